This is an optimization exercise on Yosys and OpenROAD, whose aim is small area and few clock cycles, not a production implementation. Function was checked by simulation only, so behaviour that the tests miss may differ from the original. Runs are listed by start time; runs that overlapped did not see each other's results, and the first one shown may already differ from the original design. Some runs may be left out. An edit can pass the tests and still lose a function that they never use. No activity file was given, so power comes from the tool's default toggle rates.

<file path="flow/run.sh">
#!/bin/bash
# synth_recipe.tcl (not shown) runs the flow's synth.tcl, then flattens the netlist and writes it again
# the make line also repeats each setting of config.mk as NAME=value (left out here)
make -C /OpenROAD-flow-scripts/flow DESIGN_CONFIG=/design/flow/config.mk WORK_HOME=/design/flow/orfs CLKGATE_MAP_FILE= SYNTH_SCRIPT=/design/flow/synth_recipe.tcl finish
</file>
<file path="flow/config.mk">
export PLATFORM = sky130hd
export DESIGN_NAME = rwt_sample_pack
export DESIGN_NICKNAME = rwt_sample_pack
export VERILOG_FILES = /design/flow/design.v
export SDC_FILE = /design/flow/constraint.sdc
export NUM_CORES = 4
export LEC_CHECK = 0
export CAP_MARGIN = 20
export CORE_MARGIN = 2
export CORE_UTILIZATION = 40
export PLACE_DENSITY = 0.6
export SLEW_MARGIN = 20
</file>
<file path="flow/constraint.sdc">
create_clock -name core_clock -period 4.0 [get_ports {clk}]
set_input_delay 0.8000 -clock core_clock [delete_from_list [all_inputs] [get_ports {clk}]]
set_output_delay 0.8000 -clock core_clock [all_outputs]
set_load 0.01 [all_outputs]
</file>
<file path="flow/design.v">
`timescale 1ns/100ps
module util_axis_fifo #(
  parameter DATA_WIDTH = 64,
  parameter ASYNC_CLK = 0,
  parameter ADDRESS_WIDTH = 4,
  parameter M_AXIS_REGISTERED = 1
)(
  input                       m_axis_aclk,
  input                       m_axis_aresetn,
  input                       m_axis_ready,
  output                      m_axis_valid,
  output [DATA_WIDTH-1:0]     m_axis_data,
  output                      m_axis_empty,
  output [ADDRESS_WIDTH:0]    m_axis_level,
  input                       s_axis_aclk,
  input                       s_axis_aresetn,
  output                      s_axis_ready,
  input                       s_axis_valid,
  input [DATA_WIDTH-1:0]      s_axis_data,
  output                      s_axis_full,
  output [ADDRESS_WIDTH:0]    s_axis_room);
  localparam DEPTH = 1 << ADDRESS_WIDTH;
  reg [DATA_WIDTH-1:0]  mem [0:DEPTH-1];
  reg [ADDRESS_WIDTH:0] waddr;
  reg [ADDRESS_WIDTH:0] raddr;
  wire [ADDRESS_WIDTH:0] count;
  wire                  mem_full;
  wire                  mem_empty;
  wire                  wr;
  wire                  rd;
  assign count = waddr - raddr;
  assign mem_full = (count == DEPTH);
  assign mem_empty = (count == 0);
  assign s_axis_ready = ~mem_full;
  assign s_axis_full = mem_full;
  assign s_axis_room = DEPTH - count;
  assign wr = s_axis_valid & ~mem_full;
  always @(posedge s_axis_aclk)
    if (wr)
      mem[waddr[ADDRESS_WIDTH-1:0]] <= s_axis_data;
  generate
    if (M_AXIS_REGISTERED == 1) begin : g_reg
      reg                  out_valid;
      reg [DATA_WIDTH-1:0] out_data;
      assign rd = ~mem_empty & (~out_valid | m_axis_ready);
      always @(posedge m_axis_aclk) begin
        if (m_axis_aresetn == 1'b0) begin
          out_valid <= 1'b0;
        end else if (~out_valid | m_axis_ready) begin
          out_valid <= ~mem_empty;
        end
      end
      always @(posedge m_axis_aclk)
        if (rd)
          out_data <= mem[raddr[ADDRESS_WIDTH-1:0]];
      assign m_axis_valid = out_valid;
      assign m_axis_data = out_data;
      assign m_axis_empty = ~out_valid;
      assign m_axis_level = count + out_valid;
    end else begin : g_noreg
      assign rd = ~mem_empty & m_axis_ready;
      assign m_axis_valid = ~mem_empty;
      assign m_axis_data = mem[raddr[ADDRESS_WIDTH-1:0]];
      assign m_axis_empty = mem_empty;
      assign m_axis_level = count;
    end
  endgenerate
  always @(posedge s_axis_aclk) begin
    if (s_axis_aresetn == 1'b0) begin
      waddr <= 'd0;
      raddr <= 'd0;
    end else begin
      if (wr)
        waddr <= waddr + 1'b1;
      if (rd)
        raddr <= raddr + 1'b1;
    end
  end
endmodule
module rwt_sample_pack #(
  parameter UWIDTH = 56
)(
  input               clk,
  input               aresetn,
  output              s_axi_ready,
  input               s_axi_valid,
  input [3:0]         s_axi_enables,
  input [63:0]        s_axi_data,
  input [UWIDTH-1:0]  s_axi_user,
  input               s_axi_last,
  input               m_axi_ready,
  output              m_axi_valid,
  output [63:0]       m_axi_data,
  output [UWIDTH-1:0] m_axi_user,
  output              m_axi_last
);
  wire        en_a = |s_axi_enables[1:0];
  wire        en_b = |s_axi_enables[3:2];
  wire        both = en_a & en_b;
  wire [31:0] half = en_a ? s_axi_data[31:0] : s_axi_data[63:32];
  reg         out_valid;
  reg         hold_valid;
  reg [31:0]  out_hi;       
  reg [31:0]  out_lo;
  reg [UWIDTH-1:0] out_user;
  reg         out_last;     
  wire        free = ~out_valid | m_axi_ready;
  assign s_axi_ready = free;
  assign m_axi_valid = out_valid;
  assign m_axi_data  = {out_hi, out_lo};
  assign m_axi_user  = out_user;
  assign m_axi_last  = out_last;
  always @(posedge clk)
  begin
    if (aresetn == 1'b0) begin
      out_valid <= 1'b0;
      hold_valid <= 1'b0;
    end else if (free) begin
      out_valid <= s_axi_valid & (hold_valid | both);
      if (s_axi_valid)
        hold_valid <= ~hold_valid & ~both;
    end
  end
  always @(posedge clk)
  begin
    if (free) begin
      out_lo <= half;
      out_user <= s_axi_user;
      out_last <= s_axi_last | (hold_valid & out_last);
      if (~hold_valid)
        out_hi <= (en_a & ~en_b) ? s_axi_data[31:0] : s_axi_data[63:32];
    end
  end
endmodule
</file>
==> results of run 1 <==
## critical path, delay by kind of cell
kind / cells / cell delay [ns]
buffers and inverters: 2 / 1.11
and+or+nand+nor: 1 / 0.13
## flip-flops by register name, indices dropped and copies added, names as in the netlist
name and flops:
hold_valid 1, out_valid 1, out_lo 32, out_hi 32, out_user 56, out_last 1
## power by group through the flow
stage	Clock (mW)	Sequential, mW	Combinational (mW)
final	1.40	1.58	0.546
after global routing	1.49	1.59	0.575
after CTS	1.42	1.59	0.553
after detailed placement	0	1.61	0.550
after global placement	0	1.61	0.546
after floorplan	0	1.67	0.108
## metrics by stage
| step | hold slack (ns) | std cells | util [%] |
|---|---|---|---|
| finish | 0.554 | 626 | 69.1 |
| global route | 0.572 | 626 | 69.1 |
| CTS | 0.554 | 626 | 69.1 |
| detailed placement | 0.541 | 596 | 64.4 |
| global placement | 0.549 | 596 | 64.4 |
| floorplan | 0.579 | 206 | - |
## cell usage in the layout, fill, tap and decap left out
master	Yosys	routed
clkdlybuf4s50_1	0	251
edfxtp_1	121	121
mux2_2	34	34
mux2_4	30	30
clkbuf_16	0	17
clkinv_1	0	4
clkinv_2	0	3
buf_4	0	3
bufinv_16	0	2
clkbuf_1	0	2
clkinvlp_4	0	2
dfxtp_1	2	2
nor2_4	0	1
or3_2	0	1
nand2b_4	0	1
nor2b_4	0	1
a21o_1	1	1
o22a_1	1	1
nor2_1	2	1
nand2_1	1	1
a21oi_1	1	1
a41o_1	1	1
o21ai_0	1	1
a21boi_0	1	1
## area by class of cell
cell class	count	area, sq um
well taps	143	179
multi-input cells	76	931
fillers	834	3510
flip-flops and latches	123	3670
clock buffers	19	433
repair buffers	254	2530
clock inverters	11	105
## cell families after synthesis
family | share of synthesized area (%)
multiplexers | 18.0
flip-flops | 79.3
buffers and inverters | 1.16
AND/OR/NAND/NOR | 0.648
AO/OA/AOI/OAI | 0.945
## metal layers
| metal | vias up | routed length (um) | track usage [%] |
|---|---|---|---|
| met5 | - | 0 | 0 |
| met1 | 1425 | 4990 | 25.0 |
| met2 | 171 | 6130 | 32.4 |
| met4 | 0 | 319 | 9.14 |
| met3 | 21 | 1150 | 8.17 |
| li1 | 1359 | - | - |
## final timing paths
check / end / cells after the start
max reg2reg: out_lo[17] / 3
max: s_axi_ready / 3
min reg2reg: out_last / 1
min: out_last / 1
==> reports/metrics.sh, run 1 <==
GRT_FIRST_PASS_WIRELENGTH_UM=18800
OUTCOME='complete, no violations'
POWER_SWITCHING_SHARE_PCT=20.7
HP-CLASS='register to register'
SYNTH_EDF_COUNT=121
YOSYS-TOP-CELLS-AREA='edfxtp_1 78%, mux2_4 9.7%, mux2_2 8.3%'
FF2FF_SETUP_SLACK_NS=2.05
WIRELENGTH_UM=12600
FINAL_ANTENNA_NET_COUNT=0
BIGGEST_FANOUT_ALONG_THE_WORST_TIMING_PATH=3
PEAK_CLOCK_FREQUENCY_SUPPORTED_BY_TIMING_MHz=353
CHIPHEIGHT_UM=112
TIMING.RR.START='out_valid'
SYNTHESIS.AREA_PER_INSTANCE_SQ_UM=22.5
TRITONCTS='done'
HOLDCRITSTARTPOINT='out_last'
SEQ_AREA_FRAC_SYNTH_PCT=79.3
VDD.IR_DROP.WORST_uV=294
CTS_NUM_SINKS=123
DPL_WORST_SLACK_NS=0.997
GRT_MAX_DEGREE=50
CTS_HOLD_BUF=0
ANTENNADIODECOUNT=0
CTS_INSERTED_BUFFERS=17
RSZ0062_AT_GRT='false'
GLOBAL_ROUTE.USAGE.TOTAL_PCT=20.5
CLK-INSERTION-DELAY-LATE_NS=0.40
SYNTHFLOPTYPE='edfxtp_1'
DRC=0
CAP_VIOL_MAX_COUNT=0
DETAIL_ROUTE.FIRST_PASS.ITERATIONS=5
VIASPERCELL=4.75
ANTENNA_FOUND_INITIAL=0
DRIVE_GT1_SHARE_PCT=19.7
IO-PIN-COUNT=252
FINAL-HOLD-VIOLATION-COUNT=0
GLOBALPLACE.CONGESTION=0.770
FIN_CRIT_NS=2.84
WIRELENGTH_PER_CELL_UM=20.1
INITIAL_UTILIZATION_PCT=40.8
YOSYSWARNINGS=1
SYNTH-SEQ-CELLS=123
CRIT_PATH_MAX_INCR_DELAY_NS=0.64
TIMING.CLOCK.SKEW_NS=0.00745
NUM_VIAS=2976
FINALSETUPTNS_NS=0
POWER.STATIC_LEAKAGE_nW=2.98
MAPPEDNETLISTNETS=335
VIA_COUNT_OF_THE_FIRST_GLOBAL_ROUTING_PASS=3010
REPORT.FINAL.SETUP_VIOL=0
CTS_HTREE_LEVELS=4
SYNTHARSTFLOPSHARE_PCT=0
FINAL_CELL_AREA_SQ_UM=7860
FLOORPLAN.ROWS=39
CELLINTERNALPOWER_mW=2.80
AREA_GROWTH_SYN_TO_LAYOUT_PCT=69.5
GLOBALROUTE.TOTALOVERFLOW=0
PORT_BUFFERS=251
SYNTH_MOST_COMMON_CELL='edfxtp_1'
CTSROOTBUFFERMASTER='clkbuf_16'
CRITPATHMOSTFREQUENTCELL='clkdlybuf4s50_1'
P_COMB_SHARE_PCT=15.5
P_SW_uW=731
SYNTHCELLS=206
CRITICAL-PATH-SLOWEST-CELL='clkdlybuf4s50_1'
SYNTH_TOP_CELLS_BY_COUNT='121 x edfxtp_1, 34 x mux2_2, 30 x mux2_4, 4 x buf_2, 3 x buf_6'
CRIT_PATH_START_KIND='input port'
POWER_PER_CELL_AREA_nW_PER_UM2=449
TIMING.CRITICAL_PATH.CELLS='clkdlybuf4s50_1 > nand2b_4 > clkdlybuf4s50_1'
POWER.CLOCK.FRACTION_PCT=39.6
PORTION_OF_THE_CLOCK_CYCLE_CONSUMED_BY_THE_WORST_PATH_IN_THE_FINAL_LAYOUT_PCT=70.9
DETAIL_ROUTE.ITER0.VIOLATIONS=152
LARGEST_BUFFER_COUNT_ON_ANY_CLOCK_PATH=2
SYNTH_LARGEST_AREA_CELL='edfxtp_1'
WORST_SETUP_PATH_STARTPOINT='m_axi_ready'
TOTAL_POWER_AFTER_LAYOUT_mW=3.53
TIMING.SETUP.CRITICAL_PATH_CLASS='input port to primary output'
WORSTMARGINPINSLEW_NS=1.06
SYN-CELL-AREA_SQ_UM=4630
REGISTER_SHARE_OF_TOTAL_POWER_PCT=44.9
TIMING.FINAL.MAX_SLEW_VIOLATIONS=0
REQUIRED_WORST_ENDPOINT_NS=3.20
PLACEABLECOREAREA_SQ_UM=11400
DIE_AREA_SQ_UM=12500
DPL_CELL_AREA_SQ_UM=7320
LAYOUT_SETUP_WS_NS=1.16
CP.ARRIVAL_NS=2.04
CTS.CLK_SLEW.WORST_PATHS_NS=0.05
SYNTH_TOP_AREA_SHARE_PCT=78.4
TIMING.CRITICAL_PATH.TO_TYPE='primary output'
CTS.REPAIR_TIMING.SETUP_BUFFER_COUNT=0
POST_CTS_RESIZED=0
DIE_WIDTH_UM=112
PLACE_HPWL_UM=9330
NUM-NETS-FINAL=601
SLEW_HEADROOM_PCT=29.5
YOSYS.CELL_TYPES.COUNT=17
Testbench counts, summed over its fixed seeds: cycles 26,703.
==> run 2: changes to the inputs <==
--- a/flow/design.v
+++ b/flow/design.v
@@ -100,14 +100,15 @@
   wire [31:0] half = en_a ? s_axi_data[31:0] : s_axi_data[63:32];
   reg         out_valid;
   reg         hold_valid;
-  reg [31:0]  out_hi;       
-  reg [31:0]  out_lo;
+  reg [31:0]  hold_data;
+  reg         hold_last;
+  reg [63:0]  out_data;
   reg [UWIDTH-1:0] out_user;
-  reg         out_last;     
+  reg         out_last;
   wire        free = ~out_valid | m_axi_ready;
-  assign s_axi_ready = free;
+  assign s_axi_ready = free | (~hold_valid & ~both);
   assign m_axi_valid = out_valid;
-  assign m_axi_data  = {out_hi, out_lo};
+  assign m_axi_data  = out_data;
   assign m_axi_user  = out_user;
   assign m_axi_last  = out_last;
   always @(posedge clk)
@@ -115,20 +116,23 @@
     if (aresetn == 1'b0) begin
       out_valid <= 1'b0;
       hold_valid <= 1'b0;
-    end else if (free) begin
-      out_valid <= s_axi_valid & (hold_valid | both);
-      if (s_axi_valid)
+    end else begin
+      if (free)
+        out_valid <= s_axi_valid & (hold_valid | both);
+      if (s_axi_valid & s_axi_ready)
         hold_valid <= ~hold_valid & ~both;
     end
   end
   always @(posedge clk)
   begin
     if (free) begin
-      out_lo <= half;
+      out_data <= {hold_valid ? hold_data : s_axi_data[63:32], half};
       out_user <= s_axi_user;
-      out_last <= s_axi_last | (hold_valid & out_last);
-      if (~hold_valid)
-        out_hi <= (en_a & ~en_b) ? s_axi_data[31:0] : s_axi_data[63:32];
+      out_last <= s_axi_last | (hold_valid & hold_last);
+    end
+    if (~hold_valid) begin
+      hold_data <= half;
+      hold_last <= s_axi_last;
     end
   end
 endmodule
==> run 2 against run 1 <==
Still clean on timing, DRC and antenna. Fmax decreased by 9.2%. Core utilization down 4.6 points. Combinational power is 1% lower. Synthesized cell count grew 17%. Die area rose by 19%. Clock power up 8%. Critical path depth is 2 higher. Area after synthesis grew 20%. Register-to-register slack improved by 0.47 ns. Clock skew down 0.0027 ns. Largest cell class unchanged. Highest routed layer unchanged.
==> reports/metrics.sh, run 2 <==
CTS_NUM_SINKS=156
WIRELENGTH_UM=14000
TRITONCTS='done'
IO-PIN-COUNT=252
POWER.STATIC_LEAKAGE_nW=3.23
FIN_CRIT_NS=3.12
REQUIRED_WORST_ENDPOINT_NS=3.20
ANTENNA_FOUND_INITIAL=0
CRIT_PATH_START_KIND='input port'
TIMING.SETUP.CRITICAL_PATH_CLASS='input port to primary output'
LARGEST-REGISTER='out_data'
SYNTHARSTFLOPSHARE_PCT=0
LARGEST_BUFFER_COUNT_ON_ANY_CLOCK_PATH=2
CTS.CLK_SLEW.WORST_PATHS_NS=0.06
YOSYS-TOP-CELLS-AREA='edfxtp_1 83%, mux2_2 11%, mux2_4 2.7%'
SYNTH_MOST_COMMON_CELL='edfxtp_1'
MULTI_INPUT_AREA_SQ_UM=827
SLEW_HEADROOM_PCT=63.2
SEQ_AREA_FRAC_SYNTH_PCT=83.7
VIASPERCELL=4.72
VDD.IR_DROP.WORST_uV=276
FINAL_ANTENNA_NET_COUNT=0
GRT_FIRST_PASS_WIRELENGTH_UM=20300
WORST_R2R_PATH_DEPTH=3
CAP_VIOL_MAX_COUNT=0
POWER.CLOCK.FRACTION_PCT=37.2
REPORT.FINAL.SETUP_VIOL=0
PORT_BUFFERS=251
DRC=0
PLACEABLECOREAREA_SQ_UM=13700
SYNTH_LARGEST_AREA_CELL='edfxtp_1'
NUM-FILL-CELLS=1045
GLOBALPLACE.CONGESTION=0.841
INITIAL_UTILIZATION_PCT=40.6
PLACE_HPWL_UM=10200
ANTENNADIODECOUNT=0
TIMING.HOLD.WORST_PATH_DEPTH=1
FOOTPRINT_OF_THE_FLIP_FLOPS_AND_LATCHES_SQ_UM=4670
CELLINTERNALPOWER_mW=3.21
SYNTHCELLS=240
SYN-CELL-AREA_SQ_UM=5570
POWER_SWITCHING_SHARE_PCT=20.8
CTS_HOLD_BUF=0
WORST_R2R_ENDPOINT='out_user[50]'
TIMING.CLOCK.SKEW_NS=0.00476
DETAIL_ROUTE.ITER0.VIOLATIONS=208
CTS_HTREE_LEVELS=4
HP-CLASS='register to register'
LAYOUT_TOP_REGISTERS='out_data (64), out_user (56), hold_data (32)'
SYNTHESIS.AREA_PER_INSTANCE_SQ_UM=23.2
CTSROOTBUFFERMASTER='clkbuf_16'
CTS.REPAIR_TIMING.SETUP_BUFFER_COUNT=0
PEAK_CLOCK_FREQUENCY_SUPPORTED_BY_TIMING_MHz=320
GRT_MAX_DEGREE=76
FF2FF_SETUP_SLACK_NS=2.52
DRIVE_GT1_SHARE_PCT=19.9
SYNTH_TOP_AREA_SHARE_PCT=83.0
CLK-INSERTION-DELAY-LATE_NS=0.41
WORSTMARGINPINSLEW_NS=0.552
DIE_AREA_SQ_UM=14900
DIE_WIDTH_UM=122
TIMING.CRITICAL_PATH.TO_TYPE='primary output'
SYNTH-SEQ-CELLS=156
DETAIL_ROUTE.FIRST_PASS.ITERATIONS=4
TIMING.FINAL.MAX_SLEW_VIOLATIONS=0
RSZ0062_AT_GRT='false'
TOTAL_POWER_AFTER_LAYOUT_mW=4.05
P_COMB_SHARE_PCT=13.3
TIMING.RR.START='out_valid'
CTS_INSERTED_BUFFERS=17
GLOBAL_ROUTE.USAGE.TOTAL_PCT=19.1
SYNTH_TOP_CELLS_BY_COUNT='154 x edfxtp_1, 54 x mux2_2, 10 x mux2_4, 6 x buf_6, 3 x nand2_1'
PORTION_OF_THE_CLOCK_CYCLE_CONSUMED_BY_THE_WORST_PATH_IN_THE_FINAL_LAYOUT_PCT=78.1
NUM_VIAS=3313
YOSYS.CELL_TYPES.COUNT=16
FINALSETUPTNS_NS=0
YOSYSWARNINGS=1
SYNTHFLOPTYPE='edfxtp_1'
WIRELENGTH_PER_CELL_UM=20.0
CP.ARRIVAL_NS=2.32
POST_CTS_RESIZED=0
FLOORPLAN.ROWS=43
ENDPOINT_WORST_HOLD='out_last'
FINAL_CELL_MIX='251 x clkdlybuf4s50_1, 154 x edfxtp_1, 54 x mux2_2, 17 x clkbuf_16, 10 x mux2_4'
MAPPEDNETLISTNETS=369
SYNTH_EDF_COUNT=154
HOLDCRITSTARTPOINT='hold_last'
BIGGEST_FANOUT_ALONG_THE_WORST_TIMING_PATH=3
CHIPHEIGHT_UM=122
NUM-NETS-FINAL=638
FINAL-HOLD-VIOLATION-COUNT=0
VIA_COUNT_OF_THE_FIRST_GLOBAL_ROUTING_PASS=3284
OUTCOME='complete, no violations'
MOSTFREQUENTLAYOUTCELL='clkdlybuf4s50_1'
P_SW_uW=843
AREA_GROWTH_SYN_TO_LAYOUT_PCT=58.9
LARGEST_REGISTER_FF_COUNT=64
POWER_PER_CELL_AREA_nW_PER_UM2=457
GLOBALROUTE.TOTALOVERFLOW=0
REGISTER_SHARE_OF_TOTAL_POWER_PCT=49.4
-- run 2: changes by cell type in the layout (fill, tap and decap cells not counted), sizes merged, moves of 2 or more --
cell	delta
edfxtp	+33
clkinv	+4
buf	+3
clkbuf	-2
inv	+2
nand2	+2
-- run 2: stage by stage --
stage / cells / hold WS [ns] / worst slack [ns] / instance area [sq um] / utilization, %
detailed placement: 670 / 0.531 / 0.848 / 8300 / 60.5
floorplan: 240 / 0.498 / 0.145 / 5570 / -
finish: 702 / 0.536 / 0.876 / 8850 / 64.5
CTS: 702 / 0.543 / 0.842 / 8850 / 64.5
global placement: 670 / 0.507 / 0.868 / 8300 / 60.5
global route: 702 / 0.555 / 0.790 / 8850 / 64.5
-- run 2: worst max path at each step --
| stage | to | cells after the start | from |
|---|---|---|---|
| 2_1_floorplan | hold_valid | 4 | m_axi_ready |
| 3_5_place_dp | s_axi_ready | 5 | s_axi_enables[1] |
| 6_report | s_axi_ready | 5 | s_axi_enables[1] |
| 4_1_cts | s_axi_ready | 5 | s_axi_enables[1] |
| 3_3_place_gp | s_axi_ready | 5 | s_axi_enables[1] |
| 5_1_grt | s_axi_ready | 5 | s_axi_enables[1] |
-- run 2: kinds of logic after synthesis --
kind of cell | count (synthesis) | synth area share [%]
flops | 156 | 83.7
simple gates | 5 | 0.517
mux | 64 | 13.6
compound gates | 6 | 0.719
buf+inv | 9 | 1.44
-- run 2: final cells by class --
type / count / share of cell area (%)
Clock buffer: 17 / 4.80
Clock inverter: 15 / 1.48
Inverter: 2 / 0.113
Multi-Input combinational cell: 75 / 9.34
Sequential cell: 156 / 52.7
Tap cell: 180 / 2.54
Timing Repair Buffer: 257 / 29.0
-- run 2: worst max-delay path: stages --
cell and delay (ns):
clkdlybuf4s50_1 0.46, o22ai_1 0.34, nand2_1 0.10, nand2_1 0.08, clkdlybuf4s50_1 0.54
-- run 2: per-layer routing --
metal	vias to the layer above	track usage (%)	share of wire [%]
met5	-	0	0
met4	0	6.54	1.2
met3	13	8.24	9.8
met2	167	29.0	47
met1	1634	24.7	42
li1	1499	-	-
-- run 2: power by group through the flow --
stage	Clock (mW)	Sequential, mW	Combinational [mW]
floorplan	0	2.10	0.110
global placement	0	2.03	0.542
detailed placement	0	2.04	0.544
CTS	1.54	2.00	0.547
global route	1.62	2.02	0.573
finish	1.51	2.00	0.540
Testbench counts for the RTL of run 2, summed over its fixed seeds: cycles 25,399.
==> run 3: changes to the inputs <==
--- a/flow/design.v
+++ b/flow/design.v
@@ -100,15 +100,14 @@
   wire [31:0] half = en_a ? s_axi_data[31:0] : s_axi_data[63:32];
   reg         out_valid;
   reg         hold_valid;
-  reg [31:0]  hold_data;
-  reg         hold_last;
-  reg [63:0]  out_data;
+  reg [31:0]  out_hi;       
+  reg [31:0]  out_lo;
   reg [UWIDTH-1:0] out_user;
-  reg         out_last;
+  reg         out_last;     
   wire        free = ~out_valid | m_axi_ready;
-  assign s_axi_ready = free | (~hold_valid & ~both);
+  assign s_axi_ready = free;
   assign m_axi_valid = out_valid;
-  assign m_axi_data  = out_data;
+  assign m_axi_data  = {out_hi, out_lo};
   assign m_axi_user  = out_user;
   assign m_axi_last  = out_last;
   always @(posedge clk)
@@ -116,23 +115,20 @@
     if (aresetn == 1'b0) begin
       out_valid <= 1'b0;
       hold_valid <= 1'b0;
-    end else begin
-      if (free)
-        out_valid <= s_axi_valid & (hold_valid | both);
-      if (s_axi_valid & s_axi_ready)
+    end else if (free) begin
+      out_valid <= s_axi_valid & (hold_valid | both);
+      if (s_axi_valid)
         hold_valid <= ~hold_valid & ~both;
     end
   end
   always @(posedge clk)
   begin
     if (free) begin
-      out_data <= {hold_valid ? hold_data : s_axi_data[63:32], half};
+      out_lo <= half;
       out_user <= s_axi_user;
-      out_last <= s_axi_last | (hold_valid & hold_last);
-    end
-    if (~hold_valid) begin
-      hold_data <= half;
-      hold_last <= s_axi_last;
+      out_last <= s_axi_last | (hold_valid & out_last);
+      if (~hold_valid)
+        out_hi <= (en_a & ~en_b) ? s_axi_data[31:0] : s_axi_data[63:32];
     end
   end
 endmodule
==> flow/flow/run.sh (new file) <==
#!/bin/bash
# The standard layout, with every port buffered by the smallest buffer
# (sky130_fd_sc_hd__buf_1) instead of the one buffer_ports picks by default.
set -euo pipefail
bash standard.sh "BUFFER_PORTS_ARGS=-buffer_cell sky130_fd_sc_hd__buf_1" finish > make_finish.log 2>&1
==> flow/standard.sh (new file) <==
#!/bin/bash
# synth_recipe.tcl (not shown) runs the flow's synth.tcl, then flattens the netlist and writes it again
# the make line also repeats each setting of config.mk as NAME=value (left out here)
make -C /OpenROAD-flow-scripts/flow DESIGN_CONFIG=/design/flow/config.mk WORK_HOME=/design/flow/orfs CLKGATE_MAP_FILE= SYNTH_SCRIPT=/design/flow/synth_recipe.tcl "${@:-finish}"
--- a/flow/config.mk
+++ b/flow/config.mk
@@ -5,8 +5,10 @@
 export SDC_FILE = /design/flow/constraint.sdc
 export NUM_CORES = 4
 export LEC_CHECK = 0
+export ABC_AREA = 1
 export CAP_MARGIN = 20
 export CORE_MARGIN = 2
-export CORE_UTILIZATION = 40
+export CORE_UTILIZATION = 35
+export CTS_BUF_LIST = sky130_fd_sc_hd__clkbuf_4
 export PLACE_DENSITY = 0.6
 export SLEW_MARGIN = 20
removed: flow/run.sh
==> run 3 against run 2 <==
Register-to-register slack lost 0.45 ns. Clock power shrank 39%. Global-route usage shrank 4.0 points. Non-clock buffer count shrank 4. First-iteration DRC count shrank 7.2%. Sequential power shrank 21%. Total power shrank 30%. Combinational power shrank 37%. Critical path type is now register to primary output. Critical endpoint unchanged.
==> reports/metrics.sh, run 3 <==
GLOBALROUTE.TOTALOVERFLOW=0
FINALSETUPTNS_NS=0
CHIPHEIGHT_UM=121
GLOBAL_ROUTE.USAGE.TOTAL_PCT=15.1
FINAL-HOLD-VIOLATION-COUNT=0
TIMING.CLOCK.SKEW_NS=0.0136
VIASPERCELL=4.32
FIN_CRIT_NS=2.66
SLEW_HEADROOM_PCT=31.7
SYNTH_TOP_AREA_SHARE_PCT=76.2
SEQ_AREA_FRAC_SYNTH_PCT=77.1
SYNTHFLOPTYPE='edfxtp_1'
TRITONCTS='done'
FINAL_ANTENNA_NET_COUNT=0
FINAL_CELL_MIX='251 x buf_1, 121 x edfxtp_1, 41 x nand2_1, 37 x inv_1'
MOSTFREQUENTLAYOUTCELL='buf_1'
SYNTH_TOP_CELLS_BY_COUNT='121 x edfxtp_1, 41 x nand2_1, 38 x inv_1, 32 x o21ai_1, 32 x o21ai_2'
LAYOUT_TOP_REGISTERS='out_user (56), out_hi (32), out_lo (32)'
CTS.CLK_SLEW.WORST_PATHS_NS=0.12
PLACE_HPWL_UM=8050
REPORT.FINAL.SETUP_VIOL=0
REQUIRED_WORST_ENDPOINT_NS=3.20
CTS_INSERTED_BUFFERS=17
MAPPEDNETLISTNETS=448
GRT_MAX_DEGREE=65
SYNTH-SEQ-CELLS=123
CTSROOTBUFFERMASTER='clkbuf_4'
CTS_NUM_SINKS=123
HOLDCRITSTARTPOINT='s_axi_user[23]'
CP_NUM_BUF_INV=3
OUTCOME='complete, no violations'
LARGEST_BUFFER_COUNT_ON_ANY_CLOCK_PATH=2
YOSYSWARNINGS=1
ANTENNA_FOUND_INITIAL=1
TIMING.FINAL.MAX_SLEW_VIOLATIONS=0
FLOORPLAN.ROWS=42
HP-CLASS='input port to register'
GLOBALPLACE.CONGESTION=0.781
WORST_SETUP_PATH_STARTPOINT='out_valid'
AREA_GROWTH_SYN_TO_LAYOUT_PCT=29.1
LARGEST-REGISTER='out_user'
SYNTHCELLS=319
TIMING.RR.START='out_valid'
WHS_NS=0.436
SYN-CELL-AREA_SQ_UM=4770
TIMING.CRITICAL_PATH.CELLS='inv_1 > nor2_1 > inv_4 > buf_1'
CTS.REPAIR_TIMING.SETUP_BUFFER_COUNT=0
DRC=0
GRT_FIRST_PASS_WIRELENGTH_UM=16200
NUM-NETS-FINAL=708
POWER.STATIC_LEAKAGE_nW=2.26
CRIT_PATH_MAX_INCR_DELAY_NS=0.36
SYNTH_EDF_COUNT=121
CAP_VIOL_MAX_COUNT=0
SYNTHARSTFLOPSHARE_PCT=0
TIMING.CRITICAL_PATH.MAX_DELAY_FAMILY='buffers and inverters'
CLK-INSERTION-DELAY-LATE_NS=0.52
FINAL_CELL_AREA_SQ_UM=6150
VDD.IR_DROP.WORST_uV=145
INITIAL_UTILIZATION_PCT=35.8
SYNTH_MOST_COMMON_CELL='edfxtp_1'
CTS_HTREE_LEVELS=4
DRIVE_GT1_SHARE_PCT=17.1
DETAIL_ROUTE.FIRST_PASS.ITERATIONS=4
LAYOUT_SETUP_WS_NS=1.34
NUM_VIAS=3324
DIE_AREA_SQ_UM=14600
PLACEABLECOREAREA_SQ_UM=13300
POWER_PER_CELL_AREA_nW_PER_UM2=462
IO-PIN-COUNT=252
TIMING.SETUP.CRITICAL_PATH_CLASS='register to primary output'
YOSYS-TOP-CELLS-AREA='edfxtp_1 76%, o21ai_2 5.9%, nand2_2 3.7%'
WIRELENGTH_PER_CELL_UM=14.4
DETAIL_ROUTE.ITER0.VIOLATIONS=193
BIGGEST_FANOUT_ALONG_THE_WORST_TIMING_PATH=47
POST_CTS_RESIZED=0
VIA_COUNT_OF_THE_FIRST_GLOBAL_ROUTING_PASS=3179
WIRELENGTH_UM=11100
PORTION_OF_THE_CLOCK_CYCLE_CONSUMED_BY_THE_WORST_PATH_IN_THE_FINAL_LAYOUT_PCT=66.6
LARGEST_REGISTER_FF_COUNT=56
SYNTH_LARGEST_AREA_CELL='edfxtp_1'
PEAK_CLOCK_FREQUENCY_SUPPORTED_BY_TIMING_MHz=375
CP.ARRIVAL_NS=1.86
CRIT_PATH_START_KIND='register'
CRITICAL-PATH-SLOWEST-CELL='dfxtp_1'
DPL_CELL_AREA_SQ_UM=5850
WORSTMARGINPINSLEW_NS=1.02
PORT_BUFFERS=251
DPL_WORST_SLACK_NS=1.36
DIE_WIDTH_UM=121
SYNTHESIS.AREA_PER_INSTANCE_SQ_UM=14.9
CTS_HOLD_BUF=0
RSZ0062_AT_GRT='false'
TIMING.CRITICAL_PATH.TO_TYPE='primary output'
YOSYS.CELL_TYPES.COUNT=16
==> run 3: cell types whose count changed after synthesis, moves of 2 or more <==
| cell | change |
|---|---|
| inv_1 | +36 |
| edfxtp_1 | -33 |
| mux2_2 | -54 |
| nor2_1 | +5 |
| buf_4 | +3 |
| nand2_2 | +28 |
| buf_2 | +2 |
| o21ai_1 | +32 |
| nand2_1 | +38 |
| o21ai_2 | +32 |
| mux2_4 | -10 |
| inv_2 | +4 |
==> run 3: layout make-up <==
cell class	instances	area (sq um)
fillers	1295	7140
flip-flops and latches	123	3670
repair buffers	253	957
multi-input cells	142	837
well taps	176	220
clock inverters	14	169
inverters	42	160
clock buffers	18	135
diodes	1	2.50
==> run 3: layer usage <==
metal / vias to the layer above / share of wire, % / global-route usage (%)
met1: 1510 / 39 / 16.5
met2: 156 / 51 / 25.8
met4: 0 / 1.8 / 6.76
met5: - / 0 / 0
met3: 15 / 8.7 / 5.75
li1: 1643 / - / -
==> run 3: power breakdown <==
group / switching (mW) / internal, mW / total, mW
logic: 0.227 / 0.111 / 0.338
registers: 0.0348 / 1.55 / 1.59
clock network: 0.480 / 0.439 / 0.919
total: 0.742 / 2.10 / 2.85
==> run 3: logic make-up (layout without fill, tap and decap cells) <==
family	Yosys count	after routing	synth area share, %
AOI/OAI and AO/OA	66	66	9.50
buffers and inverters	54	327	5.51
DFF	123	123	77.1
other	0	1	0
and+or+nand+nor	76	76	7.90
==> run 3: per-stage QoR <==
stage	utilization, %	power [mW]	instances
4_1_cts	46.3	2.89	768
3_5_place_dp	44.0	1.97	736
5_1_grt	46.3	2.98	769
6_report	46.3	2.85	769
2_1_floorplan	-	1.80	319
3_3_place_gp	44.0	1.96	736
==> run 3: worst paths after layout <==
check / to / slack (ns) / cells past startpoint
setup / recovery: s_axi_ready / 1.34 / 4
hold / removal: out_user[23] / 0.44 / 1
setup reg to reg: out_user[4] / 2.07 / 4
hold reg to reg: hold_valid / 0.59 / 2
==> run 3: worst register-to-register path, stage by stage, from the launching register on <==
cell	delay (ns)
dfxtp_1	0.34
inv_1	0.05
nor2_1	0.09
inv_4	0.44
buf_4	0.62
Testbench counts for the RTL of run 3, summed over its fixed seeds: cycles 26,703.
==> run 4: changes to the inputs <==
--- a/flow/config.mk
+++ b/flow/config.mk
@@ -8,7 +8,7 @@
 export ABC_AREA = 1
 export CAP_MARGIN = 20
 export CORE_MARGIN = 2
-export CORE_UTILIZATION = 35
+export CORE_UTILIZATION = 50
 export CTS_BUF_LIST = sky130_fd_sc_hd__clkbuf_4
 export PLACE_DENSITY = 0.6
 export SLEW_MARGIN = 20
==> run 4 against run 3 <==
Still clean on timing, DRC and antenna. Critical path depth is the same. Final area shrank 0.65%. Register-to-register slack lost 0.23 ns. Non-clock buffer count is the same. Via count shrank 0.90%. Flip-flop and latch count is the same. Clock-buffer cell count is the same. Area after synthesis is the same. Global-route usage grew 5.7 points. Total power is essentially flat. Largest cell class unchanged.
==> reports/metrics.sh, run 4 <==
BIGGEST_FANOUT_ALONG_THE_WORST_TIMING_PATH=28
VIA_COUNT_OF_THE_FIRST_GLOBAL_ROUTING_PASS=3108
WIRELENGTH_PER_CELL_UM=15.0
SYNTH-SEQ-CELLS=123
GLOBALROUTE.TOTALOVERFLOW=0
SYNTHESIS.AREA_PER_INSTANCE_SQ_UM=14.9
FINAL_CELL_MIX='251 x buf_1, 121 x edfxtp_1, 41 x nand2_1, 37 x inv_1'
YOSYS-TOP-CELLS-AREA='edfxtp_1 76%, o21ai_2 5.9%, nand2_2 3.7%'
TIMING.CRITICAL_PATH.MAX_DELAY_FAMILY='buffers and inverters'
POWER.STATIC_LEAKAGE_nW=2.29
FINAL_ANTENNA_NET_COUNT=0
DETAIL_ROUTE.ITER0.VIOLATIONS=139
POWER.CLOCK.FRACTION_PCT=32.3
GRT.MET2_USAGE_PCT=35.8
TRITONCTS='done'
FLOORPLAN.ROWS=35
PEAK_CLOCK_FREQUENCY_SUPPORTED_BY_TIMING_MHz=365
YOSYS.CELL_TYPES.COUNT=16
SYNTHFLOPTYPE='edfxtp_1'
VDD.IR_DROP.WORST_uV=210
VIASPERCELL=4.57
WHS_NS=0.464
ANTENNA_FOUND_INITIAL=0
CHIPHEIGHT_UM=102
CP.ARRIVAL_NS=1.94
USE_MET3_PCT=8.21
GLOBAL_ROUTE.USAGE.MET1_PCT=23.2
CTS_INSERTED_BUFFERS=17
FINAL-HOLD-VIOLATION-COUNT=0
NUM_VIAS=3294
GLOBAL_ROUTE.USAGE.TOTAL_PCT=20.8
ANTENNADIODECOUNT=0
CTS.CLK_SLEW.WORST_PATHS_NS=0.11
PLACEABLECOREAREA_SQ_UM=9240
CLK-INSERTION-DELAY-LATE_NS=0.50
CELLINTERNALPOWER_mW=2.11
POWER_PER_CELL_AREA_nW_PER_UM2=465
TIMING.CLOCK.SKEW_NS=0.0175
YOSYSWARNINGS=1
CAP_VIOL_MAX_COUNT=0
CRITICAL-PATH-SLOWEST-CELL='clkinv_2'
GRT_FIRST_PASS_WIRELENGTH_UM=15700
CTS.REPAIR_TIMING.SETUP_BUFFER_COUNT=0
SYNTH_LARGEST_AREA_CELL='edfxtp_1'
DIE_WIDTH_UM=102
TIMING.SETUP.CRITICAL_PATH_CLASS='register to primary output'
CTS_HTREE_LEVELS=4
TIMING.CRITICAL_PATH.CELLS='inv_1 > nor2_1 > clkinv_2 > buf_1'
FIN_CRIT_NS=2.74
MAPPEDNETLISTNETS=448
CP_NUM_BUF_INV=3
DP_CELLS=688
CRIT_PATH_START_KIND='register'
REGISTER_SHARE_OF_TOTAL_POWER_PCT=55.7
DRIVE_GT1_SHARE_PCT=17.1
DETAIL_ROUTE.FIRST_PASS.ITERATIONS=4
SYNTH_EDF_COUNT=121
RSZ0062_AT_GRT='false'
LARGEST_BUFFER_COUNT_ON_ANY_CLOCK_PATH=2
STDCELL_COUNT=721
FINALSETUPTNS_NS=0
CTSROOTBUFFERMASTER='clkbuf_4'
DIE_AREA_SQ_UM=10300
SYNTHARSTFLOPSHARE_PCT=0
LAYOUT_TOP_REGISTERS='out_user (56), out_hi (32), out_lo (32)'
PLACE_HPWL_UM=7680
CTS_NUM_SINKS=123
CTS_HOLD_BUF=0
P_COMB_SHARE_PCT=12.0
FOOTPRINT_OF_THE_FLIP_FLOPS_AND_LATCHES_SQ_UM=3670
HP-CLASS='input port to register'
CRIT_PATH_MAX_INCR_DELAY_NS=0.50
SYNTH_TOP_CELLS_BY_COUNT='121 x edfxtp_1, 41 x nand2_1, 38 x inv_1, 32 x o21ai_1, 32 x o21ai_2'
REPORT.FINAL.SETUP_VIOL=0
SLEW_HEADROOM_PCT=31.3
IO-PIN-COUNT=252
MOSTFREQUENTLAYOUTCELL='buf_1'
AREA_GROWTH_SYN_TO_LAYOUT_PCT=28.3
SYNTHCELLS=319
LARGEST_REGISTER_FF_COUNT=56
SYN-CELL-AREA_SQ_UM=4770
WORSTMARGINPINSLEW_NS=1.03
GRT_MAX_DEGREE=65
LARGEST-REGISTER='out_user'
DRC=0
TIMING.CRITICAL_PATH.TO_TYPE='primary output'
REQUIRED_WORST_ENDPOINT_NS=3.20
POWER_SWITCHING_SHARE_PCT=25.8
WIRELENGTH_UM=10800
NUM-FILL-CELLS=752
SYNTH_MOST_COMMON_CELL='edfxtp_1'
NUM-NETS-FINAL=708
SEQ_AREA_FRAC_SYNTH_PCT=77.1
PORT_BUFFERS=251
GLOBAL_ROUTE.PEAK_USAGE_LAYER='met2'
SYNTH_TOP_AREA_SHARE_PCT=76.2
PORTION_OF_THE_CLOCK_CYCLE_CONSUMED_BY_THE_WORST_PATH_IN_THE_FINAL_LAYOUT_PCT=68.4
MULTI_INPUT_AREA_SQ_UM=837
POST_CTS_RESIZED=0
INITIAL_UTILIZATION_PCT=51.6
GLOBALPLACE.CONGESTION=0.770
OUTCOME='complete, no violations'
TIMING.FINAL.MAX_SLEW_VIOLATIONS=0
P_SW_uW=734
-- run 4: path summary, 6_finish.rpt --
check        cells past startpoint          end          start  slack (ns)
min                              1  out_user[1]  s_axi_user[1]        0.46
max                              4  s_axi_ready      out_valid        1.26
max reg2reg                      4    out_lo[1]      out_valid        1.84
min reg2reg                      2   hold_valid     hold_valid        0.57
-- run 4: layout make-up --
| cell class | count | share of cell area [%] |
|---|---|---|
| Clock buffer | 18 | 2.21 |
| Clock inverter | 14 | 2.80 |
| Inverter | 42 | 2.60 |
| Multi-Input combinational cell | 142 | 13.7 |
| Sequential cell | 123 | 60.1 |
| Tap cell | 129 | 2.64 |
| Timing Repair Buffer | 253 | 16.0 |
-- run 4: per-stage QoR --
step | power, mW | cell area (sq um) | setup WS [ns] | util [%]
finish | 2.84 | 6110 | 1.26 | 66.2
global route | 2.98 | 6110 | 1.10 | 66.2
CTS | 2.88 | 6090 | 1.21 | 65.9
detailed placement | 1.96 | 5780 | 1.26 | 62.6
global placement | 1.95 | 5780 | 1.29 | 62.6
floorplan | 1.80 | 4770 | 0.553 | -
-- run 4: power groups by stage --
stage	clock (mW)	sequential, mW	combinational, mW
2_1_floorplan	0	1.68	0.120
3_3_place_gp	0	1.61	0.341
3_5_place_dp	0	1.62	0.345
4_1_cts	0.944	1.59	0.346
5_1_grt	0.999	1.60	0.381
6_report	0.918	1.58	0.342
-- run 4: kinds of logic (layout without fill, tap and decap cells) --
kind of cell	count (synthesis)	count (layout)	share of synthesized area, %
and+or+nand+nor	76	76	7.90
DFF	123	123	77.1
buffers and inverters	54	327	5.51
AOI/OAI and AO/OA	66	66	9.50
-- run 4: routing by layer --
metal	part of all wire, %	up-vias	wire [um]
met1	38	1497	4130
met4	0.91	0	99
met5	0	-	0
met2	52	152	5640
li1	-	1636	-
met3	8.8	9	952
-- run 4: worst register-to-register path, stage by stage (launching register included) --
cell,delay [ns]
dfxtp_1,0.36
inv_1,0.04
nor2_1,0.28
clkinv_2,0.50
buf_4,0.56
==> run 5: changes to the inputs <==
==> flow/flow/run.sh (replaced) <==
#!/bin/bash
# The standard layout, with two changes: every port is buffered by the
# smallest buffer (sky130_fd_sc_hd__buf_1) instead of the one buffer_ports
# picks by default, and after global routing cells off the critical paths are
# downsized (repair_timing -recover_power).
set -euo pipefail
bash standard.sh "BUFFER_PORTS_ARGS=-buffer_cell sky130_fd_sc_hd__buf_1" RECOVER_POWER=100 finish > make_finish.log 2>&1
--- a/flow/config.mk
+++ b/flow/config.mk
@@ -5,10 +5,10 @@
 export SDC_FILE = /design/flow/constraint.sdc
 export NUM_CORES = 4
 export LEC_CHECK = 0
-export ABC_AREA = 1
 export CAP_MARGIN = 20
 export CORE_MARGIN = 2
-export CORE_UTILIZATION = 50
+export CORE_UTILIZATION = 35
 export CTS_BUF_LIST = sky130_fd_sc_hd__clkbuf_4
+export CTS_CLUSTER_SIZE = 12
 export PLACE_DENSITY = 0.6
 export SLEW_MARGIN = 20
==> run 5 against run 4 <==
The layout now fails its checks (capacitance limit, slew limit). Flip-flop and latch count unchanged. Non-clock buffer count is the same. First-iteration DRC count up 27%. Fmax up 4.9%. Global-route usage shrank 6.6 points. Sequential power hardly changed. Total power is 3.2% lower. Largest cell class unchanged.
==> reports/metrics.sh, run 5 <==
OUTCOME='complete, but fails checks'
VIOLATEDCHECKS='capacitance limit, slew limit'
TIMING.RR.START='out_valid'
PLACEABLECOREAREA_SQ_UM=13100
SYNTH_LARGEST_AREA_CELL='edfxtp_1'
DIE_WIDTH_UM=119
CTS_HTREE_LEVELS=4
VIA_COUNT_OF_THE_FIRST_GLOBAL_ROUTING_PASS=2951
YOSYS-TOP-CELLS-AREA='edfxtp_1 78%, mux2_4 9.7%, mux2_2 8.3%'
CRITICAL-PATH-SLOWEST-CELL='clkbuf_1'
ANTENNA_FOUND_INITIAL=0
GLOBALPLACE.CONGESTION=0.677
HOLDCRITSTARTPOINT='s_axi_user[5]'
CLK-INSERTION-DELAY-LATE_NS=0.51
FINAL-HOLD-VIOLATION-COUNT=0
CTS.CLK_SLEW.WORST_PATHS_NS=0.12
FIN_CRIT_NS=2.61
AREA_GROWTH_SYN_TO_LAYOUT_PCT=28.4
IO-PIN-COUNT=252
SLEW_HEADROOM_PCT=-27.9
CTS.REPAIR_TIMING.SETUP_BUFFER_COUNT=0
WORSTMARGINPINSLEW_NS=1.92
SYNTH_TOP_AREA_SHARE_PCT=78.4
FINAL_ANTENNA_NET_COUNT=0
TRITONCTS='done'
TIMING.CLOCK.SKEW_NS=0.0154
FOOTPRINT_OF_THE_FLIP_FLOPS_AND_LATCHES_SQ_UM=3670
DPL_WORST_SLACK_NS=1.31
GRT_FIRST_PASS_WIRELENGTH_UM=14800
GRT_MAX_DEGREE=55
DETAIL_ROUTE.FIRST_PASS.ITERATIONS=4
NUM_VIAS=2906
LARGEST_BUFFER_COUNT_ON_ANY_CLOCK_PATH=2
WORST_SETUP_PATH_STARTPOINT='s_axi_enables[1]'
LARGEST-REGISTER='out_user'
TIMING.CRITICAL_PATH.CELLS='buf_1 > nor2_4 > clkbuf_1 > mux2_2'
HP-CLASS='input port to register'
POST_CTS_RESIZED=0
SYNTH_EDF_COUNT=121
SYNTHFLOPTYPE='edfxtp_1'
PORT_BUFFERS=251
VIASPERCELL=4.40
CP.ARRIVAL_NS=2.87
POWER.STATIC_LEAKAGE_nW=2.01
TIMING.CRITICAL_PATH.TO_TYPE='register'
SYNTH_MOST_COMMON_CELL='edfxtp_1'
DIE_AREA_SQ_UM=14200
MAPPEDNETLISTNETS=335
MOSTFREQUENTLAYOUTCELL='buf_1'
INITIAL_UTILIZATION_PCT=35.4
TIMING.FINAL.MAX_SLEW_VIOLATIONS=66
SYNTH_TOP_CELLS_BY_COUNT='121 x edfxtp_1, 34 x mux2_2, 30 x mux2_4, 4 x buf_2, 3 x buf_6'
FINAL_CELL_MIX='250 x buf_1, 121 x edfxtp_1, 33 x mux2_2, 31 x mux2_1, 17 x clkbuf_4'
SEQ_AREA_FRAC_SYNTH_PCT=79.3
POWER_PER_CELL_AREA_nW_PER_UM2=463
REQUIRED_WORST_ENDPOINT_NS=4.26
SYNTH-SEQ-CELLS=123
BIGGEST_FANOUT_ALONG_THE_WORST_TIMING_PATH=32
NUM-FILL-CELLS=1256
RSZ0062_AT_GRT='false'
CRIT_PATH_MAX_INCR_DELAY_NS=1.38
YOSYSWARNINGS=1
FLOORPLAN.ROWS=42
VDD.IR_DROP.WORST_uV=182
CRIT_PATH_START_KIND='input port'
NUM-NETS-FINAL=600
YOSYS.CELL_TYPES.COUNT=17
DETAIL_ROUTE.ITER0.VIOLATIONS=176
LAYOUT_TOP_REGISTERS='out_user (56), out_hi (32), out_lo (32)'
CTSROOTBUFFERMASTER='clkbuf_4'
SYNTHCELLS=206
SYNTHESIS.AREA_PER_INSTANCE_SQ_UM=22.5
DRC=0
LAYOUT_SETUP_WS_NS=1.39
GLOBALROUTE.TOTALOVERFLOW=0
MULTI_INPUT_AREA_SQ_UM=812
SYN-CELL-AREA_SQ_UM=4630
PEAK_CLOCK_FREQUENCY_SUPPORTED_BY_TIMING_MHz=383
CHIPHEIGHT_UM=119
DRIVE_GT1_SHARE_PCT=14.0
WIRELENGTH_UM=10200
SYNTHARSTFLOPSHARE_PCT=0
ANTENNADIODECOUNT=0
CTS_INSERTED_BUFFERS=17
WIRELENGTH_PER_CELL_UM=15.5
PORTION_OF_THE_CLOCK_CYCLE_CONSUMED_BY_THE_WORST_PATH_IN_THE_FINAL_LAYOUT_PCT=65.2
CTS_HOLD_BUF=0
LARGEST_REGISTER_FF_COUNT=56
CTS_NUM_SINKS=123
CAP_VIOL_MAX_COUNT=2
REPORT.FINAL.SETUP_VIOL=0
GLOBAL_ROUTE.USAGE.TOTAL_PCT=14.2
FINALSETUPTNS_NS=0
PLACE_HPWL_UM=7380
TIMING.SETUP.CRITICAL_PATH_CLASS='input port to register'
## run 5: cell types whose count changed in the layout (fill, tap and decap cells not counted), sizes merged, moves of 3 or more
cell / delta
nand2: -69
mux2: +64
o21ai: -63
inv: -39
buf: -3
clkinv: -3
nor2: -3
## run 5: power by group
| part | total [mW] | leakage (nW) | internal [mW] | switching, mW |
|---|---|---|---|---|
| Sequential | 1.58 | 1.27 | 1.55 | 0.0307 |
| Combinational | 0.298 | 0.596 | 0.114 | 0.183 |
| Clock | 0.878 | 0.145 | 0.381 | 0.496 |
## run 5: logic make-up (layout without fill, tap and decap cells)
logic type | Yosys count | count (layout) | synth area share, %
multiplexers | 64 | 64 | 18.0
buffers and inverters | 7 | 285 | 1.16
AO/OA/AOI/OAI | 6 | 6 | 0.945
flip-flops | 123 | 123 | 79.3
AND/OR/NAND/NOR | 6 | 6 | 0.648
## run 5: final timing paths
| kind | endpoint | slack, ns | cells after the start |
|---|---|---|---|
| min | out_user[5] | 0.45 | 1 |
| max reg2reg | out_hi[16] | 1.44 | 2 |
| max | out_lo[20] | 1.39 | 4 |
| min reg2reg | out_last | 0.59 | 1 |
## run 5: area by class of cell
| type | count | share of cell area [%] |
|---|---|---|
| clock buffer | 17 | 2.14 |
| clock inverter | 15 | 2.80 |
| multi-input combinational | 76 | 13.6 |
| sequential | 123 | 61.7 |
| tap | 176 | 3.70 |
| timing repair buffer | 253 | 16.0 |
## run 5: worst max-delay path, delay by kind of cell
kind	cells	cell delay (ns)
buffers and inverters	2	1.49
muxes	1	0.45
and+or+nand+nor	1	0.11
## run 5: metal layers
| layer | track usage [%] | share of wire [%] |
|---|---|---|
| met1 | 14.8 | 38 |
| met5 | 0 | 0 |
| met3 | 6.85 | 9.9 |
| met2 | 24.2 | 51 |
| met4 | 6.03 | 0.96 |
## run 5: per-stage QoR
stage               util, %  area [sq um]  std cells  power, mW  hold WS, ns
global route           45.5          5950        660       2.89        0.356
global placement       44.2          5780        628       1.93        0.548
finish                 45.5          5950        660       2.75        0.452
floorplan                 -          4640        206       1.78        0.579
detailed placement     44.2          5780        628       1.94        0.568
CTS                    46.4          6080        660       2.83        0.371
==> run 6: changes to the inputs <==
--- a/flow/config.mk
+++ b/flow/config.mk
@@ -9,6 +9,5 @@
 export CORE_MARGIN = 2
 export CORE_UTILIZATION = 35
 export CTS_BUF_LIST = sky130_fd_sc_hd__clkbuf_4
-export CTS_CLUSTER_SIZE = 12
 export PLACE_DENSITY = 0.6
 export SLEW_MARGIN = 20
==> run 6 against run 5 <==
Still fails the layout checks on capacitance limit, slew limit. Critical path depth unchanged. Via count unchanged. First-iteration DRC count unchanged. Flip-flop and latch count unchanged. Sequential power about the same. Sequential share of layout area unchanged. Clock-buffer cell count unchanged. Core utilization unchanged. Area after synthesis unchanged. Clock skew unchanged.
==> reports/metrics.sh, run 6 <==
OUTCOME='complete, but fails checks'
VIOLATEDCHECKS='capacitance limit, slew limit'
DRC=0
LARGEST-REGISTER='out_user'
REQUIRED_WORST_ENDPOINT_NS=4.26
TIMING.CRITICAL_PATH.TO_TYPE='register'
REGISTER_SHARE_OF_TOTAL_POWER_PCT=57.3
NUM-FILL-CELLS=1256
FINAL_CELL_AREA_SQ_UM=5950
MOSTFREQUENTLAYOUTCELL='buf_1'
NUM_VIAS=2906
TIMING.SETUP.CRITICAL_PATH_CLASS='input port to register'
MET3_LENGTH_UM=1020
DETAIL_ROUTE.FIRST_PASS.ITERATIONS=4
FINAL_ANTENNA_NET_COUNT=0
NUM-NETS-FINAL=600
MULTI_INPUT_AREA_SQ_UM=812
FINALSETUPTNS_NS=0
TIMING.HOLD.WORST_PATH_DEPTH=1
CTS_HOLD_BUF=0
PLACEABLECOREAREA_SQ_UM=13100
SYN-CELL-AREA_SQ_UM=4630
CAP_VIOL_MAX_COUNT=2
DP_CELLS=628
CHIPHEIGHT_UM=119
SYNTH_EDF_COUNT=121
YOSYS.CELL_TYPES.COUNT=17
CTS.CLK_SLEW.WORST_PATHS_NS=0.12
GRT_MAX_DEGREE=55
TIMING.CLOCK.SKEW_NS=0.0154
CELLINTERNALPOWER_mW=2.04
PORTION_OF_THE_CLOCK_CYCLE_CONSUMED_BY_THE_WORST_PATH_IN_THE_FINAL_LAYOUT_PCT=65.2
YOSYSWARNINGS=1
MAPPEDNETLISTNETS=335
DIE_AREA_SQ_UM=14200
FINAL_CORE_UTILIZATION_PCT=45.5
CTS_HTREE_LEVELS=4
FOOTPRINT_OF_THE_FLIP_FLOPS_AND_LATCHES_SQ_UM=3670
CP.ARRIVAL_NS=2.87
ANTENNA_FOUND_INITIAL=0
WIRELENGTH_UM=10200
FLOORPLAN.ROWS=42
CTSROOTBUFFERMASTER='clkbuf_4'
IO-PIN-COUNT=252
POWER.CLOCK.FRACTION_PCT=31.9
SYNTH_MOST_COMMON_CELL='edfxtp_1'
ANTENNADIODECOUNT=0
VIASPERCELL=4.40
TRITONCTS='done'
AREA_GROWTH_SYN_TO_LAYOUT_PCT=28.4
CRIT_PATH_START_KIND='input port'
WHS_NS=0.452
SYNTH_LARGEST_AREA_CELL='edfxtp_1'
BIGGEST_FANOUT_ALONG_THE_WORST_TIMING_PATH=32
WORST_R2R_PATH_DEPTH=2
LARGEST_REGISTER_FF_COUNT=56
PLACE_HPWL_UM=7380
YOSYS-TOP-CELLS-AREA='edfxtp_1 78%, mux2_4 9.7%, mux2_2 8.3%'
INITIAL_UTILIZATION_PCT=35.4
GLOBALROUTE.TOTALOVERFLOW=0
GLOBAL_ROUTE.USAGE.TOTAL_PCT=14.2
CTS.REPAIR_TIMING.SETUP_BUFFER_COUNT=0
DRIVE_GT1_SHARE_PCT=14.0
P_SW_uW=710
POWER_PER_CELL_AREA_nW_PER_UM2=463
SEQ_AREA_FRAC_SYNTH_PCT=79.3
FINAL_CELL_MIX='250 x buf_1, 121 x edfxtp_1, 33 x mux2_2, 31 x mux2_1, 17 x clkbuf_4'
GRT_FIRST_PASS_WIRELENGTH_UM=14800
SYNTHARSTFLOPSHARE_PCT=0
PEAK_CLOCK_FREQUENCY_SUPPORTED_BY_TIMING_MHz=383
FINAL-HOLD-VIOLATION-COUNT=0
SYNTH_TOP_CELLS_BY_COUNT='121 x edfxtp_1, 34 x mux2_2, 30 x mux2_4, 4 x buf_2, 3 x buf_6'
POST_CTS_RESIZED=0
SYNTH_TOP_AREA_SHARE_PCT=78.4
WIRELENGTH_PER_CELL_UM=15.5
STDCELL_COUNT=660
CTS_NUM_SINKS=123
FIN_CRIT_NS=2.61
SYNTHCELLS=206
REPORT.FINAL.SETUP_VIOL=0
RSZ0062_AT_GRT='false'
WORSTMARGINPINSLEW_NS=1.92
VDD.IR_DROP.WORST_uV=182
DIE_WIDTH_UM=119
LARGEST_BUFFER_COUNT_ON_ANY_CLOCK_PATH=2
CLK-INSERTION-DELAY-LATE_NS=0.51
HP-CLASS='input port to register'
POWER_SWITCHING_SHARE_PCT=25.8
SYNTHESIS.AREA_PER_INSTANCE_SQ_UM=22.5
LAYOUT_TOP_REGISTERS='out_user (56), out_hi (32), out_lo (32)'
POWER.STATIC_LEAKAGE_nW=2.01
CTS_INSERTED_BUFFERS=17
ROUTEDLENGTHMET1_UM=3900
GLOBALPLACE.CONGESTION=0.677
SLEW_HEADROOM_PCT=-27.9
HIGHEST-SIGNAL-LAYER='met4'
SYNTHFLOPTYPE='edfxtp_1'
DETAILROUTE.WIRELENGTH.MET2_UM=5230
DPL_CELL_AREA_SQ_UM=5780
DETAIL_ROUTE.ITER0.VIOLATIONS=176
TIMING.FINAL.MAX_SLEW_VIOLATIONS=66
SYNTH-SEQ-CELLS=123
VIA_COUNT_OF_THE_FIRST_GLOBAL_ROUTING_PASS=2951
P_COMB_SHARE_PCT=10.8
PORT_BUFFERS=251
[run 6: cell counts after synthesis]
No cell type changed its count.
[run 6: path summary, 6_finish.rpt]
path | slack (ns) | start | end
max | 1.39 | s_axi_enables[1] | out_lo[20]
min | 0.45 | s_axi_user[5] | out_user[5]
max reg2reg | 1.44 | out_valid | out_hi[16]
min reg2reg | 0.59 | out_last | out_last
[run 6: power groups by stage]
stage               logic, mW  clock network, mW  registers (mW)
floorplan               0.108                  0            1.67
global placement        0.323                  0            1.61
detailed placement      0.329                  0            1.61
CTS                     0.330              0.919            1.58
global route            0.327              0.970            1.59
finish                  0.298              0.878            1.58
[run 6: routing by layer]
metal,GRT usage [%],up-vias
li1,-,1362
met1,14.8,1372
met2,24.2,164
met3,6.85,8
met4,6.03,0
met5,0,-
[run 6: metrics by stage]
step	setup slack, ns	total power [mW]
2_1_floorplan	0.446	1.78
3_3_place_gp	1.36	1.93
3_5_place_dp	1.31	1.94
4_1_cts	1.56	2.83
5_1_grt	1.13	2.89
6_report	1.39	2.75
[run 6: critical path, stage by stage]
cell and delay (ns):
buf_1 0.11, nor2_4 0.11, clkbuf_1 1.38, mux2_2 0.45
[run 6: cell type report]
| cell class | count | area share (%) |
|---|---|---|
| Sequential cell | 123 | 61.7 |
| Clock buffer | 17 | 2.14 |
| Clock inverter | 15 | 2.80 |
| Multi-Input combinational cell | 76 | 13.6 |
| Tap cell | 176 | 3.70 |
| Timing Repair Buffer | 253 | 16.0 |
[run 6: cells by family (layout without fill, tap and decap cells)]
| logic type | after synthesis | in the layout | share of synthesized area [%] |
|---|---|---|---|
| AOI/OAI and AO/OA | 6 | 6 | 0.945 |
| DFF | 123 | 123 | 79.3 |
| buffers and inverters | 7 | 285 | 1.16 |
| muxes | 64 | 64 | 18.0 |
| and+or+nand+nor | 6 | 6 | 0.648 |
==> run 7: changes to the inputs <==
==> flow/flow/run.sh (replaced) <==
#!/bin/bash
# The standard layout, with two changes: every port is buffered by the
# smallest buffer (sky130_fd_sc_hd__buf_1) instead of the one buffer_ports
# picks by default, and before the placement's repair_design, cells off the
# critical paths are downsized (repair_timing -recover_power, in
# flow/pre_resize.tcl); repair_design then fixes any slew or load the
# downsizing broke.
set -euo pipefail
bash standard.sh "BUFFER_PORTS_ARGS=-buffer_cell sky130_fd_sc_hd__buf_1" \
  "PRE_RESIZE_TCL=$(pwd)/flow/pre_resize.tcl" finish > make_finish.log 2>&1
==> flow/flow/pre_resize.tcl (new file) <==
# Downsize cells off the critical paths before repair_design.
set_dont_use $::env(DONT_USE_CELLS)
estimate_parasitics -placement
repair_timing -verbose -recover_power 100
--- a/flow/config.mk
+++ b/flow/config.mk
@@ -8,6 +8,6 @@
 export CAP_MARGIN = 20
 export CORE_MARGIN = 2
 export CORE_UTILIZATION = 35
-export CTS_BUF_LIST = sky130_fd_sc_hd__clkbuf_4
+export CTS_BUF_LIST = sky130_fd_sc_hd__clkbuf_4 sky130_fd_sc_hd__clkbuf_8
 export PLACE_DENSITY = 0.6
 export SLEW_MARGIN = 20
==> run 7 against run 6 <==
Now clean on timing, DRC and antenna. Synthesized cell count stayed put. Global-route usage is 0.37 points higher. First-iteration DRC count is 39% lower. Worst setup slack better by 0.26 ns. Sequential share of layout area is 1.8 points lower. Sequential power hardly changed. Final area is 3.0% higher. Area after synthesis stayed put.
==> reports/metrics.sh, run 7 <==
CTSROOTBUFFERMASTER='clkbuf_8'
IO-PIN-COUNT=252
GLOBAL_ROUTE.USAGE.TOTAL_PCT=14.5
VIASPERCELL=4.42
YOSYS.CELL_TYPES.COUNT=17
SYNTH_TOP_AREA_SHARE_PCT=78.4
RSZ0062_AT_GRT='false'
CTS_NUM_SINKS=123
WORST_R2R_PATH_DEPTH=2
DRC=0
FINAL_ANTENNA_NET_COUNT=0
DIE_AREA_SQ_UM=14200
CRIT_PATH_END='s_axi_ready'
SYNTHFLOPTYPE='edfxtp_1'
DETAIL_ROUTE.FIRST_PASS.ITERATIONS=4
SYNTH_EDF_COUNT=121
SEQ_AREA_FRAC_SYNTH_PCT=79.3
SYNTHCELLS=206
FINALSETUPTNS_NS=0
VIA_COUNT_OF_THE_FIRST_GLOBAL_ROUTING_PASS=2942
WIRELENGTH_PER_CELL_UM=15.5
TIMING.RR.START='out_valid'
REQUIRED_WORST_ENDPOINT_NS=3.20
GLOBALROUTE.TOTALOVERFLOW=0
TIMING.FINAL.MAX_SLEW_VIOLATIONS=0
DPL_WORST_SLACK_NS=1.46
CTS.CLK_SLEW.WORST_PATHS_NS=0.07
HP-CLASS='input port to register'
GRT_FIRST_PASS_WIRELENGTH_UM=15200
FINAL_CELL_AREA_SQ_UM=6130
WORST_R2R_ENDPOINT='out_user[52]'
SLEW_HEADROOM_PCT=46.8
DETAIL_ROUTE.ITER0.VIOLATIONS=108
FF2FF_SETUP_SLACK_NS=2.06
REPORT.FINAL.SETUP_VIOL=0
CAP_VIOL_MAX_COUNT=0
INITIAL_UTILIZATION_PCT=35.4
LAYOUT_SETUP_WS_NS=1.65
ANTENNA_FOUND_INITIAL=0
WIRELENGTH_UM=10200
PLACEABLECOREAREA_SQ_UM=13100
POST_CTS_RESIZED=0
LAYOUT_TOP_REGISTERS='out_user (56), out_hi (32), out_lo (32)'
FINAL-HOLD-VIOLATION-COUNT=0
VDD.IR_DROP.WORST_uV=179
SYN-CELL-AREA_SQ_UM=4630
CRITICAL-PATH-SLOWEST-CELL='nand2b_4'
LARGEST_REGISTER_FF_COUNT=56
CLK-INSERTION-DELAY-LATE_NS=0.42
POWER.STATIC_LEAKAGE_nW=2.10
SYNTH_TOP_CELLS_BY_COUNT='121 x edfxtp_1, 34 x mux2_2, 30 x mux2_4, 4 x buf_2, 3 x buf_6'
MOSTFREQUENTLAYOUTCELL='buf_1'
POWER_PER_CELL_AREA_nW_PER_UM2=489
LARGEST-REGISTER='out_user'
CTS_HOLD_BUF=0
AREA_GROWTH_SYN_TO_LAYOUT_PCT=32.3
CTS.REPAIR_TIMING.SETUP_BUFFER_COUNT=0
NUM_VIAS=2927
MAPPEDNETLISTNETS=335
LARGEST_BUFFER_COUNT_ON_ANY_CLOCK_PATH=2
PEAK_CLOCK_FREQUENCY_SUPPORTED_BY_TIMING_MHz=425
TIMING.SETUP.CRITICAL_PATH_CLASS='input port to primary output'
CRIT_PATH_START_KIND='input port'
SYNTHESIS.AREA_PER_INSTANCE_SQ_UM=22.5
ANTENNADIODECOUNT=0
CRITICAL_PATH_DEPTH=3
SYNTH_MOST_COMMON_CELL='edfxtp_1'
NUM-NETS-FINAL=602
CRIT_PATH_MAX_INCR_DELAY_NS=0.46
NUM-FILL-CELLS=1229
SYNTH_LARGEST_AREA_CELL='edfxtp_1'
TOTAL_POWER_AFTER_LAYOUT_mW=3.00
CTS_HTREE_LEVELS=4
GLOBALPLACE.CONGESTION=0.677
TIMING.CLOCK.SKEW_NS=0.00867
WORSTMARGINPINSLEW_NS=0.798
CP.ARRIVAL_NS=1.55
CP_NUM_BUF_INV=2
TIMING.CRITICAL_PATH.TO_TYPE='primary output'
CTS_INSERTED_BUFFERS=17
PORT_BUFFERS=251
BIGGEST_FANOUT_ALONG_THE_WORST_TIMING_PATH=41
FLOORPLAN.ROWS=42
CRITPATHMOSTFREQUENTCELL='buf_1'
DRIVE_GT1_SHARE_PCT=15.0
PLACE_HPWL_UM=7460
TRITONCTS='done'
SYNTH-SEQ-CELLS=123
WORST_SETUP_PATH_STARTPOINT='m_axi_ready'
FINAL_CELL_MIX='250 x buf_1, 121 x edfxtp_1, 34 x mux2_2, 30 x mux2_1, 17 x clkbuf_8'
OUTCOME='complete, no violations'
DIE_WIDTH_UM=119
FIN_CRIT_NS=2.35
FINAL_CORE_UTILIZATION_PCT=46.8
TIMING.CRITICAL_PATH.CELLS='buf_1 > nand2b_4 > buf_1'
YOSYS-TOP-CELLS-AREA='edfxtp_1 78%, mux2_4 9.7%, mux2_2 8.3%'
GRT_MAX_DEGREE=55
DPL_CELL_AREA_SQ_UM=5720
YOSYSWARNINGS=1
PORTION_OF_THE_CLOCK_CYCLE_CONSUMED_BY_THE_WORST_PATH_IN_THE_FINAL_LAYOUT_PCT=58.8
TIMING.CRITICAL_PATH.MAX_DELAY_FAMILY='simple AND/OR/NAND/NOR gates'
SYNTHARSTFLOPSHARE_PCT=0
CHIPHEIGHT_UM=119
-- run 7: cells by family after synthesis --
kind of cell           synth area share (%)
buffers and inverters                  1.16
multiplexers                           18.0
AND/OR/NAND/NOR                       0.648
AO/OA/AOI/OAI                         0.945
flip-flops                             79.3
-- run 7: worst reg2reg max path, delay by kind of cell (launching register included) --
kind / cells / cell delay, ns
DFF: 1 / 0.35
and+or+nand+nor: 1 / 0.43
buffers and inverters: 1 / 0.76
-- run 7: layer usage --
metal / GRT usage, % / vias to the layer above / wire length (um)
li1: - / 1362 / -
met1: 15.9 / 1391 / 3830
met2: 24.3 / 159 / 5180
met3: 6.51 / 15 / 1040
met4: 6.55 / 0 / 191
met5: 0 / - / 0
-- run 7: per-stage QoR --
| step | hold WS [ns] | cells |
|---|---|---|
| finish | 0.539 | 662 |
| global route | 0.502 | 662 |
| CTS | 0.499 | 662 |
| detailed placement | 0.549 | 630 |
| global placement | 0.548 | 628 |
| floorplan | 0.579 | 206 |
-- run 7: area by class of cell --
class	instances	area, sq um	share of cell area [%]
Clock buffer	17	234	3.82
Tap cell	176	220	3.59
Multi-Input combinational cell	76	818	13.3
Sequential cell	123	3670	59.9
Timing Repair Buffer	255	1010	16.5
Clock inverter	15	174	2.84
-- run 7: worst min path at each step --
stage / from / to / slack (ns) / depth (start not counted)
6_report: s_axi_user[12] / out_user[12] / 0.54 / 1
5_1_grt: s_axi_user[17] / out_user[17] / 0.50 / 1
4_1_cts: s_axi_user[51] / out_user[51] / 0.50 / 1
3_5_place_dp: out_last / out_last / 0.55 / 1
3_3_place_gp: out_last / out_last / 0.55 / 1
2_1_floorplan: hold_valid / out_valid / 0.58 / 2
-- run 7: power breakdown --
part	leakage, nW	switching (mW)	total, mW	internal (mW)
combinational	0.633	0.185	0.307	0.122
clock	0.196	0.496	1.11	0.615
sequential	1.27	0.0315	1.58	1.55
==> run 8: changes to the inputs <==
==> flow/config.mk (replaced) <==
export PLATFORM = sky130hd
export DESIGN_NAME = rwt_sample_pack
export DESIGN_NICKNAME = rwt_sample_pack
export VERILOG_FILES = /design/flow/design.v
export SDC_FILE = /design/flow/constraint.sdc
export NUM_CORES = 4
export LEC_CHECK = 0
export CAP_MARGIN = 5
export CORE_MARGIN = 2
export CORE_UTILIZATION = 35
export CTS_BUF_LIST = sky130_fd_sc_hd__clkbuf_4
export PLACE_DENSITY = 0.6
export SLEW_MARGIN = 5
==> run 8 against run 7 <==
Clock skew up 0.0068 ns. Critical endpoint unchanged. Still clean. Via count down 1.5%. Clock-buffer cell count unchanged. Flip-flop and latch count unchanged. Synthesized cell count unchanged. Highest routed layer unchanged. Area after synthesis unchanged. Non-clock buffer count unchanged.
==> reports/metrics.sh, run 8 <==
OUTCOME='complete, no violations'
CTS_HOLD_BUF=0
HP-CLASS='input port to register'
DRC=0
SYNTH_TOP_AREA_SHARE_PCT=78.4
TIMING.CRITICAL_PATH.MAX_DELAY_FAMILY='simple AND/OR/NAND/NOR gates'
CTS.CLK_SLEW.WORST_PATHS_NS=0.12
DIE_WIDTH_UM=119
LARGEST-REGISTER='out_user'
CELLINTERNALPOWER_mW=2.05
REGISTER_SHARE_OF_TOTAL_POWER_PCT=56.9
SYNTHESIS.AREA_PER_INSTANCE_SQ_UM=22.5
TOTAL_POWER_AFTER_LAYOUT_mW=2.77
TIMING.RR.START='out_valid'
SYNTH_TOP_CELLS_BY_COUNT='121 x edfxtp_1, 34 x mux2_2, 30 x mux2_4, 4 x buf_2, 3 x buf_6'
CTSROOTBUFFERMASTER='clkbuf_4'
NUM-NETS-FINAL=602
SYNTH_EDF_COUNT=121
RSZ0062_AT_GRT='false'
ANTENNADIODECOUNT=0
FINAL_CELL_MIX='250 x buf_1, 121 x edfxtp_1, 34 x mux2_2, 30 x mux2_1, 17 x clkbuf_4'
WORST_R2R_PATH_DEPTH=3
REQUIRED_WORST_ENDPOINT_NS=3.20
WIRELENGTH_UM=10300
GLOBALPLACE.CONGESTION=0.677
DETAIL_ROUTE.FIRST_PASS.ITERATIONS=4
CTS.REPAIR_TIMING.SETUP_BUFFER_COUNT=0
WORST_R2R_ENDPOINT='out_lo[1]'
PORTION_OF_THE_CLOCK_CYCLE_CONSUMED_BY_THE_WORST_PATH_IN_THE_FINAL_LAYOUT_PCT=58.9
GLOBAL_ROUTE.PEAK_USAGE_LAYER='met2'
SYNTH_MOST_COMMON_CELL='edfxtp_1'
CHIPHEIGHT_UM=119
LAYOUT_SETUP_WS_NS=1.64
PLACEABLECOREAREA_SQ_UM=13100
POWER_PER_CELL_AREA_nW_PER_UM2=461
CP_NUM_BUF_INV=2
TIMING.HOLD.WORST_PATH_DEPTH=1
CRIT_PATH_START_KIND='input port'
STDCELL_COUNT=662
FF2FF_SETUP_SLACK_NS=2.13
LARGEST_REGISTER_FF_COUNT=56
NUM_VIAS=2884
YOSYSWARNINGS=1
VDD.IR_DROP.WORST_uV=184
ANTENNA_FOUND_INITIAL=0
POST_CTS_RESIZED=0
SYNTHFLOPTYPE='edfxtp_1'
TIMING.FINAL.MAX_SLEW_VIOLATIONS=0
POWER_SWITCHING_SHARE_PCT=26.1
MAPPEDNETLISTNETS=335
POWER.STATIC_LEAKAGE_nW=2.06
SYNTH_LARGEST_AREA_CELL='edfxtp_1'
GLOBAL_ROUTE.USAGE.MET1_PCT=16.3
FLOORPLAN.ROWS=42
DRIVE_GT1_SHARE_PCT=15.2
SYNTHCELLS=206
FINAL_ANTENNA_NET_COUNT=0
DP_CELLS=629
TIMING.CLOCK.SKEW_NS=0.0155
CRITPATHMOSTFREQUENTCELL='buf_1'
FINALSETUPTNS_NS=0
SYNTHARSTFLOPSHARE_PCT=0
CRIT_PATH_MAX_INCR_DELAY_NS=0.47
PORT_BUFFERS=251
TIMING.CRITICAL_PATH.CELLS='buf_1 > nand2b_4 > buf_1'
GRT_MAX_DEGREE=55
CTS_NUM_SINKS=123
PLACE_HPWL_UM=7380
WORSTMARGINPINSLEW_NS=0.901
LAYOUT_TOP_REGISTERS='out_user (56), out_hi (32), out_lo (32)'
SLEW_HEADROOM_PCT=39.9
CRITICAL-PATH-SLOWEST-CELL='nand2b_4'
ENDPOINT_WORST_HOLD='out_user[55]'
CTS_HTREE_LEVELS=4
CAP_VIOL_MAX_COUNT=0
FINAL-HOLD-VIOLATION-COUNT=0
SYN-CELL-AREA_SQ_UM=4630
SYNTH-SEQ-CELLS=123
USE_MET3_PCT=5.75
PEAK_CLOCK_FREQUENCY_SUPPORTED_BY_TIMING_MHz=424
INITIAL_UTILIZATION_PCT=35.4
HOLDCRITSTARTPOINT='s_axi_user[55]'
LARGEST_BUFFER_COUNT_ON_ANY_CLOCK_PATH=2
VIA_COUNT_OF_THE_FIRST_GLOBAL_ROUTING_PASS=2968
P_COMB_SHARE_PCT=11.0
CTS_INSERTED_BUFFERS=17
DIE_AREA_SQ_UM=14200
YOSYS.CELL_TYPES.COUNT=17
GRT_FIRST_PASS_WIRELENGTH_UM=15200
WHS_NS=0.430
AREA_GROWTH_SYN_TO_LAYOUT_PCT=29.6
FIN_CRIT_NS=2.36
P_SW_uW=722
IO-PIN-COUNT=252
TIMING.CRITICAL_PATH.TO_TYPE='primary output'
SEQ_AREA_FRAC_SYNTH_PCT=79.3
GRT.MET2_USAGE_PCT=24.3
MOSTFREQUENTLAYOUTCELL='buf_1'
REPORT.FINAL.SETUP_VIOL=0
TIMING.SETUP.CRITICAL_PATH_CLASS='input port to primary output'
GLOBAL_ROUTE.USAGE.TOTAL_PCT=14.6
VIASPERCELL=4.36
WIRELENGTH_PER_CELL_UM=15.6
YOSYS-TOP-CELLS-AREA='edfxtp_1 78%, mux2_4 9.7%, mux2_2 8.3%'
DETAIL_ROUTE.ITER0.VIOLATIONS=117
POWER.CLOCK.FRACTION_PCT=32.1
TRITONCTS='done'
CLK-INSERTION-DELAY-LATE_NS=0.53
BIGGEST_FANOUT_ALONG_THE_WORST_TIMING_PATH=41
GLOBALROUTE.TOTALOVERFLOW=0
DPL_WORST_SLACK_NS=1.06
CP.ARRIVAL_NS=1.56
-- run 8: cell counts after synthesis --
No cell type changed its count.
-- run 8: cell type report --
type / instances / area (sq um)
fill: 1215 / 7080
timing repair buffer: 255 / 1000
sequential: 123 / 3670
multi-input combinational: 76 / 818
clock buffer: 17 / 128
tap: 176 / 220
clock inverter: 15 / 166
-- run 8: kinds of logic (layout without fill, tap and decap cells) --
family | count (synthesis) | count (layout) | synth area share, %
buffers and inverters | 7 | 287 | 1.16
and+or+nand+nor | 6 | 6 | 0.648
AOI/OAI and AO/OA | 6 | 6 | 0.945
muxes | 64 | 64 | 18.0
DFF | 123 | 123 | 79.3
-- run 8: worst max path at each step --
stage,from,cells after the start,endpoint
after global routing,out_valid,2,s_axi_ready
after floorplan,m_axi_ready,2,out_hi[0]
final,m_axi_ready,3,s_axi_ready
after CTS,out_valid,2,s_axi_ready
after detailed placement,m_axi_ready,4,out_valid
after global placement,m_axi_ready,3,out_hi[17]
-- run 8: power by group through the flow --
stage | Clock [mW] | Combinational (mW) | Sequential [mW]
after detailed placement | 0 | 0.308 | 1.61
after floorplan | 0 | 0.108 | 1.67
final | 0.889 | 0.305 | 1.58
after CTS | 0.922 | 0.310 | 1.58
after global placement | 0 | 0.323 | 1.61
after global routing | 0.971 | 0.335 | 1.59
-- run 8: routing by layer --
| layer | part of all wire, % | vias to the layer above |
|---|---|---|
| li1 | - | 1362 |
| met5 | 0 | - |
| met3 | 8.8 | 12 |
| met4 | 1.6 | 0 |
| met2 | 50 | 155 |
| met1 | 40 | 1355 |
-- run 8: per-stage QoR --
stage	area [sq um]	util, %
after floorplan	4640	-
after global placement	5780	44.2
after detailed placement	5690	43.5
after CTS	5990	45.7
after global routing	6010	45.9
final	6010	45.9
==> run 9: changes to the inputs <==
==> flow/config.mk (replaced) <==
export PLATFORM = sky130hd
export DESIGN_NAME = rwt_sample_pack
export DESIGN_NICKNAME = rwt_sample_pack
export VERILOG_FILES = /design/flow/design.v
export SDC_FILE = /design/flow/constraint.sdc
export NUM_CORES = 4
export LEC_CHECK = 0
export CAP_MARGIN = 20
export CORE_MARGIN = 2
export CORE_UTILIZATION = 50
export CTS_BUF_LIST = sky130_fd_sc_hd__clkbuf_4
export PLACE_DENSITY = 0.8
export SLEW_MARGIN = 20
==> run 9 against run 8 <==
Still clean. Via count rose by 2.5%. Area after synthesis unchanged. Flip-flop and latch count stayed put. Clock power is 8.2% higher. Sequential power hardly changed. Critical path type unchanged. Largest power group unchanged.
==> reports/metrics.sh, run 9 <==
CLK-INSERTION-DELAY-LATE_NS=0.49
AREA_SHARE_OF_AND_OR_NAND_NOR_CELLS_AFTER_SYNTHESIS_PCT=0.648
CAP_VIOL_MAX_COUNT=0
DIE_WIDTH_UM=100
PORT_BUFFERS=251
GLOBALROUTE.TOTALOVERFLOW=0
CP.ARRIVAL_NS=1.67
TIMING.SETUP.CRITICAL_PATH_CLASS='input port to primary output'
GRT_MAX_DEGREE=47
PORTION_OF_THE_CLOCK_CYCLE_CONSUMED_BY_THE_WORST_PATH_IN_THE_FINAL_LAYOUT_PCT=61.7
SYNTH_LARGEST_AREA_CELL='edfxtp_1'
SYNTHCELLS=206
ANTENNADIODECOUNT=0
SYNTHESIS.AREA_PER_INSTANCE_SQ_UM=22.5
SYNTH.MUX.AREA_FRACTION_PCT=18.0
WIRELENGTH_PER_CELL_UM=17.4
CTSROOTBUFFERMASTER='clkbuf_4'
PLACE_HPWL_UM=7700
SYNTH-SEQ-CELLS=123
LARGEST_BUFFER_COUNT_ON_ANY_CLOCK_PATH=2
YOSYS-TOP-CELLS-AREA='edfxtp_1 78%, mux2_4 9.7%, mux2_2 8.3%'
CTS_INSERTED_BUFFERS=17
FINAL-HOLD-VIOLATION-COUNT=0
OUTCOME='complete, no violations'
DRIVE_GT1_SHARE_PCT=15.2
FIN_CRIT_NS=2.47
SLEW_HEADROOM_PCT=50.2
CRIT_PATH_START_KIND='input port'
DETAIL_ROUTE.FIRST_PASS.ITERATIONS=5
SYNTH_TOP_AREA_SHARE_PCT=78.4
IO-PIN-COUNT=252
POWER_PER_CELL_AREA_nW_PER_UM2=476
VDD.IR_DROP.WORST_uV=193
TIMING.FINAL.MAX_SLEW_VIOLATIONS=0
SYNTHXORXNORAREAFRAC_PCT=0
SYNTH_EDF_COUNT=121
FINAL_ANTENNA_NET_COUNT=0
DOMINANT_COMBINATIONAL_CELL_FAMILY_BY_AREA_AFTER_SYNTHESIS='multiplexers'
ANTENNA_FOUND_INITIAL=0
CTS.REPAIR_TIMING.SETUP_BUFFER_COUNT=0
FINAL_CELL_MIX='251 x buf_1, 121 x edfxtp_1, 34 x mux2_2, 30 x mux2_1, 17 x clkbuf_4'
TIMING.CRITICAL_PATH.TO_TYPE='primary output'
MOSTFREQUENTLAYOUTCELL='buf_1'
FLOORPLAN.ROWS=35
SEQ_AREA_FRAC_SYNTH_PCT=79.3
TIMING.CLOCK.SKEW_NS=0.00962
GRT_FIRST_PASS_WIRELENGTH_UM=15100
FINALSETUPTNS_NS=0
REPORT.FINAL.SETUP_VIOL=0
INITIAL_UTILIZATION_PCT=50.9
REQUIRED_WORST_ENDPOINT_NS=3.20
DRC=0
GLOBALPLACE.CONGESTION=0.847
BIGGEST_FANOUT_ALONG_THE_WORST_TIMING_PATH=46
MAPPEDNETLISTNETS=335
SYNTHARSTFLOPSHARE_PCT=0
PEAK_CLOCK_FREQUENCY_SUPPORTED_BY_TIMING_MHz=405
TRITONCTS='done'
CTS_NUM_SINKS=123
VIA_COUNT_OF_THE_FIRST_GLOBAL_ROUTING_PASS=2966
NUM-NETS-FINAL=603
SYNTH_MOST_COMMON_CELL='edfxtp_1'
RSZ0062_AT_GRT='false'
WORSTMARGINPINSLEW_NS=0.747
HP-CLASS='input port to register'
LARGEST_REGISTER_FF_COUNT=56
CTS_HOLD_BUF=0
POWER.STATIC_LEAKAGE_nW=2.09
NUM_VIAS=2956
SYNTH_TOP_CELLS_BY_COUNT='121 x edfxtp_1, 34 x mux2_2, 30 x mux2_4, 4 x buf_2, 3 x buf_6'
SYNTHFLOPTYPE='edfxtp_1'
DIE_AREA_SQ_UM=10100
SYN-CELL-AREA_SQ_UM=4630
GLOBAL_ROUTE.USAGE.TOTAL_PCT=20.7
WIRELENGTH_UM=10400
CTS_HTREE_LEVELS=4
CTS.CLK_SLEW.WORST_PATHS_NS=0.12
PLACEABLECOREAREA_SQ_UM=9110
CHIPHEIGHT_UM=100
FINAL_CORE_UTILIZATION_PCT=65.7
YOSYS.CELL_TYPES.COUNT=17
DETAIL_ROUTE.ITER0.VIOLATIONS=65
SYNTH_COMPOUND_AREA_SHARE_PCT=0.945
VIASPERCELL=4.95
YOSYSWARNINGS=1
POST_CTS_RESIZED=0
LARGEST-REGISTER='out_user'
POST_SYNTH_FA_HA_MAJ_AREA_FRACTION_PCT=0
AREA_GROWTH_SYN_TO_LAYOUT_PCT=29.0
LAYOUT_TOP_REGISTERS='out_user (56), out_hi (32), out_lo (32)'
NUM-FILL-CELLS=666
## run 9: changes by cell type in the layout (fill, tap and decap cells not counted)
cell and change:
buf_1 +1, buf_16 +1, buf_2 -1, bufinv_16 +2, clkbuf_1 -1, clkbuf_2 +1, clkinv_2 +1, clkinv_4 -2
clkinvlp_4 -1, inv_8 -1
## run 9: through the flow
stage	setup WS [ns]	instance area [sq um]	hold slack, ns	total power [mW]	instances
after floorplan	0.446	4640	0.579	1.78	206
after detailed placement	1.45	5660	0.555	1.92	566
after global routing	1.48	5980	0.403	2.96	597
final	1.53	5980	0.464	2.85	597
after global placement	1.33	5700	0.549	1.92	563
after CTS	1.53	5980	0.419	2.88	597
## run 9: worst max-delay path, cell delays in order
cell	delay, ns
buf_1	0.07
nand2b_4	0.51
buf_1	0.25
## run 9: layer usage
| layer | track usage, % | share of wire [%] | vias to the layer above |
|---|---|---|---|
| li1 | - | - | 1365 |
| met1 | 21.3 | 34 | 1405 |
| met2 | 36.4 | 54 | 157 |
| met3 | 7.45 | 7.6 | 29 |
| met4 | 11.2 | 4.3 | 0 |
| met5 | 0 | 0 | - |
## run 9: where the power goes
| part | leakage [nW] | internal (mW) | switching, mW | total [mW] |
|---|---|---|---|---|
| logic | 0.643 | 0.124 | 0.184 | 0.308 |
| clock network | 0.173 | 0.499 | 0.463 | 0.962 |
| registers | 1.27 | 1.55 | 0.0335 | 1.58 |
| total | 2.09 | 2.17 | 0.681 | 2.85 |
## run 9: logic make-up after synthesis
family	Yosys count
AOI/OAI and AO/OA	6
muxes	64
and+or+nand+nor	6
buffers and inverters	7
DFF	123
## run 9: area by class of cell
cell class	count	area (sq um)	share of cell area (%)
clock inverters	14	195	3.26
repair buffers	256	1030	17.2
flip-flops and latches	123	3670	61.4
multi-input cells	76	818	13.7
clock buffers	17	128	2.13
well taps	111	139	2.32
## run 9: path summary, 6_finish.rpt
path	from	to	slack [ns]	cells after the start
setup / recovery	m_axi_ready	s_axi_ready	1.53	3
hold / removal	s_axi_user[50]	out_user[50]	0.46	1
setup reg to reg	out_valid	out_user[53]	2.02	3
hold reg to reg	out_last	out_last	0.59	1
==> run 10: changes to the inputs <==
--- a/flow/config.mk
+++ b/flow/config.mk
@@ -7,7 +7,7 @@
 export LEC_CHECK = 0
 export CAP_MARGIN = 20
 export CORE_MARGIN = 2
-export CORE_UTILIZATION = 50
+export CORE_UTILIZATION = 35
 export CTS_BUF_LIST = sky130_fd_sc_hd__clkbuf_4
-export PLACE_DENSITY = 0.8
+export PLACE_DENSITY = 0.6
 export SLEW_MARGIN = 20
==> run 10 against run 9 <==
Still clean. Clock-buffer cell count did not move. Critical path depth stayed put. Final cell count increased by 11%. Worst setup slack better by 0.12 ns. Total power is 2.0% lower. Clock skew is 0.0022 ns higher. First-iteration DRC count is 49% higher. Clock power decreased by 5.7%. Largest cell class unchanged.
==> reports/metrics.sh, run 10 <==
OUTCOME='complete, no violations'
FIN_CRIT_NS=2.35
VDD.IR_DROP.WORST_uV=171
GRT_MAX_DEGREE=55
VIA_COUNT_OF_THE_FIRST_GLOBAL_ROUTING_PASS=2929
CTS_NUM_SINKS=123
PORT_BUFFERS=251
FINAL_ANTENNA_NET_COUNT=0
POWER.STATIC_LEAKAGE_nW=2.06
REPORT.FINAL.SETUP_VIOL=0
LAYOUT_SETUP_WS_NS=1.65
NUM-NETS-FINAL=602
DP_CELLS=630
YOSYS-TOP-CELLS-AREA='edfxtp_1 78%, mux2_4 9.7%, mux2_2 8.3%'
TOTAL_POWER_AFTER_LAYOUT_mW=2.79
CTS_INSERTED_BUFFERS=17
FINALSETUPTNS_NS=0
VIASPERCELL=4.41
SYNTH_MOST_COMMON_CELL='edfxtp_1'
REGISTER_SHARE_OF_TOTAL_POWER_PCT=56.5
DOMINANT_COMBINATIONAL_CELL_FAMILY_BY_AREA_AFTER_SYNTHESIS='multiplexers'
CTS.REPAIR_TIMING.SETUP_BUFFER_COUNT=0
CRIT_PATH_END='s_axi_ready'
WIRELENGTH_UM=10300
SYN-CELL-AREA_SQ_UM=4630
SYNTH_TOP_AREA_SHARE_PCT=78.4
HP-CLASS='input port to register'
WORST_SETUP_PATH_STARTPOINT='m_axi_ready'
POWER.CLOCK.FRACTION_PCT=32.5
MOSTFREQUENTLAYOUTCELL='buf_1'
CTS.CLK_SLEW.WORST_PATHS_NS=0.11
LARGEST_REGISTER_FF_COUNT=56
BIGGEST_FANOUT_ALONG_THE_WORST_TIMING_PATH=41
INITIAL_UTILIZATION_PCT=35.4
P_COMB_SHARE_PCT=11.0
REQUIRED_WORST_ENDPOINT_NS=3.20
GLOBAL_ROUTE.USAGE.TOTAL_PCT=14.6
AREA_GROWTH_SYN_TO_LAYOUT_PCT=30.0
POST_SYNTH_FA_HA_MAJ_AREA_FRACTION_PCT=0
SYNTHCELLS=206
CTSROOTBUFFERMASTER='clkbuf_4'
DPL_WORST_SLACK_NS=1.46
WORST_R2R_ENDPOINT='out_user[52]'
SYNTHFLOPTYPE='edfxtp_1'
SLEW_HEADROOM_PCT=47.6
SYNTH.MUX.AREA_FRACTION_PCT=18.0
MAPPEDNETLISTNETS=335
DRC=0
SYNTH_LARGEST_AREA_CELL='edfxtp_1'
CAP_VIOL_MAX_COUNT=0
RSZ0062_AT_GRT='false'
IO-PIN-COUNT=252
CELLINTERNALPOWER_mW=2.10
SYNTHXORXNORAREAFRAC_PCT=0
TIMING.RR.START='out_valid'
PLACE_HPWL_UM=7460
YOSYS.CELL_TYPES.COUNT=17
GRT_FIRST_PASS_WIRELENGTH_UM=15200
DETAIL_ROUTE.FIRST_PASS.ITERATIONS=4
CHIPHEIGHT_UM=119
FLOORPLAN.ROWS=42
DETAIL_ROUTE.ITER0.VIOLATIONS=97
DRIVE_GT1_SHARE_PCT=15.0
SYNTH-SEQ-CELLS=123
LAYOUT_TOP_REGISTERS='out_user (56), out_hi (32), out_lo (32)'
CRIT_PATH_START_KIND='input port'
TIMING.CLOCK.SKEW_NS=0.0118
CTS_HOLD_BUF=0
LARGEST_BUFFER_COUNT_ON_ANY_CLOCK_PATH=2
CLK-INSERTION-DELAY-LATE_NS=0.51
SYNTHARSTFLOPSHARE_PCT=0
CP.ARRIVAL_NS=1.55
FF2FF_SETUP_SLACK_NS=2.05
POST_CTS_RESIZED=0
LARGEST-REGISTER='out_user'
STDCELL_COUNT=662
FINAL_CELL_MIX='250 x buf_1, 121 x edfxtp_1, 34 x mux2_2, 30 x mux2_1, 18 x clkbuf_4'
PEAK_CLOCK_FREQUENCY_SUPPORTED_BY_TIMING_MHz=426
TRITONCTS='done'
P_SW_uW=691
GLOBALROUTE.TOTALOVERFLOW=0
WORST_R2R_PATH_DEPTH=2
TIMING.FINAL.MAX_SLEW_VIOLATIONS=0
ANTENNA_FOUND_INITIAL=0
ANTENNADIODECOUNT=0
TIMING.CRITICAL_PATH.TO_TYPE='primary output'
WIRELENGTH_PER_CELL_UM=15.5
POWER_SWITCHING_SHARE_PCT=24.8
NUM_VIAS=2922
SYNTH_COMPOUND_AREA_SHARE_PCT=0.945
PORTION_OF_THE_CLOCK_CYCLE_CONSUMED_BY_THE_WORST_PATH_IN_THE_FINAL_LAYOUT_PCT=58.7
SYNTH_EDF_COUNT=121
SEQ_AREA_FRAC_SYNTH_PCT=79.3
CTS_HTREE_LEVELS=4
DIE_WIDTH_UM=119
FINAL-HOLD-VIOLATION-COUNT=0
DIE_AREA_SQ_UM=14200
WHS_NS=0.441
POWER_PER_CELL_AREA_nW_PER_UM2=463
SYNTH_TOP_CELLS_BY_COUNT='121 x edfxtp_1, 34 x mux2_2, 30 x mux2_4, 4 x buf_2, 3 x buf_6'
WORSTMARGINPINSLEW_NS=0.786
TIMING.SETUP.CRITICAL_PATH_CLASS='input port to primary output'
AREA_SHARE_OF_AND_OR_NAND_NOR_CELLS_AFTER_SYNTHESIS_PCT=0.648
YOSYSWARNINGS=1
PLACEABLECOREAREA_SQ_UM=13100
SYNTHESIS.AREA_PER_INSTANCE_SQ_UM=22.5
GLOBALPLACE.CONGESTION=0.677
run 10: changes by cell type in the layout (fill, tap and decap cells not counted), sizes merged:
cell,change
buf,-2
clkinvlp,+3
inv,-1
bufinv,-1
clkbuf,+1
run 10: worst min path at each step:
stage | from | endpoint | slack [ns] | depth (start not counted)
2_1_floorplan | hold_valid | out_valid | 0.58 | 2
3_3_place_gp | out_last | out_last | 0.55 | 1
3_5_place_dp | out_last | out_last | 0.55 | 1
4_1_cts | s_axi_user[51] | out_user[51] | 0.37 | 1
5_1_grt | s_axi_user[17] | out_user[17] | 0.36 | 1
6_report | s_axi_user[12] | out_user[12] | 0.44 | 1
run 10: metal layers:
layer | vias up | part of all wire (%) | global-route usage, %
met1 | 1385 | 38 | 16.1
met4 | 0 | 1.2 | 5.73
met5 | - | 0 | 0
met3 | 11 | 11 | 7.47
met2 | 159 | 50 | 24.0
li1 | 1367 | - | -
run 10: final cells by class:
| class | instances | area [sq um] |
|---|---|---|
| fillers | 1244 | 7060 |
| flip-flops and latches | 123 | 3670 |
| repair buffers | 255 | 1010 |
| multi-input cells | 76 | 818 |
| well taps | 176 | 220 |
| clock inverters | 15 | 174 |
| clock buffers | 17 | 128 |
run 10: cell families (layout without fill, tap and decap cells):
| logic type | Yosys count | in the layout |
|---|---|---|
| AOI/OAI and AO/OA | 6 | 6 |
| buffers and inverters | 7 | 287 |
| DFF | 123 | 123 |
| muxes | 64 | 64 |
| and+or+nand+nor | 6 | 6 |
run 10: metrics by stage:
step           cell area [sq um]  utilization [%]
6_report                    6020             46.0
5_1_grt                     6020             46.0
4_1_cts                     6020             46.0
3_5_place_dp                5720             43.7
3_3_place_gp                5780             44.2
2_1_floorplan               4640                -
run 10: power by group through the flow:
stage | Clock (mW) | Sequential (mW) | Combinational, mW
after floorplan | 0 | 1.67 | 0.108
after global placement | 0 | 1.61 | 0.323
after detailed placement | 0 | 1.61 | 0.313
after CTS | 0.947 | 1.58 | 0.314
after global routing | 1.01 | 1.59 | 0.338
final | 0.907 | 1.58 | 0.307
run 10: worst max-delay path: stages:
cell      delay (ns)
buf_1           0.07
nand2b_4        0.46
buf_1           0.22
==> run 11: changes to the inputs <==
==> flow/flow/run.sh (replaced) <==
#!/bin/bash
# The standard layout, with these changes: every port is buffered by the
# smallest buffer (sky130_fd_sc_hd__buf_1) instead of the one buffer_ports
# picks by default; before the placement's repair_design and again after
# global routing, cells off the critical paths are downsized
# (repair_timing -recover_power; flow/pre_resize.tcl and RECOVER_POWER), and
# after global routing repair_design fixes any slew or load the downsizing
# broke (flow/post_grt.tcl).
set -euo pipefail
bash standard.sh "BUFFER_PORTS_ARGS=-buffer_cell sky130_fd_sc_hd__buf_1" \
  "PRE_RESIZE_TCL=$(pwd)/flow/pre_resize.tcl" RECOVER_POWER=100 \
  "POST_GLOBAL_ROUTE_TCL=$(pwd)/flow/post_grt.tcl" finish > make_finish.log 2>&1
==> flow/flow/post_grt.tcl (new file) <==
# Fix any slew or load the power recovery broke, then legalise and reroute.
global_route -start_incremental
repair_design -verbose -slew_margin $::env(SLEW_MARGIN) -cap_margin $::env(CAP_MARGIN)
detailed_placement
global_route -end_incremental
estimate_parasitics -global_routing
==> run 11 against run 10 <==
Non-clock buffer count grew 2. Global-route usage is the same. Fmax shrank 14%. Total power shrank 0.10%. Flip-flop and latch count is the same. Critical path depth grew 2. Worst setup slack lost 0.39 ns. Clock skew is essentially flat. Still clean on timing, DRC and antenna. Worst hold slack gained 0.013 ns. Area after synthesis is the same. Register-to-register slack gained 0.11 ns. Core utilization grew 0.096 points.
==> reports/metrics.sh, run 11 <==
LARGEST_BUFFER_COUNT_ON_ANY_CLOCK_PATH=2
CTS_HOLD_BUF=0
SYN-CELL-AREA_SQ_UM=4630
FLOORPLAN.ROWS=42
CAP_VIOL_MAX_COUNT=0
DRIVE_GT1_SHARE_PCT=14.8
DIE_AREA_SQ_UM=14200
IO-PIN-COUNT=252
CRIT_PATH_START_KIND='input port'
WIRELENGTH_UM=10200
VIASPERCELL=4.38
HOLDCRITSTARTPOINT='s_axi_user[12]'
BIGGEST_FANOUT_ALONG_THE_WORST_TIMING_PATH=19
LARGEST-REGISTER='out_user'
FIN_CRIT_NS=2.74
DRC=0
TIMING.CLOCK.SKEW_NS=0.0116
PEAK_CLOCK_FREQUENCY_SUPPORTED_BY_TIMING_MHz=366
INITIAL_UTILIZATION_PCT=35.4
ANTENNADIODECOUNT=0
GLOBALROUTE.TOTALOVERFLOW=0
CP.ARRIVAL_NS=2.98
GRT_MAX_DEGREE=55
FINAL_CELL_MIX='250 x buf_1, 121 x edfxtp_1, 33 x mux2_2, 31 x mux2_1, 17 x clkbuf_4'
MULTI_INPUT_AREA_SQ_UM=813
CLK-INSERTION-DELAY-LATE_NS=0.50
HP-CLASS='input port to register'
CHIPHEIGHT_UM=119
SYNTHESIS.AREA_PER_INSTANCE_SQ_UM=22.5
GRT_FIRST_PASS_WIRELENGTH_UM=15200
GLOBAL_ROUTE.USAGE.MET1_PCT=16.1
PORT_BUFFERS=251
DIE_WIDTH_UM=119
POST_CTS_RESIZED=0
VIA_COUNT_OF_THE_FIRST_GLOBAL_ROUTING_PASS=2929
WHS_NS=0.454
REQUIRED_WORST_ENDPOINT_NS=4.25
YOSYSWARNINGS=1
FOOTPRINT_OF_THE_FLIP_FLOPS_AND_LATCHES_SQ_UM=3670
PLACE_HPWL_UM=7460
CRITPATHMOSTFREQUENTCELL='clkbuf_1'
CTS_INSERTED_BUFFERS=17
CRITICAL-PATH-SLOWEST-CELL='clkbuf_1'
SYNTH_EDF_COUNT=121
DETAIL_ROUTE.FIRST_PASS.ITERATIONS=4
WORST_SETUP_PATH_STARTPOINT='s_axi_enables[1]'
CTS_HTREE_LEVELS=4
AREA_GROWTH_SYN_TO_LAYOUT_PCT=30.2
GLOBALPLACE.CONGESTION=0.677
SYNTH_TOP_CELLS_BY_COUNT='121 x edfxtp_1, 34 x mux2_2, 30 x mux2_4, 4 x buf_2, 3 x buf_6'
YOSYS-TOP-CELLS-AREA='edfxtp_1 78%, mux2_4 9.7%, mux2_2 8.3%'
SYNTH-SEQ-CELLS=123
SYNTHFLOPTYPE='edfxtp_1'
USE_MET3_PCT=7.47
GRT.MET2_USAGE_PCT=24.0
PLACEABLECOREAREA_SQ_UM=13100
SYNTHARSTFLOPSHARE_PCT=0
CTS_NUM_SINKS=123
POWER.STATIC_LEAKAGE_nW=2.06
CTS.CLK_SLEW.WORST_PATHS_NS=0.11
NUM-NETS-FINAL=604
ANTENNA_FOUND_INITIAL=0
SYNTHCELLS=206
LARGEST_REGISTER_FF_COUNT=56
NUM-FILL-CELLS=1242
SYNTH_MOST_COMMON_CELL='edfxtp_1'
CTSROOTBUFFERMASTER='clkbuf_4'
TIMING.FINAL.MAX_SLEW_VIOLATIONS=0
NUM_VIAS=2907
TIMING.CRITICAL_PATH.TO_TYPE='register'
SYNTH_LARGEST_AREA_CELL='edfxtp_1'
TIMING.RR.START='out_valid'
MOSTFREQUENTLAYOUTCELL='buf_1'
LAYOUT_TOP_REGISTERS='out_user (56), out_hi (32), out_lo (32)'
CTS.REPAIR_TIMING.SETUP_BUFFER_COUNT=0
TIMING.SETUP.CRITICAL_PATH_CLASS='input port to register'
REPORT.FINAL.SETUP_VIOL=0
WORSTMARGINPINSLEW_NS=1.14
OUTCOME='complete, no violations'
DETAIL_ROUTE.ITER0.VIOLATIONS=95
CRIT_PATH_MAX_INCR_DELAY_NS=0.90
MAPPEDNETLISTNETS=335
PORTION_OF_THE_CLOCK_CYCLE_CONSUMED_BY_THE_WORST_PATH_IN_THE_FINAL_LAYOUT_PCT=68.4
FINALSETUPTNS_NS=0
FINAL_ANTENNA_NET_COUNT=0
FINAL-HOLD-VIOLATION-COUNT=0
SYNTH_TOP_AREA_SHARE_PCT=78.4
SEQ_AREA_FRAC_SYNTH_PCT=79.3
YOSYS.CELL_TYPES.COUNT=17
VDD.IR_DROP.WORST_uV=171
GLOBAL_ROUTE.PEAK_USAGE_LAYER='met2'
SLEW_HEADROOM_PCT=24.1
TRITONCTS='done'
WIRELENGTH_PER_CELL_UM=15.4
TIMING.CRITICAL_PATH.CELLS='buf_1 > nor2_4 > clkbuf_1 > clkbuf_1 > mux2_1'
GLOBAL_ROUTE.USAGE.TOTAL_PCT=14.6
POWER_PER_CELL_AREA_nW_PER_UM2=462
## run 11: cell counts after synthesis
Identical to the previous run, type by type.
## run 11: layout make-up
| cell class | count | share of cell area (%) |
|---|---|---|
| clock buffer | 17 | 2.11 |
| clock inverter | 15 | 2.88 |
| multi-input combinational | 76 | 13.5 |
| sequential | 123 | 60.9 |
| tap | 176 | 3.65 |
| timing repair buffer | 257 | 17.0 |
## run 11: cells by family after synthesis
group | share of synthesized area (%)
buffers and inverters | 1.16
AOI/OAI and AO/OA | 0.945
and+or+nand+nor | 0.648
DFF | 79.3
muxes | 18.0
## run 11: final timing paths
check | end | slack (ns) | depth (start not counted)
max | out_lo[17] | 1.26 | 5
min | out_user[12] | 0.45 | 1
max reg2reg | out_user[52] | 2.16 | 2
min reg2reg | out_last | 0.58 | 1
## run 11: stage by stage
step | cells | power, mW | area [sq um] | worst slack (ns) | utilization (%)
2_1_floorplan | 206 | 1.78 | 4640 | 0.446 | -
3_3_place_gp | 628 | 1.93 | 5780 | 1.36 | 44.2
3_5_place_dp | 630 | 1.92 | 5720 | 1.46 | 43.7
4_1_cts | 662 | 2.84 | 6020 | 1.56 | 46.0
6_report | 664 | 2.79 | 6040 | 1.26 | 46.1
## run 11: where the power goes
part	internal (mW)	switching, mW
combinational	0.124	0.185
sequential	1.55	0.0311
clock	0.433	0.470
total	2.10	0.686
## run 11: worst max-delay path, delay by kind of cell
kind / cells / cell delay, ns
simple gates: 1 / 0.11
mux: 1 / 0.41
buf+inv: 3 / 1.64
## run 11: metal layers
layer  wire [um]  vias up
met2        5170      154
li1            -     1364
met4          68        0
met5           0        -
met1        3900     1383
met3        1090        6
==> run 12: changes to the inputs <==
--- a/flow/design.v
+++ b/flow/design.v
@@ -97,7 +97,6 @@
   wire        en_a = |s_axi_enables[1:0];
   wire        en_b = |s_axi_enables[3:2];
   wire        both = en_a & en_b;
-  wire [31:0] half = en_a ? s_axi_data[31:0] : s_axi_data[63:32];
   reg         out_valid;
   reg         hold_valid;
   reg [31:0]  out_hi;       
@@ -110,6 +109,13 @@
   assign m_axi_data  = {out_hi, out_lo};
   assign m_axi_user  = out_user;
   assign m_axi_last  = out_last;
+  wire        lo_keep = ~free;
+  wire        lo_a    = free & en_a;           
+  wire        lo_b    = free & ~en_a;          
+  wire        hi_load = free & ~hold_valid;
+  wire        hi_keep = ~hi_load;
+  wire        hi_a    = hi_load & en_a & ~en_b;
+  wire        hi_b    = hi_load & ~(en_a & ~en_b);
   always @(posedge clk)
   begin
     if (aresetn == 1'b0) begin
@@ -123,12 +129,15 @@
   end
   always @(posedge clk)
   begin
+    out_lo <= ({32{lo_keep}} & out_lo) |
+              ({32{lo_a}} & s_axi_data[31:0]) |
+              ({32{lo_b}} & s_axi_data[63:32]);
+    out_hi <= ({32{hi_keep}} & out_hi) |
+              ({32{hi_a}} & s_axi_data[31:0]) |
+              ({32{hi_b}} & s_axi_data[63:32]);
     if (free) begin
-      out_lo <= half;
       out_user <= s_axi_user;
       out_last <= s_axi_last | (hold_valid & out_last);
-      if (~hold_valid)
-        out_hi <= (en_a & ~en_b) ? s_axi_data[31:0] : s_axi_data[63:32];
     end
   end
 endmodule
==> flow/flow/run.sh (replaced) <==
#!/bin/bash
# The standard layout, with two changes: every port is buffered by the
# smallest buffer (sky130_fd_sc_hd__buf_1) instead of the one buffer_ports
# picks by default, and before the placement's repair_design, cells off the
# critical paths are downsized (repair_timing -recover_power, in
# flow/pre_resize.tcl); repair_design then fixes any slew or load the
# downsizing broke.
set -euo pipefail
bash standard.sh "BUFFER_PORTS_ARGS=-buffer_cell sky130_fd_sc_hd__buf_1" \
  "PRE_RESIZE_TCL=$(pwd)/flow/pre_resize.tcl" finish > make_finish.log 2>&1
--- a/flow/config.mk
+++ b/flow/config.mk
@@ -5,6 +5,7 @@
 export SDC_FILE = /design/flow/constraint.sdc
 export NUM_CORES = 4
 export LEC_CHECK = 0
+export ABC_AREA = 1
 export CAP_MARGIN = 20
 export CORE_MARGIN = 2
 export CORE_UTILIZATION = 35
removed: flow/flow/post_grt.tcl
==> run 12 against run 11 <==
Critical path depth is 1 lower. Combinational power is 29% higher. Worst hold slack worse by 0.0073 ns. Synthesized cell count is 110% higher. Final cell count is 30% higher. Clock power is 6.5% higher. Via count is 36% higher. Sequential share of layout area is 8.1 points lower. Register-to-register slack worse by 0.36 ns.
==> reports/metrics.sh, run 12 <==
WIRELENGTH_UM=12300
SYNTHCELLS=427
ANTENNA_FOUND_INITIAL=1
DIE_WIDTH_UM=116
CTS_INSERTED_BUFFERS=17
YOSYS-TOP-CELLS-AREA='edfxtp_1 39%, dfxtp_1 30%, nand2_1 17%'
TIMING.HOLD.WORST_PATH_DEPTH=1
MAPPEDNETLISTNETS=556
VIA_COUNT_OF_THE_FIRST_GLOBAL_ROUTING_PASS=3607
IO-PIN-COUNT=252
SYNTHARSTFLOPSHARE_PCT=0
CTS.CLK_SLEW.WORST_PATHS_NS=0.10
POWER_PER_CELL_AREA_nW_PER_UM2=500
CRIT_PATH_MAX_INCR_DELAY_NS=0.32
WORSTMARGINPINSLEW_NS=0.899
GLOBAL_ROUTE.PEAK_USAGE_LAYER='met2'
INITIAL_UTILIZATION_PCT=36.0
DIE_AREA_SQ_UM=13400
CTSROOTBUFFERMASTER='clkbuf_4'
VDD.IR_DROP.WORST_uV=184
CTS.REPAIR_TIMING.SETUP_BUFFER_COUNT=0
WORST_R2R_ENDPOINT='out_hi[24]'
SYNTH_TOP_CELLS_BY_COUNT='199 x nand2_1, 66 x dfxtp_1, 64 x nand3_1, 57 x edfxtp_1, 12 x buf_2'
MOSTFREQUENTLAYOUTCELL='buf_1'
GLOBAL_ROUTE.USAGE.TOTAL_PCT=17.9
NUM_VIAS=3943
GRT_MAX_DEGREE=35
USE_MET3_PCT=6.12
CAP_VIOL_MAX_COUNT=0
REPORT.FINAL.SETUP_VIOL=0
CHIPHEIGHT_UM=116
PORTION_OF_THE_CLOCK_CYCLE_CONSUMED_BY_THE_WORST_PATH_IN_THE_FINAL_LAYOUT_PCT=56.9
TIMING.FINAL.MAX_SLEW_VIOLATIONS=0
HOLDCRITSTARTPOINT='s_axi_user[27]'
FIN_CRIT_NS=2.28
PLACEABLECOREAREA_SQ_UM=12100
CRITPATHMOSTFREQUENTCELL='buf_1'
CP_NUM_BUF_INV=3
CLK-INSERTION-DELAY-LATE_NS=0.51
SYNTHFLOPTYPE='dfxtp_1'
CTS_HOLD_BUF=0
FLOORPLAN.ROWS=40
SYNTH_TOP_AREA_SHARE_PCT=39.2
TIMING.CRITICAL_PATH.MAX_DELAY_FAMILY='buffers and inverters'
CRIT_PATH_START_KIND='input port'
TIMING.CLOCK.SKEW_NS=0.00853
WIRELENGTH_PER_CELL_UM=14.2
LARGEST_BUFFER_COUNT_ON_ANY_CLOCK_PATH=2
TRITONCTS='done'
OUTCOME='complete, no violations'
PEAK_CLOCK_FREQUENCY_SUPPORTED_BY_TIMING_MHz=439
CTS_HTREE_LEVELS=4
TIMING.RR.START='out_valid'
WORST_R2R_PATH_DEPTH=5
GRT_FIRST_PASS_WIRELENGTH_UM=18000
DETAIL_ROUTE.ITER0.VIOLATIONS=235
FINAL_ANTENNA_NET_COUNT=0
DRIVE_GT1_SHARE_PCT=6.20
GLOBALPLACE.CONGESTION=0.776
PORT_BUFFERS=251
SYNTH-SEQ-CELLS=123
SYNTHESIS.AREA_PER_INSTANCE_SQ_UM=10.2
REQUIRED_WORST_ENDPOINT_NS=3.20
STDCELL_COUNT=864
AREA_GROWTH_SYN_TO_LAYOUT_PCT=31.8
FINALSETUPTNS_NS=0
YOSYS.CELL_TYPES.COUNT=16
GLOBALROUTE.TOTALOVERFLOW=0
RSZ0062_AT_GRT='false'
PLACE_HPWL_UM=8820
VIASPERCELL=4.56
CTS_NUM_SINKS=123
LAYOUT_TOP_REGISTERS='out_user (56), out_hi (32), out_lo (32)'
BIGGEST_FANOUT_ALONG_THE_WORST_TIMING_PATH=31
LARGEST-REGISTER='out_user'
DETAIL_ROUTE.FIRST_PASS.ITERATIONS=4
TOTAL_POWER_AFTER_LAYOUT_mW=2.88
ENDPOINT_WORST_HOLD='out_user[27]'
SYNTH_EDF_COUNT=57
NUM-NETS-FINAL=810
TIMING.CRITICAL_PATH.CELLS='buf_1 > inv_1 > nand2_4 > buf_1'
FF2FF_SETUP_SLACK_NS=1.80
FINAL-HOLD-VIOLATION-COUNT=0
YOSYSWARNINGS=1
FINAL_CELL_MIX='251 x buf_1, 199 x nand2_1, 66 x dfxtp_1, 64 x nand3_1, 57 x edfxtp_1'
TIMING.CRITICAL_PATH.TO_TYPE='primary output'
GLOBAL_ROUTE.USAGE.MET1_PCT=20.8
POST_CTS_RESIZED=0
POWER.STATIC_LEAKAGE_nW=2.29
SYNTH_MOST_COMMON_CELL='nand2_1'
SLEW_HEADROOM_PCT=39.9
TIMING.SETUP.CRITICAL_PATH_CLASS='input port to primary output'
HP-CLASS='input port to register'
CP.ARRIVAL_NS=1.48
LARGEST_REGISTER_FF_COUNT=56
DRC=0
GRT.MET2_USAGE_PCT=29.9
SEQ_AREA_FRAC_SYNTH_PCT=69.5
DP_CELLS=830
CRITICAL-PATH-SLOWEST-CELL='nand2_4'
SYN-CELL-AREA_SQ_UM=4360
SYNTH_LARGEST_AREA_CELL='edfxtp_1'
run 12: cell families after synthesis:
group / share of synthesized area [%]
simple gates: 26.7
flops: 69.5
compound gates: 0.402
buf+inv: 3.36
run 12: where the power goes:
| part | internal [mW] | switching, mW | total [mW] |
|---|---|---|---|
| Clock | 0.524 | 0.437 | 0.961 |
| Combinational | 0.136 | 0.264 | 0.400 |
| Sequential | 1.45 | 0.0628 | 1.51 |
| Total | 2.11 | 0.764 | 2.88 |
run 12: per-layer routing:
metal	vias to the layer above	part of all wire [%]
met3	20	8.9
met1	1809	40
li1	1913	-
met2	201	50
met4	0	1.6
met5	-	0
run 12: per-stage QoR:
stage / worst slack (ns) / hold slack (ns) / util, % / area [sq um]
finish: 1.72 / 0.447 / 47.5 / 5750
global route: 1.59 / 0.382 / 47.5 / 5750
CTS: 1.72 / 0.379 / 47.4 / 5750
detailed placement: 1.16 / 0.454 / 44.8 / 5430
global placement: 1.20 / 0.451 / 44.6 / 5410
floorplan: 1.91 / 0.503 / - / 4360
run 12: area by class of cell:
| class | count | area [sq um] |
|---|---|---|
| inverter | 8 | 30.0 |
| clock inverter | 10 | 150 |
| clock buffer | 22 | 165 |
| fill | 1192 | 6360 |
| multi-input combinational | 278 | 1180 |
| antenna | 2 | 5.00 |
| tap | 168 | 210 |
| sequential | 123 | 3030 |
| timing repair buffer | 253 | 975 |
run 12: worst max path at each step:
stage                      startpoint          end  slack [ns]  cells past startpoint
after detailed placement  m_axi_ready   out_hi[24]        1.16                      7
final                     m_axi_ready  s_axi_ready        1.72                      4
after CTS                 m_axi_ready  s_axi_ready        1.72                      4
after global placement    m_axi_ready    out_hi[5]        1.20                      7
after floorplan           m_axi_ready  s_axi_ready        1.91                      2
after global routing      m_axi_ready   out_hi[15]        1.59                      7
Testbench counts for the RTL of run 12, summed over its fixed seeds: cycles 26,703.
==> run 13: changes to the inputs <==
==> flow/flow/run.sh (replaced) <==
#!/bin/bash
# The standard layout, with these changes:
# - synthesis is the standard one (synth_recipe.tcl, run by flow/synth.tcl)
#   except that ABC maps the combinational logic with flow/abc.script, an
#   area-oriented mapping (amap); the flip-flops are mapped before ABC runs,
#   so they are the standard synthesis's;
# - every port is buffered by the smallest buffer (sky130_fd_sc_hd__buf_1)
#   instead of the one buffer_ports picks by default;
# - before the placement's repair_design, cells off the critical paths are
#   downsized (repair_timing -recover_power, flow/pre_resize.tcl).
set -euo pipefail
here=$(pwd)
bash standard.sh "SYNTH_SCRIPT=$here/flow/synth.tcl" \
  "FLOW_SYNTH_TCL=$here/synth_recipe.tcl" "MY_ABC_SCRIPT=$here/flow/abc.script" \
  "BUFFER_PORTS_ARGS=-buffer_cell sky130_fd_sc_hd__buf_1" \
  "PRE_RESIZE_TCL=$here/flow/pre_resize.tcl" finish > make_finish.log 2>&1
==> flow/flow/abc.script (new file) <==
strash
dch -f
amap
topo
==> flow/flow/synth.tcl (new file) <==
# The standard synthesis (synth_recipe.tcl), with ABC's script replaced.
proc abc {args} {
  set i [lsearch -exact $args -script]
  if { $i >= 0 } {
    lset args [expr {$i + 1}] $::env(MY_ABC_SCRIPT)
  }
  puts "abc with script $::env(MY_ABC_SCRIPT)"
  yosys abc {*}$args
}
source $::env(FLOW_SYNTH_TCL)
--- a/flow/config.mk
+++ b/flow/config.mk
@@ -5,7 +5,6 @@
 export SDC_FILE = /design/flow/constraint.sdc
 export NUM_CORES = 4
 export LEC_CHECK = 0
-export ABC_AREA = 1
 export CAP_MARGIN = 20
 export CORE_MARGIN = 2
 export CORE_UTILIZATION = 35
==> run 13 against run 12 <==
Total power fell by 1.3%. Non-clock buffer count rose by 4. Clock skew rose by 0.0038 ns. Critical path depth rose by 1. Highest routed layer unchanged.
==> reports/metrics.sh, run 13 <==
TIMING.CRITICAL_PATH.MAX_DELAY_FAMILY='buffers and inverters'
SYNTH_LARGEST_AREA_CELL='edfxtp_1'
CLK-INSERTION-DELAY-LATE_NS=0.49
CTS.CLK_SLEW.WORST_PATHS_NS=0.12
PORT_BUFFERS=251
GLOBALPLACE.CONGESTION=0.769
LARGEST_BUFFER_COUNT_ON_ANY_CLOCK_PATH=2
CRITICAL-PATH-SLOWEST-CELL='clkbuf_4'
SYNTH_TOP_AREA_SHARE_PCT=42.8
SEQ_AREA_FRAC_SYNTH_PCT=75.8
SYNTHESIS.AREA_PER_INSTANCE_SQ_UM=14.8
TIMING.CRITICAL_PATH.TO_TYPE='primary output'
WORSTMARGINPINSLEW_NS=0.798
CHIPHEIGHT_UM=111
FOOTPRINT_OF_THE_FLIP_FLOPS_AND_LATCHES_SQ_UM=3030
MAPPEDNETLISTNETS=400
CTS.REPAIR_TIMING.SETUP_BUFFER_COUNT=0
CTS_HOLD_BUF=0
VIA_COUNT_OF_THE_FIRST_GLOBAL_ROUTING_PASS=3443
DETAIL_ROUTE.FIRST_PASS.ITERATIONS=8
INITIAL_UTILIZATION_PCT=35.5
FINAL_ANTENNA_NET_COUNT=0
SYNTH_TOP_CELLS_BY_COUNT='68 x clkinv_1, 66 x dfxtp_1, 64 x a222oi_1, 57 x edfxtp_1, 9 x nor2_1'
CRITPATHMOSTFREQUENTCELL='buf_1'
VDD.IR_DROP.WORST_uV=239
TIMING.SETUP.CRITICAL_PATH_CLASS='input port to primary output'
DIE_WIDTH_UM=111
GLOBALROUTE.TOTALOVERFLOW=0
YOSYS.CELL_TYPES.COUNT=11
CRIT_PATH_MAX_INCR_DELAY_NS=0.47
GLOBAL_ROUTE.USAGE.TOTAL_PCT=18.9
LARGEST-REGISTER='out_user'
HP-CLASS='input port to register'
PEAK_CLOCK_FREQUENCY_SUPPORTED_BY_TIMING_MHz=359
FLOORPLAN.ROWS=39
ANTENNA_FOUND_INITIAL=1
DRIVE_GT1_SHARE_PCT=7.50
NUM-NETS-FINAL=676
REPORT.FINAL.SETUP_VIOL=0
CRIT_PATH_START_KIND='input port'
MOSTFREQUENTLAYOUTCELL='buf_1'
TIMING.CLOCK.SKEW_NS=0.0123
VIASPERCELL=5.04
WHS_NS=0.473
STDCELL_COUNT=704
CAP_VIOL_MAX_COUNT=0
SYNTHFLOPTYPE='dfxtp_1'
YOSYS-TOP-CELLS-AREA='edfxtp_1 43%, dfxtp_1 33%, a222oi_1 16%'
CTS_INSERTED_BUFFERS=17
DRC=0
FINAL_CELL_MIX='251 x buf_1, 68 x clkinv_1, 66 x dfxtp_1, 64 x a222oi_1, 57 x edfxtp_1'
OUTCOME='complete, no violations'
DETAIL_ROUTE.ITER0.VIOLATIONS=383
TRITONCTS='done'
CTSROOTBUFFERMASTER='clkbuf_4'
TIMING.CRITICAL_PATH.CELLS='buf_1 > nor2b_1 > clkinvlp_4 > clkbuf_4 > buf_1'
IO-PIN-COUNT=252
POWER_PER_CELL_AREA_nW_PER_UM2=516
SYN-CELL-AREA_SQ_UM=4000
WIRELENGTH_UM=11600
PORTION_OF_THE_CLOCK_CYCLE_CONSUMED_BY_THE_WORST_PATH_IN_THE_FINAL_LAYOUT_PCT=69.7
NUM_VIAS=3547
LARGEST_REGISTER_FF_COUNT=56
DPL_WORST_SLACK_NS=1.01
LAYOUT_SETUP_WS_NS=1.21
CP.ARRIVAL_NS=1.99
SYNTHARSTFLOPSHARE_PCT=0
MULTI_INPUT_AREA_SQ_UM=737
RSZ0062_AT_GRT='false'
SYNTH_MOST_COMMON_CELL='clkinv_1'
DP_CELLS=671
SLEW_HEADROOM_PCT=46.6
DIE_AREA_SQ_UM=12300
FIN_CRIT_NS=2.79
WIRELENGTH_PER_CELL_UM=16.5
AREA_GROWTH_SYN_TO_LAYOUT_PCT=37.4
POWER.STATIC_LEAKAGE_nW=1.91
PLACEABLECOREAREA_SQ_UM=11300
NUM-FILL-CELLS=1054
LAYOUT_TOP_REGISTERS='out_user (56), out_hi (32), out_lo (32)'
REQUIRED_WORST_ENDPOINT_NS=3.20
SYNTHCELLS=271
FINAL_CELL_AREA_SQ_UM=5500
GRT_MAX_DEGREE=60
POST_CTS_RESIZED=0
PLACE_HPWL_UM=8040
FINALSETUPTNS_NS=0
SYNTH_EDF_COUNT=57
CP_NUM_BUF_INV=4
BIGGEST_FANOUT_ALONG_THE_WORST_TIMING_PATH=59
GRT_FIRST_PASS_WIRELENGTH_UM=18200
CTS_NUM_SINKS=123
CTS_HTREE_LEVELS=4
TIMING.FINAL.MAX_SLEW_VIOLATIONS=0
SYNTH-SEQ-CELLS=123
YOSYSWARNINGS=1
FINAL-HOLD-VIOLATION-COUNT=0
DPL_CELL_AREA_SQ_UM=5190
-- run 13: power breakdown --
group	internal, mW	total, mW	switching [mW]
sequential	1.45	1.52	0.0640
combinational	0.155	0.416	0.261
clock	0.433	0.904	0.471
total	2.04	2.84	0.796
-- run 13: worst paths after layout --
| check | from | end | slack, ns | cells past startpoint |
|---|---|---|---|---|
| min reg2reg | out_lo[22] | out_lo[22] | 0.47 | 2 |
| min | s_axi_user[35] | out_user[35] | 0.47 | 1 |
| max reg2reg | out_valid | out_hi[23] | 1.52 | 7 |
| max | m_axi_ready | s_axi_ready | 1.21 | 5 |
-- run 13: cells by family after synthesis --
family / after synthesis / share of synthesized area (%)
DFF: 123 / 75.8
AOI/OAI and AO/OA: 67 / 16.5
buffers and inverters: 68 / 6.38
and+or+nand+nor: 13 / 1.34
-- run 13: area by class of cell --
cell class,instances,area share [%]
clock inverters,15,3.19
repair buffers,257,17.9
well taps,143,3.25
inverters,68,4.71
multi-input cells,80,13.4
flip-flops and latches,123,55.2
clock buffers,17,2.32
diodes,1,0.0455
-- run 13: metrics by stage --
step | util (%) | power, mW
4_1_cts | 48.8 | 2.88
3_5_place_dp | 46.1 | 1.96
3_3_place_gp | 46.2 | 1.96
5_1_grt | 48.8 | 2.98
6_report | 48.8 | 2.84
2_1_floorplan | - | 1.75
-- run 13: metal layers --
layer	part of all wire (%)	track usage, %	up-vias
met5	0	0	-
met1	39	22.0	1659
met2	49	32.4	243
met3	12	7.16	5
li1	-	-	1640
met4	0.71	6.08	0
==> run 14: changes to the inputs <==
--- a/flow/flow/run.sh
+++ b/flow/flow/run.sh
@@ -6,6 +6,8 @@
 #   so they are the standard synthesis's;
 # - every port is buffered by the smallest buffer (sky130_fd_sc_hd__buf_1)
 #   instead of the one buffer_ports picks by default;
+# - the floorplan does not resize cells for timing estimated with wire-load
+#   models (REMOVE_ABC_BUFFERS=1; ABC inserted no buffers to remove);
 # - before the placement's repair_design, cells off the critical paths are
 #   downsized (repair_timing -recover_power, flow/pre_resize.tcl).
 set -euo pipefail
@@ -13,4 +15,4 @@
 bash standard.sh "SYNTH_SCRIPT=$here/flow/synth.tcl" \
   "FLOW_SYNTH_TCL=$here/synth_recipe.tcl" "MY_ABC_SCRIPT=$here/flow/abc.script" \
   "BUFFER_PORTS_ARGS=-buffer_cell sky130_fd_sc_hd__buf_1" \
-  "PRE_RESIZE_TCL=$here/flow/pre_resize.tcl" finish > make_finish.log 2>&1
+  "PRE_RESIZE_TCL=$here/flow/pre_resize.tcl" REMOVE_ABC_BUFFERS=1 finish > make_finish.log 2>&1
==> run 14 against run 13 <==
Still clean on timing, DRC and antenna. Final cell count shrank 0.28%. Total power grew 1.2%. Wire length grew 0.13%. Area after synthesis is the same. Clock skew is essentially flat. Critical path depth grew 3. Core utilization is essentially flat. Synthesized cell count is the same. Largest cell class unchanged.
==> reports/metrics.sh, run 14 <==
OUTCOME='complete, no violations'
PEAK_CLOCK_FREQUENCY_SUPPORTED_BY_TIMING_MHz=335
CAP_VIOL_MAX_COUNT=0
SYNTHCELLS=271
WHS_NS=0.433
SYNTHFLOPTYPE='dfxtp_1'
SYNTH_TOP_AREA_SHARE_PCT=42.8
DIE_AREA_SQ_UM=12300
PORT_BUFFERS=251
SYN-CELL-AREA_SQ_UM=4000
POST_CTS_RESIZED=0
FIN_CRIT_NS=2.98
VDD.IR_DROP.WORST_uV=255
CHIPHEIGHT_UM=111
FINAL_CELL_AREA_SQ_UM=5500
CRITICAL_PATH_DEPTH=8
YOSYS-TOP-CELLS-AREA='edfxtp_1 43%, dfxtp_1 33%, a222oi_1 16%'
DRIVE_GT1_SHARE_PCT=6.98
STDCELL_COUNT=702
CTS.REPAIR_TIMING.SETUP_BUFFER_COUNT=0
SYNTH_TOP_CELLS_BY_COUNT='68 x clkinv_1, 66 x dfxtp_1, 64 x a222oi_1, 57 x edfxtp_1, 9 x nor2_1'
P_COMB_SHARE_PCT=14.3
WORST_R2R_PATH_DEPTH=8
DIE_WIDTH_UM=111
HP-CLASS='input port to register'
DP_CELLS=670
WORSTMARGINPINSLEW_NS=0.828
POWER.STATIC_LEAKAGE_nW=1.91
VIA_COUNT_OF_THE_FIRST_GLOBAL_ROUTING_PASS=3465
TRITONCTS='done'
CTS_HTREE_LEVELS=4
SYNTHESIS.AREA_PER_INSTANCE_SQ_UM=14.8
SEQ_AREA_FRAC_SYNTH_PCT=75.8
FINALSETUPTNS_NS=0
GRT_FIRST_PASS_WIRELENGTH_UM=18000
CTS_NUM_SINKS=123
YOSYS.CELL_TYPES.COUNT=11
REGISTER_SHARE_OF_TOTAL_POWER_PCT=52.8
CTS_HOLD_BUF=0
GLOBALPLACE.CONGESTION=0.826
LARGEST-REGISTER='out_user'
CP.ARRIVAL_NS=3.39
SYNTH_EDF_COUNT=57
YOSYSWARNINGS=1
CRIT_PATH_START_KIND='register'
SYNTHARSTFLOPSHARE_PCT=0
DPL_WORST_SLACK_NS=0.442
VIASPERCELL=5.01
REQUIRED_WORST_ENDPOINT_NS=4.41
CRIT_PATH_MAX_INCR_DELAY_NS=0.65
PORTION_OF_THE_CLOCK_CYCLE_CONSUMED_BY_THE_WORST_PATH_IN_THE_FINAL_LAYOUT_PCT=74.5
TIMING.CRITICAL_PATH.MAX_DELAY_FAMILY='buffers and inverters'
CTSROOTBUFFERMASTER='clkbuf_4'
FLOORPLAN.ROWS=39
IO-PIN-COUNT=252
CRITICAL-PATH-SLOWEST-CELL='clkbuf_2'
CTS_INSERTED_BUFFERS=17
TIMING.HOLD.WORST_PATH_DEPTH=1
FINAL-HOLD-VIOLATION-COUNT=0
REPORT.FINAL.SETUP_VIOL=0
CTS.CLK_SLEW.WORST_PATHS_NS=0.11
FINAL_CORE_UTILIZATION_PCT=48.8
POWER_PER_CELL_AREA_nW_PER_UM2=523
DPL_CELL_AREA_SQ_UM=5180
ANTENNA_FOUND_INITIAL=0
CP_NUM_BUF_INV=4
CLK-INSERTION-DELAY-LATE_NS=0.53
MOSTFREQUENTLAYOUTCELL='buf_1'
SYNTH-SEQ-CELLS=123
PLACEABLECOREAREA_SQ_UM=11300
CELLINTERNALPOWER_mW=2.10
SLEW_HEADROOM_PCT=44.7
SYNTH_MOST_COMMON_CELL='clkinv_1'
POWER_SWITCHING_SHARE_PCT=26.9
TIMING.SETUP.CRITICAL_PATH_CLASS='register to register'
GLOBALROUTE.TOTALOVERFLOW=0
SYNTH_LARGEST_AREA_CELL='edfxtp_1'
GLOBAL_ROUTE.USAGE.TOTAL_PCT=19.1
PLACE_HPWL_UM=8110
TIMING.FINAL.MAX_SLEW_VIOLATIONS=0
LARGEST_BUFFER_COUNT_ON_ANY_CLOCK_PATH=2
WIRELENGTH_PER_CELL_UM=16.6
TIMING.CRITICAL_PATH.TO_TYPE='register'
DETAIL_ROUTE.FIRST_PASS.ITERATIONS=8
NUM-NETS-FINAL=675
GRT_MAX_DEGREE=59
RSZ0062_AT_GRT='false'
TIMING.CLOCK.SKEW_NS=0.0121
P_SW_uW=772
FINAL_ANTENNA_NET_COUNT=0
NUM_VIAS=3516
POWER.CLOCK.FRACTION_PCT=32.9
ANTENNADIODECOUNT=0
NUM-FILL-CELLS=1064
LAYOUT_TOP_REGISTERS='out_user (56), out_hi (32), out_lo (32)'
TIMING.CRITICAL_PATH.CELLS='nor2b_1 > inv_1 > nand2_1 > clkbuf_2 > a21oi_2 > buf_4 > a222oi_1 > clkinv_1'
INITIAL_UTILIZATION_PCT=35.5
FINAL_CELL_MIX='251 x buf_1, 69 x clkinv_1, 66 x dfxtp_1, 64 x a222oi_1, 57 x edfxtp_1'
DETAIL_ROUTE.ITER0.VIOLATIONS=496
DRC=0
BIGGEST_FANOUT_ALONG_THE_WORST_TIMING_PATH=34
AREA_GROWTH_SYN_TO_LAYOUT_PCT=37.3
LARGEST_REGISTER_FF_COUNT=56
WIRELENGTH_UM=11600
TOTAL_POWER_AFTER_LAYOUT_mW=2.87
LAYOUT_SETUP_WS_NS=1.02
## run 14: cell counts after synthesis
Identical to the previous run, type by type.
## run 14: logic make-up (layout without fill, tap and decap cells)
kind of cell	after synthesis	count (layout)	synth area share [%]
buffers and inverters	68	356	6.38
flip-flops	123	123	75.8
AND/OR/NAND/NOR	13	13	1.34
AO/OA/AOI/OAI	67	67	16.5
## run 14: per-layer routing
layer	vias up	wire, um	part of all wire (%)	track usage (%)
met2	233	5460	47	31.3
met3	21	1300	11	7.71
met5	-	0	0	0
met4	0	239	2.1	8.67
li1	1637	-	-	-
met1	1625	4640	40	22.0
## run 14: layout make-up
cell class              count  area, sq um  share of cell area, %
repair buffers            256          977                   17.8
inverters                  68          255                   4.64
clock buffers              18          135                   2.46
flip-flops and latches    123         3030                   55.2
clock inverters            14          178                   3.23
multi-input cells          80          739                   13.5
well taps                 143          179                   3.26
## run 14: worst paths after layout
check	startpoint	endpoint	slack, ns
worst max-delay path	out_valid	out_hi[9]	1.02
worst min-delay path	s_axi_user[51]	out_user[51]	0.43
worst max register to register	out_valid	out_hi[9]	1.02
worst min register to register	out_hi[5]	out_hi[5]	0.47
## run 14: worst reg2reg max path, delay by kind of cell (launching register included)
| family | cells | cell delay (ns) |
|---|---|---|
| DFF | 1 | 0.35 |
| buffers and inverters | 4 | 1.34 |
| and+or+nand+nor | 2 | 0.70 |
| AOI/OAI and AO/OA | 2 | 0.50 |
## run 14: power groups by stage
stage | Clock, mW | Sequential [mW] | Combinational [mW]
detailed placement | 0 | 1.54 | 0.414
floorplan | 0 | 1.60 | 0.147
finish | 0.944 | 1.52 | 0.411
global route | 1.03 | 1.53 | 0.455
global placement | 0 | 1.54 | 0.408
CTS | 0.978 | 1.52 | 0.416
==> run 15: changes to the inputs <==
--- a/flow/flow/run.sh
+++ b/flow/flow/run.sh
@@ -8,6 +8,8 @@
 #   instead of the one buffer_ports picks by default;
 # - the floorplan does not resize cells for timing estimated with wire-load
 #   models (REMOVE_ABC_BUFFERS=1; ABC inserted no buffers to remove);
+# - clock tree synthesis adds no dummy loads to balance the leaf buffers
+#   (CTS_ARGS: the standard arguments plus -dont_use_dummy_load);
 # - before the placement's repair_design, cells off the critical paths are
 #   downsized (repair_timing -recover_power, flow/pre_resize.tcl).
 set -euo pipefail
@@ -15,4 +17,6 @@
 bash standard.sh "SYNTH_SCRIPT=$here/flow/synth.tcl" \
   "FLOW_SYNTH_TCL=$here/synth_recipe.tcl" "MY_ABC_SCRIPT=$here/flow/abc.script" \
   "BUFFER_PORTS_ARGS=-buffer_cell sky130_fd_sc_hd__buf_1" \
-  "PRE_RESIZE_TCL=$here/flow/pre_resize.tcl" REMOVE_ABC_BUFFERS=1 finish > make_finish.log 2>&1
+  "PRE_RESIZE_TCL=$here/flow/pre_resize.tcl" REMOVE_ABC_BUFFERS=1 \
+  "CTS_ARGS=-sink_clustering_enable -repair_clock_nets -dont_use_dummy_load -buf_list sky130_fd_sc_hd__clkbuf_4" \
+  finish > make_finish.log 2>&1
==> run 15 against run 14 <==
Sequential power barely moved. First-iteration DRC count rose by 10%. Die area did not move. Area after synthesis did not move. Critical path depth rose by 1. Final area fell by 3.4%. Flip-flop and latch count did not move. Critical path type is now input port to register. Largest cell class unchanged. Highest routed layer unchanged.
==> reports/metrics.sh, run 15 <==
DP_CELLS=670
CTS.REPAIR_TIMING.SETUP_BUFFER_COUNT=0
AREA_GROWTH_SYN_TO_LAYOUT_PCT=32.7
GRT_MAX_DEGREE=59
CTS_INSERTED_BUFFERS=17
TIMING.SETUP.CRITICAL_PATH_CLASS='input port to register'
POWER_PER_CELL_AREA_nW_PER_UM2=468
PLACEABLECOREAREA_SQ_UM=11300
SYNTHESIS.AREA_PER_INSTANCE_SQ_UM=14.8
NUM-NETS-FINAL=675
BIGGEST_FANOUT_ALONG_THE_WORST_TIMING_PATH=34
DIE_WIDTH_UM=111
SYNTHFLOPTYPE='dfxtp_1'
WORSTMARGINPINSLEW_NS=0.816
CTS_HTREE_LEVELS=4
TIMING.CLOCK.SKEW_NS=0.0238
PORT_BUFFERS=251
GLOBAL_ROUTE.PEAK_USAGE_LAYER='met2'
HOLDCRITSTARTPOINT='s_axi_user[51]'
CTSROOTBUFFERMASTER='clkbuf_4'
FIN_CRIT_NS=2.99
VIASPERCELL=5.08
TIMING.RR.START='out_valid'
DPL_CELL_AREA_SQ_UM=5180
CHIPHEIGHT_UM=111
GRT.MET2_USAGE_PCT=30.5
TIMING.FINAL.MAX_SLEW_VIOLATIONS=0
ANTENNA_FOUND_INITIAL=0
SYNTH_TOP_AREA_SHARE_PCT=42.8
MOSTFREQUENTLAYOUTCELL='buf_1'
GLOBAL_ROUTE.USAGE.TOTAL_PCT=18.7
DIE_AREA_SQ_UM=12300
TIMING.CRITICAL_PATH.TO_TYPE='register'
GLOBALROUTE.TOTALOVERFLOW=0
PEAK_CLOCK_FREQUENCY_SUPPORTED_BY_TIMING_MHz=334
VDD.IR_DROP.WORST_uV=207
SYNTH_LARGEST_AREA_CELL='edfxtp_1'
WORST_R2R_PATH_DEPTH=8
PLACE_HPWL_UM=8110
CAP_VIOL_MAX_COUNT=0
REGISTER_SHARE_OF_TOTAL_POWER_PCT=61.0
SYNTH_EDF_COUNT=57
TIMING.HOLD.WORST_PATH_DEPTH=1
DRIVE_GT1_SHARE_PCT=4.78
FINAL_ANTENNA_NET_COUNT=0
TOTAL_POWER_AFTER_LAYOUT_mW=2.49
FINAL_CELL_AREA_SQ_UM=5310
YOSYS-TOP-CELLS-AREA='edfxtp_1 43%, dfxtp_1 33%, a222oi_1 16%'
WIRELENGTH_PER_CELL_UM=16.7
WIRELENGTH_UM=11400
DRC=0
YOSYS.CELL_TYPES.COUNT=11
TRITONCTS='done'
CRIT_PATH_START_KIND='input port'
SYNTHCELLS=271
HP-CLASS='input port to register'
FINAL-HOLD-VIOLATION-COUNT=0
SYNTH_MOST_COMMON_CELL='clkinv_1'
POWER.STATIC_LEAKAGE_nW=1.83
P_COMB_SHARE_PCT=16.5
GLOBAL_ROUTE.USAGE.MET1_PCT=21.5
REPORT.FINAL.SETUP_VIOL=0
WORST_R2R_ENDPOINT='out_hi[9]'
CP.ARRIVAL_NS=3.37
VIA_COUNT_OF_THE_FIRST_GLOBAL_ROUTING_PASS=3439
DETAIL_ROUTE.FIRST_PASS.ITERATIONS=8
ANTENNADIODECOUNT=0
ENDPOINT_WORST_HOLD='out_user[51]'
LARGEST_REGISTER_FF_COUNT=56
P_SW_uW=685
SYN-CELL-AREA_SQ_UM=4000
YOSYSWARNINGS=1
GRT_FIRST_PASS_WIRELENGTH_UM=17600
SEQ_AREA_FRAC_SYNTH_PCT=75.8
REQUIRED_WORST_ENDPOINT_NS=4.38
CTS_HOLD_BUF=0
SYNTHARSTFLOPSHARE_PCT=0
DETAIL_ROUTE.ITER0.VIOLATIONS=546
CTS_NUM_SINKS=123
LAYOUT_TOP_REGISTERS='out_user (56), out_hi (32), out_lo (32)'
RSZ0062_AT_GRT='false'
POWER.CLOCK.FRACTION_PCT=22.5
FLOORPLAN.ROWS=39
CELLINTERNALPOWER_mW=1.80
SYNTH-SEQ-CELLS=123
LARGEST-REGISTER='out_user'
IO-PIN-COUNT=252
POWER_SWITCHING_SHARE_PCT=27.6
FF2FF_SETUP_SLACK_NS=1.01
NUM_VIAS=3491
POST_CTS_RESIZED=0
CTS.CLK_SLEW.WORST_PATHS_NS=0.11
USE_MET3_PCT=7.76
CLK-INSERTION-DELAY-LATE_NS=0.52
FINAL_CELL_MIX='251 x buf_1, 67 x clkinv_1, 66 x dfxtp_1, 64 x a222oi_1, 57 x edfxtp_1'
SLEW_HEADROOM_PCT=45.6
INITIAL_UTILIZATION_PCT=35.5
LARGEST_BUFFER_COUNT_ON_ANY_CLOCK_PATH=2
PORTION_OF_THE_CLOCK_CYCLE_CONSUMED_BY_THE_WORST_PATH_IN_THE_FINAL_LAYOUT_PCT=74.8
STDCELL_COUNT=687
SYNTH_TOP_CELLS_BY_COUNT='68 x clkinv_1, 66 x dfxtp_1, 64 x a222oi_1, 57 x edfxtp_1, 9 x nor2_1'
OUTCOME='complete, no violations'
GLOBALPLACE.CONGESTION=0.826
-- run 15: critical path, cell delays in order --
cell      delay [ns]
buf_1           0.07
nor2b_1         0.55
inv_1           0.26
nand2_1         0.13
clkbuf_2        0.64
a21oi_2         0.08
buf_4           0.29
a222oi_1        0.40
clkinv_1        0.13
-- run 15: area by class of cell --
cell class | instances | area (sq um)
Timing Repair Buffer | 256 | 977
Fill cell | 1081 | 5960
Sequential cell | 123 | 3030
Clock buffer | 17 | 128
Inverter | 68 | 255
Tap cell | 143 | 179
Multi-Input combinational cell | 80 | 739
-- run 15: logic make-up (layout without fill, tap and decap cells) --
| logic type | Yosys count | in the layout | synth area share, % |
|---|---|---|---|
| flip-flops | 123 | 123 | 75.8 |
| buffers and inverters | 68 | 341 | 6.38 |
| AO/OA/AOI/OAI | 67 | 67 | 16.5 |
| AND/OR/NAND/NOR | 13 | 13 | 1.34 |
-- run 15: worst max path at each step --
stage                 end             start  cells past startpoint
6_report        out_hi[9]       m_axi_ready                      9
5_1_grt        out_hi[22]         out_valid                      8
2_1_floorplan   out_hi[0]       m_axi_ready                      6
3_3_place_gp    out_lo[3]  s_axi_enables[1]                      6
3_5_place_dp    out_hi[9]       m_axi_ready                      9
4_1_cts         out_hi[9]         out_valid                      8
-- run 15: layer usage --
metal	share of wire, %	wire (um)
met1	40	4520
met2	48	5460
met3	11	1290
met4	1.5	170
met5	0	0
-- run 15: metrics by stage --
stage / hold slack (ns) / utilization, % / setup WS, ns / setup TNS, ns
floorplan: 0.450 / - / -2.29 / -104.61
global placement: 0.442 / 45.9 / 1.20 / 0
detailed placement: 0.445 / 46.0 / 0.442 / 0
CTS: 0.371 / 47.1 / 0.952 / 0
global route: 0.357 / 47.1 / 0.739 / 0
finish: 0.444 / 47.1 / 1.01 / 0
-- run 15: power groups by stage --
stage                     logic [mW]  clock network (mW)  registers [mW]
after floorplan                0.147                   0            1.60
after global placement         0.408                   0            1.54
after detailed placement       0.414                   0            1.54
after CTS                      0.415               0.591            1.52
after global routing           0.455               0.639            1.53
final                          0.410               0.559            1.52
==> run 16: changes to the inputs <==
--- a/flow/flow/run.sh
+++ b/flow/flow/run.sh
@@ -18,5 +18,5 @@
   "FLOW_SYNTH_TCL=$here/synth_recipe.tcl" "MY_ABC_SCRIPT=$here/flow/abc.script" \
   "BUFFER_PORTS_ARGS=-buffer_cell sky130_fd_sc_hd__buf_1" \
   "PRE_RESIZE_TCL=$here/flow/pre_resize.tcl" REMOVE_ABC_BUFFERS=1 \
-  "CTS_ARGS=-sink_clustering_enable -repair_clock_nets -dont_use_dummy_load -buf_list sky130_fd_sc_hd__clkbuf_4" \
+  "CTS_ARGS=-sink_clustering_enable -repair_clock_nets -dont_use_dummy_load -buf_list sky130_fd_sc_hd__clkbuf_4 -sink_clustering_size 10 -sink_clustering_max_diameter 40 -sink_clustering_levels 0" \
   finish > make_finish.log 2>&1
==> run 16 against run 15 <==
Still clean. Core utilization is the same. Critical path depth is the same. Final area is the same. Via count is the same. Clock-buffer cell count is the same. Sequential share of layout area is the same. Area after synthesis is the same. Clock power is essentially flat. Flip-flop and latch count is the same. Non-clock buffer count is the same. First-iteration DRC count is the same. Critical endpoint unchanged. Largest power group unchanged. Highest routed layer unchanged.
==> reports/metrics.sh, run 16 <==
GLOBALROUTE.TOTALOVERFLOW=0
CTSROOTBUFFERMASTER='clkbuf_4'
REPORT.FINAL.SETUP_VIOL=0
CLK-INSERTION-DELAY-LATE_NS=0.52
GLOBALPLACE.CONGESTION=0.826
WORST_R2R_ENDPOINT='out_hi[9]'
SYNTH-SEQ-CELLS=123
FF2FF_SETUP_SLACK_NS=1.01
VDD.IR_DROP.WORST_uV=207
YOSYS.CELL_TYPES.COUNT=11
CTS_NUM_SINKS=123
YOSYSWARNINGS=1
LARGEST-REGISTER='out_user'
POWER_PER_CELL_AREA_nW_PER_UM2=468
FLOORPLAN.ROWS=39
DPL_CELL_AREA_SQ_UM=5180
SYNTHCELLS=271
NUM-NETS-FINAL=675
GRT_MAX_DEGREE=59
POWER.CLOCK.FRACTION_PCT=22.5
GRT_FIRST_PASS_WIRELENGTH_UM=17600
DRC=0
VIASPERCELL=5.08
DETAIL_ROUTE.ITER0.VIOLATIONS=546
POWER_SWITCHING_SHARE_PCT=27.6
LARGEST_REGISTER_FF_COUNT=56
INITIAL_UTILIZATION_PCT=35.5
P_SW_uW=685
HP-CLASS='input port to register'
CTS.REPAIR_TIMING.SETUP_BUFFER_COUNT=0
VIA_COUNT_OF_THE_FIRST_GLOBAL_ROUTING_PASS=3439
FINAL-HOLD-VIOLATION-COUNT=0
FINAL_ANTENNA_NET_COUNT=0
AREA_GROWTH_SYN_TO_LAYOUT_PCT=32.7
TIMING.FINAL.MAX_SLEW_VIOLATIONS=0
SYNTH_MOST_COMMON_CELL='clkinv_1'
SEQ_AREA_FRAC_SYNTH_PCT=75.8
YOSYS-TOP-CELLS-AREA='edfxtp_1 43%, dfxtp_1 33%, a222oi_1 16%'
TIMING.CRITICAL_PATH.TO_TYPE='register'
CRIT_PATH_END='out_hi[9]'
DP_CELLS=670
POST_CTS_RESIZED=0
DIE_AREA_SQ_UM=12300
FINAL_CELL_AREA_SQ_UM=5310
DETAIL_ROUTE.FIRST_PASS.ITERATIONS=8
SYNTHARSTFLOPSHARE_PCT=0
NUM_VIAS=3491
TIMING.CRITICAL_PATH.CELLS='buf_1 > nor2b_1 > inv_1 > nand2_1 > clkbuf_2 > a21oi_2 > buf_4 > a222oi_1 > clkinv_1'
TIMING.CLOCK.SKEW_NS=0.0238
FINAL_CELL_MIX='251 x buf_1, 67 x clkinv_1, 66 x dfxtp_1, 64 x a222oi_1, 57 x edfxtp_1'
SLEW_HEADROOM_PCT=45.6
LAYOUT_TOP_REGISTERS='out_user (56), out_hi (32), out_lo (32)'
TRITONCTS='done'
POWER.STATIC_LEAKAGE_nW=1.83
HOLDCRITSTARTPOINT='s_axi_user[51]'
CTS_HOLD_BUF=0
TIMING.RR.START='out_valid'
CHIPHEIGHT_UM=111
PLACE_HPWL_UM=8110
MULTI_INPUT_AREA_SQ_UM=739
MOSTFREQUENTLAYOUTCELL='buf_1'
PORT_BUFFERS=251
DIE_WIDTH_UM=111
PLACEABLECOREAREA_SQ_UM=11300
CRIT_PATH_MAX_INCR_DELAY_NS=0.64
PORTION_OF_THE_CLOCK_CYCLE_CONSUMED_BY_THE_WORST_PATH_IN_THE_FINAL_LAYOUT_PCT=74.8
TOTAL_POWER_AFTER_LAYOUT_mW=2.49
SYNTH_TOP_CELLS_BY_COUNT='68 x clkinv_1, 66 x dfxtp_1, 64 x a222oi_1, 57 x edfxtp_1, 9 x nor2_1'
DRIVE_GT1_SHARE_PCT=4.78
FIN_CRIT_NS=2.99
SYNTH_EDF_COUNT=57
SYNTHFLOPTYPE='dfxtp_1'
GLOBAL_ROUTE.USAGE.TOTAL_PCT=18.7
IO-PIN-COUNT=252
REGISTER_SHARE_OF_TOTAL_POWER_PCT=61.0
CTS_HTREE_LEVELS=4
BIGGEST_FANOUT_ALONG_THE_WORST_TIMING_PATH=34
LARGEST_BUFFER_COUNT_ON_ANY_CLOCK_PATH=2
FINAL_CORE_UTILIZATION_PCT=47.1
PEAK_CLOCK_FREQUENCY_SUPPORTED_BY_TIMING_MHz=334
RSZ0062_AT_GRT='false'
CTS.CLK_SLEW.WORST_PATHS_NS=0.11
CP.ARRIVAL_NS=3.37
SYNTH_LARGEST_AREA_CELL='edfxtp_1'
SYNTHESIS.AREA_PER_INSTANCE_SQ_UM=14.8
WIRELENGTH_UM=11400
CELLINTERNALPOWER_mW=1.80
P_COMB_SHARE_PCT=16.5
SYN-CELL-AREA_SQ_UM=4000
CRITICAL-PATH-SLOWEST-CELL='clkbuf_2'
WORST_R2R_PATH_DEPTH=8
ANTENNADIODECOUNT=0
WORST_SETUP_PATH_STARTPOINT='m_axi_ready'
TIMING.SETUP.CRITICAL_PATH_CLASS='input port to register'
OUTCOME='complete, no violations'
WORSTMARGINPINSLEW_NS=0.816
NUM-FILL-CELLS=1081
TIMING.HOLD.WORST_PATH_DEPTH=1
CTS_INSERTED_BUFFERS=17
REQUIRED_WORST_ENDPOINT_NS=4.38
CAP_VIOL_MAX_COUNT=0
SYNTH_TOP_AREA_SHARE_PCT=42.8
FOOTPRINT_OF_THE_FLIP_FLOPS_AND_LATCHES_SQ_UM=3030
CRIT_PATH_START_KIND='input port'
WIRELENGTH_PER_CELL_UM=16.7
STDCELL_COUNT=687
ANTENNA_FOUND_INITIAL=0
run 16: cell counts in the layout (fill, tap and decap cells not counted):
No cell type changed its count.
run 16: worst min path at each step:
stage | endpoint | slack (ns)
after floorplan | hold_valid | 0.45
after global placement | out_hi[13] | 0.44
after detailed placement | out_hi[6] | 0.45
after CTS | out_user[55] | 0.37
after global routing | out_user[36] | 0.36
final | out_user[51] | 0.44
run 16: worst max-delay path: cells and delay by family:
family | cells | cell delay [ns]
and+or+nand+nor | 2 | 0.68
buffers and inverters | 5 | 1.39
AOI/OAI and AO/OA | 2 | 0.48
run 16: final cells by class:
cell class | count | share of cell area, %
Sequential cell | 123 | 57.1
Tap cell | 143 | 3.37
Clock buffer | 17 | 2.40
Inverter | 68 | 4.81
Multi-Input combinational cell | 80 | 13.9
Timing Repair Buffer | 256 | 18.4
run 16: logic make-up (layout without fill, tap and decap cells):
family	after synthesis	in the layout	share of synthesized area, %
buf+inv	68	341	6.38
flops	123	123	75.8
simple gates	13	13	1.34
compound gates	67	67	16.5
run 16: layer usage:
metal	global-route usage, %	wire length, um
met5	0	0
met4	8.67	170
met3	7.76	1290
met2	30.5	5460
met1	21.5	4520
run 16: power by group through the flow:
| stage | clock, mW | combinational, mW | sequential (mW) |
|---|---|---|---|
| detailed placement | 0 | 0.414 | 1.54 |
| global route | 0.639 | 0.455 | 1.53 |
| finish | 0.559 | 0.410 | 1.52 |
| floorplan | 0 | 0.147 | 1.60 |
| CTS | 0.591 | 0.415 | 1.52 |
| global placement | 0 | 0.408 | 1.54 |
run 16: stage by stage:
step / setup TNS [ns] / hold WS (ns) / setup WS (ns)
6_report: 0 / 0.444 / 1.01
5_1_grt: 0 / 0.357 / 0.739
4_1_cts: 0 / 0.371 / 0.952
3_5_place_dp: 0 / 0.445 / 0.442
3_3_place_gp: 0 / 0.442 / 1.20
2_1_floorplan: -104.61 / 0.450 / -2.29
==> run 17: changes to the inputs <==
--- a/flow/flow/run.sh
+++ b/flow/flow/run.sh
@@ -18,5 +18,5 @@
   "FLOW_SYNTH_TCL=$here/synth_recipe.tcl" "MY_ABC_SCRIPT=$here/flow/abc.script" \
   "BUFFER_PORTS_ARGS=-buffer_cell sky130_fd_sc_hd__buf_1" \
   "PRE_RESIZE_TCL=$here/flow/pre_resize.tcl" REMOVE_ABC_BUFFERS=1 \
-  "CTS_ARGS=-sink_clustering_enable -repair_clock_nets -dont_use_dummy_load -buf_list sky130_fd_sc_hd__clkbuf_4 -sink_clustering_size 10 -sink_clustering_max_diameter 40 -sink_clustering_levels 0" \
+  "CTS_ARGS=-sink_clustering_enable -repair_clock_nets -dont_use_dummy_load -buf_list sky130_fd_sc_hd__clkbuf_8 -sink_clustering_size 16 -sink_clustering_max_diameter 60" \
   finish > make_finish.log 2>&1
==> run 17 against run 16 <==
Global-route usage is 0.19 points higher. Worst hold slack improved by 0.012 ns. Core utilization increased by 0.94 points. Clock-buffer cell count stayed put. Wire length grew 0.51%. Clock power is 36% higher. Critical path type unchanged.
==> reports/metrics.sh, run 17 <==
GLOBALPLACE.CONGESTION=0.826
FIN_CRIT_NS=3.05
DETAIL_ROUTE.ITER0.VIOLATIONS=460
NUM-FILL-CELLS=1075
NUM-NETS-FINAL=675
REPORT.FINAL.SETUP_VIOL=0
VIASPERCELL=5.09
POST_CTS_RESIZED=0
VDD.IR_DROP.WORST_uV=218
SYNTH-SEQ-CELLS=123
CTS_HOLD_BUF=0
CTS_HTREE_LEVELS=4
TOTAL_POWER_AFTER_LAYOUT_mW=2.69
IO-PIN-COUNT=252
SYNTHFLOPTYPE='dfxtp_1'
DIE_AREA_SQ_UM=12300
LARGEST_BUFFER_COUNT_ON_ANY_CLOCK_PATH=2
SYNTHCELLS=271
INITIAL_UTILIZATION_PCT=35.5
WORST_R2R_PATH_DEPTH=8
LARGEST_REGISTER_FF_COUNT=56
FINAL_CELL_AREA_SQ_UM=5420
WORSTMARGINPINSLEW_NS=0.814
PEAK_CLOCK_FREQUENCY_SUPPORTED_BY_TIMING_MHz=328
SYNTH_TOP_CELLS_BY_COUNT='68 x clkinv_1, 66 x dfxtp_1, 64 x a222oi_1, 57 x edfxtp_1, 9 x nor2_1'
CTS_INSERTED_BUFFERS=17
STDCELL_COUNT=687
GRT_MAX_DEGREE=59
FINAL_CELL_MIX='251 x buf_1, 67 x clkinv_1, 66 x dfxtp_1, 64 x a222oi_1, 57 x edfxtp_1'
ANTENNA_FOUND_INITIAL=0
CHIPHEIGHT_UM=111
ANTENNADIODECOUNT=0
FINAL_ANTENNA_NET_COUNT=0
SEQ_AREA_FRAC_SYNTH_PCT=75.8
CRIT_PATH_START_KIND='input port'
SYNTH_TOP_AREA_SHARE_PCT=42.8
CTS.REPAIR_TIMING.SETUP_BUFFER_COUNT=0
ENDPOINT_WORST_HOLD='out_hi[5]'
SYNTHARSTFLOPSHARE_PCT=0
HP-CLASS='register to register'
CTSROOTBUFFERMASTER='clkbuf_8'
DP_CELLS=670
LAYOUT_TOP_REGISTERS='out_user (56), out_hi (32), out_lo (32)'
PORT_BUFFERS=251
POWER.STATIC_LEAKAGE_nW=1.88
SLEW_HEADROOM_PCT=45.6
CP.ARRIVAL_NS=3.34
DPL_CELL_AREA_SQ_UM=5180
SYNTH_LARGEST_AREA_CELL='edfxtp_1'
DRIVE_GT1_SHARE_PCT=4.78
FINAL-HOLD-VIOLATION-COUNT=0
LARGEST-REGISTER='out_user'
YOSYS.CELL_TYPES.COUNT=11
PLACE_HPWL_UM=8110
BIGGEST_FANOUT_ALONG_THE_WORST_TIMING_PATH=34
YOSYSWARNINGS=1
CLK-INSERTION-DELAY-LATE_NS=0.43
WORST_R2R_ENDPOINT='out_hi[9]'
HOLDCRITSTARTPOINT='out_hi[5]'
DIE_WIDTH_UM=111
FINALSETUPTNS_NS=0
SYN-CELL-AREA_SQ_UM=4000
GLOBAL_ROUTE.USAGE.TOTAL_PCT=18.9
DETAIL_ROUTE.FIRST_PASS.ITERATIONS=9
FINAL_CORE_UTILIZATION_PCT=48.1
PORTION_OF_THE_CLOCK_CYCLE_CONSUMED_BY_THE_WORST_PATH_IN_THE_FINAL_LAYOUT_PCT=76.3
AREA_GROWTH_SYN_TO_LAYOUT_PCT=35.4
SYNTH_EDF_COUNT=57
TIMING.CRITICAL_PATH.TO_TYPE='register'
RSZ0062_AT_GRT='false'
CAP_VIOL_MAX_COUNT=0
NUM_VIAS=3495
FLOORPLAN.ROWS=39
FF2FF_SETUP_SLACK_NS=1.04
SYNTHESIS.AREA_PER_INSTANCE_SQ_UM=14.8
TRITONCTS='done'
TIMING.FINAL.MAX_SLEW_VIOLATIONS=0
TIMING.HOLD.WORST_PATH_DEPTH=2
OUTCOME='complete, no violations'
GRT_FIRST_PASS_WIRELENGTH_UM=17700
TIMING.SETUP.CRITICAL_PATH_CLASS='input port to register'
CTS.CLK_SLEW.WORST_PATHS_NS=0.06
DRC=0
YOSYS-TOP-CELLS-AREA='edfxtp_1 43%, dfxtp_1 33%, a222oi_1 16%'
MOSTFREQUENTLAYOUTCELL='buf_1'
VIA_COUNT_OF_THE_FIRST_GLOBAL_ROUTING_PASS=3429
POWER_PER_CELL_AREA_nW_PER_UM2=497
REQUIRED_WORST_ENDPOINT_NS=4.29
SYNTH_MOST_COMMON_CELL='clkinv_1'
GLOBALROUTE.TOTALOVERFLOW=0
CTS_NUM_SINKS=123
TIMING.RR.START='out_valid'
WIRELENGTH_PER_CELL_UM=16.7
TIMING.CLOCK.SKEW_NS=0.0160
PLACEABLECOREAREA_SQ_UM=11300
WIRELENGTH_UM=11500
## run 17: cell type report
| type | instances | area (sq um) | share of cell area (%) |
|---|---|---|---|
| sequential | 123 | 3030 | 56.0 |
| timing repair buffer | 256 | 977 | 18.0 |
| multi-input combinational | 80 | 739 | 13.6 |
| inverter | 68 | 255 | 4.71 |
| clock buffer | 17 | 234 | 4.32 |
| tap | 143 | 179 | 3.30 |
## run 17: critical path: stages
cell and delay (ns):
buf_1 0.07, nor2b_1 0.54, inv_1 0.26, nand2_1 0.13
clkbuf_2 0.63, a21oi_2 0.07, buf_4 0.29, a222oi_1 0.40
clkinv_1 0.13
## run 17: worst max-delay path by stage
stage,startpoint,to,cells past startpoint
finish,m_axi_ready,out_hi[9],9
detailed placement,m_axi_ready,out_hi[9],9
global placement,s_axi_enables[1],out_lo[3],6
CTS,m_axi_ready,out_hi[9],9
global route,m_axi_ready,out_hi[22],9
floorplan,m_axi_ready,out_hi[0],6
## run 17: cells by family (layout without fill, tap and decap cells)
kind of cell | Yosys count | after routing | share of synthesized area, %
AND/OR/NAND/NOR | 13 | 13 | 1.34
AO/OA/AOI/OAI | 67 | 67 | 16.5
flip-flops | 123 | 123 | 75.8
buffers and inverters | 68 | 341 | 6.38
## run 17: metal layers
| metal | vias up | track usage, % | wire, um |
|---|---|---|---|
| met5 | - | 0 | 0 |
| met4 | 0 | 7.67 | 74 |
| met3 | 8 | 9.08 | 1370 |
| met2 | 265 | 30.5 | 5540 |
| met1 | 1609 | 21.6 | 4520 |
| li1 | 1613 | - | - |
## run 17: power by group
| part | switching, mW | total, mW | internal [mW] |
|---|---|---|---|
| Combinational | 0.256 | 0.410 | 0.154 |
| Clock | 0.391 | 0.763 | 0.373 |
| Sequential | 0.0636 | 1.52 | 1.46 |
| Total | 0.710 | 2.69 | 1.98 |
## run 17: stage by stage
step,hold WS (ns),setup slack (ns)
6_report,0.455,0.947
5_1_grt,0.473,0.720
4_1_cts,0.461,0.908
3_5_place_dp,0.445,0.442
3_3_place_gp,0.442,1.20
2_1_floorplan,0.450,-2.29
==> run 18: changes to the inputs <==
--- a/flow/flow/run.sh
+++ b/flow/flow/run.sh
@@ -18,5 +18,5 @@
   "FLOW_SYNTH_TCL=$here/synth_recipe.tcl" "MY_ABC_SCRIPT=$here/flow/abc.script" \
   "BUFFER_PORTS_ARGS=-buffer_cell sky130_fd_sc_hd__buf_1" \
   "PRE_RESIZE_TCL=$here/flow/pre_resize.tcl" REMOVE_ABC_BUFFERS=1 \
-  "CTS_ARGS=-sink_clustering_enable -repair_clock_nets -dont_use_dummy_load -buf_list sky130_fd_sc_hd__clkbuf_8 -sink_clustering_size 16 -sink_clustering_max_diameter 60" \
+  "CTS_ARGS=-sink_clustering_enable -repair_clock_nets -dont_use_dummy_load -buf_list sky130_fd_sc_hd__clkbuf_4" \
   finish > make_finish.log 2>&1
==> flow/config.mk (replaced) <==
export PLATFORM = sky130hd
export DESIGN_NAME = rwt_sample_pack
export DESIGN_NICKNAME = rwt_sample_pack
export VERILOG_FILES = /design/flow/design.v
export SDC_FILE = /design/flow/constraint.sdc
export NUM_CORES = 4
export LEC_CHECK = 0
export CAP_MARGIN = 5
export CORE_MARGIN = 2
export CORE_UTILIZATION = 45
export CTS_BUF_LIST = sky130_fd_sc_hd__clkbuf_4
export PLACE_DENSITY = 0.75
export SLEW_MARGIN = 5
==> run 18 against run 17 <==
Synthesized cell count did not move. Final area is 2.4% lower. Combinational power is essentially flat. Critical endpoint is now s_axi_ready. Still clean. Clock power fell by 29%. Critical path type is now input port to primary output. Fmax grew 26%. Register-to-register slack improved by 0.62 ns. Area after synthesis unchanged. First-iteration DRC count fell by 5.9%. Largest power group unchanged. Via count increased by 0.92%.
==> reports/metrics.sh, run 18 <==
GLOBALROUTE.TOTALOVERFLOW=0
GLOBAL_ROUTE.USAGE.TOTAL_PCT=22.8
FINAL_ANTENNA_NET_COUNT=0
WHS_NS=0.460
CRIT_PATH_MAX_INCR_DELAY_NS=0.38
SYNTH_COMPOUND_AREA_SHARE_PCT=16.5
DETAILROUTE.WIRELENGTH.MET2_UM=5590
AREA_GROWTH_SYN_TO_LAYOUT_PCT=32.1
CRIT_PATH_START_KIND='input port'
TIMING.SETUP.CRITICAL_PATH_CLASS='input port to primary output'
REPORT.FINAL.SETUP_VIOL=0
ENDPOINT_WORST_HOLD='out_lo[11]'
WORST_R2R_ENDPOINT='out_lo[14]'
SYNTH.MUX.AREA_FRACTION_PCT=0
DOMINANT_COMBINATIONAL_CELL_FAMILY_BY_AREA_AFTER_SYNTHESIS='compound AO/OA/AOI/OAI gates'
SLEW_HEADROOM_PCT=21.9
SYNTHFLOPTYPE='dfxtp_1'
PLACEABLECOREAREA_SQ_UM=8680
SYNTH_EDF_COUNT=57
TIMING.RR.START='out_valid'
PORTION_OF_THE_CLOCK_CYCLE_CONSUMED_BY_THE_WORST_PATH_IN_THE_FINAL_LAYOUT_PCT=60.4
DIE_AREA_SQ_UM=9660
NUM_VIAS=3527
DIE_WIDTH_UM=98.3
YOSYS.CELL_TYPES.COUNT=11
YOSYS-TOP-CELLS-AREA='edfxtp_1 43%, dfxtp_1 33%, a222oi_1 16%'
TIMING.CLOCK.SKEW_NS=0.0308
CTS.REPAIR_TIMING.SETUP_BUFFER_COUNT=0
WORST_R2R_PATH_DEPTH=6
AREA_SHARE_OF_AND_OR_NAND_NOR_CELLS_AFTER_SYNTHESIS_PCT=1.34
INITIAL_UTILIZATION_PCT=46.1
SEQ_AREA_FRAC_SYNTH_PCT=75.8
SYNTH_LARGEST_AREA_CELL='edfxtp_1'
PORT_BUFFERS=251
TIMING.CRITICAL_PATH.TO_TYPE='primary output'
FINAL_CELL_MIX='251 x buf_1, 67 x clkinv_1, 66 x dfxtp_1, 64 x a222oi_1, 57 x edfxtp_1'
VIA_COUNT_OF_THE_FIRST_GLOBAL_ROUTING_PASS=3427
CHIPHEIGHT_UM=98.3
TRITONCTS='done'
CRITPATHMOSTFREQUENTCELL='buf_1'
FINAL-HOLD-VIOLATION-COUNT=0
CP.ARRIVAL_NS=1.62
GLOBALPLACE.CONGESTION=0.840
CTS_NUM_SINKS=123
SYNTH-SEQ-CELLS=123
CTS_HOLD_BUF=0
ROUTEDLENGTHMET1_UM=4090
POST_CTS_RESIZED=0
FIN_CRIT_NS=2.42
RSZ0062_AT_GRT='false'
WORSTMARGINPINSLEW_NS=1.17
FF2FF_SETUP_SLACK_NS=1.66
WIRELENGTH_UM=11200
OUTCOME='complete, no violations'
ANTENNADIODECOUNT=0
DETAIL_ROUTE.FIRST_PASS.ITERATIONS=10
CTS_HTREE_LEVELS=4
LARGEST-REGISTER='out_user'
LAYOUT_TOP_REGISTERS='out_user (56), out_hi (32), out_lo (32)'
SYNTH_TOP_AREA_SHARE_PCT=42.8
POWER.STATIC_LEAKAGE_nW=1.85
MET3_LENGTH_UM=1290
YOSYSWARNINGS=1
CAP_VIOL_MAX_COUNT=0
TIMING.FINAL.MAX_SLEW_VIOLATIONS=0
HP-CLASS='register to register'
MOSTFREQUENTLAYOUTCELL='buf_1'
POST_SYNTH_FA_HA_MAJ_AREA_FRACTION_PCT=0
FLOORPLAN.ROWS=34
DRC=0
GRT_MAX_DEGREE=60
BIGGEST_FANOUT_ALONG_THE_WORST_TIMING_PATH=19
POWER_PER_CELL_AREA_nW_PER_UM2=469
CRITICAL-PATH-SLOWEST-CELL='buf_2'
SYNTHCELLS=271
LARGEST_REGISTER_FF_COUNT=56
IO-PIN-COUNT=252
VDD.IR_DROP.WORST_uV=214
CTS_INSERTED_BUFFERS=17
DETAIL_ROUTE.ITER0.VIOLATIONS=433
WIRELENGTH_PER_CELL_UM=17.1
CLK-INSERTION-DELAY-LATE_NS=0.48
LARGEST_BUFFER_COUNT_ON_ANY_CLOCK_PATH=2
GRT_FIRST_PASS_WIRELENGTH_UM=17200
ANTENNA_FOUND_INITIAL=0
SYNTH_TOP_CELLS_BY_COUNT='68 x clkinv_1, 66 x dfxtp_1, 64 x a222oi_1, 57 x edfxtp_1, 9 x nor2_1'
HOLDCRITSTARTPOINT='out_lo[11]'
DRIVE_GT1_SHARE_PCT=5.12
VIASPERCELL=5.38
SYN-CELL-AREA_SQ_UM=4000
SYNTHXORXNORAREAFRAC_PCT=0
HIGHEST-SIGNAL-LAYER='met4'
SYNTH_MOST_COMMON_CELL='clkinv_1'
SYNTHARSTFLOPSHARE_PCT=0
TIMING.HOLD.WORST_PATH_DEPTH=2
CTSROOTBUFFERMASTER='clkbuf_4'
SYNTHESIS.AREA_PER_INSTANCE_SQ_UM=14.8
NUM-NETS-FINAL=678
REQUIRED_WORST_ENDPOINT_NS=3.20
PLACE_HPWL_UM=8170
TIMING.CRITICAL_PATH.CELLS='buf_1 > nor2b_4 > inv_1 > buf_2 > buf_1'
TOTAL_POWER_AFTER_LAYOUT_mW=2.48
CTS.CLK_SLEW.WORST_PATHS_NS=0.07
PEAK_CLOCK_FREQUENCY_SUPPORTED_BY_TIMING_MHz=414
==> run 18: cell counts after synthesis <==
No cell type changed its count.
==> run 18: cells by family (layout without fill, tap and decap cells) <==
| logic type | Yosys count | after routing |
|---|---|---|
| and+or+nand+nor | 13 | 13 |
| AOI/OAI and AO/OA | 67 | 67 |
| DFF | 123 | 123 |
| buffers and inverters | 68 | 344 |
==> run 18: cell type report <==
cell class / count / area, sq um
Fill cell: 710 / 3390
Sequential cell: 123 / 3030
Timing Repair Buffer: 259 / 1010
Multi-Input combinational cell: 80 / 728
Inverter: 68 / 255
Tap cell: 108 / 135
Clock buffer: 17 / 128
==> run 18: worst max path at each step <==
stage,from,slack [ns],end,cells past startpoint
2_1_floorplan,m_axi_ready,-2.29,out_hi[0],6
3_3_place_gp,s_axi_enables[1],1.36,out_hi[26],7
3_5_place_dp,m_axi_ready,0.91,s_axi_ready,5
4_1_cts,m_axi_ready,0.91,s_axi_ready,5
5_1_grt,out_valid,1.48,out_hi[19],8
6_report,m_axi_ready,1.58,s_axi_ready,5
==> run 18: through the flow <==
stage          std cells  instance area, sq um  setup WS (ns)  TNS [ns]  utilization [%]
2_1_floorplan        271                  4000          -2.29   -104.61                -
3_3_place_gp         637                  5150           1.36         0             59.4
3_5_place_dp         637                  5130          0.907         0             59.2
4_1_cts              654                  5260          0.905         0             60.6
5_1_grt              655                  5290           1.48         0             60.9
6_report             655                  5290           1.58         0             60.9
==> run 18: critical path, delay by kind of cell <==
| family | cells | cell delay, ns |
|---|---|---|
| and+or+nand+nor | 1 | 0.05 |
| buffers and inverters | 4 | 0.77 |
==> run 18: power breakdown <==
part / switching [mW] / leakage, nW / internal [mW]
sequential: 0.0680 / 1.15 / 1.45
clock: 0.350 / 0.0782 / 0.195
combinational: 0.254 / 0.620 / 0.157
==> run 18: routing by layer <==
metal | track usage [%] | vias up
li1 | - | 1624
met1 | 27.2 | 1613
met2 | 37.9 | 270
met3 | 7.44 | 20
met4 | 10.1 | 0
met5 | 0 | -
==> run 19: changes to the inputs <==
--- a/flow/flow/run.sh
+++ b/flow/flow/run.sh
@@ -18,5 +18,5 @@
   "FLOW_SYNTH_TCL=$here/synth_recipe.tcl" "MY_ABC_SCRIPT=$here/flow/abc.script" \
   "BUFFER_PORTS_ARGS=-buffer_cell sky130_fd_sc_hd__buf_1" \
   "PRE_RESIZE_TCL=$here/flow/pre_resize.tcl" REMOVE_ABC_BUFFERS=1 \
-  "CTS_ARGS=-sink_clustering_enable -repair_clock_nets -dont_use_dummy_load -buf_list sky130_fd_sc_hd__clkbuf_4" \
+  "CTS_ARGS=-sink_clustering_enable -repair_clock_nets -dont_use_dummy_load -buf_list sky130_fd_sc_hd__clkbuf_16 -sink_clustering_size 32 -sink_clustering_max_diameter 120" \
   finish > make_finish.log 2>&1
==> flow/config.mk (replaced) <==
export PLATFORM = sky130hd
export DESIGN_NAME = rwt_sample_pack
export DESIGN_NICKNAME = rwt_sample_pack
export VERILOG_FILES = /design/flow/design.v
export SDC_FILE = /design/flow/constraint.sdc
export NUM_CORES = 4
export LEC_CHECK = 0
export CAP_MARGIN = 20
export CORE_MARGIN = 2
export CORE_UTILIZATION = 35
export CTS_BUF_LIST = sky130_fd_sc_hd__clkbuf_4
export PLACE_DENSITY = 0.6
export SLEW_MARGIN = 20
==> run 19 against run 18 <==
Final cell count increased by 4.9%. Wire length increased by 2.5%. Die area increased by 27%. Core utilization decreased by 11 points. Flip-flop and latch count unchanged. Clock-buffer cell count unchanged. Fmax decreased by 22%. First-iteration DRC count increased by 30%. Largest cell class unchanged.
==> reports/metrics.sh, run 19 <==
OUTCOME='complete, no violations'
FINAL_CELL_MIX='251 x buf_1, 67 x clkinv_1, 66 x dfxtp_1, 64 x a222oi_1, 57 x edfxtp_1'
NUM_VIAS=3491
FIN_CRIT_NS=3.08
CAP_VIOL_MAX_COUNT=0
TIMING.FINAL.MAX_SLEW_VIOLATIONS=0
ANTENNADIODECOUNT=0
DRC=0
CTS_HOLD_BUF=0
MOSTFREQUENTLAYOUTCELL='buf_1'
TIMING.CLOCK.SKEW_NS=0.00726
CP_NUM_BUF_INV=5
PLACE_HPWL_UM=8110
CRIT_PATH_END='out_hi[9]'
LAYOUT_SETUP_WS_NS=0.916
CTS_HTREE_LEVELS=4
FINAL-HOLD-VIOLATION-COUNT=0
VIASPERCELL=5.08
DIE_AREA_SQ_UM=12300
LARGEST_REGISTER_FF_COUNT=56
CRITICAL-PATH-SLOWEST-CELL='clkbuf_2'
TIMING.CRITICAL_PATH.CELLS='buf_1 > nor2b_1 > inv_1 > nand2_1 > clkbuf_2 > a21oi_2 > buf_4 > a222oi_1 > clkinv_1'
WORSTMARGINPINSLEW_NS=0.825
REQUIRED_WORST_ENDPOINT_NS=4.27
FINAL_ANTENNA_NET_COUNT=0
CP.ARRIVAL_NS=3.35
PORT_BUFFERS=251
SYNTH_LARGEST_AREA_CELL='edfxtp_1'
BIGGEST_FANOUT_ALONG_THE_WORST_TIMING_PATH=34
WORST_R2R_ENDPOINT='out_hi[9]'
YOSYSWARNINGS=1
FF2FF_SETUP_SLACK_NS=1.03
WORST_SETUP_PATH_STARTPOINT='m_axi_ready'
CTS_NUM_SINKS=123
TOTAL_POWER_AFTER_LAYOUT_mW=3.11
CRIT_PATH_START_KIND='input port'
SYNTH_TOP_CELLS_BY_COUNT='68 x clkinv_1, 66 x dfxtp_1, 64 x a222oi_1, 57 x edfxtp_1, 9 x nor2_1'
YOSYS.CELL_TYPES.COUNT=11
SYNTH_TOP_AREA_SHARE_PCT=42.8
MULTI_INPUT_AREA_SQ_UM=739
YOSYS-TOP-CELLS-AREA='edfxtp_1 43%, dfxtp_1 33%, a222oi_1 16%'
CTS.REPAIR_TIMING.SETUP_BUFFER_COUNT=0
SYNTHESIS.AREA_PER_INSTANCE_SQ_UM=14.8
GRT_MAX_DEGREE=59
TIMING.CRITICAL_PATH.MAX_DELAY_FAMILY='buffers and inverters'
CLK-INSERTION-DELAY-LATE_NS=0.40
POST_CTS_RESIZED=0
DRIVE_GT1_SHARE_PCT=4.78
SYNTH_MOST_COMMON_CELL='clkinv_1'
LARGEST-REGISTER='out_user'
TIMING.RR.START='out_valid'
POWER_PER_CELL_AREA_nW_PER_UM2=554
GLOBAL_ROUTE.USAGE.TOTAL_PCT=18.8
GLOBALPLACE.CONGESTION=0.826
FINAL_CORE_UTILIZATION_PCT=49.8
WIRELENGTH_PER_CELL_UM=16.7
DIE_WIDTH_UM=111
ANTENNA_FOUND_INITIAL=0
TIMING.CRITICAL_PATH.TO_TYPE='register'
POWER.STATIC_LEAKAGE_nW=1.97
TRITONCTS='done'
CHIPHEIGHT_UM=111
GLOBALROUTE.TOTALOVERFLOW=0
SYNTHCELLS=271
PEAK_CLOCK_FREQUENCY_SUPPORTED_BY_TIMING_MHz=324
PLACEABLECOREAREA_SQ_UM=11300
NUM-FILL-CELLS=1041
VDD.IR_DROP.WORST_uV=347
WIRELENGTH_UM=11500
SYNTH-SEQ-CELLS=123
CRITICAL_PATH_DEPTH=9
CTS.CLK_SLEW.WORST_PATHS_NS=0.05
PORTION_OF_THE_CLOCK_CYCLE_CONSUMED_BY_THE_WORST_PATH_IN_THE_FINAL_LAYOUT_PCT=77.1
REPORT.FINAL.SETUP_VIOL=0
DPL_WORST_SLACK_NS=0.442
FOOTPRINT_OF_THE_FLIP_FLOPS_AND_LATCHES_SQ_UM=3030
SYNTHFLOPTYPE='dfxtp_1'
SYNTHARSTFLOPSHARE_PCT=0
INITIAL_UTILIZATION_PCT=35.5
GRT_FIRST_PASS_WIRELENGTH_UM=17900
SYN-CELL-AREA_SQ_UM=4000
SYNTH_EDF_COUNT=57
WORST_R2R_PATH_DEPTH=8
IO-PIN-COUNT=252
SLEW_HEADROOM_PCT=45.0
DETAIL_ROUTE.FIRST_PASS.ITERATIONS=9
NUM-NETS-FINAL=675
TIMING.HOLD.WORST_PATH_DEPTH=2
HP-CLASS='register to register'
FLOORPLAN.ROWS=39
CTSROOTBUFFERMASTER='clkbuf_16'
SEQ_AREA_FRAC_SYNTH_PCT=75.8
CTS_INSERTED_BUFFERS=17
AREA_GROWTH_SYN_TO_LAYOUT_PCT=40.1
RSZ0062_AT_GRT='false'
DETAIL_ROUTE.ITER0.VIOLATIONS=562
TIMING.SETUP.CRITICAL_PATH_CLASS='input port to register'
CRIT_PATH_MAX_INCR_DELAY_NS=0.65
LARGEST_BUFFER_COUNT_ON_ANY_CLOCK_PATH=2
VIA_COUNT_OF_THE_FIRST_GLOBAL_ROUTING_PASS=3453
LAYOUT_TOP_REGISTERS='out_user (56), out_hi (32), out_lo (32)'
-- run 19: cell counts after synthesis --
Identical to the previous run, type by type.
-- run 19: how the worst min path moves through the flow --
stage                    start         end  slack (ns)
global route        out_hi[17]  out_hi[17]        0.49
global placement    out_hi[13]  out_hi[13]        0.44
finish               out_hi[5]   out_hi[5]        0.45
CTS                  out_hi[5]   out_hi[5]        0.46
detailed placement   out_hi[6]   out_hi[6]        0.45
floorplan           hold_valid  hold_valid        0.45
-- run 19: final cells by class --
type | instances | share of cell area, %
flip-flops and latches | 123 | 54.1
repair buffers | 256 | 17.4
multi-input cells | 80 | 13.2
clock buffers | 17 | 7.58
inverters | 68 | 4.55
well taps | 143 | 3.19
-- run 19: worst register-to-register path, stage by stage, from the launching register on --
cell and delay, ns:
dfxtp_1 0.33, nor2b_1 0.57, inv_1 0.26, nand2_1 0.12, clkbuf_2 0.65, a21oi_2 0.08, buf_4 0.29, a222oi_1 0.42
clkinv_1 0.13
-- run 19: report_power, final --
part	total (mW)	switching [mW]	internal (mW)
sequential	1.52	0.0643	1.46
combinational	0.411	0.257	0.154
clock	1.17	0.441	0.731
total	3.11	0.762	2.34
-- run 19: cell families after synthesis --
group | Yosys count | share of synthesized area [%]
flops | 123 | 75.8
buf+inv | 68 | 6.38
compound gates | 67 | 16.5
simple gates | 13 | 1.34
-- run 19: per-layer routing --
layer  global-route usage, %  up-vias  part of all wire [%]
li1                        -     1619                     -
met1                    22.0     1615                    40
met2                    31.2      246                    48
met3                    7.27       11                    11
met4                    7.42        0                   1.3
met5                       0        -                     0
-- run 19: metrics by stage --
stage / TNS, ns / cells / instance area (sq um) / hold slack (ns)
floorplan: -104.61 / 271 / 4000 / 0.450
global placement: 0 / 670 / 5180 / 0.442
detailed placement: 0 / 670 / 5180 / 0.445
CTS: 0 / 687 / 5610 / 0.458
global route: 0 / 687 / 5610 / 0.486
finish: 0 / 687 / 5610 / 0.453

port drivers added, routing unchanged:
Ports are ideal in the flow. The routed layouts listed here were re-timed in OpenROAD.
Step 1, drivers: a clkbuf_16 drives clk and a buf_2 each remaining input, both assumed.
Step 2, shift: input delay + t, output delay - t, t = (earliest + latest rising clock arrival at the registers) / 2. This alone moves slack from input paths to output paths.
Slacks: ideal / step 1 / step 2; pairs: ideal / step 1.
| run | t, ns | setup slack, ns | slew at the worst register clock pin (ns) | worst slew at a driven data input, ns |
|---|---|---|---|---|
| run 1 | 0.443 | 1.165 / 1.132 / 0.996 | 0.06 / 0.06 | 0.10 |
| run 2 | 0.453 | 0.876 / 0.850 / 0.850 | 0.06 / 0.06 | 0.09 |
| run 3 | 0.546 | 1.337 / 1.303 / 1.353 | 0.12 / 0.12 | 0.06 |
| run 4 | 0.519 | 1.263 / 1.234 / 1.247 | 0.12 / 0.12 | 0.06 |
| run 5 | 0.527 | 1.390 / 1.399 / 0.872 | 0.12 / 0.12 | 0.05 |
| run 6 | 0.527 | 1.390 / 1.399 / 0.872 | 0.12 / 0.12 | 0.05 |
| run 7 | 0.451 | 1.647 / 1.625 / 1.469 | 0.08 / 0.08 | 0.06 |
| run 8 | 0.552 | 1.643 / 1.621 / 1.480 | 0.12 / 0.12 | 0.06 |
| run 9 | 0.514 | 1.533 / 1.512 / 1.454 | 0.12 / 0.12 | 0.07 |
| run 10 | 0.544 | 1.650 / 1.629 / 1.484 | 0.12 / 0.12 | 0.06 |
| run 11 | 0.533 | 1.265 / 1.277 / 0.744 | 0.12 / 0.12 | 0.06 |
| run 12 | 0.546 | 1.724 / 1.696 / 1.194 | 0.11 / 0.11 | 0.06 |
| run 13 | 0.512 | 1.212 / 1.190 / 1.014 | 0.12 / 0.12 | 0.07 |
| run 14 | 0.550 | 1.019 / 1.019 / 0.506 | 0.11 / 0.11 | 0.06 |
| run 15 | 0.531 | 1.008 / 1.010 / 0.488 | 0.11 / 0.11 | 0.06 |
| run 16 | 0.531 | 1.008 / 1.010 / 0.488 | 0.11 / 0.11 | 0.06 |
| run 17 | 0.449 | 0.947 / 0.960 / 0.511 | 0.07 / 0.07 | 0.06 |
| run 18 | 0.483 | 1.582 / 1.558 / 1.105 | 0.12 / 0.12 | 0.06 |
| run 19 | 0.430 | 0.916 / 0.932 / 0.502 | 0.05 / 0.05 | 0.06 |
For run 12, which loses most, drivers alone change the setup slack by -0.028 ns; drivers and shift together by -0.530 ns.
